This design comes from an exercise in tuning for small area on the open sky130 flow, not from production work.
At most, simulation tests tie the RTL to the original design; equivalence was not proved.
Order is by start time. A run may have started before the one above it ended, and the first run may already hold edits.
Some runs may be left out. An edit can pass the tests and still lose a function that they never use.
Function not checked in runs 7 and 11: the RTL went through the layout flow alone.
Power figures rest on the tool's default switching activity, not on a simulated workload.

## flow/run.sh

```bash
#!/bin/bash
# synth_recipe.tcl (not shown) runs the flow's synth.tcl, then flattens the netlist and writes it again
# the make line also repeats each setting of config.mk as NAME=value (left out here)
make -C /OpenROAD-flow-scripts/flow DESIGN_CONFIG=/design/flow/config.mk WORK_HOME=/design/flow/orfs CLKGATE_MAP_FILE= SYNTH_SCRIPT=/design/flow/synth_recipe.tcl finish
```

## flow/config.mk

```make
export PLATFORM = sky130hd
export DESIGN_NAME = pipeline
export DESIGN_NICKNAME = pipeline
export VERILOG_FILES = /design/flow/design.v
export SDC_FILE = /design/flow/constraint.sdc
export NUM_CORES = 4
export LEC_CHECK = 0
export CAP_MARGIN = 20
export CORE_MARGIN = 2
export CORE_UTILIZATION = 40
export PLACE_DENSITY = 0.6
export SLEW_MARGIN = 20
```

## flow/constraint.sdc

```tcl
create_clock -name core_clock -period 12.0 [get_ports {clk}]
set_input_delay 2.4000 -clock core_clock [delete_from_list [all_inputs] [get_ports {clk}]]
set_output_delay 2.4000 -clock core_clock [all_outputs]
set_load 0.01 [all_outputs]
```

## flow/design.v

```verilog
module pipeline(
    input           clk,
    input           reset,
    input           stall,
    output[15:0]    iaddr,
    input[15:0]     idata,
    output[15:0]    daddr,
    output[15:0]    ddata_out,
    input[15:0]     ddata_in,
    output          dwrite_en,
    output          dread_en);
    localparam LINK_REGISTER = 3'd7;
    localparam IT_ARITH = 3'b000;
    localparam IT_LOAD = 3'b001;
    localparam IT_STORE = 3'b010;
    localparam IT_ADDI = 3'b011;
    localparam IT_LUI = 3'b100;
    localparam IT_CONDBR = 3'b101;
    localparam IT_UNCONDBR = 3'b110;
    localparam IT_BRANCHREG = 3'b111;
    localparam OP_AND = 3'b000;
    localparam OP_OR = 3'b001;
    localparam OP_SHL = 3'b010;
    localparam OP_SHR = 3'b011;
    localparam OP_ADD = 3'b100;
    localparam OP_SUB = 3'b101;
    localparam OP_XOR = 3'b110;
    localparam OP_NOT = 3'b111;
    localparam CC_Z = 2'd0;
    localparam CC_N = 2'd1;
    localparam CC_C = 2'd2;
    localparam CC_O = 2'd3;
    reg[15:0] pc;
    reg[127:0] registers;    
    reg[3:0] condition_codes;
    reg[15:0] if_id_pc;
    wire[15:0] if_id_instruction;
    reg[15:0] id_ex_instruction;    
    reg[15:0] id_ex_rega;
    reg[15:0] id_ex_regb;
    reg id_ex_has_writeback;
    reg[15:0] id_ex_immediate;
    reg[15:0] id_ex_pc;
    reg[15:0] ex_wb_instruction;
    reg ex_wb_has_writeback;
    reg[15:0] ex_alu_result;
    reg[15:0] ex_wb_result;
    wire[16:0] ex_add_sub_result;    
    wire ex_ignore;
    wire[3:0] ex_instruction_type;
    wire[3:0] ex_arith_op;
    reg[15:0] ex_wb_pc;
    reg[15:0] ex_regb_bypassed;
    reg[15:0] ex_operand1;
    reg[15:0] ex_operand2;
    wire ex_carry_in;
    reg ex_carry_out;
    wire use_cc;
    wire ex_do_subtract;
    wire ex_is_branch;
    wire ex_overflow;
    reg ex_branch_flag;
    reg ex_if_branch_en;
    wire[15:0] ex_if_branch_target;
    wire[2:0] wb_writeback_reg;
    reg[15:0] wb_writeback_value;
    wire wb_is_call;
    wire[2:0] wb_instruction_type;
    wire wb_link;
    reg[15:0] id_immediate;
    reg[2:0] wb_ex_bypass_reg;
    reg[15:0] wb_ex_bypass_value;
    reg wb_ex_has_bypass;
    wire wb_save_link;
    reg[15:0] pc_nxt;
    always @*
    begin
        if (ex_if_branch_en)
            pc_nxt = ex_if_branch_target;
        else if (stall)
            pc_nxt = pc;
        else 
            pc_nxt = pc + 16'd1;
    end
    assign iaddr = pc_nxt;
    assign if_id_instruction = idata;    
    always @(posedge clk, posedge reset)
    begin
        if (reset)
        begin
            if_id_pc <= 0;
            pc <= 16'hffff;
        end
        else if (!stall)
        begin
            pc <= pc_nxt;
            if_id_pc <= iaddr + 16'd1;
        end
    end
    always @*
    begin
        case (if_id_instruction[15:13])
            IT_LOAD,
            IT_ADDI: id_immediate = { {9{if_id_instruction[12]}}, 
                if_id_instruction[12:6] };
            IT_STORE: id_immediate = { {9{if_id_instruction[12]}}, 
                if_id_instruction[12:9], if_id_instruction[2:0] };
            IT_LUI: id_immediate = { if_id_instruction[12:3], 6'd0 };
            IT_CONDBR: id_immediate = { {6{if_id_instruction[9]}}, 
                if_id_instruction[9:0] };
            IT_UNCONDBR: id_immediate = { {4{if_id_instruction[11]}}, 
                if_id_instruction[11:0] };
            default: id_immediate = 0;
        endcase 
    end
    always @(posedge clk, posedge reset)
    begin
        if (reset)
        begin
            id_ex_instruction <= 0;
            id_ex_rega <= 0;
            id_ex_regb <= 0;
            id_ex_has_writeback <= 0;
            id_ex_immediate <= 0;
            id_ex_pc <= 0;
        end
        else if (!stall)
        begin
            id_ex_instruction <= if_id_instruction;
            id_ex_rega <= registers[if_id_instruction[5:3] * 16 +: 16];
            id_ex_regb <= registers[if_id_instruction[8:6] * 16 +: 16];
            id_ex_pc <= if_id_pc;
            id_ex_immediate <= id_immediate;
            case (if_id_instruction[15:13])
                IT_ARITH,
                IT_LOAD,
                IT_ADDI,
                IT_LUI: id_ex_has_writeback <= 1;
                default: id_ex_has_writeback <= 0;
            endcase
        end
    end 
    assign ex_instruction_type = id_ex_instruction[15:13];
    assign ex_arith_op = id_ex_instruction[11:9];
    assign ex_is_branch = ex_instruction_type == IT_CONDBR
        || ex_instruction_type == IT_UNCONDBR
        || ex_instruction_type == IT_BRANCHREG;
    always @*
    begin
        if (ex_is_branch)
            ex_operand1 = id_ex_pc;
        else if (ex_wb_has_writeback && ex_wb_instruction[2:0] == id_ex_instruction[5:3])
            ex_operand1 = ex_wb_result; 
        else if (wb_ex_has_bypass && wb_ex_bypass_reg == id_ex_instruction[5:3])
            ex_operand1 = wb_ex_bypass_value;
        else
            ex_operand1 = id_ex_rega;
    end
    always @*
    begin
        if (ex_wb_has_writeback && ex_wb_instruction[2:0] == id_ex_instruction[8:6])
            ex_regb_bypassed = ex_wb_result; 
        else if (wb_ex_has_bypass && wb_ex_bypass_reg == id_ex_instruction[8:6])
            ex_regb_bypassed = wb_ex_bypass_value;
        else
            ex_regb_bypassed = id_ex_regb;
    end
    always @*
    begin
        if (ex_instruction_type == IT_ARITH)
            ex_operand2 = ex_regb_bypassed;
        else 
            ex_operand2 = id_ex_immediate;
    end
    assign use_cc = ex_arith_op[3];
    assign ex_do_subtract = ex_instruction_type == IT_ARITH && ex_arith_op == OP_SUB;
    assign ex_carry_in = (ex_do_subtract ^ (condition_codes[CC_C] && use_cc));
    assign { ex_add_sub_result, ex_ignore } = { 1'b0, ex_operand1, ex_carry_in } 
        + { ex_do_subtract, {16{ex_do_subtract}} ^ ex_operand2, ex_carry_in };
    assign ex_overflow = ex_operand2[15] == ex_add_sub_result[15] 
        && ex_operand1[15] != ex_operand2[15];
    always @*
    begin
        ex_carry_out = 0;
        if (ex_instruction_type == IT_LUI)
            ex_alu_result = id_ex_immediate;
        else if (ex_instruction_type == IT_ARITH)
        begin
            case (ex_arith_op[2:0])
                OP_AND: ex_alu_result = ex_operand1 & ex_operand2;
                OP_OR: ex_alu_result = ex_operand1 | ex_operand2; 
                OP_XOR: ex_alu_result = ex_operand1 ^ ex_operand2;
                OP_ADD,
                OP_SUB: { ex_carry_out, ex_alu_result } = ex_add_sub_result;
                OP_SHL: { ex_carry_out, ex_alu_result } = { ex_operand1, condition_codes[CC_C] && use_cc };
                OP_SHR: { ex_alu_result, ex_carry_out } = { use_cc && condition_codes[CC_C], ex_operand1 };
                OP_NOT: ex_alu_result = ~ex_operand1;
            endcase
        end
        else
            ex_alu_result = ex_add_sub_result[15:0];
    end
    always @*
    begin
        case (id_ex_instruction[11:10])
            CC_Z: ex_branch_flag = condition_codes[CC_Z];
            CC_N: ex_branch_flag = condition_codes[CC_N];
            CC_C: ex_branch_flag = condition_codes[CC_C];
            CC_O: ex_branch_flag = condition_codes[CC_O];
        endcase
    end
    assign ex_if_branch_target = ex_instruction_type == IT_BRANCHREG
        ? ex_regb_bypassed
        : ex_alu_result; 
    always @*
    begin
        if (ex_instruction_type == IT_UNCONDBR || ex_instruction_type == IT_BRANCHREG)
            ex_if_branch_en = 1;
        else if (ex_instruction_type == IT_CONDBR)
            ex_if_branch_en = ex_branch_flag ^ id_ex_instruction[12];
        else
            ex_if_branch_en = 0;
    end
    assign daddr = ex_alu_result;
    assign dwrite_en = ex_instruction_type == IT_STORE;
    assign dread_en = ex_instruction_type == IT_LOAD;
    assign ddata_out = ex_regb_bypassed;
    always @(posedge clk, posedge reset)
    begin
        if (reset)
        begin
            ex_wb_instruction <= 0;
            ex_wb_has_writeback <= 0;
            ex_wb_result <= 0;
            ex_wb_pc <= 0;
            condition_codes <= 0;
        end
        else if (!stall)
        begin
            ex_wb_instruction <= id_ex_instruction;
            ex_wb_has_writeback <= id_ex_has_writeback;
            ex_wb_result <= ex_alu_result;
            ex_wb_pc <= id_ex_pc;
            if (ex_instruction_type == IT_ARITH || ex_instruction_type == IT_ADDI)
            begin
                condition_codes <= { ex_overflow, ex_carry_out, ex_alu_result[15], 
                    ex_alu_result == 0 };  
            end
        end
    end     
    assign wb_save_link = (wb_instruction_type == IT_UNCONDBR 
        || wb_instruction_type == IT_BRANCHREG) && ex_wb_instruction[12];
    assign wb_writeback_reg = wb_save_link ? LINK_REGISTER : ex_wb_instruction[2:0];
    assign wb_instruction_type = ex_wb_instruction[15:13];
    always @*
    begin
        if (wb_save_link)
            wb_writeback_value = ex_wb_pc;
        else if (wb_instruction_type == IT_LOAD)
            wb_writeback_value = ddata_in;
        else
            wb_writeback_value = ex_wb_result;
    end
    always @(posedge clk, posedge reset)
    begin
        if (reset)
        begin
            wb_ex_bypass_reg <= 0;
            wb_ex_bypass_value <= 0;
            wb_ex_has_bypass <= 0;
            registers <= 0;
        end
        else if (!stall)
        begin
            wb_ex_has_bypass <= ex_wb_has_writeback;
            if (ex_wb_has_writeback)
            begin
                registers[wb_writeback_reg * 16 +: 16] <= wb_writeback_value;
                wb_ex_bypass_reg <= wb_writeback_reg;
                wb_ex_bypass_value <= wb_writeback_value;
            end
        end
    end
endmodule
```

==> results of run 1 <==
## layout by cell type, fill, tap and decap left out, types with 15 or more instances in the layout
cell type,count
nand3_1,26
a211oi_1,18
xnor2_1,37
o211ai_1,17
dfrtp_1,289
xor2_1,15
clkbuf_16,38
a21oi_1,65
ha_1,54
inv_1,64
dfstp_2,16
o21a_1,24
nand2_1,346
nor3_1,18
buf_4,36
o21ai_0,261
a22o_1,51
clkdlybuf4s50_1,79
mux2i_1,70
nand4_1,19
mux4_2,65
nor2_1,99
mux2_2,82
and3_1,18
## stage by stage
step / hold WS, ps / worst slack (ps) / area [um2] / utilization / instances
2_1_floorplan: 443 / 1200 / 19500 / - / 2060
3_3_place_gp: 464 / 3190 / 20800 / 0.435 / 2656
3_5_place_dp: 469 / 3140 / 20800 / 0.435 / 2656
4_1_cts: 479 / 2540 / 22000 / 0.460 / 2717
5_1_grt: 496 / 2270 / 22000 / 0.460 / 2717
6_report: 481 / 2520 / 22000 / 0.460 / 2718
## worst paths after layout
kind,slack [ps],cells after the start,end
worst max-delay path,2520,17,iaddr[12]
worst min-delay path,480,2,pc[15]$_DFFE_PP1N_
worst max register to register,5680,18,if_id_pc[12]$_DFFE_PP0N_
worst min register to register,480,2,pc[15]$_DFFE_PP1N_
max in group asynchronous,7460,4,registers[31]$_DFFE_PP0P_
min in group asynchronous,2390,2,id_ex_immediate[12]$_DFFE_PP0N_
## synth_stat cells (all sizes together) (15+ instances only)
master	count
xor2	15
mux4	65
a211oi	20
o21ai	270
inv	72
dfstp	16
o21a	25
xnor2	38
dfrtp	289
nor3	20
nor2	100
nand3	28
o211ai	19
a21oi	65
mux2	83
ha	54
and3	20
mux2i	70
a221oi	18
nand4	20
nand2	346
a22o	51
clkbuf	121
buf	18
## worst max-delay path, stage by stage, from the launching register on
cell and delay, ps:
dfrtp_1 510, inv_2 110, or4_1 930, a221o_1 590, mux2i_1 190, or2_2 340, ha_1 260, nor2_1 200
o211ai_1 110, mux2_1 340, a211o_1 290, o2bb2ai_2 220, o221ai_1 260, a311oi_2 540, nor2_1 100, a211oi_1 470
a21boi_1 420, clkdlybuf4s50_1 620
## final cells by class
class | count | area, um2
clock inverter | 13 | 144
antenna | 1 | 2.50
timing repair buffer | 120 | 1090
multi-input combinational | 1543 | 11000
inverter | 73 | 282
fill | 4544 | 25800
tap | 615 | 769
sequential | 305 | 7650
clock buffer | 48 | 1020
## metal layers
layer  vias to the layer above  wire length (um)  global-route usage
met1                      8346             31100               0.404
li1                       7560                 -                   -
met2                       772             31700               0.427
met5                         -                 0                   0
met4                         0              3730               0.139
met3                       161              4790              0.0385
## power by group
group          switching, mW  internal [mW]  leakage [nW]  total [mW]
Sequential             0.372           1.43          3.87        1.80
Combinational           1.40          0.983          5.00        2.39
Clock                  0.480          0.627         0.557        1.11
Total                   2.26           3.04          9.43        5.29
## cell families after synthesis
| group | Yosys count |
|---|---|
| buffers and inverters | 212 |
| and+or+nand+nor | 615 |
| muxes | 218 |
| DFF | 305 |
| adders and majority gates | 54 |
| xor gates and xnor gates | 53 |
| AOI/OAI and AO/OA | 603 |
==> key figures, run 1 <==
Outcome
  • Status: no timing/DRC/antenna violations

Synth
  • Synthesis Warnings: 1
  • Avg Synthesized Cell Area: 9.45 um2
  • FF+latch count, synth: 305
  • Synth cell types: 100
  • Complex-gate fraction of the synthesized area: 0.205
  • Synth Instances: 2060
  • Post-synthesis mux area share: 0.159
  • Yosys top cell by area: dfrtp_1
  • Simple-Gate Fraction of Synth Area: 0.142
  • Net Count, Synth: 2149
  • XOR/XNOR share of the synthesized area: 0.0242
  • Top_reg_cell synth: dfrtp_1
  • Fraction of registers with async set/reset: 1.00
  • Leading post-synthesis cells by cell area: dfrtp_1 (37%), mux4_2 (7.5%), o21ai_0 (6.7%)
  • Post-synthesis adder-cell area fraction: 0.0347
  • Largest family of logic cells by synthesized area: compound AO/OA/AOI/OAI gates
  • Number of synthesized flops with an enable pin: 0
  • Syn Std Cell Area: 19500 um2
  • Post-synth top area share: 0.372
  • Sequential share of the synthesized area: 0.393

Pwr
  • Peak VDD IR: 87.3 uV
  • Power Dens Cells: 240 nW/um2
  • P_leak: 9.43 nW
  • Power, Total: 5.29 mW

Clock network
  • Cts hold-fix bufs: 0
  • Root Driver: clkbuf_16
  • Clk sinks: 305
  • Clock Latency Late Sink: 570 ps
  • CTS buffer count: 37
  • CTS-repair resized insts: 0
  • CTS tree: yes
  • Clk slew on worst S/H paths: 60 ps
  • Clk buf depth: 3
  • CTS H-tree depth: 2
  • Post-CTS Setup Bufs: 0

Drt
  • Via-to-Cell Ratio: 6.20
  • Drt pass-1 iters: 5
  • Drc violations: 0
  • Post-Route WL: 71.3 mm
  • Via count: 16800
  • DRT antenna net count: 0
  • Wire length per cell: 26.2 um
  • Iter 0 DRT Violations: 1852

Run
  • Max Cap Viol: 0

Floorplan
  • Core area: 47800 um2
  • FP Rows: 80
  • Ports: 85
  • Initial core utilization: 0.407
  • Die width: 225 um
  • Die area: 50400 um2
  • Die extent in y: 225 um

STA
  • Slew HR: 0.205
  • # setup viols final: 0
  • Max-slew violations: 0
  • F_max: 105 MHz
  • Clk_skew: 17.0 ps
  • RSZ-0062 raised after global routing: false
  • Tmin final: 9480 ps
  • Worst Tran Pin Value: 1190 ps
  • Setup TNS: 0 ps
  • Fin. Hold Viols: 0
  • Final period util: 0.790

Global route
  • Global-route wire length before repair: 107 mm
  • Number of global-route vias before repair: 16000
  • Initial antenna violation count: 0
  • All-Layer GR Usage: 0.284
  • Pin count of the biggest net entering global routing: 113
  • GRT Residual Overflow: 0

Place
  • RePlAce Congestion: 1.00
  • HPWL Detailed: 51.2 mm
  • Number of I/O port buffers: 84

Cells and area
  • Biggest register: registers
  • Synthesis-to-finish area growth: 13.0%
  • Layout cells sized above 1: 0.149
  • Max reg flops: 128
  • Final net count: 2169

Setup path
  • Crit path max fanout: 19
  • Critical Path AT: 7080 ps
  • Crit path kind: reg2out
  • CP endpoint kind: output port
  • Critical path data required time: 9600 ps
  • R2R Path Start: wb_ex_has_bypass$_DFFE_PP0N_
  • Setup crit start: wb_ex_has_bypass$_DFFE_PP0N_
  • Crit path launch type: flop

Hold path
  • Hold wc startpoint: pc[15]$_DFFE_PP1N_
  • Tightest Hold Check Type: reg2reg
==> run 2, diff against run 1 <==
==> flow/design.v (replaced) <==
module pipeline(
    input           clk,
    input           reset,
    input           stall,
    output[15:0]    iaddr,
    input[15:0]     idata,
    output[15:0]    daddr,
    output[15:0]    ddata_out,
    input[15:0]     ddata_in,
    output          dwrite_en,
    output          dread_en);
    localparam IT_ARITH = 3'b000;
    localparam IT_LOAD = 3'b001;
    localparam IT_STORE = 3'b010;
    localparam IT_ADDI = 3'b011;
    localparam IT_LUI = 3'b100;
    localparam IT_CONDBR = 3'b101;
    localparam IT_UNCONDBR = 3'b110;
    localparam IT_BRANCHREG = 3'b111;
    localparam OP_AND = 3'b000;
    localparam OP_OR = 3'b001;
    localparam OP_SHL = 3'b010;
    localparam OP_SHR = 3'b011;
    localparam OP_ADD = 3'b100;
    localparam OP_SUB = 3'b101;
    localparam OP_XOR = 3'b110;
    localparam OP_NOT = 3'b111;
    reg[15:0] pc;                
    reg[127:0] registers;        
    reg[3:0] condition_codes;    
    reg[15:0] id_ex_instruction;
    reg[15:0] id_ex_pc;          
    reg ex_wb_has_writeback;
    reg ex_wb_is_load;
    reg[2:0] ex_wb_reg;
    reg[15:0] ex_wb_result;
    wire[15:0] inst = id_ex_instruction;
    wire[2:0] ex_type = inst[15:13];
    wire[2:0] ex_op = inst[11:9];
    wire[2:0] ex_ra = inst[5:3];
    wire[2:0] ex_rb = inst[8:6];
    wire ex_is_arith = ex_type == IT_ARITH;
    wire ex_is_branch = ex_type == IT_CONDBR || ex_type == IT_UNCONDBR
        || ex_type == IT_BRANCHREG;
    reg[15:0] ex_immediate;
    always @*
    begin
        case (ex_type)
            IT_STORE: ex_immediate = { {9{inst[12]}}, inst[12:9], inst[2:0] };
            IT_LUI: ex_immediate = { inst[12:3], 6'd0 };
            IT_CONDBR: ex_immediate = { {6{inst[9]}}, inst[9:0] };
            IT_UNCONDBR: ex_immediate = { {4{inst[11]}}, inst[11:0] };
            default: ex_immediate = { {9{inst[12]}}, inst[12:6] };
        endcase
    end
    wire[15:0] ex_rega = registers[ex_ra * 16 +: 16];
    wire[15:0] ex_regb = registers[ex_rb * 16 +: 16];
    wire[15:0] ex_rega_bypassed = (ex_wb_has_writeback && ex_wb_reg == ex_ra)
        ? ex_wb_result : ex_rega;
    wire[15:0] ex_regb_bypassed = (ex_wb_has_writeback && ex_wb_reg == ex_rb)
        ? ex_wb_result : ex_regb;
    wire[15:0] ex_operand1 = ex_is_branch ? id_ex_pc
        : (ex_type == IT_LUI ? 16'd0 : ex_rega_bypassed);
    wire[15:0] ex_operand2 = ex_is_arith ? ex_regb_bypassed : ex_immediate;
    wire ex_do_subtract = ex_is_arith && ex_op == OP_SUB;
    wire[16:0] ex_sum = { 1'b0, ex_operand1 }
        + { 1'b0, {16{ex_do_subtract}} ^ ex_operand2 } + { 16'd0, ex_do_subtract };
    wire ex_overflow = ex_operand2[15] == ex_sum[15]
        && ex_operand1[15] != ex_operand2[15];
    reg[15:0] ex_alu_result;
    reg ex_carry_out;
    always @*
    begin
        ex_carry_out = 0;
        if (ex_is_arith)
        begin
            case (ex_op)
                OP_AND: ex_alu_result = ex_operand1 & ex_operand2;
                OP_OR: ex_alu_result = ex_operand1 | ex_operand2;
                OP_XOR: ex_alu_result = ex_operand1 ^ ex_operand2;
                OP_ADD,
                OP_SUB: { ex_carry_out, ex_alu_result } = { ex_sum[16] ^ ex_do_subtract, ex_sum[15:0] };
                OP_SHL: { ex_carry_out, ex_alu_result } = { ex_operand1, 1'b0 };
                OP_SHR: { ex_alu_result, ex_carry_out } = { 1'b0, ex_operand1 };
                default: ex_alu_result = ~ex_operand1;
            endcase
        end
        else
            ex_alu_result = ex_sum[15:0];
    end
    wire ex_branch_flag = condition_codes[inst[11:10]];
    wire ex_branch_en = ex_type == IT_UNCONDBR || ex_type == IT_BRANCHREG
        || (ex_type == IT_CONDBR && (ex_branch_flag ^ inst[12]));
    wire[15:0] ex_branch_target = ex_type == IT_BRANCHREG
        ? ex_regb_bypassed : ex_alu_result;
    assign daddr = ex_alu_result;
    assign dwrite_en = ex_type == IT_STORE;
    assign dread_en = ex_type == IT_LOAD;
    assign ddata_out = ex_regb_bypassed;
    wire[15:0] pc_inc = pc + { 15'd0, !stall };
    assign iaddr = ex_branch_en ? ex_branch_target : pc_inc;
    always @(posedge clk, posedge reset)
    begin
        if (reset)
            pc <= 16'hffff;
        else
            pc <= iaddr;
    end
    always @(posedge clk)
        id_ex_pc <= pc_inc;
    always @(posedge clk, posedge reset)
    begin
        if (reset)
            id_ex_instruction <= 0;
        else if (!stall)
            id_ex_instruction <= idata;
    end
    always @(posedge clk, posedge reset)
    begin
        if (reset)
        begin
            ex_wb_has_writeback <= 0;
            condition_codes <= 0;
        end
        else if (!stall)
        begin
            ex_wb_has_writeback <= ex_is_arith || ex_type == IT_LOAD
                || ex_type == IT_ADDI || ex_type == IT_LUI;
            if (ex_is_arith || ex_type == IT_ADDI)
                condition_codes <= { ex_overflow, ex_carry_out, ex_alu_result[15],
                    ex_alu_result == 16'd0 };
        end
    end
    always @(posedge clk)
    begin
        if (!stall)
        begin
            ex_wb_is_load <= ex_type == IT_LOAD;
            ex_wb_reg <= inst[2:0];
            ex_wb_result <= ex_alu_result;
        end
    end
    wire[15:0] wb_value = ex_wb_is_load ? ddata_in : ex_wb_result;
    always @(posedge clk, posedge reset)
    begin
        if (reset)
            registers <= 0;
        else if (ex_wb_has_writeback)
            registers[ex_wb_reg * 16 +: 16] <= wb_value;
    end
endmodule
==> run 2 against run 1 <==
Against the previous run: still clean; cell count fell by 34%; clock power fell by 31%; sequential cell count fell by 104; final area fell by 30%; global-route usage fell by 0.65 points; sequential power fell by about 30%; power fell by 24%; worst setup slack improved by 320 ps; utilization rose by 1.2 points; largest cell class unchanged; highest routed layer unchanged.
==> key figures, run 2 <==
Setup path
  • Slowest CP cell: clkdlybuf4s50_1
  • Slowest stage delay, CP: 620 ps (-310 ps)
  • Crit path kind: reg2out
  • CP delay by family, top: compound AO/OA/AOI/OAI gates
  • Crit path buf inv count: 3 (+1)
  • CP cell instances: buf_4 > mux4_2 > mux2i_1 > a21o_1 > inv_1 > a221oi_1 > a31o_2 > o21ai_0 > ha_1 > nand2_1 > or3_1 > a311oi_1 > a21oi_1 > or4_1 > nand4b_1 > o21ai_0 > o21ai_0 > clkdlybuf4s50_1
  • Most frequent CP cell: o21ai_0
  • Crit path launch type: flop
  • Critical path data required time: 9600 ps (about the same)
  • Critical Path AT: 6760 ps (-320 ps)
  • CP endpoint kind: output port
  • Crit path max fanout: 27 (+8)

Drt
  • Iter 0 DRT Violations: 1125 (-39%)
  • Drc violations: 0 (unchanged)
  • DRT antenna net count: 0 (unchanged)
  • Post-Route WL: 49.1 mm (-31%)
  • Drt pass-1 iters: 7 (+2)
  • Via-to-Cell Ratio: 6.47 (+4.4%)
  • Wire length per cell: 27.4 um (+4.6%)
  • Via count: 11600 (-31%)

Cells and area
  • Fin area: 15400 um2 (-30%)
  • Fin util: 0.472 (+0.0122)
  • Most common cell after layout, fill and taps aside: dfrtp_1
  • Max reg flops: 128 (unchanged)
  • Final net count: 1422 (-34%)
  • Layout cells sized above 1: 0.160 (+0.0112)
  • Fin cells: 1791 (-34%)
  • Biggest register: registers
  • Most frequent cells in the layout: dfrtp_1 (144), a22o_1 (132), nand2_1 (97), clkdlybuf4s50_1 (84)
  • Synthesis-to-finish area growth: 15.7%
  • Inserted Diodes: 0 (-1)

Clock network
  • Post-CTS Setup Bufs: 0 (unchanged)
  • Clk buf depth: 3 (unchanged)
  • CTS H-tree depth: 1 (-1)
  • Clk sinks: 201 (-34%)
  • Clk slew on worst S/H paths: 60 ps (about the same)
  • CTS buffer count: 26 (-30%)
  • CTS tree: yes
  • Root Driver: clkbuf_16
  • CTS-repair resized insts: 0 (unchanged)
  • Cts hold-fix bufs: 0 (unchanged)
  • Clock Latency Late Sink: 560 ps (about the same)

Global route
  • GRT Residual Overflow: 0 (unchanged)
  • GR Util met2: 0.442 (+0.0150)
  • Grt met1 use: 0.361 (-0.0433)
  • GRT Max-Usage Layer: met2
  • Initial antenna violation count: 0 (unchanged)
  • GR Util met3: 0.0643 (+0.0258)
  • Global-route wire length before repair: 73.5 mm (-31%)
  • All-Layer GR Usage: 0.278 (-0.00645)
  • Number of global-route vias before repair: 11300 (-29%)
  • Pin count of the biggest net entering global routing: 105 (-7.1%)

Synth
  • Synth Instances: 1287 (-38%)
  • FF+latch count, synth: 201 (-34%)
  • Post-synthesis adder-cell area fraction: 0.0540 (+0.0193)
  • XOR/XNOR share of the synthesized area: 0.0315 (+0.00728)
  • Simple-Gate Fraction of Synth Area: 0.103 (-0.0384)
  • Synthesis Warnings: 1 (unchanged)
  • Post-synth top area share: 0.279 (-0.0920)
  • Synth cell count leaders: dfrtp_1 (149), a22o_1 (132), nand2_1 (97), nor2_1 (74), o21ai_0 (74)
  • Post-synthesis mux area share: 0.178 (+0.0185)
  • Largest family of logic cells by synthesized area: compound AO/OA/AOI/OAI gates
  • Yosys top cell by area: dfrtp_1
  • Top_reg_cell synth: dfrtp_1
  • Most common cell in the netlist: dfrtp_1
  • Avg Synthesized Cell Area: 10.4 um2 (+9.7%)
  • Complex-gate fraction of the synthesized area: 0.204 (-0.00163)
  • Synth cell types: 72 (-28%)
  • Net Count, Synth: 1379 (-36%)
  • Leading post-synthesis cells by cell area: dfrtp_1 (28%), mux4_2 (11%), a22o_1 (8.7%)
  • Number of synthesized flops with an enable pin: 20 (+20)
  • Fraction of registers with async set/reset: 0.821 (-0.179)
  • Sequential share of the synthesized area: 0.380 (-0.0131)
  • Syn Std Cell Area: 13300 um2 (-31%)

STA
  • RSZ-0062 raised after global routing: false
  • Fin. Hold Viols: 0 (unchanged)
  • F_max: 109 MHz (+3.5%)
  • # setup viols final: 0 (unchanged)
  • Setup TNS: 0 ps (unchanged)
  • Slew HR: 0.196 (-0.00820)
  • Final period util: 0.764 (-0.0266)
  • Min setup slack post-route: 2840 ps (+320 ps)
  • Final Hold Slack: 509 ps (+28.3 ps)
  • Max-slew violations: 0 (unchanged)
  • Clk_skew: 23.3 ps (+6.32 ps)
  • Worst Tran Pin Value: 1200 ps (+12.0 ps)
  • Tmin final: 9160 ps (-320 ps)

Floorplan
  • FP Rows: 66 (-18%)
  • Ports: 85 (unchanged)
  • Die extent in y: 187 um (-17%)
  • Die area: 34800 um2 (-31%)
  • Die width: 187 um (-17%)
  • Core area: 32700 um2 (-32%)
  • Initial core utilization: 0.408 (+0.00112)

Pwr
  • Peak VDD IR: 117 uV (+34%)
  • Power, Total: 4.02 mW (-24%)
  • Power Dens Cells: 261 nW/um2 (+8.3%)
  • P_leak: 6.60 nW (-30%)

Place
  • Number of I/O port buffers: 84 (unchanged)
  • Dpl cells: 1744 (-34%)
  • Placed instance area: 14600 um2 (-30%)
  • RePlAce Congestion: 0.944 (-5.9%)
  • HPWL Detailed: 33.5 mm (-35%)
  • Pre-CTS setup slack: 3590 ps (+443 ps)

Hold path
  • Tightest Hold Check Type: reg2reg

Outcome
  • Status: no timing/DRC/antenna violations

Run
  • Max Cap Viol: 0 (unchanged)
==> run 2: changes by cell type after synthesis, moves of 18 or more <==
cell / before / now
mux2_2: 82 / 28
a22o_1: 51 / 132
clkbuf_1: 121 / 71
dfrtp_1: 289 / 149
o21ai_0: 261 / 74
o21a_1: 24 / 5
edfxtp_1: 0 / 20
nand2_1: 346 / 97
xnor2_1: 37 / 19
nor2_1: 100 / 74
==> run 2: logic make-up (layout without fill, tap and decap cells) <==
| group | count (synthesis) | in the layout |
|---|---|---|
| simple gates | 293 | 293 |
| compound gates | 375 | 375 |
| mux | 151 | 151 |
| fa+ha+maj | 57 | 57 |
| xor+xnor | 48 | 48 |
| flops | 201 | 201 |
| buf+inv | 162 | 224 |
==> run 2: worst paths after layout <==
path                                                   start                          endpoint  slack (ps)  cells past startpoint
max reg2reg                id_ex_instruction[15]$_DFFE_PP0N_    condition_codes[0]$_DFFE_PP0P_        5890                     15
max in group asynchronous                              reset  id_ex_instruction[4]$_DFFE_PP0N_        8190                      3
min in group asynchronous                              reset         registers[44]$_DFFE_PP0P_        2400                      2
max                         id_ex_instruction[6]$_DFFE_PP0N_                         iaddr[11]        2840                     18
min reg2reg                   condition_codes[2]$_DFFE_PP0P_    condition_codes[2]$_DFFE_PP0P_         510                      2
min                           condition_codes[2]$_DFFE_PP0P_    condition_codes[2]$_DFFE_PP0P_         510                      2
==> run 2: area by class of cell <==
class	instances	area [um2]
fillers	3064	17300
multi-input cells	924	7660
flip-flops and latches	201	5080
repair buffers	115	1070
clock buffers	32	693
well taps	442	553
inverters	62	238
clock inverters	15	148
==> run 2: where the power goes <==
| part | switching, mW | internal, mW |
|---|---|---|
| Combinational | 1.10 | 0.898 |
| Sequential | 0.257 | 1.00 |
| Clock | 0.328 | 0.438 |
| Total | 1.68 | 2.34 |
==> run 2: worst register-to-register path: cells and delay by family, from the launching register on <==
kind	cells	cell delay (ps)
adder cells (fa/ha/maj)	1	480
AND/OR/NAND/NOR	5	2800
XOR/XNOR	1	210
flip-flops	1	390
AO/OA/AOI/OAI	5	1320
multiplexers	1	140
buffers and inverters	2	670
==> run 2: layer usage <==
layer  up-vias  routed length [um]  share of wire
li1       4952                   -              -
met1      5809               19000           0.39
met2       691               22700           0.46
met3       131                5000           0.10
met4         0                2400          0.049
met5         -                   0              0
==> run 3, diff against run 2 <==
--- a/flow/design.v
+++ b/flow/design.v
@@ -27,6 +27,7 @@
     localparam OP_NOT = 3'b111;
     reg[15:0] pc;                
     reg[127:0] registers;        
+    reg[7:0] reg_valid;          
     reg[3:0] condition_codes;    
     reg[15:0] id_ex_instruction;
     reg[15:0] id_ex_pc;          
@@ -40,8 +41,7 @@
     wire[2:0] ex_ra = inst[5:3];
     wire[2:0] ex_rb = inst[8:6];
     wire ex_is_arith = ex_type == IT_ARITH;
-    wire ex_is_branch = ex_type == IT_CONDBR || ex_type == IT_UNCONDBR
-        || ex_type == IT_BRANCHREG;
+    wire ex_is_pc_relative = ex_type == IT_CONDBR || ex_type == IT_UNCONDBR;
     reg[15:0] ex_immediate;
     always @*
     begin
@@ -53,46 +53,78 @@
             default: ex_immediate = { {9{inst[12]}}, inst[12:6] };
         endcase
     end
-    wire[15:0] ex_rega = registers[ex_ra * 16 +: 16];
-    wire[15:0] ex_regb = registers[ex_rb * 16 +: 16];
-    wire[15:0] ex_rega_bypassed = (ex_wb_has_writeback && ex_wb_reg == ex_ra)
-        ? ex_wb_result : ex_rega;
-    wire[15:0] ex_regb_bypassed = (ex_wb_has_writeback && ex_wb_reg == ex_rb)
-        ? ex_wb_result : ex_regb;
-    wire[15:0] ex_operand1 = ex_is_branch ? id_ex_pc
-        : (ex_type == IT_LUI ? 16'd0 : ex_rega_bypassed);
-    wire[15:0] ex_operand2 = ex_is_arith ? ex_regb_bypassed : ex_immediate;
+    wire ex_bypass_a = ex_wb_has_writeback && ex_wb_reg == ex_ra;
+    wire ex_bypass_b = ex_wb_has_writeback && ex_wb_reg == ex_rb;
+    wire ex_a_is_reg = !ex_type[2];
+    reg[15:0] ex_operand1;
+    reg[15:0] ex_regb_bypassed;
+    integer k;
+    always @*
+    begin
+        ex_operand1 = ({16{ex_is_pc_relative}} & id_ex_pc)
+            | ({16{ex_a_is_reg && ex_bypass_a}} & ex_wb_result);
+        ex_regb_bypassed = {16{ex_bypass_b}} & ex_wb_result;
+        for (k = 0; k < 8; k = k + 1)
+        begin
+            ex_operand1 = ex_operand1 | ({16{ex_a_is_reg && !ex_bypass_a
+                && ex_ra == k && reg_valid[k]}} & registers[k * 16 +: 16]);
+            ex_regb_bypassed = ex_regb_bypassed | ({16{!ex_bypass_b
+                && ex_rb == k && reg_valid[k]}} & registers[k * 16 +: 16]);
+        end
+    end
+    wire[15:0] ex_operand2 = (ex_is_arith || ex_type == IT_BRANCHREG)
+        ? ex_regb_bypassed : ex_immediate;
     wire ex_do_subtract = ex_is_arith && ex_op == OP_SUB;
-    wire[16:0] ex_sum = { 1'b0, ex_operand1 }
-        + { 1'b0, {16{ex_do_subtract}} ^ ex_operand2 } + { 16'd0, ex_do_subtract };
+    wire[15:0] ex_addend = {16{ex_do_subtract}} ^ ex_operand2;
+    wire[15:0] ex_g = ex_operand1 & ex_addend;
+    wire[15:0] ex_p = ex_operand1 ^ ex_addend;
+    wire[16:0] ex_carry;
+    wire[16:0] ex_sum;
+    wire[4:0] ex_block_carry;
+    assign ex_block_carry[0] = ex_do_subtract;
+    genvar i;
+    generate
+        for (i = 0; i < 4; i = i + 1)
+        begin : cla
+            wire[3:0] g = ex_g[4 * i +: 4];
+            wire[3:0] p = ex_p[4 * i +: 4];
+            wire block_g = g[3] | (p[3] & g[2]) | (p[3] & p[2] & g[1])
+                | (p[3] & p[2] & p[1] & g[0]);
+            wire block_p = &p;
+            assign ex_block_carry[i + 1] = block_g | (block_p & ex_block_carry[i]);
+            assign ex_carry[4 * i] = ex_block_carry[i];
+            assign ex_carry[4 * i + 1] = g[0] | (p[0] & ex_carry[4 * i]);
+            assign ex_carry[4 * i + 2] = g[1] | (p[1] & ex_carry[4 * i + 1]);
+            assign ex_carry[4 * i + 3] = g[2] | (p[2] & ex_carry[4 * i + 2]);
+        end
+    endgenerate
+    assign ex_carry[16] = ex_block_carry[4];
+    assign ex_sum[15:0] = ex_p ^ ex_carry[15:0];
+    assign ex_sum[16] = ex_carry[16];
     wire ex_overflow = ex_operand2[15] == ex_sum[15]
         && ex_operand1[15] != ex_operand2[15];
-    reg[15:0] ex_alu_result;
-    reg ex_carry_out;
-    always @*
-    begin
-        ex_carry_out = 0;
-        if (ex_is_arith)
-        begin
-            case (ex_op)
-                OP_AND: ex_alu_result = ex_operand1 & ex_operand2;
-                OP_OR: ex_alu_result = ex_operand1 | ex_operand2;
-                OP_XOR: ex_alu_result = ex_operand1 ^ ex_operand2;
-                OP_ADD,
-                OP_SUB: { ex_carry_out, ex_alu_result } = { ex_sum[16] ^ ex_do_subtract, ex_sum[15:0] };
-                OP_SHL: { ex_carry_out, ex_alu_result } = { ex_operand1, 1'b0 };
-                OP_SHR: { ex_alu_result, ex_carry_out } = { 1'b0, ex_operand1 };
-                default: ex_alu_result = ~ex_operand1;
-            endcase
-        end
-        else
-            ex_alu_result = ex_sum[15:0];
-    end
+    wire ex_sel_sum = !ex_is_arith || ex_op == OP_ADD || ex_op == OP_SUB;
+    wire ex_sel_and = ex_is_arith && ex_op == OP_AND;
+    wire ex_sel_or = ex_is_arith && ex_op == OP_OR;
+    wire ex_sel_xor = ex_is_arith && ex_op == OP_XOR;
+    wire ex_sel_not = ex_is_arith && ex_op == OP_NOT;
+    wire ex_sel_shl = ex_is_arith && ex_op == OP_SHL;
+    wire ex_sel_shr = ex_is_arith && ex_op == OP_SHR;
+    wire[15:0] ex_alu_result = ({16{ex_sel_sum}} & ex_sum[15:0])
+        | ({16{ex_sel_and}} & (ex_operand1 & ex_operand2))
+        | ({16{ex_sel_or}} & (ex_operand1 | ex_operand2))
+        | ({16{ex_sel_xor}} & (ex_operand1 ^ ex_operand2))
+        | ({16{ex_sel_not}} & ~ex_operand1)
+        | ({16{ex_sel_shl}} & { ex_operand1[14:0], 1'b0 })
+        | ({16{ex_sel_shr}} & { 1'b0, ex_operand1[15:1] });
+    wire ex_carry_out = (ex_is_arith && (ex_op == OP_ADD || ex_op == OP_SUB)
+            && (ex_sum[16] ^ ex_do_subtract))
+        | (ex_sel_shl & ex_operand1[15])
+        | (ex_sel_shr & ex_operand1[0]);
     wire ex_branch_flag = condition_codes[inst[11:10]];
     wire ex_branch_en = ex_type == IT_UNCONDBR || ex_type == IT_BRANCHREG
         || (ex_type == IT_CONDBR && (ex_branch_flag ^ inst[12]));
-    wire[15:0] ex_branch_target = ex_type == IT_BRANCHREG
-        ? ex_regb_bypassed : ex_alu_result;
+    wire[15:0] ex_branch_target = ex_alu_result;
     assign daddr = ex_alu_result;
     assign dwrite_en = ex_type == IT_STORE;
     assign dread_en = ex_type == IT_LOAD;
@@ -144,8 +176,19 @@
     always @(posedge clk, posedge reset)
     begin
         if (reset)
-            registers <= 0;
+            reg_valid <= 0;
         else if (ex_wb_has_writeback)
-            registers[ex_wb_reg * 16 +: 16] <= wb_value;
+            reg_valid[ex_wb_reg] <= 1'b1;
     end
+    genvar r;
+    generate
+        for (r = 0; r < 8; r = r + 1)
+        begin : regfile
+            always @(posedge clk)
+            begin
+                if (ex_wb_has_writeback && ex_wb_reg == r)
+                    registers[r * 16 +: 16] <= wb_value;
+            end
+        end
+    endgenerate
 endmodule
==> flow/flow/run.sh (new file) <==
#!/bin/bash
# Own layout flow: the standard flow (standard.sh) with one change in
# synthesis: ABC maps the logic with an area-oriented script
# (flow/abc_area.script) instead of ORFS's delay-oriented one. Everything
# before ABC (including flip-flop mapping) is the standard synthesis, so the
# registers, their names and their cells are the standard synthesis's.
set -euo pipefail
W=$(pwd)
HERE=$(cd "$(dirname "${BASH_SOURCE[0]}")" && pwd)

# ORFS's synth.tcl with the ABC script swapped right after its preamble.
awk -v abc="$HERE/abc_area.script" '
  { print }
  /^source \$::env\(SCRIPTS_DIR\)\/synth_preamble.tcl/ {
    print "lset abc_args 1 {" abc "}"
    print "puts \"Own flow: ABC script [lindex $abc_args 1]\""
  }' "$FLOW_HOME/scripts/synth.tcl" > "$W/own_synth.tcl"
grep -q "^lset abc_args 1" "$W/own_synth.tcl"

# synth_recipe.tcl (the standard synthesis wrapper), sourcing the copy above.
sed "s#source \$::env(SCRIPTS_DIR)/synth.tcl#source {$W/own_synth.tcl}#" \
  synth_recipe.tcl > "$W/own_synth_recipe.tcl"
grep -q "own_synth.tcl" "$W/own_synth_recipe.tcl"

# standard.sh, with the synthesis script replaced.
sed -E "s#SYNTH_SCRIPT=[^ ]+#SYNTH_SCRIPT=$W/own_synth_recipe.tcl#" standard.sh > "$W/own_standard.sh"
grep -q "own_synth_recipe.tcl" "$W/own_standard.sh"

bash "$W/own_standard.sh" finish > "$W/flow_make.log" 2>&1
test -s "$W/out/final.def"
==> flow/flow/abc_area.script (new file) <==
strash
ifraig
scorr
dc2
strash
&get -n
&st
&dch -f
&nf -a -R 1000
&put
==> flow/standard.sh (new file) <==
#!/bin/bash
# synth_recipe.tcl (not shown) runs the flow's synth.tcl, then flattens the netlist and writes it again
# the make line also repeats each setting of config.mk as NAME=value (left out here)
make -C /OpenROAD-flow-scripts/flow DESIGN_CONFIG=/design/flow/config.mk WORK_HOME=/design/flow/orfs CLKGATE_MAP_FILE= SYNTH_SCRIPT=/design/flow/synth_recipe.tcl "${@:-finish}"
removed: flow/run.sh
==> run 3 against run 2 <==
Against the previous run: clock-buffer cell count fell by 4; power shrank 26%; sequential cell count grew 8; die area decreased by 18%; non-clock buffer count is 7 lower; wire length is 24% lower; critical path depth up 11; maximum frequency shrank 19%; clock skew decreased by 14 ps; still clean on timing, DRC and antenna; utilization increased by 1.6 points; first-iteration DRC count is 75% higher; critical path type unchanged; global-route usage decreased by 2.1 points.
==> key figures, run 3 <==
Outcome
  • Status: no timing/DRC/antenna violations

Global route
  • All-Layer GR Usage: 0.256 (-0.0213)
  • GRT Residual Overflow: 0 (unchanged)
  • Initial antenna violation count: 1 (+1)
  • Global-route wire length before repair: 54.6 mm (-26%)
  • Number of global-route vias before repair: 8546 (-24%)
  • Pin count of the biggest net entering global routing: 46 (-56%)

Drt
  • DRT antenna net count: 0 (unchanged)
  • Drc violations: 0 (unchanged)
  • Iter 0 DRT Violations: 1969 (+75%)
  • Drt pass-1 iters: 11 (+4)
  • Post-Route WL: 37.4 mm (-24%)
  • Via count: 8862 (-23%)
  • Wire length per cell: 27.5 um (+0.28%)
  • Via-to-Cell Ratio: 6.53 (+0.90%)

Cells and area
  • Most common cell after layout, fill and taps aside: edfxtp_1
  • FILL cells: 2376 (-22%)
  • Most frequent cells in the layout: edfxtp_1 (148), a222oi_1 (85), clkdlybuf4s50_1 (84), nand2_1 (63), ha_1 (57)
  • Biggest register: registers
  • Inserted Diodes: 0 (unchanged)
  • Layout cells sized above 1: 0.0865 (-0.0736)
  • Fin cells: 1358 (-24%)
  • Max reg flops: 128 (unchanged)
  • Synthesis-to-finish area growth: 20.4%
  • Final net count: 1102 (-23%)

Pwr
  • Peak VDD IR: 129 uV (+10%)
  • Internal power: 1.86 mW (-21%)
  • P_leak: 4.71 nW (-29%)
  • Sw Share: 0.375 (-0.0436)
  • Power, Total: 2.97 mW (-26%)
  • Logic pwr share: 0.401 (-0.096)
  • Seq pwr share: 0.372 (+0.059)
  • Sw Pwr: 1.12 mW (-34%)
  • Power Dens Cells: 227 nW/um2 (-13%)
  • Clock share of power: 0.227 (+0.036)

Floorplan
  • Die extent in y: 169 um (-9.5%)
  • FP Rows: 60 (-9.1%)
  • Die width: 169 um (-9.5%)
  • Initial core utilization: 0.406 (-0.00234)
  • Die area: 28500 um2 (-18%)
  • Core area: 26800 um2 (-18%)
  • Ports: 85 (unchanged)

Place
  • Number of I/O port buffers: 84 (unchanged)
  • Dpl cells: 1316 (-25%)
  • RePlAce Congestion: 0.907 (-3.9%)
  • HPWL Detailed: 25.3 mm (-24%)

Synth
  • Most common cell in the netlist: edfxtp_1
  • Synth Instances: 867 (-33%)
  • Post-synth top area share: 0.409 (+0.129)
  • Synth cell count leaders: edfxtp_1 (148), a222oi_1 (85), nand2_1 (63), ha_1 (57), clkinv_1 (54)
  • Fraction of registers with async set/reset: 0.215 (-0.606)
  • Leading post-synthesis cells by cell area: edfxtp_1 (41%), a222oi_1 (7.8%), dfrtp_1 (6.7%)
  • Yosys top cell by area: edfxtp_1
  • Sequential share of the synthesized area: 0.544 (+0.164)
  • Number of synthesized flops with an enable pin: 148 (+640%)
  • Synth cell types: 50 (-31%)
  • Avg Synthesized Cell Area: 12.5 um2 (+21%)
  • Synthesis Warnings: 1 (unchanged)
  • Top_reg_cell synth: edfxtp_1
  • Net Count, Synth: 969 (-30%)
  • Syn Std Cell Area: 10900 um2 (-19%)
  • FF+latch count, synth: 209 (+4.0%)

Clock network
  • Clk sinks: 209 (+4.0%)
  • CTS H-tree depth: 1 (unchanged)
  • Clock Latency Late Sink: 530 ps (-30 ps)
  • Root Driver: clkbuf_16
  • CTS buffer count: 23 (-12%)
  • Clk buf depth: 3 (unchanged)
  • CTS tree: yes
  • Clk slew on worst S/H paths: 60 ps (about the same)

Run
  • Max Cap Viol: 0 (unchanged)

Setup path
  • CP endpoint kind: output port
  • Crit path kind: reg2out
  • Crit path launch type: flop
  • Crit path buf inv count: 2 (-1)
  • Slowest stage delay, CP: 570 ps (-50 ps)
  • Critical path data required time: 9600 ps (about the same)
  • Critical Path AT: 8900 ps (+2140 ps)
  • Slowest CP cell: a211oi_4
  • CP delay by family, top: compound AO/OA/AOI/OAI gates
  • Crit path max fanout: 16 (-41%)

STA
  • # setup viols final: 0 (unchanged)
  • Worst Tran Pin Value: 1150 ps (-56.2 ps)
  • Tmin final: 11300 ps (+2140 ps)
  • RSZ-0062 raised after global routing: false
  • F_max: 88.5 MHz (-19%)
  • Setup TNS: 0 ps (unchanged)
  • Max-slew violations: 0 (unchanged)
  • Fin. Hold Viols: 0 (unchanged)
  • Clk_skew: 9.57 ps (-13.8 ps)
  • Slew HR: 0.236 (+0.0400)
  • Final Hold Slack: 493 ps (-15.9 ps)
  • Final period util: 0.942 (+0.178)

Hold path
  • Tightest Hold Check Type: reg2reg
[run 3: changes by cell type after synthesis, sizes merged, moves of 54 or more]
cell    change
clkbuf     -72
inv        -62
clkinv     +54
a22o      -126
edfxtp    +128
dfrtp     -120
a222oi     +83
mux2i      -58
mux4       -64
[run 3: metrics by stage]
stage          cell area, um2  worst slack, ps   util
3_3_place_gp            12300             1330  0.461
6_report                13100              700  0.488
2_1_floorplan           10900             1800      -
3_5_place_dp            12300             1160  0.461
5_1_grt                 13100             83.8  0.488
4_1_cts                 13100              557  0.488
[run 3: layer usage]
layer	GRT usage	vias up	part of all wire	wire [um]
met2	0.408	582	0.45	16900
met5	0	-	0	0
met4	0.0828	0	0.037	1390
li1	-	3812	-	-
met3	0.0666	100	0.10	3910
met1	0.343	4368	0.40	15100
[run 3: layout make-up]
cell class,instances,area (um2),share of cell area
sequential,209,5910,0.452
multi-input combinational,604,4800,0.367
timing repair buffer,108,1020,0.0780
clock buffer,28,624,0.0477
tap,341,427,0.0326
inverter,54,203,0.0155
clock inverter,14,103,0.00784
[run 3: power groups by stage]
| stage | Combinational [mW] | Sequential [mW] | Clock (mW) |
|---|---|---|---|
| finish | 1.19 | 1.11 | 0.676 |
| global placement | 1.16 | 1.12 | 0 |
| detailed placement | 1.17 | 1.11 | 0 |
| floorplan | 0.635 | 1.06 | 0 |
| CTS | 1.18 | 1.10 | 0.686 |
| global route | 1.29 | 1.12 | 0.716 |
[run 3: repair_timing]
action	in CTS	in global routing
endpoints found under the setup margin	0	2
resized for setup	0	1
buffers inserted	0	0
hold buffers	0	0
[run 3: kinds of logic (layout without fill, tap and decap cells)]
group | after synthesis | in the layout | synth area share
fa+ha+maj | 67 | 67 | 0.0840
buf+inv | 54 | 204 | 0.0186
compound gates | 240 | 240 | 0.179
flops | 209 | 209 | 0.544
mux | 47 | 47 | 0.0497
xor+xnor | 38 | 38 | 0.0306
simple gates | 212 | 212 | 0.0939
[run 3: path summary, 6_finish.rpt]
check | start | endpoint | slack, ps | cells after the start
max in group asynchronous | reset | reg_valid[3]$_DFFE_PP0P_ | 9190 | 3
hold reg to reg | condition_codes[3]$_DFFE_PP0P_ | condition_codes[3]$_DFFE_PP0P_ | 490 | 1
setup reg to reg | ex_wb_reg[0]$_DFFE_PN_ | condition_codes[0]$_DFFE_PP0P_ | 3810 | 30
hold / removal | condition_codes[3]$_DFFE_PP0P_ | condition_codes[3]$_DFFE_PP0P_ | 490 | 1
min in group asynchronous | reset | id_ex_instruction[3]$_DFFE_PP0N_ | 2370 | 3
setup / recovery | ex_wb_reg[0]$_DFFE_PN_ | iaddr[15] | 700 | 29
==> run 4, diff against run 3 <==
--- a/flow/flow/run.sh
+++ b/flow/flow/run.sh
@@ -1,9 +1,12 @@
 #!/bin/bash
-# Own layout flow: the standard flow (standard.sh) with one change in
-# synthesis: ABC maps the logic with an area-oriented script
-# (flow/abc_area.script) instead of ORFS's delay-oriented one. Everything
-# before ABC (including flip-flop mapping) is the standard synthesis, so the
-# registers, their names and their cells are the standard synthesis's.
+# Own layout flow: the standard flow (standard.sh) with these changes:
+#  - synthesis: ABC maps the logic with an area-oriented script
+#    (flow/abc_area.script) instead of ORFS's delay-oriented one. Everything
+#    before ABC (including flip-flop mapping) is the standard synthesis, so
+#    the registers, their names and their cells are the standard synthesis's.
+#  - placement: every input and output port still gets a buffer, but the
+#    smallest buffer cell (buf_1) rather than a delay buffer.
+#  - clock tree: larger sink clusters and no dummy loads.
 set -euo pipefail
 W=$(pwd)
 HERE=$(cd "$(dirname "${BASH_SOURCE[0]}")" && pwd)
@@ -26,5 +29,8 @@
 sed -E "s#SYNTH_SCRIPT=[^ ]+#SYNTH_SCRIPT=$W/own_synth_recipe.tcl#" standard.sh > "$W/own_standard.sh"
 grep -q "own_synth_recipe.tcl" "$W/own_standard.sh"
 
+export BUFFER_PORTS_ARGS="-buffer_cell sky130_fd_sc_hd__buf_1"
+export CTS_ARGS="-sink_clustering_enable -repair_clock_nets -dont_use_dummy_load -sink_clustering_size 20 -sink_clustering_max_diameter 100"
+
 bash "$W/own_standard.sh" finish > "$W/flow_make.log" 2>&1
 test -s "$W/out/final.def"
==> run 4 against run 3 <==
Against the previous run: sequential power about the same; die area unchanged; worst setup slack better by 540 ps; final area down 6.9%; clock-buffer cell count down 13; global-route usage down 0.31 points; clock skew up 37 ps; sequential cell count unchanged; via count down 2.3%; maximum frequency up 5.0%; critical endpoint unchanged.
==> key figures, run 4 <==
STA
  • Final period util: 0.897 (-0.0447)
  • Setup TNS: 0 ps (unchanged)
  • RSZ-0062 raised after global routing: false
  • F_max: 92.9 MHz (+5.0%)
  • Slew HR: 0.218 (-0.0180)
  • Fin. Hold Viols: 0 (unchanged)
  • # setup viols final: 0 (unchanged)
  • Clk_skew: 46.2 ps (+36.6 ps)
  • Min setup slack post-route: 1240 ps (+536 ps)
  • Tmin final: 10760 ps (-536 ps)
  • Max-slew violations: 0 (unchanged)
  • Worst Tran Pin Value: 1170 ps (+25.3 ps)

Floorplan
  • Die area: 28500 um2 (unchanged)
  • Die width: 169 um (unchanged)
  • Initial core utilization: 0.406 (unchanged)
  • Die extent in y: 169 um (unchanged)
  • Ports: 85 (unchanged)
  • FP Rows: 60 (unchanged)
  • Core area: 26800 um2 (unchanged)

Cells and area
  • Layout cells sized above 1: 0.0608 (-0.0257)
  • Most common cell after layout, fill and taps aside: edfxtp_1
  • FILL cells: 2440 (+2.7%)
  • Synthesis-to-finish area growth: 12.1%
  • Most frequent cells in the layout: edfxtp_1 (148), a222oi_1 (85), buf_1 (84), nand2_1 (63), ha_1 (57)
  • Inserted Diodes: 0 (unchanged)
  • Final net count: 1091 (-1.0%)
  • Biggest register: registers
  • Max reg flops: 128 (unchanged)

Place
  • Pre-CTS setup slack: 1850 ps (+688 ps)
  • HPWL Detailed: 25.1 mm (-0.79%)
  • RePlAce Congestion: 0.905 (-0.21%)
  • Number of I/O port buffers: 84 (unchanged)

Pwr
  • Peak VDD IR: 118 uV (-8.7%)
  • P_leak: 4.31 nW (-8.5%)
  • Power Dens Cells: 214 nW/um2 (-5.9%)

Clock network
  • CTS H-tree depth: 1 (unchanged)
  • Clock Latency Late Sink: 500 ps (-30 ps)
  • Root Driver: clkbuf_16
  • Clk slew on worst S/H paths: 90 ps (+30 ps)
  • Clk sinks: 209 (unchanged)
  • Clk buf depth: 3 (unchanged)
  • CTS tree: yes
  • CTS-repair resized insts: 0 (unchanged)
  • Cts hold-fix bufs: 0 (unchanged)
  • CTS buffer count: 15 (-35%)
  • Post-CTS Setup Bufs: 0 (unchanged)

Synth
  • Net Count, Synth: 969 (unchanged)
  • Sequential share of the synthesized area: 0.544 (unchanged)
  • Yosys top cell by area: edfxtp_1
  • Avg Synthesized Cell Area: 12.5 um2 (unchanged)
  • Leading post-synthesis cells by cell area: edfxtp_1 (41%), a222oi_1 (7.8%), dfrtp_1 (6.7%)
  • Synth cell count leaders: edfxtp_1 (148), a222oi_1 (85), nand2_1 (63), ha_1 (57), clkinv_1 (54)
  • Post-synth top area share: 0.409 (unchanged)
  • Fraction of registers with async set/reset: 0.215 (unchanged)
  • Top_reg_cell synth: edfxtp_1
  • FF+latch count, synth: 209 (unchanged)
  • Syn Std Cell Area: 10900 um2 (unchanged)
  • Synth cell types: 50 (unchanged)
  • Most common cell in the netlist: edfxtp_1
  • Synthesis Warnings: 1 (unchanged)
  • Synth Instances: 867 (unchanged)
  • Number of synthesized flops with an enable pin: 148 (unchanged)

Setup path
  • R2r worst-path depth: 29 (-3.3%)
  • CP delay by family, top: compound AO/OA/AOI/OAI gates
  • Most frequent CP cell: fa_1
  • Slowest stage delay, CP: 1030 ps (+460 ps)
  • Setup crit start: ex_wb_reg[2]$_DFFE_PN_
  • Crit path kind: reg2out
  • Critical Path AT: 8360 ps (-540 ps)
  • Slowest CP cell: nor4bb_4
  • Critical R2R Capture: condition_codes[0]$_DFFE_PP0P_
  • Critical path data required time: 9600 ps (about the same)
  • Worst path depth: 29 (unchanged)
  • CP endpoint kind: output port
  • Reg2reg setup slack: 3840 ps (+30 ps)
  • R2R Path Start: ex_wb_reg[2]$_DFFE_PN_
  • Crit path launch type: flop
  • Crit path buf inv count: 4 (+2)
  • CP endpoint: iaddr[15]
  • Crit path max fanout: 21 (+5)

Global route
  • All-Layer GR Usage: 0.253 (-0.00314)
  • Number of global-route vias before repair: 8339 (-2.4%)
  • GRT Residual Overflow: 0 (unchanged)
  • Global-route wire length before repair: 53.9 mm (-1.2%)
  • Pin count of the biggest net entering global routing: 46 (unchanged)
  • Initial antenna violation count: 1 (unchanged)

Outcome
  • Status: no timing/DRC/antenna violations

Drt
  • Iter 0 DRT Violations: 2059 (+4.6%)
  • DRT antenna net count: 0 (unchanged)
  • Via-to-Cell Ratio: 6.52 (-0.14%)
  • Drt pass-1 iters: 14 (+3)
  • Post-Route WL: 36.7 mm (-1.8%)
  • Drc violations: 0 (unchanged)
  • Wire length per cell: 27.6 um (+0.44%)
  • Via count: 8654 (-2.3%)

Hold path
  • Tightest Hold Check Type: reg2reg

Run
  • Max Cap Viol: 0 (unchanged)
## run 4: cell counts after synthesis
No cell type changed its count.
## run 4: area by class of cell
cell class                      count  area [um2]  area share
Inverter                           54         203      0.0166
Multi-Input combinational cell    604        4800       0.394
Timing Repair Buffer              105         473      0.0388
Clock buffer                       15         375      0.0308
Sequential cell                   209        5910       0.485
Tap cell                          341         427      0.0350
## run 4: cell families after synthesis
family	after synthesis	synth area share
XOR/XNOR	38	0.0306
AO/OA/AOI/OAI	240	0.179
flip-flops	209	0.544
multiplexers	47	0.0497
buffers and inverters	54	0.0186
AND/OR/NAND/NOR	212	0.0939
adder cells (fa/ha/maj)	67	0.0840
## run 4: how the worst min path moves through the flow
stage                                         startpoint                        endpoint  slack (ps)  cells past startpoint
after floorplan                 reg_valid[5]$_DFFE_PP0P_        reg_valid[5]$_DFFE_PP0P_         430                      1
after global placement    condition_codes[1]$_DFFE_PP0P_  condition_codes[1]$_DFFE_PP0P_         490                      2
after detailed placement  condition_codes[3]$_DFFE_PP0P_  condition_codes[3]$_DFFE_PP0P_         490                      1
after CTS                 condition_codes[3]$_DFFE_PP0P_  condition_codes[3]$_DFFE_PP0P_         500                      1
after global routing      condition_codes[3]$_DFFE_PP0P_  condition_codes[3]$_DFFE_PP0P_         510                      1
final                     condition_codes[3]$_DFFE_PP0P_  condition_codes[3]$_DFFE_PP0P_         500                      1
## run 4: metrics by stage
stage | utilization | power [mW] | cell area [um2] | std cells | hold slack [ps]
2_1_floorplan | - | 1.69 | 10900 | 867 | 433
3_3_place_gp | 0.441 | 2.13 | 11800 | 1313 | 487
3_5_place_dp | 0.441 | 2.14 | 11800 | 1313 | 488
4_1_cts | 0.455 | 2.60 | 12200 | 1328 | 498
5_1_grt | 0.455 | 2.74 | 12200 | 1328 | 515
6_report | 0.455 | 2.61 | 12200 | 1328 | 498
## run 4: power breakdown
| group | switching [mW] | internal, mW |
|---|---|---|
| sequential | 0.120 | 0.984 |
| clock | 0.236 | 0.222 |
| combinational | 0.694 | 0.349 |
| total | 1.05 | 1.56 |
## run 4: layer usage
| metal | routed length (um) | vias to the layer above | part of all wire | track usage |
|---|---|---|---|---|
| met5 | 0 | - | 0 | 0 |
| met4 | 1500 | 0 | 0.041 | 0.0903 |
| met1 | 14700 | 4229 | 0.40 | 0.351 |
| li1 | - | 3764 | - | - |
| met3 | 3910 | 103 | 0.11 | 0.0528 |
| met2 | 16600 | 558 | 0.45 | 0.395 |
==> run 5, diff against run 4 <==
--- a/flow/design.v
+++ b/flow/design.v
@@ -31,6 +31,8 @@
     reg[3:0] condition_codes;    
     reg[15:0] id_ex_instruction;
     reg[15:0] id_ex_pc;          
+    reg id_ex_bypass_a;          
+    reg id_ex_bypass_b;          
     reg ex_wb_has_writeback;
     reg ex_wb_is_load;
     reg[2:0] ex_wb_reg;
@@ -53,8 +55,8 @@
             default: ex_immediate = { {9{inst[12]}}, inst[12:6] };
         endcase
     end
-    wire ex_bypass_a = ex_wb_has_writeback && ex_wb_reg == ex_ra;
-    wire ex_bypass_b = ex_wb_has_writeback && ex_wb_reg == ex_rb;
+    wire ex_bypass_a = id_ex_bypass_a;
+    wire ex_bypass_b = id_ex_bypass_b;
     wire ex_a_is_reg = !ex_type[2];
     reg[15:0] ex_operand1;
     reg[15:0] ex_regb_bypassed;
@@ -80,25 +82,14 @@
     wire[15:0] ex_p = ex_operand1 ^ ex_addend;
     wire[16:0] ex_carry;
     wire[16:0] ex_sum;
-    wire[4:0] ex_block_carry;
-    assign ex_block_carry[0] = ex_do_subtract;
+    assign ex_carry[0] = ex_do_subtract;
     genvar i;
     generate
-        for (i = 0; i < 4; i = i + 1)
-        begin : cla
-            wire[3:0] g = ex_g[4 * i +: 4];
-            wire[3:0] p = ex_p[4 * i +: 4];
-            wire block_g = g[3] | (p[3] & g[2]) | (p[3] & p[2] & g[1])
-                | (p[3] & p[2] & p[1] & g[0]);
-            wire block_p = &p;
-            assign ex_block_carry[i + 1] = block_g | (block_p & ex_block_carry[i]);
-            assign ex_carry[4 * i] = ex_block_carry[i];
-            assign ex_carry[4 * i + 1] = g[0] | (p[0] & ex_carry[4 * i]);
-            assign ex_carry[4 * i + 2] = g[1] | (p[1] & ex_carry[4 * i + 1]);
-            assign ex_carry[4 * i + 3] = g[2] | (p[2] & ex_carry[4 * i + 2]);
+        for (i = 0; i < 16; i = i + 1)
+        begin : rca
+            assign ex_carry[i + 1] = ex_g[i] | (ex_p[i] & ex_carry[i]);
         end
     endgenerate
-    assign ex_carry[16] = ex_block_carry[4];
     assign ex_sum[15:0] = ex_p ^ ex_carry[15:0];
     assign ex_sum[16] = ex_carry[16];
     wire ex_overflow = ex_operand2[15] == ex_sum[15]
@@ -111,9 +102,9 @@
     wire ex_sel_shl = ex_is_arith && ex_op == OP_SHL;
     wire ex_sel_shr = ex_is_arith && ex_op == OP_SHR;
     wire[15:0] ex_alu_result = ({16{ex_sel_sum}} & ex_sum[15:0])
-        | ({16{ex_sel_and}} & (ex_operand1 & ex_operand2))
-        | ({16{ex_sel_or}} & (ex_operand1 | ex_operand2))
-        | ({16{ex_sel_xor}} & (ex_operand1 ^ ex_operand2))
+        | ({16{ex_sel_and}} & ex_g)
+        | ({16{ex_sel_or}} & (ex_g | ex_p))
+        | ({16{ex_sel_xor}} & ex_p)
         | ({16{ex_sel_not}} & ~ex_operand1)
         | ({16{ex_sel_shl}} & { ex_operand1[14:0], 1'b0 })
         | ({16{ex_sel_shr}} & { 1'b0, ex_operand1[15:1] });
@@ -140,12 +131,22 @@
     end
     always @(posedge clk)
         id_ex_pc <= pc_inc;
+    wire ex_has_writeback = ex_is_arith || ex_type == IT_LOAD
+        || ex_type == IT_ADDI || ex_type == IT_LUI;
     always @(posedge clk, posedge reset)
     begin
         if (reset)
+        begin
             id_ex_instruction <= 0;
+            id_ex_bypass_a <= 0;
+            id_ex_bypass_b <= 0;
+        end
         else if (!stall)
+        begin
             id_ex_instruction <= idata;
+            id_ex_bypass_a <= ex_has_writeback && inst[2:0] == idata[5:3];
+            id_ex_bypass_b <= ex_has_writeback && inst[2:0] == idata[8:6];
+        end
     end
     always @(posedge clk, posedge reset)
     begin
@@ -156,8 +157,7 @@
         end
         else if (!stall)
         begin
-            ex_wb_has_writeback <= ex_is_arith || ex_type == IT_LOAD
-                || ex_type == IT_ADDI || ex_type == IT_LUI;
+            ex_wb_has_writeback <= ex_has_writeback;
             if (ex_is_arith || ex_type == IT_ADDI)
                 condition_codes <= { ex_overflow, ex_carry_out, ex_alu_result[15],
                     ex_alu_result == 16'd0 };
--- a/flow/flow/run.sh
+++ b/flow/flow/run.sh
@@ -1,9 +1,11 @@
 #!/bin/bash
 # Own layout flow: the standard flow (standard.sh) with these changes:
 #  - synthesis: ABC maps the logic with an area-oriented script
-#    (flow/abc_area.script) instead of ORFS's delay-oriented one. Everything
-#    before ABC (including flip-flop mapping) is the standard synthesis, so
-#    the registers, their names and their cells are the standard synthesis's.
+#    (flow/abc_area.script) instead of ORFS's delay-oriented one, and the
+#    adder step (extract_fa to full/half adder cells) is skipped so that ABC
+#    maps that logic too. The flip-flop mapping and everything else is the
+#    standard synthesis, so the registers, their names and their cells are
+#    the standard synthesis's.
 #  - placement: every input and output port still gets a buffer, but the
 #    smallest buffer cell (buf_1) rather than a delay buffer.
 #  - clock tree: larger sink clusters and no dummy loads.
@@ -17,8 +19,12 @@
   /^source \$::env\(SCRIPTS_DIR\)\/synth_preamble.tcl/ {
     print "lset abc_args 1 {" abc "}"
     print "puts \"Own flow: ABC script [lindex $abc_args 1]\""
+  }
+  /^# Technology mapping of adders/ {
+    print "set ::env(ADDER_MAP_FILE) {}"
   }' "$FLOW_HOME/scripts/synth.tcl" > "$W/own_synth.tcl"
 grep -q "^lset abc_args 1" "$W/own_synth.tcl"
+grep -q "^set ::env(ADDER_MAP_FILE) {}" "$W/own_synth.tcl"
 
 # synth_recipe.tcl (the standard synthesis wrapper), sourcing the copy above.
 sed "s#source \$::env(SCRIPTS_DIR)/synth.tcl#source {$W/own_synth.tcl}#" \
--- a/flow/config.mk
+++ b/flow/config.mk
@@ -7,6 +7,6 @@
 export LEC_CHECK = 0
 export CAP_MARGIN = 20
 export CORE_MARGIN = 2
-export CORE_UTILIZATION = 40
-export PLACE_DENSITY = 0.6
+export CORE_UTILIZATION = 30
+export PLACE_DENSITY = 0.45
 export SLEW_MARGIN = 20
==> run 5 against run 4 <==
Against the previous run: still clean; clock skew decreased by 2.5 ps; via count decreased by 4.7%; wire length increased by 4.8%; utilization decreased by 10 points; clock-buffer cell count unchanged; critical path type unchanged; largest cell class unchanged; highest routed layer unchanged.
==> key figures, run 5 <==
Outcome
  • Status: no timing/DRC/antenna violations

STA
  • Final Hold Slack: 496 ps (-2.09 ps)
  • Max-slew violations: 0 (unchanged)
  • # setup viols final: 0 (unchanged)
  • F_max: 99.9 MHz (+7.5%)
  • Worst Tran Pin Value: 1040 ps (-129 ps)
  • Fin. Hold Viols: 0 (unchanged)
  • Final period util: 0.834 (-0.0629)
  • Slew HR: 0.306 (+0.0875)
  • Setup TNS: 0 ps (unchanged)
  • RSZ-0062 raised after global routing: false
  • Min setup slack post-route: 1990 ps (+755 ps)
  • Clk_skew: 43.6 ps (-2.53 ps)
  • Tmin final: 10010 ps (-755 ps)

Setup path
  • Reg2reg setup slack: 4590 ps (+750 ps)
  • R2R Path Start: id_ex_bypass_b$_DFFE_PP0N_
  • Critical Path AT: 7610 ps (-750 ps)
  • Crit path max fanout: 20 (-4.8%)
  • Most frequent CP cell: o21a_1
  • Crit path launch type: flop
  • Critical R2R Capture: condition_codes[1]$_DFFE_PP0P_
  • CP endpoint kind: output port
  • Slowest stage delay, CP: 940 ps (-90 ps)
  • Critical path data required time: 9600 ps (about the same)
  • Setup crit start: id_ex_bypass_b$_DFFE_PP0N_
  • Crit path kind: reg2out
  • Slowest CP cell: dfrtp_1
  • R2r worst-path depth: 29 (unchanged)

Synth
  • Synth cell count leaders: edfxtp_1 (148), a222oi_1 (88), nor2_1 (59), nand2_1 (49), a21oi_1 (40)
  • Net Count, Synth: 847 (-13%)
  • Leading post-synthesis cells by cell area: edfxtp_1 (44%), a222oi_1 (8.7%), dfrtp_1 (7.6%)
  • Post-synth top area share: 0.437 (+0.0281)
  • FF+latch count, synth: 211 (+0.96%)
  • Top_reg_cell synth: edfxtp_1
  • Number of synthesized flops with an enable pin: 148 (unchanged)
  • Fraction of registers with async set/reset: 0.223 (+0.00744)
  • Avg Synthesized Cell Area: 12.5 um2 (about the same)
  • Most common cell in the netlist: edfxtp_1
  • Synthesis Warnings: 1 (unchanged)
  • Syn Std Cell Area: 10200 um2 (-6.4%)
  • Synth cell types: 50 (unchanged)
  • Sequential share of the synthesized area: 0.586 (+0.0423)
  • Synth Instances: 812 (-6.3%)
  • Yosys top cell by area: edfxtp_1

Global route
  • All-Layer GR Usage: 0.211 (-0.0422)
  • Number of global-route vias before repair: 7917 (-5.1%)
  • Initial antenna violation count: 1 (unchanged)
  • Global-route wire length before repair: 55.2 mm (+2.4%)
  • Pin count of the biggest net entering global routing: 48 (+4.3%)
  • GRT Residual Overflow: 0 (unchanged)

Cells and area
  • Inserted Diodes: 0 (unchanged)
  • Most common cell after layout, fill and taps aside: edfxtp_1
  • Final net count: 981 (-10%)
  • Max reg flops: 128 (unchanged)
  • Biggest register: registers
  • Fin area: 11700 um2 (-3.7%)
  • Fin cells: 1392 (+4.8%)
  • Most frequent cells in the layout: edfxtp_1 (148), a222oi_1 (88), buf_1 (84), nor2_1 (53), nand2_1 (49)
  • FILL cells: 3295 (+35%)
  • Layout cells sized above 1: 0.0837 (+0.0229)
  • Fin util: 0.351 (-0.104)
  • Synthesis-to-finish area growth: 15.3%

Drt
  • Post-Route WL: 38.5 mm (+4.8%)
  • Met3 Wirelength: 3.43 mm (-12%)
  • Iter 0 DRT Violations: 1508 (-27%)
  • WL met1: 16.7 mm (+14%)
  • Drt pass-1 iters: 12 (-2)
  • Via-to-Cell Ratio: 5.92 (-9.1%)
  • Via count: 8247 (-4.7%)
  • Drc violations: 0 (unchanged)
  • Top Metal Used: met4
  • Met2 Wirelength: 17.3 mm (+4.0%)
  • Wire length per cell: 27.6 um (about the same)
  • DRT antenna net count: 0 (unchanged)

Clock network
  • Clk slew on worst S/H paths: 70 ps (-20 ps)
  • Post-CTS Setup Bufs: 0 (unchanged)
  • CTS-repair resized insts: 0 (unchanged)
  • CTS tree: yes
  • Cts hold-fix bufs: 0 (unchanged)
  • CTS buffer count: 15 (unchanged)
  • Clock Latency Late Sink: 500 ps (about the same)
  • Clk sinks: 211 (+0.96%)
  • Root Driver: clkbuf_16
  • CTS H-tree depth: 1 (unchanged)
  • Clk buf depth: 3 (unchanged)

Place
  • Placed instance area: 11400 um2 (-3.9%)
  • Pre-CTS setup slack: 2610 ps (+760 ps)
  • Number of I/O port buffers: 84 (unchanged)
  • HPWL Detailed: 25.5 mm (+1.5%)
  • Dpl cells: 1377 (+4.9%)
  • RePlAce Congestion: 0.857 (-5.3%)

Hold path
  • WHS Endpoint: condition_codes[1]$_DFFE_PP0P_
  • Tightest Hold Check Type: reg2reg
  • Worst Hold Depth: 1 (unchanged)
  • Hold wc startpoint: condition_codes[1]$_DFFE_PP0P_

Floorplan
  • Ports: 85 (unchanged)
  • Core area: 33400 um2 (+25%)
  • Die extent in y: 188 um (+11%)
  • Die width: 188 um (+11%)
  • Initial core utilization: 0.304 (-0.102)
  • FP Rows: 67 (+12%)
  • Die area: 35400 um2 (+24%)

Pwr
  • Power, Total: 2.38 mW (-8.6%)
  • Peak VDD IR: 106 uV (-11%)
  • Power Dens Cells: 203 nW/um2 (-5.0%)
  • P_leak: 3.78 nW (-12%)

Run
  • Max Cap Viol: 0 (unchanged)
[run 5: per-layer routing]
layer / track usage / vias to the layer above
met5: 0 / -
met4: 0.0578 / 0
met3: 0.0472 / 73
met2: 0.327 / 452
met1: 0.297 / 4080
li1: - / 3642
[run 5: how the worst max path moves through the flow]
stage	end	cells past startpoint	slack [ps]
CTS	daddr[15]	29	2110
global placement	iaddr[15]	29	2860
floorplan	iaddr[15]	28	3120
detailed placement	daddr[15]	29	2610
finish	daddr[15]	29	1990
global route	daddr[15]	29	1440
[run 5: logic make-up after synthesis]
logic type,count (synthesis),synth area share
buffers and inverters,22,0.00812
AO/OA/AOI/OAI,242,0.193
adder cells (fa/ha/maj),1,0.000984
flip-flops,211,0.586
AND/OR/NAND/NOR,241,0.119
XOR/XNOR,54,0.0465
multiplexers,41,0.0463
[run 5: where the power goes]
group | internal, mW | switching (mW)
sequential | 0.973 | 0.115
clock | 0.223 | 0.238
combinational | 0.271 | 0.561
total | 1.47 | 0.915
[run 5: layout make-up]
cell class,count,area (um2),share of cell area
inverter,22,82.6,0.00704
tap,448,561,0.0478
multi-input combinational,579,4190,0.357
sequential,211,5960,0.508
clock buffer,15,375,0.0320
timing repair buffer,117,563,0.0480
[run 5: critical path: cells and delay by family, from the launching register on]
kind                   cells  cell delay, ps
multiplexers               1             160
AO/OA/AOI/OAI             14            3450
AND/OR/NAND/NOR           10            2150
XOR/XNOR                   1             130
buffers and inverters      3             310
flip-flops                 1             940
==> run 6, diff against run 5 <==
--- a/flow/flow/run.sh
+++ b/flow/flow/run.sh
@@ -36,7 +36,7 @@
 grep -q "own_synth_recipe.tcl" "$W/own_standard.sh"
 
 export BUFFER_PORTS_ARGS="-buffer_cell sky130_fd_sc_hd__buf_1"
-export CTS_ARGS="-sink_clustering_enable -repair_clock_nets -dont_use_dummy_load -sink_clustering_size 20 -sink_clustering_max_diameter 100"
+export CTS_ARGS="-sink_clustering_enable -repair_clock_nets -dont_use_dummy_load -sink_clustering_size 25 -sink_clustering_max_diameter 100"
 
 bash "$W/own_standard.sh" finish > "$W/flow_make.log" 2>&1
 test -s "$W/out/final.def"
--- a/flow/config.mk
+++ b/flow/config.mk
@@ -5,8 +5,9 @@
 export SDC_FILE = /design/flow/constraint.sdc
 export NUM_CORES = 4
 export LEC_CHECK = 0
-export CAP_MARGIN = 20
+export CAP_MARGIN = 10
 export CORE_MARGIN = 2
 export CORE_UTILIZATION = 30
+export GPL_TIMING_DRIVEN = 0
 export PLACE_DENSITY = 0.45
-export SLEW_MARGIN = 20
+export SLEW_MARGIN = 10
==> run 6 against run 5 <==
Against the previous run: still clean on timing, DRC and antenna; clock skew is 6.8 ps higher; sequential cell count stayed put; register-to-register slack worse by 680 ps; worst hold slack better by 0.60 ps; die area did not move; sequential share of layout area is essentially flat; cell count fell by 1.4%; wire length rose by 1.2%; critical endpoint is now iaddr[15]; largest cell class unchanged.
==> key figures, run 6 <==
Floorplan
  • Die area: 35400 um2 (unchanged)
  • Ports: 85 (unchanged)
  • Die width: 188 um (unchanged)
  • FP Rows: 67 (unchanged)
  • Die extent in y: 188 um (unchanged)
  • Initial core utilization: 0.304 (unchanged)
  • Core area: 33400 um2 (unchanged)

Clock network
  • CTS tree: yes
  • CTS-repair resized insts: 0 (unchanged)
  • Clk slew on worst S/H paths: 80 ps (about the same)
  • Clk buf depth: 3 (unchanged)
  • Post-CTS Setup Bufs: 0 (unchanged)
  • CTS H-tree depth: 1 (unchanged)
  • Clock Latency Late Sink: 500 ps (about the same)
  • Root Driver: clkbuf_16
  • Cts hold-fix bufs: 0 (unchanged)
  • CTS buffer count: 12 (-3)
  • Clk sinks: 211 (unchanged)

Hold path
  • Tightest Hold Check Type: reg2reg

STA
  • Setup TNS: 0 ps (unchanged)
  • Final period util: 0.892 (+0.0584)
  • # setup viols final: 0 (unchanged)
  • Clk_skew: 50.4 ps (+6.79 ps)
  • RSZ-0062 raised after global routing: false
  • Worst Tran Pin Value: 1260 ps (+221 ps)
  • Slew HR: 0.159 (-0.147)
  • Tmin final: 10710 ps (+700 ps)
  • Final Hold Slack: 496 ps (+0.597 ps)
  • F_max: 93.4 MHz (-6.5%)
  • Fin. Hold Viols: 0 (unchanged)
  • Max-slew violations: 0 (unchanged)

Synth
  • Top_reg_cell synth: edfxtp_1
  • Number of synthesized flops with an enable pin: 148 (unchanged)
  • Syn Std Cell Area: 10200 um2 (unchanged)
  • Post-synthesis adder-cell area fraction: 0.000984 (unchanged)
  • Sequential share of the synthesized area: 0.586 (unchanged)
  • Post-synthesis mux area share: 0.0463 (unchanged)
  • Net Count, Synth: 847 (unchanged)
  • FF+latch count, synth: 211 (unchanged)
  • Avg Synthesized Cell Area: 12.5 um2 (unchanged)
  • XOR/XNOR share of the synthesized area: 0.0465 (unchanged)
  • Post-synth top area share: 0.437 (unchanged)
  • Fraction of registers with async set/reset: 0.223 (unchanged)
  • Synth cell count leaders: edfxtp_1 (148), a222oi_1 (88), nor2_1 (59), nand2_1 (49), a21oi_1 (40)
  • Simple-Gate Fraction of Synth Area: 0.119 (unchanged)
  • Leading post-synthesis cells by cell area: edfxtp_1 (44%), a222oi_1 (8.7%), dfrtp_1 (7.6%)
  • Synth Instances: 812 (unchanged)
  • Most common cell in the netlist: edfxtp_1
  • Yosys top cell by area: edfxtp_1
  • Synth cell types: 50 (unchanged)
  • Synthesis Warnings: 1 (unchanged)
  • Complex-gate fraction of the synthesized area: 0.193 (unchanged)
  • Largest family of logic cells by synthesized area: compound AO/OA/AOI/OAI gates

Drt
  • Wire length per cell: 28.3 um (+2.6%)
  • DRT antenna net count: 0 (unchanged)
  • Iter 0 DRT Violations: 1519 (+0.73%)
  • Post-Route WL: 38.9 mm (+1.2%)
  • Drt pass-1 iters: 10 (-2)
  • Via count: 8324 (+0.93%)
  • Drc violations: 0 (unchanged)
  • Via-to-Cell Ratio: 6.06 (+2.3%)

Place
  • Number of I/O port buffers: 84 (unchanged)
  • RePlAce Congestion: 0.845 (-1.4%)
  • Dpl cells: 1361 (-1.2%)
  • HPWL Detailed: 26.1 mm (+2.6%)

Cells and area
  • Max reg flops: 128 (unchanged)
  • Most common cell after layout, fill and taps aside: edfxtp_1
  • Final net count: 962 (-1.9%)
  • Layout cells sized above 1: 0.0724 (-0.0113)
  • Multi-input gate area: 4240 um2 (+1.3%)
  • Biggest register: registers
  • Most frequent cells in the layout: edfxtp_1 (148), a222oi_1 (88), buf_1 (83), nor2_1 (50), nand2_1 (49)
  • Synthesis-to-finish area growth: 15.2% (about the same)
  • Fin cells: 1373 (-1.4%)
  • FILL cells: 3295 (unchanged)
  • Inserted Diodes: 0 (unchanged)
  • Fin util: 0.350 (about the same)
  • Register area: 5960 um2 (unchanged)

Global route
  • Pin count of the biggest net entering global routing: 38 (-21%)
  • Global-route wire length before repair: 55.9 mm (+1.4%)
  • GRT Residual Overflow: 0 (unchanged)
  • Initial antenna violation count: 0 (-1)
  • Number of global-route vias before repair: 8045 (+1.6%)
  • All-Layer GR Usage: 0.215 (+0.00404)

Setup path
  • Slowest CP cell: and4b_1
  • Slowest stage delay, CP: 1070 ps (+130 ps)
  • CP endpoint kind: output port
  • Critical Path AT: 8310 ps (+700 ps)
  • Crit path kind: reg2out
  • Crit path launch type: flop
  • Most frequent CP cell: o21a_1
  • Crit path max fanout: 20 (unchanged)
  • Reg2reg setup slack: 3910 ps (-680 ps)
  • Critical path data required time: 9600 ps (about the same)

Pwr
  • Peak VDD IR: 80.3 uV (-24%)
  • P_leak: 3.72 nW (-1.7%)
  • Power Dens Cells: 198 nW/um2 (-2.8%)

Outcome
  • Status: no timing/DRC/antenna violations

Run
  • Max Cap Viol: 0 (unchanged)
## run 6: layout make-up
cell class,count,share of cell area
clock buffers,12,0.0256
flip-flops and latches,211,0.509
multi-input cells,579,0.362
well taps,448,0.0478
repair buffers,101,0.0488
inverters,22,0.00715
## run 6: critical path, delay by kind of cell (launching register included)
kind	cells	cell delay (ps)
AO/OA/AOI/OAI	15	3440
AND/OR/NAND/NOR	9	2750
buffers and inverters	2	220
flip-flops	1	870
XOR/XNOR	3	580
## run 6: where the power goes
group / switching, mW / leakage, nW / total (mW) / internal [mW]
clock: 0.231 / 0.148 / 0.411 / 0.180
sequential: 0.106 / 2.01 / 1.08 / 0.973
combinational: 0.557 / 1.56 / 0.825 / 0.267
total: 0.894 / 3.72 / 2.31 / 1.42
## run 6: layer usage
metal,GRT usage,vias to the layer above,share of wire
met5,0,-,0
met1,0.310,4110,0.43
li1,-,3602,-
met2,0.322,531,0.43
met3,0.0331,81,0.097
met4,0.0869,0,0.045
## run 6: stage by stage
| stage | setup WS (ps) | power (mW) | instance area [um2] |
|---|---|---|---|
| CTS | 1470 | 2.32 | 11700 |
| global route | 874 | 2.43 | 11700 |
| finish | 1290 | 2.31 | 11700 |
| floorplan | 3120 | 1.54 | 10200 |
| detailed placement | 1990 | 1.91 | 11400 |
| global placement | -831 | 1.89 | 11000 |
## run 6: logic make-up (layout without fill, tap and decap cells)
group	Yosys count	count (layout)
buffers and inverters	22	135
AO/OA/AOI/OAI	242	242
flip-flops	211	211
XOR/XNOR	54	54
adder cells (fa/ha/maj)	1	1
multiplexers	41	41
AND/OR/NAND/NOR	241	241
## run 6: path summary, 6_finish.rpt
path	start	depth (start not counted)	endpoint
setup / recovery	id_ex_bypass_b$_DFFE_PP0N_	29	iaddr[15]
hold / removal	condition_codes[1]$_DFFE_PP0P_	1	condition_codes[1]$_DFFE_PP0P_
setup reg to reg	id_ex_bypass_b$_DFFE_PP0N_	29	condition_codes[1]$_DFFE_PP0P_
hold reg to reg	condition_codes[1]$_DFFE_PP0P_	1	condition_codes[1]$_DFFE_PP0P_
max in group asynchronous	reset	3	pc[11]$_DFF_PP1_
min in group asynchronous	reset	2	id_ex_instruction[0]$_DFFE_PP0N_
==> run 7, diff against run 6 <==
--- a/flow/design.v
+++ b/flow/design.v
@@ -31,8 +31,6 @@
     reg[3:0] condition_codes;    
     reg[15:0] id_ex_instruction;
     reg[15:0] id_ex_pc;          
-    reg id_ex_bypass_a;          
-    reg id_ex_bypass_b;          
     reg ex_wb_has_writeback;
     reg ex_wb_is_load;
     reg[2:0] ex_wb_reg;
@@ -55,8 +53,8 @@
             default: ex_immediate = { {9{inst[12]}}, inst[12:6] };
         endcase
     end
-    wire ex_bypass_a = id_ex_bypass_a;
-    wire ex_bypass_b = id_ex_bypass_b;
+    wire ex_bypass_a = ex_wb_has_writeback && ex_wb_reg == ex_ra;
+    wire ex_bypass_b = ex_wb_has_writeback && ex_wb_reg == ex_rb;
     wire ex_a_is_reg = !ex_type[2];
     reg[15:0] ex_operand1;
     reg[15:0] ex_regb_bypassed;
@@ -131,22 +129,12 @@
     end
     always @(posedge clk)
         id_ex_pc <= pc_inc;
-    wire ex_has_writeback = ex_is_arith || ex_type == IT_LOAD
-        || ex_type == IT_ADDI || ex_type == IT_LUI;
     always @(posedge clk, posedge reset)
     begin
         if (reset)
-        begin
             id_ex_instruction <= 0;
-            id_ex_bypass_a <= 0;
-            id_ex_bypass_b <= 0;
-        end
         else if (!stall)
-        begin
             id_ex_instruction <= idata;
-            id_ex_bypass_a <= ex_has_writeback && inst[2:0] == idata[5:3];
-            id_ex_bypass_b <= ex_has_writeback && inst[2:0] == idata[8:6];
-        end
     end
     always @(posedge clk, posedge reset)
     begin
@@ -157,7 +145,8 @@
         end
         else if (!stall)
         begin
-            ex_wb_has_writeback <= ex_has_writeback;
+            ex_wb_has_writeback <= ex_is_arith || ex_type == IT_LOAD
+                || ex_type == IT_ADDI || ex_type == IT_LUI;
             if (ex_is_arith || ex_type == IT_ADDI)
                 condition_codes <= { ex_overflow, ex_carry_out, ex_alu_result[15],
                     ex_alu_result == 16'd0 };
--- a/flow/config.mk
+++ b/flow/config.mk
@@ -8,6 +8,5 @@
 export CAP_MARGIN = 10
 export CORE_MARGIN = 2
 export CORE_UTILIZATION = 30
-export GPL_TIMING_DRIVEN = 0
 export PLACE_DENSITY = 0.45
 export SLEW_MARGIN = 10
==> run 7 against run 6 <==
Against the previous run: still clean on timing, DRC and antenna; worst hold slack got worse by 5.1 ps; final area decreased by 0.30%; first-iteration DRC count increased by 19%; global-route usage increased by 0.51 points; clock power increased by 9.2%; sequential power about the same; sequential cell count decreased by 2; cell count increased by 3.9%; power increased by 0.95%; sequential share of layout area decreased by 0.28 points; largest cell class unchanged.
==> key figures, run 7 <==
Global route
  • Pin count of the biggest net entering global routing: 46 (+21%)
  • GRT Residual Overflow: 0 (unchanged)
  • Global-route wire length before repair: 57.2 mm (+2.2%)
  • Number of global-route vias before repair: 8179 (+1.7%)
  • All-Layer GR Usage: 0.220 (+0.00515)
  • Initial antenna violation count: 0 (unchanged)

Pwr
  • P_leak: 3.86 nW (+3.9%)
  • Power Dens Cells: 200 nW/um2 (+1.3%)
  • Power, Total: 2.34 mW (+0.95%)
  • Peak VDD IR: 138 uV (+71%)

Clock network
  • Post-CTS Setup Bufs: 0 (unchanged)
  • Cts hold-fix bufs: 0 (unchanged)
  • Clock Latency Late Sink: 500 ps (about the same)
  • Clk slew on worst S/H paths: 80 ps (about the same)
  • Clk buf depth: 3 (unchanged)
  • CTS-repair resized insts: 0 (unchanged)
  • CTS tree: yes
  • Clk sinks: 209 (-0.95%)
  • CTS buffer count: 14 (+2)
  • CTS H-tree depth: 1 (unchanged)
  • Root Driver: clkbuf_16

Cells and area
  • Layout cells sized above 1: 0.0860 (+0.0135)
  • Fin area: 11700 um2 (-0.30%)
  • Most common cell after layout, fill and taps aside: edfxtp_1
  • Most frequent cells in the layout: edfxtp_1 (148), buf_1 (84), a222oi_1 (83), nor2_1 (68), a21oi_1 (58)
  • Final net count: 1014 (+5.4%)
  • Synthesis-to-finish area growth: 15.6%
  • Biggest register: registers
  • Fin util: 0.350 (about the same)
  • Max reg flops: 128 (unchanged)
  • Fin cells: 1426 (+3.9%)

Floorplan
  • Core area: 33400 um2 (-0.25%)
  • Die extent in y: 188 um (-0.28%)
  • Die width: 188 um (-0.28%)
  • Die area: 35200 um2 (-0.57%)
  • Ports: 85 (unchanged)
  • FP Rows: 67 (unchanged)
  • Initial core utilization: 0.303 (-0.000999)

Setup path
  • Reg2reg setup slack: 3790 ps (-120 ps)
  • Crit path max fanout: 20 (unchanged)
  • Crit path launch type: flop
  • Critical path data required time: 9600 ps (about the same)
  • Slowest CP cell: dfrtp_1
  • Setup crit start: id_ex_instruction[7]$_DFFE_PP0N_
  • CP endpoint kind: output port
  • Critical Path AT: 8010 ps (-300 ps)
  • Crit path kind: reg2out
  • R2R Path Start: id_ex_instruction[7]$_DFFE_PP0N_
  • CP delay by family, top: compound AO/OA/AOI/OAI gates
  • Crit path buf inv count: 4 (+2)
  • R2r worst-path depth: 36 (+24%)
  • Slowest stage delay, CP: 590 ps (-480 ps)
  • Critical R2R Capture: condition_codes[0]$_DFFE_PP0P_

Synth
  • Synthesis Warnings: 1 (unchanged)
  • Syn Std Cell Area: 10100 um2 (-0.58%)
  • Leading post-synthesis cells by cell area: edfxtp_1 (44%), a222oi_1 (8.2%), dfrtp_1 (7.2%)
  • Most common cell in the netlist: edfxtp_1
  • Number of synthesized flops with an enable pin: 148 (unchanged)
  • Synth cell count leaders: edfxtp_1 (148), a222oi_1 (83), nor2_1 (74), a21oi_1 (58), nand2_1 (54)
  • Sequential share of the synthesized area: 0.585 (-0.00154)
  • Fraction of registers with async set/reset: 0.215 (-0.00744)
  • Synth cell types: 48 (-4.0%)
  • Yosys top cell by area: edfxtp_1
  • Avg Synthesized Cell Area: 12.0 um2 (-3.9%)
  • FF+latch count, synth: 209 (-0.95%)
  • Post-synth top area share: 0.439 (+0.00254)
  • Net Count, Synth: 875 (+3.3%)
  • Synth Instances: 840 (+3.4%)
  • Top_reg_cell synth: edfxtp_1

Drt
  • Drc violations: 0 (unchanged)
  • Post-Route WL: 39.7 mm (+1.9%)
  • Wire length per cell: 27.8 um (-1.9%)
  • Via count: 8523 (+2.4%)
  • Iter 0 DRT Violations: 1804 (+19%)
  • DRT antenna net count: 0 (unchanged)
  • Via-to-Cell Ratio: 5.98 (-1.4%)
  • Drt pass-1 iters: 10 (unchanged)

STA
  • Min setup slack post-route: 1590 ps (+301 ps)
  • Max-slew violations: 0 (unchanged)
  • Final period util: 0.867 (-0.0251)
  • Final Hold Slack: 491 ps (-5.15 ps)
  • Worst Tran Pin Value: 995 ps (-268 ps)
  • RSZ-0062 raised after global routing: false
  • # setup viols final: 0 (unchanged)
  • F_max: 96.1 MHz (+2.9%)
  • Fin. Hold Viols: 0 (unchanged)
  • Clk_skew: 61.9 ps (+11.4 ps)
  • Setup TNS: 0 ps (unchanged)
  • Tmin final: 10410 ps (-301 ps)
  • Slew HR: 0.331 (+0.172)

Run
  • Max Cap Viol: 0 (unchanged)

Place
  • RePlAce Congestion: 0.895 (+5.8%)
  • Number of I/O port buffers: 84 (unchanged)
  • Placed instance area: 11300 um2 (-0.77%)
  • Pre-CTS setup slack: 2210 ps (+218 ps)
  • Dpl cells: 1411 (+3.7%)
  • HPWL Detailed: 26.5 mm (+1.6%)

Hold path
  • WHS Endpoint: condition_codes[1]$_DFFE_PP0P_
  • Tightest Hold Check Type: reg2reg
  • Worst Hold Depth: 1 (unchanged)
  • Hold wc startpoint: condition_codes[1]$_DFFE_PP0P_

Outcome
  • Status: no timing/DRC/antenna violations
==> run 7: changes by cell type after synthesis, sizes merged, moves of 12 or more <==
cell and change:
a21oi +18, a22oi +16, nand3 +12, nor2 +15, xnor2 +13, xor2 -15
==> run 7: cell type report <==
class	instances	area, um2
Multi-Input combinational cell	603	4150
Inverter	28	105
Timing Repair Buffer	123	608
Tap cell	448	561
Sequential cell	209	5910
Clock buffer	14	350
Fill cell	3390	21700
Antenna cell	1	2.50
==> run 7: worst reg2reg max path, delay by kind of cell (launching register included) <==
kind | cells | cell delay [ps]
XOR/XNOR | 3 | 630
AO/OA/AOI/OAI | 14 | 2810
buffers and inverters | 4 | 970
flip-flops | 1 | 590
AND/OR/NAND/NOR | 15 | 3110
==> run 7: power by group <==
group	internal (mW)	switching [mW]
Clock	0.209	0.240
Sequential	0.961	0.101
Combinational	0.255	0.572
==> run 7: worst max path at each step <==
stage                           end  slack, ps  cells past startpoint
final                     iaddr[15]       1590                     38
after floorplan           iaddr[15]       2630                     35
after CTS                 iaddr[15]       1620                     38
after global placement    iaddr[15]       2370                     38
after detailed placement  iaddr[15]       2210                     37
after global routing      iaddr[15]        890                     37
==> run 7: logic make-up after synthesis <==
family	count (synthesis)	synth area share
adder cells (fa/ha/maj)	1	0.000990
multiplexers	34	0.0389
XOR/XNOR	52	0.0450
buffers and inverters	28	0.0104
AO/OA/AOI/OAI	258	0.197
flip-flops	209	0.585
AND/OR/NAND/NOR	258	0.123
==> run 7: routing by layer <==
| metal | wire length [um] | GRT usage | vias to the layer above |
|---|---|---|---|
| met2 | 18300 | 0.353 | 540 |
| met4 | 989 | 0.0612 | 0 |
| met1 | 16500 | 0.309 | 4209 |
| met5 | 0 | 0 | - |
| li1 | - | - | 3716 |
| met3 | 3870 | 0.0348 | 58 |
==> run 8, diff against run 7 <==
--- a/flow/design.v
+++ b/flow/design.v
@@ -31,6 +31,8 @@
     reg[3:0] condition_codes;    
     reg[15:0] id_ex_instruction;
     reg[15:0] id_ex_pc;          
+    reg id_ex_bypass_a;          
+    reg id_ex_bypass_b;          
     reg ex_wb_has_writeback;
     reg ex_wb_is_load;
     reg[2:0] ex_wb_reg;
@@ -53,8 +55,8 @@
             default: ex_immediate = { {9{inst[12]}}, inst[12:6] };
         endcase
     end
-    wire ex_bypass_a = ex_wb_has_writeback && ex_wb_reg == ex_ra;
-    wire ex_bypass_b = ex_wb_has_writeback && ex_wb_reg == ex_rb;
+    wire ex_bypass_a = id_ex_bypass_a;
+    wire ex_bypass_b = id_ex_bypass_b;
     wire ex_a_is_reg = !ex_type[2];
     reg[15:0] ex_operand1;
     reg[15:0] ex_regb_bypassed;
@@ -129,12 +131,22 @@
     end
     always @(posedge clk)
         id_ex_pc <= pc_inc;
+    wire ex_has_writeback = ex_is_arith || ex_type == IT_LOAD
+        || ex_type == IT_ADDI || ex_type == IT_LUI;
     always @(posedge clk, posedge reset)
     begin
         if (reset)
+        begin
             id_ex_instruction <= 0;
+            id_ex_bypass_a <= 0;
+            id_ex_bypass_b <= 0;
+        end
         else if (!stall)
+        begin
             id_ex_instruction <= idata;
+            id_ex_bypass_a <= ex_has_writeback && inst[2:0] == idata[5:3];
+            id_ex_bypass_b <= ex_has_writeback && inst[2:0] == idata[8:6];
+        end
     end
     always @(posedge clk, posedge reset)
     begin
@@ -145,8 +157,7 @@
         end
         else if (!stall)
         begin
-            ex_wb_has_writeback <= ex_is_arith || ex_type == IT_LOAD
-                || ex_type == IT_ADDI || ex_type == IT_LUI;
+            ex_wb_has_writeback <= ex_has_writeback;
             if (ex_is_arith || ex_type == IT_ADDI)
                 condition_codes <= { ex_overflow, ex_carry_out, ex_alu_result[15],
                     ex_alu_result == 16'd0 };
--- a/flow/flow/run.sh
+++ b/flow/flow/run.sh
@@ -36,7 +36,7 @@
 grep -q "own_synth_recipe.tcl" "$W/own_standard.sh"
 
 export BUFFER_PORTS_ARGS="-buffer_cell sky130_fd_sc_hd__buf_1"
-export CTS_ARGS="-sink_clustering_enable -repair_clock_nets -dont_use_dummy_load -sink_clustering_size 25 -sink_clustering_max_diameter 100"
+export CTS_ARGS="-sink_clustering_enable -repair_clock_nets -dont_use_dummy_load -sink_clustering_size 32 -sink_clustering_max_diameter 120"
 
 bash "$W/own_standard.sh" finish > "$W/flow_make.log" 2>&1
 test -s "$W/out/final.def"
==> run 8 against run 7 <==
Against the previous run: largest cell class unchanged; critical endpoint is now daddr[15]; highest routed layer unchanged; critical path depth decreased by 9; clock power decreased by 18%; sequential cell count increased by 2; register-to-register slack improved by 740 ps; clock-buffer cell count decreased by 4; maximum frequency increased by 3.7%; power decreased by 2.1%; worst setup slack improved by 370 ps; sequential share of layout area increased by 0.79 points; combinational power increased by 0.5%; synthesized cell count decreased by 3.3%.
==> key figures, run 8 <==
Outcome
  • Status: no timing/DRC/antenna violations

Clock network
  • Cts hold-fix bufs: 0 (unchanged)
  • Clock Latency Late Sink: 510 ps (about the same)
  • CTS tree: yes
  • Root Driver: clkbuf_16
  • Clk buf depth: 3 (unchanged)
  • Post-CTS Setup Bufs: 0 (unchanged)
  • Clk sinks: 211 (+0.96%)
  • CTS-repair resized insts: 0 (unchanged)
  • CTS buffer count: 10 (-4)
  • CTS H-tree depth: 1 (unchanged)
  • Clk slew on worst S/H paths: 110 ps (+30 ps)

Global route
  • Initial antenna violation count: 0 (unchanged)
  • Pin count of the biggest net entering global routing: 48 (+4.3%)
  • Number of global-route vias before repair: 7843 (-4.1%)
  • GR Util met3: 0.0419 (+0.00711)
  • GRT Residual Overflow: 0 (unchanged)
  • Grt met1 use: 0.299 (-0.00982)
  • All-Layer GR Usage: 0.209 (-0.0113)
  • GRT Max-Usage Layer: met2
  • Global-route wire length before repair: 54.7 mm (-4.3%)
  • GR Util met2: 0.323 (-0.0301)

Setup path
  • Crit path max fanout: 20 (unchanged)
  • Crit path launch type: flop
  • R2R Path Start: id_ex_bypass_b$_DFFE_PP0N_
  • Most frequent CP cell: o21a_1
  • R2r worst-path depth: 29 (-19%)
  • Reg2reg setup slack: 4530 ps (+740 ps)
  • Critical path data required time: 9600 ps (about the same)
  • Crit path kind: reg2out
  • Critical R2R Capture: condition_codes[1]$_DFFE_PP0P_
  • Slowest CP cell: dfrtp_1
  • Critical Path AT: 7630 ps (-380 ps)
  • Slowest stage delay, CP: 940 ps (+350 ps)
  • Setup crit start: id_ex_bypass_b$_DFFE_PP0N_
  • CP endpoint kind: output port

Place
  • Number of I/O port buffers: 84 (unchanged)
  • RePlAce Congestion: 0.857 (-4.2%)
  • HPWL Detailed: 25.5 mm (-4.0%)

Drt
  • Drt pass-1 iters: 14 (+4)
  • Drc violations: 0 (unchanged)
  • Iter 0 DRT Violations: 1577 (-13%)
  • DRT antenna net count: 0 (unchanged)
  • Via count: 8338 (-2.2%)
  • Via-to-Cell Ratio: 6.01 (+0.58%)
  • Post-Route WL: 38.2 mm (-3.6%)
  • Wire length per cell: 27.5 um (-0.92%)

Floorplan
  • Die area: 35400 um2 (+0.57%)
  • Die extent in y: 188 um (+0.29%)
  • Core area: 33400 um2 (+0.25%)
  • FP Rows: 67 (unchanged)
  • Initial core utilization: 0.304 (+0.000999)
  • Ports: 85 (unchanged)
  • Die width: 188 um (+0.29%)

Hold path
  • Tightest Hold Check Type: reg2reg
  • WHS Endpoint: condition_codes[1]$_DFFE_PP0P_
  • Hold wc startpoint: condition_codes[1]$_DFFE_PP0P_
  • Worst Hold Depth: 1 (unchanged)

STA
  • Clk_skew: 78.5 ps (+16.6 ps)
  • # setup viols final: 0 (unchanged)
  • F_max: 99.7 MHz (+3.7%)
  • Final period util: 0.836 (-0.0311)
  • Worst Tran Pin Value: 1030 ps (+30.4 ps)
  • Max-slew violations: 0 (unchanged)
  • RSZ-0062 raised after global routing: false
  • Slew HR: 0.317 (-0.0142)
  • Tmin final: 10030 ps (-373 ps)
  • Fin. Hold Viols: 0 (unchanged)
  • Setup TNS: 0 ps (unchanged)

Synth
  • Synth cell types: 50 (+4.2%)
  • Avg Synthesized Cell Area: 12.5 um2 (+4.0%)
  • Yosys top cell by area: edfxtp_1
  • Top_reg_cell synth: edfxtp_1
  • Syn Std Cell Area: 10200 um2 (+0.58%)
  • Fraction of registers with async set/reset: 0.223 (+0.00744)
  • Synthesis Warnings: 1 (unchanged)
  • Number of synthesized flops with an enable pin: 148 (unchanged)
  • Synth Instances: 812 (-3.3%)
  • Sequential share of the synthesized area: 0.586 (+0.00154)
  • FF+latch count, synth: 211 (+0.96%)
  • Net Count, Synth: 847 (-3.2%)
  • Post-synth top area share: 0.437 (-0.00254)
  • Leading post-synthesis cells by cell area: edfxtp_1 (44%), a222oi_1 (8.7%), dfrtp_1 (7.6%)
  • Most common cell in the netlist: edfxtp_1
  • Synth cell count leaders: edfxtp_1 (148), a222oi_1 (88), nor2_1 (59), nand2_1 (49), a21oi_1 (40)

Cells and area
  • Biggest register: registers
  • Final net count: 976 (-3.7%)
  • Most frequent cells in the layout: edfxtp_1 (148), a222oi_1 (88), buf_1 (84), nor2_1 (53), nand2_1 (49)
  • Layout cells sized above 1: 0.0788 (-0.00717)
  • Inserted Diodes: 0 (-1)
  • Max reg flops: 128 (unchanged)
  • Most common cell after layout, fill and taps aside: edfxtp_1
  • Synthesis-to-finish area growth: 14.1%

Pwr
  • Power, Total: 2.29 mW (-2.1%)
  • Power Dens Cells: 197 nW/um2 (-1.5%)
  • P_leak: 3.72 nW (-3.6%)
  • Peak VDD IR: 120 uV (-13%)

Run
  • Max Cap Viol: 0 (unchanged)
run 8: final cells by class:
type                    count  area [um2]
inverters                  22        82.6
clock buffers              10         250
repair buffers            117         563
fillers                  3305       21800
multi-input cells         579        4190
well taps                 448         561
flip-flops and latches    211        5960
run 8: cells by family after synthesis:
logic type / count (synthesis) / synth area share
muxes: 41 / 0.0463
buffers and inverters: 22 / 0.00812
xor gates and xnor gates: 54 / 0.0465
AOI/OAI and AO/OA: 242 / 0.193
adders and majority gates: 1 / 0.000984
DFF: 211 / 0.586
and+or+nand+nor: 241 / 0.119
run 8: worst max-delay path, delay by kind of cell, from the launching register on:
family | cells | cell delay [ps]
xor gates and xnor gates | 1 | 130
muxes | 1 | 160
AOI/OAI and AO/OA | 14 | 3450
DFF | 1 | 940
buffers and inverters | 3 | 310
and+or+nand+nor | 10 | 2190
run 8: metrics by stage:
step	cell area, um2	hold WS [ps]	cells	utilization	setup WS [ps]
5_1_grt	11600	539	1387	0.347	1420
4_1_cts	11600	508	1387	0.347	2100
6_report	11600	503	1387	0.347	1970
2_1_floorplan	10200	449	812	-	3120
3_3_place_gp	11400	495	1377	0.339	2860
3_5_place_dp	11400	488	1377	0.339	2610
run 8: how the worst max path moves through the flow:
| stage | endpoint | slack, ps | cells past startpoint |
|---|---|---|---|
| after floorplan | iaddr[15] | 3120 | 28 |
| after CTS | daddr[15] | 2100 | 29 |
| after detailed placement | daddr[15] | 2610 | 29 |
| after global routing | daddr[15] | 1420 | 29 |
| final | daddr[15] | 1970 | 29 |
| after global placement | iaddr[15] | 2860 | 29 |
run 8: layer usage:
layer / up-vias / share of wire
li1: 3627 / -
met1: 4132 / 0.44
met2: 512 / 0.45
met3: 67 / 0.088
met4: 0 / 0.021
met5: - / 0
run 8: power breakdown:
group          switching, mW  internal [mW]
Combinational          0.559          0.271
Clock                  0.215          0.152
Sequential             0.117          0.973
Total                  0.891           1.40
==> run 9, diff against run 8 <==
--- a/flow/flow/run.sh
+++ b/flow/flow/run.sh
@@ -36,7 +36,7 @@
 grep -q "own_synth_recipe.tcl" "$W/own_standard.sh"
 
 export BUFFER_PORTS_ARGS="-buffer_cell sky130_fd_sc_hd__buf_1"
-export CTS_ARGS="-sink_clustering_enable -repair_clock_nets -dont_use_dummy_load -sink_clustering_size 32 -sink_clustering_max_diameter 120"
+export CTS_ARGS="-sink_clustering_enable -repair_clock_nets -dont_use_dummy_load -sink_clustering_size 25 -sink_clustering_max_diameter 100"
 
 bash "$W/own_standard.sh" finish > "$W/flow_make.log" 2>&1
 test -s "$W/out/final.def"
==> run 9 against run 8 <==
Against the previous run: non-clock buffer count stayed put; sequential share of layout area down 0.34 points; combinational power barely moved; critical path depth stayed put; worst hold slack got worse by 8.3 ps; cell count is 0.29% higher; critical endpoint unchanged; largest cell class unchanged; largest power group unchanged.
==> key figures, run 9 <==
Outcome
  • Status: no timing/DRC/antenna violations

Drt
  • Iter 0 DRT Violations: 1511 (-4.2%)
  • Post-Route WL: 38.3 mm (+0.30%)
  • Drt pass-1 iters: 12 (-2)
  • DRT antenna net count: 0 (unchanged)
  • Wire length per cell: 27.6 um (about the same)
  • Via count: 8271 (-0.80%)
  • Via-to-Cell Ratio: 5.95 (-1.1%)
  • Drc violations: 0 (unchanged)

Global route
  • Global-route wire length before repair: 55.0 mm (+0.53%)
  • All-Layer GR Usage: 0.210 (+0.00131)
  • Number of global-route vias before repair: 7891 (+0.61%)
  • Initial antenna violation count: 0 (unchanged)
  • Pin count of the biggest net entering global routing: 48 (unchanged)
  • GRT Residual Overflow: 0 (unchanged)

Synth
  • Sequential share of the synthesized area: 0.586 (unchanged)
  • FF+latch count, synth: 211 (unchanged)
  • Avg Synthesized Cell Area: 12.5 um2 (unchanged)
  • Fraction of registers with async set/reset: 0.223 (unchanged)
  • Syn Std Cell Area: 10200 um2 (unchanged)
  • Yosys top cell by area: edfxtp_1
  • Top_reg_cell synth: edfxtp_1
  • Most common cell in the netlist: edfxtp_1
  • Post-synth top area share: 0.437 (unchanged)
  • Leading post-synthesis cells by cell area: edfxtp_1 (44%), a222oi_1 (8.7%), dfrtp_1 (7.6%)
  • Synth Instances: 812 (unchanged)
  • Synth cell types: 50 (unchanged)
  • Net Count, Synth: 847 (unchanged)
  • Synthesis Warnings: 1 (unchanged)
  • Synth cell count leaders: edfxtp_1 (148), a222oi_1 (88), nor2_1 (59), nand2_1 (49), a21oi_1 (40)
  • Number of synthesized flops with an enable pin: 148 (unchanged)

Place
  • HPWL Detailed: 25.5 mm (unchanged)
  • RePlAce Congestion: 0.857 (unchanged)
  • Number of I/O port buffers: 84 (unchanged)

STA
  • Tmin final: 10050 ps (+19.1 ps)
  • Setup TNS: 0 ps (unchanged)
  • Worst Tran Pin Value: 1010 ps (-13.2 ps)
  • F_max: 99.5 MHz (-0.19%)
  • Max-slew violations: 0 (unchanged)
  • Slew HR: 0.325 (+0.00883)
  • Final period util: 0.838 (+0.00159)
  • # setup viols final: 0 (unchanged)
  • RSZ-0062 raised after global routing: false
  • Clk_skew: 59.1 ps (-19.4 ps)
  • Fin. Hold Viols: 0 (unchanged)

Pwr
  • P_leak: 3.76 nW (+0.99%)
  • Power, Total: 2.35 mW (+2.6%)
  • Power Dens Cells: 201 nW/um2 (+1.9%)
  • Peak VDD IR: 110 uV (-8.0%)

Hold path
  • Hold wc startpoint: condition_codes[1]$_DFFE_PP0P_
  • WHS Endpoint: condition_codes[1]$_DFFE_PP0P_
  • Tightest Hold Check Type: reg2reg
  • Worst Hold Depth: 1 (unchanged)

Clock network
  • Root Driver: clkbuf_16
  • Post-CTS Setup Bufs: 0 (unchanged)
  • Cts hold-fix bufs: 0 (unchanged)
  • CTS H-tree depth: 1 (unchanged)
  • Clk buf depth: 3 (unchanged)
  • Clk slew on worst S/H paths: 70 ps (-40 ps)
  • Clock Latency Late Sink: 510 ps (about the same)
  • CTS-repair resized insts: 0 (unchanged)
  • CTS tree: yes
  • CTS buffer count: 13 (+3)
  • Clk sinks: 211 (unchanged)

Setup path
  • Crit path max fanout: 20 (unchanged)
  • Crit path launch type: flop
  • R2r worst-path depth: 29 (unchanged)
  • Most frequent CP cell: o21a_1
  • CP endpoint kind: output port
  • Reg2reg setup slack: 4530 ps (about the same)
  • Crit path kind: reg2out
  • Critical path data required time: 9600 ps (about the same)
  • Slowest stage delay, CP: 960 ps (+20 ps)
  • Critical Path AT: 7650 ps (+20 ps)
  • R2R Path Start: id_ex_bypass_b$_DFFE_PP0N_
  • Slowest CP cell: dfrtp_1
  • Critical R2R Capture: condition_codes[1]$_DFFE_PP0P_

Cells and area
  • Multi-input gate area: 4190 um2 (unchanged)
  • Synthesis-to-finish area growth: 14.8%
  • Most frequent cells in the layout: edfxtp_1 (148), a222oi_1 (88), buf_1 (84), nor2_1 (53), nand2_1 (49)
  • FILL cells: 3298 (-0.21%)
  • Final net count: 979 (+0.31%)
  • Most common cell after layout, fill and taps aside: edfxtp_1
  • Layout cells sized above 1: 0.0817 (+0.00293)
  • Biggest register: registers
  • Max reg flops: 128 (unchanged)
  • Register area: 5960 um2 (unchanged)

Floorplan
  • FP Rows: 67 (unchanged)
  • Ports: 85 (unchanged)
  • Die extent in y: 188 um (unchanged)
  • Core area: 33400 um2 (unchanged)
  • Initial core utilization: 0.304 (unchanged)
  • Die area: 35400 um2 (unchanged)
  • Die width: 188 um (unchanged)

Run
  • Max Cap Viol: 0 (unchanged)
[run 9: power breakdown]
part / switching, mW / internal, mW / leakage [nW]
combinational: 0.560 / 0.271 / 1.58
sequential: 0.115 / 0.973 / 2.01
clock: 0.232 / 0.194 / 0.160
[run 9: worst max path at each step]
| stage | endpoint | slack, ps | from | cells past startpoint |
|---|---|---|---|---|
| 2_1_floorplan | iaddr[15] | 3120 | id_ex_bypass_b$_DFFE_PP0N_ | 28 |
| 3_3_place_gp | iaddr[15] | 2860 | id_ex_bypass_b$_DFFE_PP0N_ | 29 |
| 3_5_place_dp | daddr[15] | 2610 | id_ex_bypass_b$_DFFE_PP0N_ | 29 |
| 4_1_cts | daddr[15] | 2090 | id_ex_bypass_b$_DFFE_PP0N_ | 29 |
| 5_1_grt | daddr[15] | 1420 | id_ex_bypass_b$_DFFE_PP0N_ | 29 |
| 6_report | daddr[15] | 1950 | id_ex_bypass_b$_DFFE_PP0N_ | 29 |
[run 9: worst max-delay path: cells and delay by family, from the launching register on]
| family | cells | cell delay, ps |
|---|---|---|
| compound gates | 14 | 3450 |
| simple gates | 10 | 2160 |
| buf+inv | 3 | 310 |
| xor+xnor | 1 | 130 |
| flops | 1 | 960 |
| mux | 1 | 160 |
[run 9: layout make-up]
| cell class | instances | share of cell area |
|---|---|---|
| antenna | 1 | 0.000214 |
| clock buffer | 13 | 0.0278 |
| inverter | 22 | 0.00707 |
| multi-input combinational | 579 | 0.358 |
| sequential | 211 | 0.510 |
| tap | 448 | 0.0480 |
| timing repair buffer | 117 | 0.0482 |
[run 9: stage by stage]
step	hold WS, ps	setup slack [ps]	instances	instance area, um2	util
after global routing	532	1420	1390	11700	0.349
after CTS	503	2090	1390	11700	0.349
after detailed placement	488	2610	1377	11400	0.339
final	495	1950	1391	11700	0.349
after floorplan	449	3120	812	10200	-
after global placement	495	2860	1377	11400	0.339
[run 9: cell families (layout without fill, tap and decap cells)]
family                   Yosys count  in the layout  synth area share
other                              0              1                 0
XOR/XNOR                          54             54            0.0465
flip-flops                       211            211             0.586
AO/OA/AOI/OAI                    242            242             0.193
adder cells (fa/ha/maj)            1              1          0.000984
AND/OR/NAND/NOR                  241            241             0.119
buffers and inverters             22            152           0.00812
multiplexers                      41             41            0.0463
[run 9: layer usage]
| layer | vias up | global-route usage | wire, um |
|---|---|---|---|
| met4 | 0 | 0.0545 | 945 |
| met5 | - | 0 | 0 |
| met2 | 457 | 0.326 | 17100 |
| met1 | 4111 | 0.296 | 16800 |
| met3 | 62 | 0.0481 | 3500 |
| li1 | 3641 | - | - |
==> run 10, diff against run 9 <==
--- a/flow/flow/run.sh
+++ b/flow/flow/run.sh
@@ -36,7 +36,7 @@
 grep -q "own_synth_recipe.tcl" "$W/own_standard.sh"
 
 export BUFFER_PORTS_ARGS="-buffer_cell sky130_fd_sc_hd__buf_1"
-export CTS_ARGS="-sink_clustering_enable -repair_clock_nets -dont_use_dummy_load -sink_clustering_size 25 -sink_clustering_max_diameter 100"
+export CTS_ARGS="-sink_clustering_enable -repair_clock_nets -dont_use_dummy_load -sink_clustering_size 28 -sink_clustering_max_diameter 110"
 
 bash "$W/own_standard.sh" finish > "$W/flow_make.log" 2>&1
 test -s "$W/out/final.def"
==> run 10 against run 9 <==
Against the previous run: non-clock buffer count is the same; sequential power is essentially flat; clock power shrank 9.8%; clock-buffer cell count shrank 2.
==> key figures, run 10 <==
Outcome
  • Status: no timing/DRC/antenna violations

Hold path
  • Tightest Hold Check Type: reg2reg

STA
  • Final period util: 0.838 (about the same)
  • Setup TNS: 0 ps (unchanged)
  • RSZ-0062 raised after global routing: false
  • Worst Tran Pin Value: 1070 ps (+54.3 ps)
  • Fin. Hold Viols: 0 (unchanged)
  • F_max: 99.5 MHz (about the same)
  • Slew HR: 0.289 (-0.0362)
  • Clk_skew: 30.3 ps (-28.8 ps)
  • # setup viols final: 0 (unchanged)
  • Tmin final: 10050 ps (-0.200 ps)
  • Max-slew violations: 0 (unchanged)

Drt
  • Via count: 8341 (+0.85%)
  • Post-Route WL: 38.2 mm (-0.24%)
  • Drt pass-1 iters: 11 (-1)
  • DRT antenna net count: 0 (unchanged)
  • Drc violations: 0 (unchanged)
  • Wire length per cell: 27.5 um (about the same)
  • Via-to-Cell Ratio: 6.01 (+1.1%)
  • Iter 0 DRT Violations: 1450 (-4.0%)

Synth
  • Avg Synthesized Cell Area: 12.5 um2 (unchanged)
  • Post-synth top area share: 0.437 (unchanged)
  • Simple-Gate Fraction of Synth Area: 0.119 (unchanged)
  • Most common cell in the netlist: edfxtp_1
  • Yosys top cell by area: edfxtp_1
  • Largest family of logic cells by synthesized area: compound AO/OA/AOI/OAI gates
  • Synthesis Warnings: 1 (unchanged)
  • Post-synthesis mux area share: 0.0463 (unchanged)
  • Post-synthesis adder-cell area fraction: 0.000984 (unchanged)
  • Synth cell count leaders: edfxtp_1 (148), a222oi_1 (88), nor2_1 (59), nand2_1 (49), a21oi_1 (40)
  • Number of synthesized flops with an enable pin: 148 (unchanged)
  • Complex-gate fraction of the synthesized area: 0.193 (unchanged)
  • Top_reg_cell synth: edfxtp_1
  • FF+latch count, synth: 211 (unchanged)
  • XOR/XNOR share of the synthesized area: 0.0465 (unchanged)
  • Fraction of registers with async set/reset: 0.223 (unchanged)
  • Synth Instances: 812 (unchanged)
  • Leading post-synthesis cells by cell area: edfxtp_1 (44%), a222oi_1 (8.7%), dfrtp_1 (7.6%)
  • Sequential share of the synthesized area: 0.586 (unchanged)
  • Net Count, Synth: 847 (unchanged)
  • Syn Std Cell Area: 10200 um2 (unchanged)
  • Synth cell types: 50 (unchanged)

Global route
  • Initial antenna violation count: 0 (unchanged)
  • Global-route wire length before repair: 54.6 mm (-0.59%)
  • All-Layer GR Usage: 0.209 (-0.00105)
  • Number of global-route vias before repair: 7858 (-0.42%)
  • Pin count of the biggest net entering global routing: 48 (unchanged)
  • GRT Residual Overflow: 0 (unchanged)

Pwr
  • Logic pwr share: 0.361 (+0.007)
  • Internal power: 1.41 mW (-2.0%)
  • Power Dens Cells: 199 nW/um2 (-1.2%)
  • Power, Total: 2.31 mW (-1.6%)
  • Clock share of power: 0.167 (-0.015)
  • Peak VDD IR: 115 uV (+4.2%)
  • P_leak: 3.73 nW (-0.66%)
  • Sw Pwr: 0.898 mW (-1.0%)
  • Seq pwr share: 0.472 (+0.008)
  • Sw Share: 0.389 (+0.00239)

Floorplan
  • Die width: 188 um (unchanged)
  • Initial core utilization: 0.304 (unchanged)
  • Die extent in y: 188 um (unchanged)
  • Ports: 85 (unchanged)
  • Core area: 33400 um2 (unchanged)
  • Die area: 35400 um2 (unchanged)
  • FP Rows: 67 (unchanged)

Clock network
  • CTS tree: yes
  • Clk sinks: 211 (unchanged)
  • Post-CTS Setup Bufs: 0 (unchanged)
  • CTS buffer count: 11 (-2)
  • Clk slew on worst S/H paths: 110 ps (+40 ps)
  • CTS H-tree depth: 1 (unchanged)
  • Clk buf depth: 3 (unchanged)
  • Root Driver: clkbuf_16
  • Cts hold-fix bufs: 0 (unchanged)
  • Clock Latency Late Sink: 490 ps (-20 ps)
  • CTS-repair resized insts: 0 (unchanged)

Setup path
  • Critical Path AT: 7650 ps (about the same)
  • CP endpoint kind: output port
  • Crit path max fanout: 20 (unchanged)
  • Crit path buf inv count: 3 (unchanged)
  • CP delay by family, top: compound AO/OA/AOI/OAI gates
  • Crit path launch type: flop
  • Most frequent CP cell: o21a_1
  • Slowest stage delay, CP: 960 ps (about the same)
  • Critical path data required time: 9600 ps (about the same)
  • Crit path kind: reg2out
  • Slowest CP cell: dfrtp_1

Cells and area
  • Register area: 5960 um2 (unchanged)
  • Final net count: 977 (-0.20%)
  • Synthesis-to-finish area growth: 14.3%
  • Biggest register: registers
  • Inserted Diodes: 0 (-1)
  • Max reg flops: 128 (unchanged)
  • Multi-input gate area: 4190 um2 (unchanged)
  • FILL cells: 3300 (+0.061%)
  • Layout cells sized above 1: 0.0798 (-0.00195)
  • Most frequent cells in the layout: edfxtp_1 (148), a222oi_1 (88), buf_1 (84), nor2_1 (53), nand2_1 (49)
  • Most common cell after layout, fill and taps aside: edfxtp_1

Run
  • Max Cap Viol: 0 (unchanged)

Place
  • Number of I/O port buffers: 84 (unchanged)
  • RePlAce Congestion: 0.857 (unchanged)
  • HPWL Detailed: 25.5 mm (unchanged)
## run 10: cell counts after synthesis
No cell type changed its count.
## run 10: metal layers
| metal | track usage | wire length (um) | up-vias |
|---|---|---|---|
| li1 | - | - | 3633 |
| met1 | 0.297 | 16700 | 4157 |
| met2 | 0.327 | 17200 | 486 |
| met3 | 0.0427 | 3460 | 65 |
| met4 | 0.0515 | 953 | 0 |
| met5 | 0 | 0 | - |
## run 10: final timing paths
path | startpoint | end | slack (ps) | cells past startpoint
setup reg to reg | id_ex_bypass_b$_DFFE_PP0N_ | condition_codes[1]$_DFFE_PP0P_ | 4550 | 29
max in group asynchronous | reset | condition_codes[3]$_DFFE_PP0P_ | 9430 | 3
hold reg to reg | condition_codes[1]$_DFFE_PP0P_ | condition_codes[1]$_DFFE_PP0P_ | 500 | 1
setup / recovery | id_ex_bypass_b$_DFFE_PP0N_ | daddr[15] | 1950 | 29
hold / removal | condition_codes[1]$_DFFE_PP0P_ | condition_codes[1]$_DFFE_PP0P_ | 500 | 1
min in group asynchronous | reset | id_ex_instruction[2]$_DFFE_PP0N_ | 2070 | 3
## run 10: power by group through the flow
stage / logic [mW] / clock network [mW] / registers [mW]
after floorplan: 0.502 / 0 / 1.04
after global placement: 0.828 / 0 / 1.11
after detailed placement: 0.827 / 0 / 1.10
final: 0.834 / 0.385 / 1.09
after global routing: 0.905 / 0.419 / 1.10
after CTS: 0.832 / 0.399 / 1.09
## run 10: cell families after synthesis
kind of cell,Yosys count
AO/OA/AOI/OAI,242
AND/OR/NAND/NOR,241
flip-flops,211
XOR/XNOR,54
multiplexers,41
buffers and inverters,22
adder cells (fa/ha/maj),1
## run 10: final cells by class
class / instances / share of cell area
sequential: 211 / 0.513
multi-input combinational: 579 / 0.360
timing repair buffer: 117 / 0.0484
inverter: 22 / 0.00710
tap: 448 / 0.0482
clock buffer: 11 / 0.0237
## run 10: per-stage QoR
step	hold slack [ps]	setup slack (ps)	utilization	cell area (um2)	instances
6_report	504	1950	0.348	11600	1388
3_3_place_gp	495	2860	0.339	11400	1377
2_1_floorplan	449	3120	-	10200	812
5_1_grt	540	1390	0.348	11600	1388
4_1_cts	509	2070	0.348	11600	1388
3_5_place_dp	488	2610	0.339	11400	1377
==> run 11, diff against run 10 <==
--- a/flow/design.v
+++ b/flow/design.v
@@ -37,6 +37,7 @@
     reg ex_wb_is_load;
     reg[2:0] ex_wb_reg;
     reg[15:0] ex_wb_result;
+    reg wb_written;              
     wire[15:0] inst = id_ex_instruction;
     wire[2:0] ex_type = inst[15:13];
     wire[2:0] ex_op = inst[11:9];
@@ -55,8 +56,8 @@
             default: ex_immediate = { {9{inst[12]}}, inst[12:6] };
         endcase
     end
-    wire ex_bypass_a = id_ex_bypass_a;
-    wire ex_bypass_b = id_ex_bypass_b;
+    wire ex_bypass_a = id_ex_bypass_a && !wb_written;
+    wire ex_bypass_b = id_ex_bypass_b && !wb_written;
     wire ex_a_is_reg = !ex_type[2];
     reg[15:0] ex_operand1;
     reg[15:0] ex_regb_bypassed;
@@ -169,15 +170,24 @@
         begin
             ex_wb_is_load <= ex_type == IT_LOAD;
             ex_wb_reg <= inst[2:0];
-            ex_wb_result <= ex_alu_result;
-        end
-    end
-    wire[15:0] wb_value = ex_wb_is_load ? ddata_in : ex_wb_result;
+        end
+    end
+    always @(posedge clk)
+        ex_wb_result <= ex_alu_result;
+    always @(posedge clk, posedge reset)
+    begin
+        if (reset)
+            wb_written <= 1'b0;
+        else
+            wb_written <= stall;
+    end
+    wire wb_write = ex_wb_has_writeback && (!wb_written || (!stall && ex_wb_is_load));
+    wire[15:0] wb_value = (ex_wb_is_load && !stall) ? ddata_in : ex_wb_result;
     always @(posedge clk, posedge reset)
     begin
         if (reset)
             reg_valid <= 0;
-        else if (ex_wb_has_writeback)
+        else if (wb_write)
             reg_valid[ex_wb_reg] <= 1'b1;
     end
     genvar r;
@@ -186,7 +196,7 @@
         begin : regfile
             always @(posedge clk)
             begin
-                if (ex_wb_has_writeback && ex_wb_reg == r)
+                if (wb_write && ex_wb_reg == r)
                     registers[r * 16 +: 16] <= wb_value;
             end
         end
==> run 11 against run 10 <==
Against the previous run: combinational power shrank 6.1%; via count grew 0.52%; final area grew 0.48%; clock power grew 5.7%; sequential cell count grew 1; sequential share of layout area shrank 1.4 points; clock-buffer cell count grew 1; non-clock buffer count grew 7; highest routed layer unchanged.
==> key figures, run 11 <==
Setup path
  • Critical R2R Capture: condition_codes[2]$_DFFE_PP0P_
  • CP endpoint kind: output port
  • Setup crit start: id_ex_bypass_b$_DFFE_PP0N_
  • Crit path kind: reg2out
  • Crit path buf inv count: 4 (+1)
  • R2R Path Start: id_ex_bypass_b$_DFFE_PP0N_
  • Critical Path AT: 8110 ps (+460 ps)
  • Reg2reg setup slack: 4330 ps (-220 ps)
  • Slowest CP cell: nor4b_2
  • R2r worst-path depth: 37 (+28%)
  • Crit path max fanout: 24 (+20%)
  • Most frequent CP cell: and2_0
  • CP endpoint: iaddr[15]
  • Critical path data required time: 9600 ps (about the same)
  • Crit path launch type: flop
  • Slowest stage delay, CP: 1060 ps (+100 ps)
  • Worst path depth: 39 (+34%)
  • CP delay by family, top: simple AND/OR/NAND/NOR gates

Run
  • Max Cap Viol: 0 (unchanged)

Synth
  • Net Count, Synth: 874 (+3.2%)
  • Post-synth top area share: 0.392 (-0.0452)
  • Yosys top cell by area: edfxtp_1
  • Most common cell in the netlist: edfxtp_1
  • Top_reg_cell synth: edfxtp_1
  • FF+latch count, synth: 212 (+0.47%)
  • Syn Std Cell Area: 10100 um2 (-0.52%)
  • Leading post-synthesis cells by cell area: edfxtp_1 (39%), a222oi_1 (9.5%), dfrtp_1 (7.9%)
  • Fraction of registers with async set/reset: 0.226 (+0.00367)
  • Sequential share of the synthesized area: 0.576 (-0.0103)
  • Synthesis Warnings: 1 (unchanged)
  • Synth cell count leaders: edfxtp_1 (132), a222oi_1 (96), nor2_1 (69), a21oi_1 (54), nand2_1 (52)
  • Synth cell types: 53 (+6.0%)
  • Synth Instances: 839 (+3.3%)
  • Number of synthesized flops with an enable pin: 132 (-11%)
  • Avg Synthesized Cell Area: 12.1 um2 (-3.7%)

Drt
  • Drt pass-1 iters: 11 (unchanged)
  • Via-to-Cell Ratio: 5.89 (-2.0%)
  • DRT antenna net count: 0 (unchanged)
  • Via count: 8384 (+0.52%)
  • Iter 0 DRT Violations: 2099 (+45%)
  • Drc violations: 0 (unchanged)
  • Post-Route WL: 39.0 mm (+2.0%)
  • Wire length per cell: 27.4 um (-0.48%)

Clock network
  • Clock Latency Late Sink: 490 ps (about the same)
  • Cts hold-fix bufs: 0 (unchanged)
  • CTS H-tree depth: 1 (unchanged)
  • CTS tree: yes
  • Clk sinks: 212 (+0.47%)
  • Clk slew on worst S/H paths: 100 ps (about the same)
  • CTS buffer count: 12 (+1)
  • Root Driver: clkbuf_16
  • Clk buf depth: 3 (unchanged)
  • CTS-repair resized insts: 0 (unchanged)
  • Post-CTS Setup Bufs: 0 (unchanged)

Floorplan
  • Die area: 35200 um2 (-0.51%)
  • Die width: 188 um (-0.26%)
  • FP Rows: 67 (unchanged)
  • Core area: 33400 um2 (-0.25%)
  • Initial core utilization: 0.303 (-0.000811)
  • Ports: 85 (unchanged)
  • Die extent in y: 188 um (-0.26%)

Hold path
  • Worst Hold Depth: 2 (+1)
  • Tightest Hold Check Type: reg2reg

Cells and area
  • Fin util: 0.350 (+0.00256)
  • FILL cells: 3399 (+3.0%)
  • Synthesis-to-finish area growth: 15.5%
  • Most common cell after layout, fill and taps aside: edfxtp_1
  • Inserted Diodes: 0 (unchanged)
  • Final net count: 1012 (+3.6%)
  • Fin cells: 1423 (+2.5%)
  • Biggest register: registers
  • Fin area: 11700 um2 (+0.48%)
  • Max reg flops: 128 (unchanged)
  • Layout cells sized above 1: 0.0933 (+0.0135)
  • Most frequent cells in the layout: edfxtp_1 (132), a222oi_1 (96), buf_1 (83), nor2_1 (63), a21oi_1 (53)

Outcome
  • Status: no timing/DRC/antenna violations

Place
  • Placed instance area: 11400 um2 (+0.28%)
  • RePlAce Congestion: 0.863 (+0.70%)
  • Number of I/O port buffers: 84 (unchanged)
  • Pre-CTS setup slack: 2120 ps (-489 ps)
  • Dpl cells: 1411 (+2.5%)
  • HPWL Detailed: 26.7 mm (+4.9%)

Pwr
  • Power Dens Cells: 196 nW/um2 (-1.4%)
  • P_leak: 3.81 nW (+2.2%)
  • Peak VDD IR: 110 uV (-4.6%)

STA
  • Fin. Hold Viols: 0 (unchanged)
  • Min setup slack post-route: 1490 ps (-453 ps)
  • Tmin final: 10510 ps (+453 ps)
  • Worst Tran Pin Value: 1220 ps (+152 ps)
  • F_max: 95.2 MHz (-4.3%)
  • # setup viols final: 0 (unchanged)
  • Clk_skew: 52.6 ps (+22.3 ps)
  • RSZ-0062 raised after global routing: false
  • Setup TNS: 0 ps (unchanged)
  • Final period util: 0.876 (+0.0378)
  • Slew HR: 0.186 (-0.103)
  • Max-slew violations: 0 (unchanged)

Global route
  • Pin count of the biggest net entering global routing: 49 (+2.1%)
  • All-Layer GR Usage: 0.217 (+0.00751)
  • GR Util met2: 0.332 (+0.00591)
  • Global-route wire length before repair: 56.5 mm (+3.3%)
  • GR Util met3: 0.0425 (-0.000187)
  • GRT Max-Usage Layer: met2
  • GRT Residual Overflow: 0 (unchanged)
  • Initial antenna violation count: 0 (unchanged)
  • Grt met1 use: 0.311 (+0.0133)
  • Number of global-route vias before repair: 8216 (+4.6%)
## run 11: cell count changes after synthesis, sizes merged, moves of 10 or more
cell	delta
edfxtp	-16
nor2	+10
and3	-10
a221oi	-12
a21oi	+14
dfxtp	+16
## run 11: final cells by class
class                      instances  area, um2  area share
inverter                          25       93.8     0.00803
clock buffer                      12        300      0.0257
timing repair buffer             124        617      0.0528
multi-input combinational        602       4290       0.367
sequential                       212       5830       0.499
tap                              448        561      0.0480
## run 11: report_power, final
group / total [mW] / switching [mW] / internal [mW]
clock: 0.407 / 0.227 / 0.180
sequential: 1.10 / 0.121 / 0.976
combinational: 0.783 / 0.528 / 0.255
## run 11: how the worst min path moves through the flow
stage,slack [ps],start,endpoint
after floorplan,440,id_ex_bypass_b$_DFFE_PP0N_,id_ex_bypass_b$_DFFE_PP0N_
after global placement,460,id_ex_bypass_b$_DFFE_PP0N_,id_ex_bypass_b$_DFFE_PP0N_
after detailed placement,480,ex_wb_has_writeback$_DFFE_PP0N_,ex_wb_has_writeback$_DFFE_PP0N_
after CTS,500,ex_wb_has_writeback$_DFFE_PP0N_,ex_wb_has_writeback$_DFFE_PP0N_
after global routing,520,ex_wb_has_writeback$_DFFE_PP0N_,ex_wb_has_writeback$_DFFE_PP0N_
final,500,id_ex_bypass_b$_DFFE_PP0N_,id_ex_bypass_b$_DFFE_PP0N_
## run 11: cells by family (layout without fill, tap and decap cells)
group                    Yosys count  in the layout  synth area share
buffers and inverters             25            161           0.00927
XOR/XNOR                          53             53            0.0459
adder cells (fa/ha/maj)            1              1          0.000989
AO/OA/AOI/OAI                    256            256             0.201
multiplexers                      39             39            0.0444
flip-flops                       212            212             0.576
AND/OR/NAND/NOR                  253            253             0.123
## run 11: per-stage QoR
| stage | hold WS, ps | total power, mW |
|---|---|---|
| global placement | 465 | 1.89 |
| finish | 496 | 2.29 |
| detailed placement | 476 | 1.88 |
| CTS | 500 | 2.30 |
| global route | 516 | 2.40 |
| floorplan | 438 | 1.52 |
## run 11: routing by layer
metal / part of all wire / wire length (um) / up-vias
met4: 0.026 / 1010 / 0
li1: - / - / 3721
met1: 0.45 / 17500 / 4083
met3: 0.088 / 3430 / 70
met2: 0.44 / 17100 / 510
met5: 0 / 0 / -
## run 11: worst min-delay path, cell delays in order (launching register included)
cell	delay, ps
dfrtp_1	350
nand2_1	50
o41ai_1	60
==> run 12, diff against run 11 <==
--- a/flow/design.v
+++ b/flow/design.v
@@ -37,7 +37,6 @@
     reg ex_wb_is_load;
     reg[2:0] ex_wb_reg;
     reg[15:0] ex_wb_result;
-    reg wb_written;              
     wire[15:0] inst = id_ex_instruction;
     wire[2:0] ex_type = inst[15:13];
     wire[2:0] ex_op = inst[11:9];
@@ -56,8 +55,8 @@
             default: ex_immediate = { {9{inst[12]}}, inst[12:6] };
         endcase
     end
-    wire ex_bypass_a = id_ex_bypass_a && !wb_written;
-    wire ex_bypass_b = id_ex_bypass_b && !wb_written;
+    wire ex_bypass_a = id_ex_bypass_a;
+    wire ex_bypass_b = id_ex_bypass_b;
     wire ex_a_is_reg = !ex_type[2];
     reg[15:0] ex_operand1;
     reg[15:0] ex_regb_bypassed;
@@ -170,24 +169,15 @@
         begin
             ex_wb_is_load <= ex_type == IT_LOAD;
             ex_wb_reg <= inst[2:0];
+            ex_wb_result <= ex_alu_result;
         end
     end
-    always @(posedge clk)
-        ex_wb_result <= ex_alu_result;
-    always @(posedge clk, posedge reset)
-    begin
-        if (reset)
-            wb_written <= 1'b0;
-        else
-            wb_written <= stall;
-    end
-    wire wb_write = ex_wb_has_writeback && (!wb_written || (!stall && ex_wb_is_load));
-    wire[15:0] wb_value = (ex_wb_is_load && !stall) ? ddata_in : ex_wb_result;
+    wire[15:0] wb_value = ex_wb_is_load ? ddata_in : ex_wb_result;
     always @(posedge clk, posedge reset)
     begin
         if (reset)
             reg_valid <= 0;
-        else if (wb_write)
+        else if (ex_wb_has_writeback)
             reg_valid[ex_wb_reg] <= 1'b1;
     end
     genvar r;
@@ -196,7 +186,7 @@
         begin : regfile
             always @(posedge clk)
             begin
-                if (wb_write && ex_wb_reg == r)
+                if (ex_wb_has_writeback && ex_wb_reg == r)
                     registers[r * 16 +: 16] <= wb_value;
             end
         end
--- a/flow/config.mk
+++ b/flow/config.mk
@@ -5,8 +5,8 @@
 export SDC_FILE = /design/flow/constraint.sdc
 export NUM_CORES = 4
 export LEC_CHECK = 0
-export CAP_MARGIN = 10
+export CAP_MARGIN = 0
 export CORE_MARGIN = 2
 export CORE_UTILIZATION = 30
 export PLACE_DENSITY = 0.45
-export SLEW_MARGIN = 10
+export SLEW_MARGIN = 0
==> run 12 against run 11 <==
Against the previous run: critical endpoint is now daddr[15]; clock skew down 22 ps; utilization fell by 0.26 points; global-route usage is 0.75 points lower; power grew 0.91%; first-iteration DRC count fell by 31%; sequential share of layout area rose by 1.4 points; synthesized cell count fell by 3.2%; largest power group unchanged.
==> key figures, run 12 <==
Outcome
  • Status: no timing/DRC/antenna violations

Clock network
  • Clock Latency Late Sink: 490 ps (about the same)
  • Post-CTS Setup Bufs: 0 (unchanged)
  • CTS-repair resized insts: 0 (unchanged)
  • CTS H-tree depth: 1 (unchanged)
  • Clk buf depth: 3 (unchanged)
  • Cts hold-fix bufs: 0 (unchanged)
  • CTS buffer count: 11 (-1)
  • CTS tree: yes
  • Clk sinks: 211 (-0.47%)
  • Clk slew on worst S/H paths: 110 ps (about the same)
  • Root Driver: clkbuf_16

Setup path
  • Critical Path AT: 7650 ps (-460 ps)
  • Critical path data required time: 9600 ps (about the same)
  • CP endpoint kind: output port
  • R2r worst-path depth: 29 (-22%)
  • Crit path max fanout: 20 (-17%)
  • Critical R2R Capture: condition_codes[1]$_DFFE_PP0P_
  • Slowest stage delay, CP: 960 ps (-100 ps)
  • Reg2reg setup slack: 4550 ps (+220 ps)
  • Slowest CP cell: dfrtp_1
  • Crit path launch type: flop
  • Most frequent CP cell: o21a_1
  • Crit path kind: reg2out
  • R2R Path Start: id_ex_bypass_b$_DFFE_PP0N_

Floorplan
  • Core area: 33400 um2 (+0.25%)
  • Initial core utilization: 0.304 (+0.000811)
  • Ports: 85 (unchanged)
  • Die extent in y: 188 um (+0.26%)
  • Die width: 188 um (+0.26%)
  • FP Rows: 67 (unchanged)
  • Die area: 35400 um2 (+0.51%)

Synth
  • Synth Instances: 812 (-3.2%)
  • Avg Synthesized Cell Area: 12.5 um2 (+3.9%)
  • Synth cell types: 50 (-5.7%)
  • Largest family of logic cells by synthesized area: compound AO/OA/AOI/OAI gates
  • Synth cell count leaders: edfxtp_1 (148), a222oi_1 (88), nor2_1 (59), nand2_1 (49), a21oi_1 (40)
  • Post-synth top area share: 0.437 (+0.0452)
  • Top_reg_cell synth: edfxtp_1
  • Post-synthesis mux area share: 0.0463 (+0.00186)
  • Leading post-synthesis cells by cell area: edfxtp_1 (44%), a222oi_1 (8.7%), dfrtp_1 (7.6%)
  • Synthesis Warnings: 1 (unchanged)
  • Simple-Gate Fraction of Synth Area: 0.119 (-0.00420)
  • Sequential share of the synthesized area: 0.586 (+0.0103)
  • Most common cell in the netlist: edfxtp_1
  • Net Count, Synth: 847 (-3.1%)
  • Fraction of registers with async set/reset: 0.223 (-0.00367)
  • Yosys top cell by area: edfxtp_1
  • Post-synthesis adder-cell area fraction: 0.000984 (-0.00000511)
  • FF+latch count, synth: 211 (-0.47%)
  • XOR/XNOR share of the synthesized area: 0.0465 (+0.000624)
  • Number of synthesized flops with an enable pin: 148 (+12%)
  • Complex-gate fraction of the synthesized area: 0.193 (-0.00743)
  • Syn Std Cell Area: 10200 um2 (+0.52%)

Cells and area
  • Synthesis-to-finish area growth: 14.3%
  • FILL cells: 3300 (-2.9%)
  • Layout cells sized above 1: 0.0798 (-0.0135)
  • Most frequent cells in the layout: edfxtp_1 (148), a222oi_1 (88), buf_1 (84), nor2_1 (53), nand2_1 (49)
  • Final net count: 977 (-3.5%)
  • Most common cell after layout, fill and taps aside: edfxtp_1
  • Inserted Diodes: 0 (unchanged)
  • Biggest register: registers
  • Fin area: 11600 um2 (-0.48%)
  • Fin cells: 1388 (-2.5%)
  • Max reg flops: 128 (unchanged)

STA
  • Worst Tran Pin Value: 1070 ps (-152 ps)
  • # setup viols final: 0 (unchanged)
  • Max-slew violations: 0 (unchanged)
  • Final period util: 0.838 (-0.0378)
  • RSZ-0062 raised after global routing: false
  • Setup TNS: 0 ps (unchanged)
  • Tmin final: 10050 ps (-453 ps)
  • F_max: 99.5 MHz (+4.5%)
  • Clk_skew: 30.3 ps (-22.3 ps)
  • Fin. Hold Viols: 0 (unchanged)
  • Final Hold Slack: 504 ps (+7.97 ps)
  • Slew HR: 0.289 (+0.103)

Global route
  • Pin count of the biggest net entering global routing: 48 (-2.0%)
  • Initial antenna violation count: 0 (unchanged)
  • GRT Residual Overflow: 0 (unchanged)
  • Global-route wire length before repair: 54.6 mm (-3.2%)
  • All-Layer GR Usage: 0.209 (-0.00751)
  • Number of global-route vias before repair: 7858 (-4.4%)

Pwr
  • Sw Share: 0.389 (+0.00626)
  • Logic pwr share: 0.361 (+0.019)
  • Clock share of power: 0.167 (-0.011)
  • P_leak: 3.73 nW (-2.1%)
  • Power, Total: 2.31 mW (+0.91%)
  • Peak VDD IR: 115 uV (+4.8%)
  • Seq pwr share: 0.472 (-0.008)
  • Sw Pwr: 0.898 mW (+2.6%)
  • Power Dens Cells: 199 nW/um2 (+1.4%)
  • Internal power: 1.41 mW (-0.11%)

Drt
  • Via-to-Cell Ratio: 6.01 (+2.0%)
  • DRT antenna net count: 0 (unchanged)
  • Drc violations: 0 (unchanged)
  • Drt pass-1 iters: 11 (unchanged)
  • Wire length per cell: 27.5 um (+0.48%)
  • Via count: 8341 (-0.51%)
  • Post-Route WL: 38.2 mm (-2.0%)
  • Iter 0 DRT Violations: 1450 (-31%)

Hold path
  • Tightest Hold Check Type: reg2reg
  • Worst Hold Depth: 1 (-1)
  • WHS Endpoint: condition_codes[1]$_DFFE_PP0P_
  • Hold wc startpoint: condition_codes[1]$_DFFE_PP0P_

Place
  • HPWL Detailed: 25.5 mm (-4.7%)
  • Placed instance area: 11400 um2 (-0.27%)
  • Dpl cells: 1377 (-2.4%)
  • RePlAce Congestion: 0.857 (-0.70%)
  • Number of I/O port buffers: 84 (unchanged)

Run
  • Max Cap Viol: 0 (unchanged)
## run 12: worst max-delay path by stage
stage | start | end | slack (ps) | depth (start not counted)
finish | id_ex_bypass_b$_DFFE_PP0N_ | daddr[15] | 1950 | 29
global route | id_ex_bypass_b$_DFFE_PP0N_ | daddr[15] | 1390 | 29
CTS | id_ex_bypass_b$_DFFE_PP0N_ | daddr[15] | 2070 | 29
detailed placement | id_ex_bypass_b$_DFFE_PP0N_ | daddr[15] | 2610 | 29
global placement | id_ex_bypass_b$_DFFE_PP0N_ | iaddr[15] | 2860 | 29
floorplan | id_ex_bypass_b$_DFFE_PP0N_ | iaddr[15] | 3120 | 28
## run 12: critical path, delay by kind of cell, from the launching register on
kind	cells	cell delay, ps
AO/OA/AOI/OAI	14	3450
XOR/XNOR	1	130
buffers and inverters	3	310
flip-flops	1	960
multiplexers	1	160
AND/OR/NAND/NOR	10	2150
## run 12: power by group through the flow
stage	clock (mW)	combinational, mW	sequential (mW)
2_1_floorplan	0	0.502	1.04
3_3_place_gp	0	0.828	1.11
3_5_place_dp	0	0.827	1.10
4_1_cts	0.399	0.832	1.09
5_1_grt	0.419	0.905	1.10
6_report	0.385	0.834	1.09
## run 12: metal layers
layer | part of all wire | GRT usage
met1 | 0.44 | 0.297
met2 | 0.45 | 0.327
met3 | 0.090 | 0.0427
met4 | 0.025 | 0.0515
met5 | 0 | 0
## run 12: cell families after synthesis
logic type	count (synthesis)
AOI/OAI and AO/OA	242
xor gates and xnor gates	54
adders and majority gates	1
buffers and inverters	22
DFF	211
muxes	41
and+or+nand+nor	241
## run 12: stage by stage
stage / setup WS (ps) / util
4_1_cts: 2070 / 0.348
5_1_grt: 1390 / 0.348
6_report: 1950 / 0.348
2_1_floorplan: 3120 / -
3_3_place_gp: 2860 / 0.339
3_5_place_dp: 2610 / 0.339
## run 12: layout make-up
type                    instances  area (um2)  share of cell area
well taps                     448         561              0.0482
inverters                      22        82.6             0.00710
repair buffers                117         563              0.0484
clock buffers                  11         275              0.0237
multi-input cells             579        4190               0.360
flip-flops and latches        211        5960               0.513
==> run 13, diff against run 12 <==
==> flow/config.mk (replaced) <==
export PLATFORM = sky130hd
export DESIGN_NAME = pipeline
export DESIGN_NICKNAME = pipeline
export VERILOG_FILES = /design/flow/design.v
export SDC_FILE = /design/flow/constraint.sdc
export NUM_CORES = 4
export LEC_CHECK = 0
export CAP_MARGIN = 10
export CORE_MARGIN = 2
export CORE_UTILIZATION = 45
export PLACE_DENSITY = 0.65
export SLEW_MARGIN = 10
==> run 13 against run 12 <==
Against the previous run: power decreased by 1.5%; non-clock buffer count decreased by 5; worst setup slack improved by 50 ps; critical path depth unchanged; global-route usage increased by 6.5 points; sequential share of layout area increased by 1.2 points; final area decreased by 2.3%; first-iteration DRC count increased by 45%; cell count decreased by 12%; utilization increased by 16 points; synthesized cell count unchanged; critical endpoint is now iaddr[15]; highest routed layer unchanged.
==> key figures, run 13 <==
Hold path
  • WHS Endpoint: condition_codes[1]$_DFFE_PP0P_
  • Worst Hold Depth: 1 (unchanged)
  • Tightest Hold Check Type: reg2reg
  • Hold wc startpoint: condition_codes[1]$_DFFE_PP0P_

STA
  • Tmin final: 10000 ps (-50.5 ps)
  • Clk_skew: 22.2 ps (-8.13 ps)
  • Slew HR: 0.199 (-0.0903)
  • Setup TNS: 0 ps (unchanged)
  • F_max: 100 MHz (+0.50%)
  • Final period util: 0.834 (-0.00421)
  • Max-slew violations: 0 (unchanged)
  • Fin. Hold Viols: 0 (unchanged)
  • # setup viols final: 0 (unchanged)
  • Worst Tran Pin Value: 1200 ps (+130 ps)
  • Final Hold Slack: 492 ps (-12.7 ps)
  • RSZ-0062 raised after global routing: false

Pwr
  • Peak VDD IR: 111 uV (-3.4%)
  • Power Dens Cells: 200 nW/um2 (+0.81%)
  • P_leak: 3.70 nW (-0.95%)
  • Power, Total: 2.27 mW (-1.5%)

Drt
  • Via-to-Cell Ratio: 6.87 (+14%)
  • Via count: 8378 (+0.44%)
  • Wire length per cell: 27.4 um (-0.42%)
  • Drc violations: 0 (unchanged)
  • Drt pass-1 iters: 10 (-1)
  • Iter 0 DRT Violations: 2097 (+45%)
  • Post-Route WL: 33.5 mm (-12%)
  • DRT antenna net count: 0 (unchanged)

Setup path
  • Critical path data required time: 9600 ps (about the same)
  • CP endpoint kind: output port
  • Critical R2R Capture: condition_codes[1]$_DFFE_PP0P_
  • Worst path depth: 29 (unchanged)
  • Crit path buf inv count: 3 (unchanged)
  • Slowest CP cell: dfrtp_1
  • Crit path max fanout: 20 (unchanged)
  • R2r worst-path depth: 29 (unchanged)
  • Reg2reg setup slack: 4610 ps (+60 ps)
  • Most frequent CP cell: o21a_1
  • Slowest stage delay, CP: 920 ps (-40 ps)
  • Crit path launch type: flop
  • Critical Path AT: 7600 ps (-50 ps)
  • R2R Path Start: id_ex_bypass_b$_DFFE_PP0N_
  • Crit path kind: reg2out
  • CP delay by family, top: compound AO/OA/AOI/OAI gates

Floorplan
  • Die width: 154 um (-18%)
  • Die extent in y: 154 um (-18%)
  • FP Rows: 55 (-18%)
  • Ports: 85 (unchanged)
  • Die area: 23800 um2 (-33%)
  • Initial core utilization: 0.453 (+0.149)
  • Core area: 22400 um2 (-33%)

Cells and area
  • Synthesis-to-finish area growth: 11.7%
  • FILL cells: 1968 (-40%)
  • Most frequent cells in the layout: edfxtp_1 (148), a222oi_1 (88), buf_1 (84), nor2_1 (59), nand2_1 (49)
  • Most common cell after layout, fill and taps aside: edfxtp_1
  • Max reg flops: 128 (unchanged)
  • Inserted Diodes: 0 (unchanged)
  • Fin util: 0.506 (+0.159)
  • Final net count: 972 (-0.51%)
  • Layout cells sized above 1: 0.0674 (-0.0124)
  • Biggest register: registers

Synth
  • Most common cell in the netlist: edfxtp_1
  • Net Count, Synth: 847 (unchanged)
  • Synthesis Warnings: 1 (unchanged)
  • Post-synth top area share: 0.437 (unchanged)
  • Synth cell types: 50 (unchanged)
  • Top_reg_cell synth: edfxtp_1
  • Fraction of registers with async set/reset: 0.223 (unchanged)
  • Avg Synthesized Cell Area: 12.5 um2 (unchanged)
  • Number of synthesized flops with an enable pin: 148 (unchanged)
  • Yosys top cell by area: edfxtp_1
  • Leading post-synthesis cells by cell area: edfxtp_1 (44%), a222oi_1 (8.7%), dfrtp_1 (7.6%)
  • FF+latch count, synth: 211 (unchanged)
  • Synth cell count leaders: edfxtp_1 (148), a222oi_1 (88), nor2_1 (59), nand2_1 (49), a21oi_1 (40)
  • Sequential share of the synthesized area: 0.586 (unchanged)
  • Synth Instances: 812 (unchanged)
  • Syn Std Cell Area: 10200 um2 (unchanged)

Place
  • HPWL Detailed: 22.3 mm (-12%)
  • Number of I/O port buffers: 84 (unchanged)
  • RePlAce Congestion: 0.949 (+11%)

Clock network
  • CTS H-tree depth: 1 (unchanged)
  • Post-CTS Setup Bufs: 0 (unchanged)
  • CTS tree: yes
  • Root Driver: clkbuf_16
  • Clk slew on worst S/H paths: 100 ps (about the same)
  • Clk sinks: 211 (unchanged)
  • CTS buffer count: 11 (unchanged)
  • Clk buf depth: 3 (unchanged)
  • Clock Latency Late Sink: 480 ps (about the same)
  • Cts hold-fix bufs: 0 (unchanged)
  • CTS-repair resized insts: 0 (unchanged)

Global route
  • All-Layer GR Usage: 0.274 (+0.0652)
  • Initial antenna violation count: 0 (unchanged)
  • Global-route wire length before repair: 49.2 mm (-10%)
  • Pin count of the biggest net entering global routing: 48 (unchanged)
  • Number of global-route vias before repair: 7836 (-0.28%)
  • GRT Residual Overflow: 0 (unchanged)

Outcome
  • Status: no timing/DRC/antenna violations

Run
  • Max Cap Viol: 0 (unchanged)
[run 13: layout make-up]
| cell class | instances | area [um2] | share of cell area |
|---|---|---|---|
| Tap cell | 285 | 357 | 0.0314 |
| Multi-Input combinational cell | 579 | 4160 | 0.366 |
| Inverter | 22 | 82.6 | 0.00727 |
| Timing Repair Buffer | 112 | 526 | 0.0463 |
| Sequential cell | 211 | 5960 | 0.525 |
| Clock buffer | 11 | 275 | 0.0242 |
[run 13: kinds of logic after synthesis]
group           after synthesis  share of synthesized area
mux                          41                     0.0463
flops                       211                      0.586
buf+inv                      22                    0.00812
fa+ha+maj                     1                   0.000984
xor+xnor                     54                     0.0465
simple gates                241                      0.119
compound gates              242                      0.193
[run 13: power by group]
part | switching (mW) | internal [mW]
clock network | 0.217 | 0.166
registers | 0.109 | 0.973
logic | 0.539 | 0.269
[run 13: worst max-delay path by stage]
| stage | slack, ps | startpoint | to |
|---|---|---|---|
| after floorplan | 3120 | id_ex_bypass_b$_DFFE_PP0N_ | iaddr[15] |
| after global placement | 3060 | id_ex_bypass_b$_DFFE_PP0N_ | iaddr[15] |
| after detailed placement | 2790 | id_ex_bypass_b$_DFFE_PP0N_ | iaddr[15] |
| after CTS | 2240 | id_ex_bypass_b$_DFFE_PP0N_ | iaddr[15] |
| after global routing | 1530 | id_ex_bypass_b$_DFFE_PP0N_ | iaddr[15] |
| final | 2000 | id_ex_bypass_b$_DFFE_PP0N_ | iaddr[15] |
[run 13: routing by layer]
metal	vias up	track usage	share of wire
li1	3631	-	-
met1	4005	0.396	0.41
met4	0	0.109	0.045
met2	627	0.410	0.43
met3	115	0.0535	0.12
met5	-	0	0
[run 13: metrics by stage]
step,worst slack (ps),instances,instance area [um2]
5_1_grt,1530,1220,11400
6_report,2000,1220,11400
4_1_cts,2240,1220,11400
2_1_floorplan,3120,812,10200
3_3_place_gp,3060,1209,11100
3_5_place_dp,2790,1209,11100
==> run 14, diff against run 13 <==
--- a/flow/config.mk
+++ b/flow/config.mk
@@ -7,6 +7,6 @@
 export LEC_CHECK = 0
 export CAP_MARGIN = 10
 export CORE_MARGIN = 2
-export CORE_UTILIZATION = 45
-export PLACE_DENSITY = 0.65
+export CORE_UTILIZATION = 52
+export PLACE_DENSITY = 0.72
 export SLEW_MARGIN = 10
==> run 14 against run 13 <==
Against the previous run: critical path depth did not move; still clean on timing, DRC and antenna; final area fell by 0.28%; critical endpoint unchanged; clock skew rose by 13 ps; register-to-register slack improved by 120 ps; sequential power barely moved; largest power group unchanged; cell count fell by 1.8%; clock power barely moved; sequential cell count did not move; power barely moved.
==> key figures, run 14 <==
STA
  • Fin. Hold Viols: 0 (unchanged)
  • Max-slew violations: 0 (unchanged)
  • Final period util: 0.822 (-0.0119)
  • Worst Tran Pin Value: 1150 ps (-49.5 ps)
  • F_max: 101 MHz (+1.4%)
  • Min setup slack post-route: 2140 ps (+142 ps)
  • Slew HR: 0.232 (+0.0332)
  • RSZ-0062 raised after global routing: false
  • Clk_skew: 35.5 ps (+13.4 ps)
  • Setup TNS: 0 ps (unchanged)
  • # setup viols final: 0 (unchanged)
  • Tmin final: 9860 ps (-142 ps)
  • Final Hold Slack: 498 ps (+6.21 ps)

Global route
  • GRT Residual Overflow: 0 (unchanged)
  • Number of global-route vias before repair: 7721 (-1.5%)
  • Global-route wire length before repair: 47.3 mm (-3.9%)
  • All-Layer GR Usage: 0.307 (+0.0331)
  • Initial antenna violation count: 0 (unchanged)
  • Pin count of the biggest net entering global routing: 48 (unchanged)

Cells and area
  • Most frequent cells in the layout: edfxtp_1 (148), a222oi_1 (88), buf_1 (84), nor2_1 (59), nand2_1 (49)
  • Layout cells sized above 1: 0.0654 (-0.00200)
  • Final net count: 970 (-0.21%)
  • Inserted Diodes: 0 (unchanged)
  • Biggest register: registers
  • Max reg flops: 128 (unchanged)
  • Synthesis-to-finish area growth: 11.4%
  • Most common cell after layout, fill and taps aside: edfxtp_1

Clock network
  • Clk buf depth: 3 (unchanged)
  • CTS-repair resized insts: 0 (unchanged)
  • Cts hold-fix bufs: 0 (unchanged)
  • Root Driver: clkbuf_16
  • CTS H-tree depth: 1 (unchanged)
  • CTS buffer count: 11 (unchanged)
  • Post-CTS Setup Bufs: 0 (unchanged)
  • Clk sinks: 211 (unchanged)
  • Clk slew on worst S/H paths: 110 ps (about the same)
  • Clock Latency Late Sink: 490 ps (about the same)
  • CTS tree: yes

Synth
  • Yosys top cell by area: edfxtp_1
  • Net Count, Synth: 847 (unchanged)
  • Syn Std Cell Area: 10200 um2 (unchanged)
  • Most common cell in the netlist: edfxtp_1
  • Fraction of registers with async set/reset: 0.223 (unchanged)
  • Leading post-synthesis cells by cell area: edfxtp_1 (44%), a222oi_1 (8.7%), dfrtp_1 (7.6%)
  • Top_reg_cell synth: edfxtp_1
  • Synth cell count leaders: edfxtp_1 (148), a222oi_1 (88), nor2_1 (59), nand2_1 (49), a21oi_1 (40)
  • Synthesis Warnings: 1 (unchanged)
  • Number of synthesized flops with an enable pin: 148 (unchanged)
  • Synth Instances: 812 (unchanged)
  • Sequential share of the synthesized area: 0.586 (unchanged)
  • Synth cell types: 50 (unchanged)
  • Avg Synthesized Cell Area: 12.5 um2 (unchanged)
  • FF+latch count, synth: 211 (unchanged)
  • Post-synth top area share: 0.437 (unchanged)

Place
  • RePlAce Congestion: 0.968 (+1.9%)
  • Number of I/O port buffers: 84 (unchanged)
  • HPWL Detailed: 21.4 mm (-4.2%)
  • Pre-CTS setup slack: 2900 ps (+111 ps)

Setup path
  • Most frequent CP cell: o21a_1
  • Critical path data required time: 9600 ps (about the same)
  • CP endpoint kind: output port
  • Slowest stage delay, CP: 870 ps (-50 ps)
  • Slowest CP cell: dfrtp_1
  • Crit path launch type: flop
  • Crit path max fanout: 20 (unchanged)
  • Crit path kind: reg2out
  • R2r worst-path depth: 29 (unchanged)
  • Critical Path AT: 7460 ps (-140 ps)
  • Reg2reg setup slack: 4730 ps (+120 ps)

Pwr
  • Peak VDD IR: 159 uV (+43%)
  • P_leak: 3.70 nW (unchanged)
  • Power Dens Cells: 201 nW/um2 (+0.37%)
  • Power, Total: 2.28 mW (about the same)

Drt
  • Via count: 8518 (+1.7%)
  • Wire length per cell: 27.2 um (-0.89%)
  • Drc violations: 0 (unchanged)
  • DRT antenna net count: 0 (unchanged)
  • Post-Route WL: 32.6 mm (-2.7%)
  • Iter 0 DRT Violations: 2307 (+10%)
  • Via-to-Cell Ratio: 7.11 (+3.5%)
  • Drt pass-1 iters: 14 (+4)

Hold path
  • Worst Hold Depth: 1 (unchanged)
  • Tightest Hold Check Type: reg2reg

Floorplan
  • Ports: 85 (unchanged)
  • Core area: 19300 um2 (-14%)
  • Initial core utilization: 0.526 (+0.0727)
  • Die area: 20700 um2 (-13%)
  • FP Rows: 51 (-7.3%)
  • Die width: 144 um (-6.8%)
  • Die extent in y: 144 um (-6.8%)

Outcome
  • Status: no timing/DRC/antenna violations

Run
  • Max Cap Viol: 0 (unchanged)
run 14: area by class of cell:
type | count | area (um2)
Fill cell | 1579 | 8010
Clock buffer | 11 | 275
Inverter | 22 | 82.6
Multi-Input combinational cell | 579 | 4170
Sequential cell | 211 | 5960
Tap cell | 265 | 332
Timing Repair Buffer | 110 | 510
run 14: critical path, delay by kind of cell (launching register included):
kind	cells	cell delay (ps)
buffers and inverters	3	320
and+or+nand+nor	9	1940
AOI/OAI and AO/OA	15	3570
DFF	1	870
xor gates and xnor gates	1	130
muxes	1	140
run 14: metal layers:
layer,vias up,global-route usage,part of all wire
met5,-,0,0
met4,0,0.0980,0.040
met3,126,0.0666,0.13
met2,685,0.473,0.44
met1,4086,0.438,0.39
li1,3621,-,-
run 14: cell families after synthesis:
logic type / after synthesis / synth area share
AO/OA/AOI/OAI: 242 / 0.193
AND/OR/NAND/NOR: 241 / 0.119
flip-flops: 211 / 0.586
XOR/XNOR: 54 / 0.0465
multiplexers: 41 / 0.0463
buffers and inverters: 22 / 0.00812
adder cells (fa/ha/maj): 1 / 0.000984
run 14: final timing paths:
| check | startpoint | endpoint |
|---|---|---|
| max | id_ex_bypass_b$_DFFE_PP0N_ | iaddr[15] |
| min | condition_codes[1]$_DFFE_PP0P_ | condition_codes[1]$_DFFE_PP0P_ |
| max reg2reg | id_ex_bypass_b$_DFFE_PP0N_ | condition_codes[1]$_DFFE_PP0P_ |
| min reg2reg | condition_codes[1]$_DFFE_PP0P_ | condition_codes[1]$_DFFE_PP0P_ |
| max in group asynchronous | reset | condition_codes[1]$_DFFE_PP0P_ |
| min in group asynchronous | reset | id_ex_bypass_a$_DFFE_PP0N_ |
run 14: per-stage QoR:
step,cells,utilization,instance area (um2)
2_1_floorplan,812,-,10200
3_3_place_gp,1187,0.572,11100
3_5_place_dp,1187,0.572,11100
4_1_cts,1198,0.586,11300
5_1_grt,1198,0.586,11300
6_report,1198,0.586,11300
run 14: power by group:
group | leakage, nW | internal, mW | switching (mW)
clock network | 0.136 | 0.166 | 0.218
registers | 2.01 | 0.973 | 0.114
logic | 1.55 | 0.270 | 0.535

-- what the ideal ports hide --
The flow's constraints put no driver on any port. The routed layouts listed below were extracted and timed again, unchanged, in two steps.
Step 1, drivers: a clkbuf_16 drives clk and a buf_2 each remaining input, both assumed.
Step 2 adds t to the input delays and takes it off the output delays; t is the mean of the earliest and latest rising clock arrival at the registers after step 1. Input paths then give back, and output paths get back, about the clock's delay inside the block.
a / b / c = no drivers / after step 1 / after step 2; a / b = the first two.
run | shift t [ns] | setup WS [ns] | latest minus earliest clock arrival (ns) | cell pins on the clock port's net
run 1 | 0.622 | 2.515 / 2.457 / 3.079 | 0.018 / 0.018 | 1
run 2 | 0.599 | 2.835 / 2.783 / 3.382 | 0.025 / 0.025 | 1
run 3 | 0.573 | 0.700 / 0.652 / 1.225 | 0.011 / 0.011 | 1
run 4 | 0.518 | 1.236 / 1.191 / 1.708 | 0.046 / 0.047 | 1
run 5 | 0.527 | 1.991 / 1.944 / 2.471 | 0.044 / 0.044 | 1
run 6 | 0.524 | 1.291 / 1.241 / 1.765 | 0.051 / 0.051 | 1
run 7 | 0.521 | 1.592 / 1.543 / 2.064 | 0.062 / 0.062 | 1
run 8 | 0.512 | 1.965 / 1.920 / 2.432 | 0.079 / 0.078 | 1
run 9 | 0.526 | 1.946 / 1.897 / 2.424 | 0.059 / 0.059 | 1
run 10 | 0.521 | 1.946 / 1.899 / 2.420 | 0.030 / 0.030 | 1
run 11 | 0.511 | 1.493 / 1.445 / 1.956 | 0.053 / 0.052 | 1
run 12 | 0.521 | 1.946 / 1.899 / 2.420 | 0.030 / 0.030 | 1
run 13 | 0.524 | 1.997 / 1.945 / 2.468 | 0.023 / 0.023 | 1
run 14 | 0.517 | 2.139 / 2.093 / 2.610 | 0.036 / 0.036 | 1
After both steps setup and hold are still met in every run listed.
